This design comes from an exercise in tuning for small area on the open sky130 flow, not from production work.
Where RTL was checked, it was by simulation tests only, not by an equivalence proof against the original.
The runs stand in the order in which they began. Some may have run side by side, so a run need not build on the results above it, and the first need not be the original design.
The series may have gaps, and a smaller design here may also do less where the tests do not look.
Only the layout flow was run in runs 1 and 3 to 5; the RTL was not checked for function there.
Power and IR drop assume default switching activity.

$ cat flow/design.v
`timescale 1ns / 1ps
module BCDtoSEG(
    input [4:0] bcd,
    output reg[7:0] seg
    );
    always @(bcd) begin
        case(bcd)
        5'h0_0: seg= 8'hc0;
        5'h0_1: seg= 8'hf9;
        5'h0_2: seg = 8'ha4;
        5'h0_3: seg=8'hb0;
        5'h0_4: seg=8'h99;
        5'h0_5: seg=8'h92;
        5'h0_6: seg=8'h82;
        5'h0_7: seg=8'hf8;
        5'h0_8: seg=8'h80;
        5'h0_9: seg=8'h90;
        5'h0_a: seg=8'h7f;
        5'h0_b: seg=8'h83;
        5'h0_c: seg=8'hc6;
        5'h0_d: seg=8'ha1;
        5'h0_e: seg=8'h86;
        5'h0_f: seg=8'hff;
        5'h1_0: seg=8'h86;  
        5'h1_1: seg=8'h8f;  
        5'h1_2: seg = 8'h0f;  
        5'h1_3: seg=8'h87;  
        5'h1_4: seg=8'ha3;  
        5'h1_5: seg=8'he3;  
        5'h1_6: seg=8'h89;  
        5'h1_7: seg=8'ha1;  
        default:seg=8'hff;
        endcase
    end
endmodule
`timescale 1ns / 1ps
module dht_to_data#(
    parameter DATA_WIDTH=8,
    parameter ADDR_WIDTH=4    
)(
    input clk,
    input rst,
    input tick_100hz,
    input i_error,
    input [3:0] humi0,
    input [3:0] humi10,
    input [3:0] humi_minority,
    input [3:0] temp0,
    input [3:0] temp10,
    input [3:0] temp_minority,
    output[DATA_WIDTH-1:0] o_data
    );
    wire [DATA_WIDTH-1:0] pc_to_humi0, pc_to_humi10, pc_to_humi_minority, 
        pc_to_temp0, pc_to_temp10, pc_to_temp_minority;
    wire [4:0] sel_out;
    reg [4:0] sel_reg, sel_next;
    assign sel_out = sel_reg;
    always @(posedge clk or posedge rst) begin
        if(rst) begin
            sel_reg <= 0;
        end else begin
            sel_reg <= sel_next;
        end
    end
    always @(*) begin
        sel_next = sel_reg;
        if(tick_100hz) begin
            if(sel_reg == 25-1) begin
                sel_next = 0;
            end else begin
                sel_next= sel_reg +1;
            end
        end
    end
    t_mux_25X1 U_MUX25X1_t(
        .sel(sel_out),
        .x0(8'h74),  
        .x1(8'h65),  
        .x2(8'h6d),  
        .x3(8'h70),  
        .x4(8'h3a),  
        .x5(8'h20),  
        .x6(pc_to_temp10), 
        .x7(pc_to_temp0),
        .x8(8'h2e),  
        .x9(pc_to_temp_minority),
        .x10(8'h20),
        .x11(8'h68),  
        .x12(8'h75),  
        .x13(8'h6d),  
        .x14(8'h69),  
        .x15(8'h3a),  
        .x16(8'h20),  
        .x17(pc_to_humi10),
        .x18(pc_to_humi0),
        .x19(8'h2e),
        .x20(pc_to_humi_minority),
        .x21(8'h09),
        .x22((i_error)?8'h58:8'h4f),
        .x23((i_error)? 8'h58:8'h4b),
        .x24(8'h0a),
        .y(o_data)
    );
    timeTOascii humi0_to_ascii(
        .i_time(humi0),
        .ascii(pc_to_humi0)
    );
    timeTOascii humi10_to_ascii(
        .i_time(humi10),
        .ascii(pc_to_humi10)
    );
    timeTOascii humi_minority_to_ascii(
        .i_time(humi_minority),
        .ascii(pc_to_humi_minority)
    );    
    timeTOascii temp0_to_ascii(
        .i_time(temp0),
        .ascii(pc_to_temp0)
    );    
    timeTOascii temp10_to_ascii(
        .i_time(temp10),
        .ascii(pc_to_temp10)
    );    
    timeTOascii temp_minority_to_ascii(
        .i_time(temp_minority),
        .ascii(pc_to_temp_minority)
    );    
endmodule
`timescale 1ns / 1ps
module DHTtoFND(
    input clk,
    input rst,
    input [7:0] temp_integral,
    input [7:0] temp_decimal,
    input [7:0] humi_integral,
    input [7:0] humi_decimal,
    input [7:0] parity,
    output [4:0] o_temp,
    output [4:0] o_humi,
    output [3:0] temp0, 
    output [3:0] temp10, 
    output [3:0] temp_minority,
    output [3:0] humi0, 
    output [3:0] humi10, 
    output [3:0] humi_minority
    );
    wire [2:0] sel;
    wire o_clk;
    digitSplitter_4 temp_inte(
        .i_digit(temp_integral),
        .o_digit_1(temp0),
        .o_digit_10(temp10),
        .o_digit_100(),
        .o_digit_1000()  
    );
    digitSplitter_4 temp_deci(
        .i_digit(temp_decimal),
        .o_digit_1(),
        .o_digit_10(),
        .o_digit_100(temp_minority),
        .o_digit_1000()  
    );
    digitSplitter_4 humi_inte(
        .i_digit(humi_integral),
        .o_digit_1(humi0),
        .o_digit_10(humi10),
        .o_digit_100(),
        .o_digit_1000()  
    );
    digitSplitter_4 humi_deci(
        .i_digit(humi_decimal),
        .o_digit_1(),
        .o_digit_10(),
        .o_digit_100(humi_minority),
        .o_digit_1000()  
    );
    clk_divider U_Clk_Divider(
        .clk(clk),
        .reset(rst),
        .o_clk(o_clk)
    );
    counter_8 U_Counter_8(
        .clk(clk),
        .en(o_clk),
        .reset(rst),
        .o_sel(sel)
    );
    mux5_8X1 U_Mux_Temp(
        .sel(sel),
        .x0(temp_minority),
        .x1(temp0),
        .x2(temp10),
        .x3(5'h1_3),  
        .x4(5'h0_f),
        .x5(5'h0_a),  
        .x6(5'h0_f),
        .x7(5'h0_f),
        .y(o_temp)
    );
    mux5_8X1 U_Mux_Humi(
        .sel(sel),
        .x0(humi_minority),
        .x1(humi0),
        .x2(humi10),
        .x3(5'h1_6),  
        .x4(5'h0_f),
        .x5(5'h0_a),  
        .x6(5'h0_f),
        .x7(5'h0_f),
        .y(o_humi)
    );
endmodule
`timescale 1ns / 1ps
module DSTtoFND(
    input clk,
    input rst,
    input [8:0] distance,
    output [4:0] o_dst
    );
    wire [2:0] sel;
    wire o_clk;
    wire [3:0] dst_1 ;
    wire [3:0] dst_10 ;
    wire [3:0] dst_100 ;
    digitSplitter_4 #(.DATAWIDTH (9)) U_digitsplitter_3 
(
        .i_digit(distance),
        .o_digit_1(dst_1),
        .o_digit_10(dst_10),
        .o_digit_100(dst_100),
        .o_digit_1000()  
    );
    clk_divider U_Clk_Divider(
        .clk(clk),
        .reset(rst),
        .o_clk(o_clk)
    );
    counter_8 U_Counter_8(
        .clk(clk),
        .en(o_clk),
        .reset(rst),
        .o_sel(sel)
    );
    mux5_8X1 U_Mux_DST(
        .sel(sel),
        .x0(dst_1),
        .x1(dst_10),
        .x2(dst_100),
        .x3(5'h1_7),  
        .x4(5'h0_f),
        .x5(5'h0_f), 
        .x6(5'h0_f),
        .x7(5'h0_a),  
        .y(o_dst)
    );
endmodule
`timescale 1ns / 1ps
module FIFO #(
    parameter ADDR_WIDTH =4,
    parameter DATA_WIDTH =8
)(
    input clk,
    input rst,
    input [DATA_WIDTH-1:0] wdata,
    input we, re,
    output full, empty,
    output [DATA_WIDTH-1:0] rdata
    );
    wire [ADDR_WIDTH-1:0] w_raddr, w_waddr;
    wire [DATA_WIDTH-1:0] w_rdata;
    ram_ip #(
        .ADDR_WIDTH(ADDR_WIDTH),
        .DATA_WIDTH(DATA_WIDTH)
    )U_REG(
        .clk(clk),
        .waddr(w_waddr),
        .wdata(wdata),
        .raddr(w_raddr),
        .we(we&&!full),
        .rdata(w_rdata)
    );
    controllUnit #(
        .ADDR_WIDTH(ADDR_WIDTH)
    )U_CU(
        .clk(clk),
        .rst(rst),
        .we(we),
        .re(re),
        .wptr(w_waddr),
        .rptr(w_raddr),
        .empty(empty),
        .full(full)
    );
    assign rdata=(re && !empty)?w_rdata :8'h00;
endmodule
`timescale 1ns / 1ps
module TIME_to_DATA#(
    parameter DATA_WIDTH=8,
    parameter ADDR_WIDTH=4,    
    parameter BIT_100HZ = 100,
    parameter SECOND_60 = 60,
    parameter HOUR = 24
)(
    input clk,
    input rst,
    input sw_mode,
    input tick_100hz,
    input [3:0] sec0,
    input [3:0] sec1,
    input [3:0] min0,
    input [3:0] min1,
    input [3:0] hour0,
    input [3:0] hour1,
    output[DATA_WIDTH-1:0] time_data
    );
    wire [DATA_WIDTH-1:0] pc_to_sec0, pc_to_sec1, pc_to_min0, pc_to_min1, pc_to_hour0, pc_to_hour1;
    wire [3:0] sel_out;
    reg [3:0] sel_reg, sel_next;
    assign sel_out = sel_reg;
    always @(posedge clk or posedge rst) begin
        if(rst) begin
            sel_reg <= 0;
        end else begin
            sel_reg <= sel_next;
        end
    end
    always @(*) begin
        sel_next = sel_reg;
        if(tick_100hz) begin
            if(sel_reg == 11) begin
                sel_next = 0;
            end else begin
                sel_next= sel_reg +1;
            end
        end
    end
    t_mux_12X1 U_MUX12X1_t(
        .sel(sel_out),
        .x0(sw_mode?"C":"S"),
        .x1(sw_mode?"L":"W"),
        .x2(8'h20),
        .x3(pc_to_hour1),
        .x4(pc_to_hour0),
        .x5(8'h3a), 
        .x6(pc_to_min1),
        .x7(pc_to_min0),
        .x8(8'h3a),
        .x9(pc_to_sec1),
        .x10(pc_to_sec0),
        .x11(8'h0a),
        .y(time_data)
    );
    timeTOascii sec0_to_ascii(
        .i_time(sec0),
        .ascii(pc_to_sec0)
    );
    timeTOascii sec1_to_ascii(
        .i_time(sec1),
        .ascii(pc_to_sec1)
    );
    timeTOascii min0_to_ascii(
        .i_time(min0),
        .ascii(pc_to_min0)
    );    
    timeTOascii min1_to_ascii(
        .i_time(min1),
        .ascii(pc_to_min1)
    );    
    timeTOascii hour0_to_ascii(
        .i_time(hour0),
        .ascii(pc_to_hour0)
    );    
    timeTOascii hour1_to_ascii(
        .i_time(hour1),
        .ascii(pc_to_hour1)
    );    
endmodule
`timescale 1ns / 1ps
module UART_FIFO #(
    parameter DATA_WIDTH =8,
        ADDR_WIDTH=4
)(
    input clk,
    input rst,
    input rx,
    input sel,
    input tick_100hz,
    input tick_1s,
    input [7:0] i_data,
    output tx,
    output [DATA_WIDTH-1:0] o_data,
    output re_rx
);
wire [DATA_WIDTH-1:0] w_rdata, RX_out;
wire w_rdone;
wire RX_empty;
wire TX_empty, TX_full, TX_done;
wire [DATA_WIDTH-1:0] TX_wdata;
wire [DATA_WIDTH-1:0] TX_out;
wire RX_RE, TX_WE, TX_START;
reg tick_reg, tick_next;
assign TX_START = sel? (!TX_done &!TX_empty)&tick_reg:!TX_empty;
assign TX_wdata=sel?i_data:RX_out;
assign TX_WE=sel?(!TX_full & tick_100hz):!RX_empty;
assign RX_RE=sel?!RX_empty:!TX_full;
assign o_data=RX_out;
assign re_rx= RX_RE;
always @(posedge clk or posedge rst) begin
    if(rst) begin
        tick_reg <=0;
    end else begin
        tick_reg <= tick_next;
    end
end
always @(*) begin
    tick_next=1'b0;
    if(tick_100hz) begin
        tick_next= 1'b1;
    end
end
top_uart U_UART(
    .clk(clk),
    .rst(rst),
    .tx_start(TX_START),
    .rx(rx),
    .tx_data_in(TX_out),
    .tx_done(TX_done),
    .tx(tx),  
    .rx_data(w_rdata),
    .rx_done(w_rdone)
);
FIFO #(
    .ADDR_WIDTH(ADDR_WIDTH)
)FIFO_RX(
    .clk(clk),
    .rst(rst),
    .wdata(w_rdata),
    .we(w_rdone), 
    .re(RX_RE),
    .full(),  
    .empty(RX_empty),
    .rdata(RX_out)
    );
FIFO #(
    .ADDR_WIDTH(ADDR_WIDTH)
)FIFO_TX(
    .clk(clk),
    .rst(rst),
    .wdata(TX_wdata),
    .we(TX_WE), 
    .re(!TX_done &!TX_empty),
    .full(TX_full),  
    .empty(TX_empty),
    .rdata(TX_out)
    );
endmodule
`timescale 1ns / 1ps
module WATCHtoFND(
    input clk,
    input rst,
    input [6:0] msec,
    input [3:0] digit_msec_1, 
    input [3:0] digit_msec_10,
    input [3:0] digit_sec_1, 
    input [3:0] digit_sec_10,
    input [3:0] digit_min_1, 
    input [3:0] digit_min_10,
    input [3:0] digit_hour_1, 
    input [3:0] digit_hour_10,
    output [3:0] msec_sec,
    output [3:0] min_hour
    );
    wire [3:0] w_msec_sec;
    wire [3:0] w_min_hour;
    wire [2:0] sel;
    wire [3:0] dot;
    assign msec_sec=w_msec_sec;
    assign min_hour = w_min_hour;
    detect_dot U_detect_dot(
        .msec(msec),
        .dot(dot)
    );
    clk_divider U_Clk_Divider(
        .clk(clk),
        .reset(rst),
        .o_clk(o_clk)
    );
    counter_8 U_Counter_8(
        .clk(clk),
        .en(o_clk),
        .reset(rst),
        .o_sel(sel)
    );
    mux_8X1 U_Mux_Msec_Sec(
        .sel(sel),
        .x0(digit_msec_1),
        .x1(digit_msec_10),
        .x2(digit_sec_1),
        .x3(digit_sec_10),
        .x4(4'hf),
        .x5(4'hf),
        .x6(dot),
        .x7(4'hf),
        .y(w_msec_sec)
    );
    mux_8X1 U_Mux_Min_Hour(
        .sel(sel),
        .x0(digit_min_1),
        .x1(digit_min_10),
        .x2(digit_hour_1),
        .x3(digit_hour_10),
        .x4(4'hf),
        .x5(4'hf),
        .x6(dot),
        .x7(4'hf),
        .y(w_min_hour)
    );
endmodule
`timescale 1ns / 1ps
module baud_tick_gen(
    input clk,
    input rst,
    output baud_tick
    );
    parameter BAUD_RATE = 9600;  
    localparam BAUD_COUNT = 3;  
    reg [$clog2(BAUD_COUNT)-1:0] count_reg, count_next;
    reg tick_reg, tick_next;
    assign baud_tick = tick_reg;
    always @(posedge clk or posedge rst) begin
        if(rst) begin
            tick_reg <=0;
            count_reg <=0;
        end else begin
            tick_reg <= tick_next;
            count_reg <= count_next;
        end
    end
    always @(*) begin
        tick_next = 1'b0;
        count_next = count_reg;
        if(count_next == BAUD_COUNT -1) begin
            tick_next = 1'b1;
            count_next = 0;
        end else begin
            tick_next= 1'b0;
            count_next=count_reg +1;
        end
    end
endmodule
`timescale 1ns / 1ps
module btn_debounce(
    input clk,
    input reset,
    input i_btn,
    output o_btn
    );
    wire btn_debounce;
    reg [7:0] q_reg, q_next;
    reg edge_detect;
    reg r_1khz;
    parameter COUNT =50;
    reg [$clog2(COUNT)-1:0] counter;
    always @(posedge clk or posedge reset) begin
        if(reset) begin
            counter <= 0;
            r_1khz<=1'b0;
        end else begin
            if (counter == COUNT -1) begin
                counter <=0;
                r_1khz <=1'b1;
            end else begin
                counter <= counter +1;
                r_1khz <=1'b0;
            end
        end
    end
    always @(posedge clk or posedge reset) begin
        if(reset) q_reg <=0;
        else if (r_1khz) q_reg <= q_next;
    end
    always @(*) begin
        q_next = {i_btn, q_reg[7:1]};
    end 
    assign btn_debounce = ~&q_reg;
    always @(posedge clk or posedge reset) begin
        if(reset) begin
            edge_detect <= 0;
        end else begin
            edge_detect <= btn_debounce;
        end
    end
    assign o_btn =(~edge_detect) & btn_debounce;
endmodule
`timescale 1ns / 1ps
module clk_divider(
    input clk,
    input reset,
    output o_clk
    );
    parameter FCOUNT = 50 ;
    reg r_clk;
    reg [$clog2(FCOUNT)-1:0] r_counter;
    always @(posedge clk or posedge reset) begin
        if (reset) begin
            r_counter <= 0;
            r_clk <=1'b0;
        end else begin
            if (r_counter == FCOUNT -1) begin
                r_counter <=0;
                r_clk <= 1'b1;
            end else begin
                r_clk <= 1'b0;
                r_counter <= r_counter+1;
            end
        end 
    end
    assign o_clk = r_clk;
endmodule
`timescale 1ns / 1ps
module controllUnit #(
    parameter ADDR_WIDTH=4
)(
    input clk,
    input rst,
    input we,
    input re,
    output [ADDR_WIDTH-1:0] wptr,
    output [ADDR_WIDTH-1:0] rptr,
    output empty,
    output full
    );
    reg [1:0] state, next;    
    reg full_reg, full_next;
    reg empty_reg, empty_next;
    reg [ADDR_WIDTH-1:0] wptr_reg, wptr_next;
    reg [ADDR_WIDTH-1:0] rptr_reg, rptr_next;
    assign wptr= wptr_reg;
    assign rptr= rptr_reg;
    assign full=full_reg;
    assign empty=empty_reg;
    always @(posedge clk or posedge rst) begin
        if(rst) begin
            full_reg <=0;
            empty_reg=1;
            wptr_reg <=0;
            rptr_reg <=0;
            state <=0;
        end else begin
            full_reg <= full_next;
            empty_reg <= empty_next;
            wptr_reg <= wptr_next;
            rptr_reg <= rptr_next;
            state <= next;
        end
    end
    always @(*) begin
        wptr_next=wptr_reg;
        rptr_next=rptr_reg;
        next = 2'b00;
        case ({we, re})
            2'b01: begin  
                if(!empty_reg) begin
                    rptr_next=rptr_reg+1;
                    next = 2'b01;
                end
            end
            2'b10: begin  
                if(!full_reg) begin
                    wptr_next =wptr_reg+1;
                    next=2'b10;
                end
            end
            2'b11: begin
                if(empty_reg) begin
                    wptr_next=wptr_reg+1;
                    next= 2'b10;
                end else if (full_reg) begin
                    rptr_next=rptr_reg+1;
                    next=2'b01;
                end else begin
                    wptr_next=wptr_reg+1;
                    rptr_next=rptr_reg+1;
                    next=2'b00;
                end
            end
        endcase
    end
    always @(*) begin
       full_next= full_reg;
       empty_next=empty_reg;
        case (next)
            2'b00: begin
                empty_next=empty_next;
                full_next=full_next;
            end
            2'b01: begin  
                if(rptr_next==wptr_reg) begin
                    empty_next = 1'b1;
                    full_next=1'b0;
                end else begin
                    empty_next = 1'b0;
                    full_next=1'b0;
                end
            end
            2'b10: begin
                if(wptr_next == rptr_reg) begin
                    full_next= 1'b1;
                    empty_next=1'b0;
                end else begin
                    full_next= 1'b0;
                    empty_next=1'b0;
                end
            end
        endcase
    end
endmodule
`timescale 1ns / 1ps
module controller(
    input clk,
    input reset,
    input i_run,
    input i_clear,
    output o_run,
    output o_clear
    );
    parameter [1:0] STOP = 2'b00;
    parameter [1:0] RUN = 2'b01;
    parameter [1:0] CLEAR = 2'b10;
    reg [1:0] p_state;
    reg [1:0] n_state;
    reg r_o_run;
    reg r_o_clear;
    always @(posedge clk or posedge reset) begin
        if (reset) begin
            p_state <=STOP;
        end else begin
            p_state <= n_state;
        end
    end
    always @(*) begin
        case(p_state)
            STOP: begin
                if(i_run) n_state <= RUN;
                else if (i_clear) n_state <= CLEAR;
                else n_state <= STOP;
            end
            RUN: begin
                if(i_run) n_state <=STOP;
                else n_state <= RUN;
            end
            CLEAR: begin
                if(i_clear) n_state <= STOP;
                else n_state <= CLEAR;
            end
            default: begin
                n_state <= p_state;
            end
        endcase
    end
    always @(*) begin
        case(p_state)
            STOP: begin
                r_o_run = 1'b0;
                r_o_clear=1'b0;
            end
            RUN: begin
                r_o_run = 1'b1;
                r_o_clear=1'b0;
            end
            CLEAR: begin
                r_o_run=1'b0;
                r_o_clear=1'b1;
            end
            default: begin
                r_o_run = 1'b0;
                r_o_clear=1'b0;
            end
        endcase
    end
    assign o_run= r_o_run;
    assign o_clear = r_o_clear;
endmodule
`timescale 1ns / 1ps
module counter #(
    parameter COUNT =100,
    parameter INIT=0
)(
    input clk,
    input tick,
    input reset,
    input clear,
    input i_btn,
    input sw_mode,
    output [$clog2(COUNT)-1:0] o_counter,
    output o_tick
    );
    parameter BIT_WIDTH= $clog2(COUNT);
    reg [BIT_WIDTH-1:0] count_bit;
    reg [BIT_WIDTH-1:0] count_next;
    reg tick_reg, tick_next;
    reg delay_tick;
    reg delay;
    always @(posedge clk, posedge reset) begin
        if(reset) begin
            count_bit <=0;
            tick_reg <=0;
            delay_tick <=0;
            delay <=0;
        end else if(!delay_tick) begin
            delay_tick <=1;
            delay <= 1;
        end else begin 
            count_bit <= count_next;
            tick_reg <= tick_next;
            delay <=0;
        end
    end
    assign o_counter = count_bit;
    always @(*) begin
        count_next = count_bit;
        tick_next = 1'b0;
        if (delay) begin
            count_next = sw_mode ? INIT : 0;   
            tick_next = 0;
        end else if (tick) begin
            if (count_bit == COUNT-1) begin
                count_next =0;
                tick_next =1'b1;
            end else begin
                count_next = count_bit+1;
                tick_next =1'b0;
            end
        end else if (clear) begin
            count_next = 0;
            tick_next = tick_next;
        end else if (i_btn) begin
            if(count_bit == COUNT-1) begin
                count_next=0;
                tick_next=1'b1;
            end else begin
                count_next= count_bit +1;
            end
        end
    end
    assign o_tick = tick_reg;
endmodule
`timescale 1ns / 1ps
module counter_8(
    input clk,
    input en,
    input reset,
    output [2:0] o_sel
    );
    reg [2:0] r_counter;
    always @(posedge clk, posedge reset) begin
        if(reset) begin
            r_counter <=3'b000;
        end else if (en) begin
            r_counter <= r_counter +1;
        end
    end
    assign o_sel=r_counter;
endmodule
`timescale 1ns / 1ps
module cu_DHT #(
    parameter DHT_OUT=40
)(
    input clk,
    input rst,
    input i_start,
    input tick_1ms,
    input tick_1us,
    input dht_in,
    output dht_oe,
    output dht_drv,
    output [DHT_OUT-1:0] dht_out,
    output done,
    output o_tOut
);
    parameter MCU_LOW_CNT=18, SYNC_CNT=8, DATA_LOW=40, 
                MCU_HIGH_CNT=30, TIME_OUT=150, RECEIVED_TIME=40, TIME_OUT_ms=30;
    parameter MAX_BIT=100;
    parameter CNT_10s=500;
    parameter IDLE=0, MCU_LOW=1, MCU_HIGH=2, WAIT=3,SYNC_LOW=4, SYNC_HIGH=5, DATA_SYNC=6, DATA_L=7, DATA_H=8, DONE=9, STOP=10;
    reg [3:0] state, next;
    reg [1:0] time_state, time_next;
    parameter WAIT_10s=1, DONE_10s=2;
    reg [DHT_OUT -1:0] dht_reg, dht_next;
    reg o_tOut_reg, o_tOut_next;
    reg done_reg, done_next;
    assign dht_out=dht_reg;
    assign done=done_reg;
    assign o_tOut=o_tOut_reg;
    reg [$clog2(MAX_BIT)-1:0] counter_reg, counter_next;
    reg [$clog2(RECEIVED_TIME)-1:0] recivedTimes_reg, recivedTimes_next;
    reg [$clog2(TIME_OUT)-1:0] timeOut_reg, timeOut_next;
    reg [$clog2(CNT_10s)-1:0] time_10s_reg, time_10s_next;
    reg io_oe_reg, io_oe_next; 
    reg r_mcu, n_mcu;
    assign dht_oe = io_oe_reg;
    assign dht_drv = r_mcu;
    wire io_dht = dht_in;
    reg start_DHT, start_DHT_next;
    reg go_IDLE_reg, go_IDLE_next;
    always @(posedge clk or posedge rst) begin
        if (rst) begin
            o_tOut_reg <=0;
            done_reg <=0;
            time_state <=0;
            start_DHT<=0;
            time_10s_reg <=0;
            go_IDLE_reg <=0;
        end else begin
            o_tOut_reg <= o_tOut_next;
            done_reg <= done_next;
            time_state <= time_next;
            start_DHT <=start_DHT_next;
            time_10s_reg <= time_10s_next;
            go_IDLE_reg <= go_IDLE_next;
        end
    end
    always @(posedge clk or posedge rst) begin
        if(rst) begin
            state <=0;
            r_mcu <=1'b1;  
            io_oe_reg <= 1'b0;
            counter_reg <=0;
            dht_reg <= 0;
            recivedTimes_reg <=0;
            timeOut_reg <=0;
        end else begin
            state <= next;
            r_mcu <= n_mcu;
            io_oe_reg <= io_oe_next;
            counter_reg <=counter_next;
            dht_reg <= dht_next;
            recivedTimes_reg <= recivedTimes_next;
            timeOut_reg <= timeOut_next;
        end
    end
    always @(*) begin
        next = state;
        n_mcu=r_mcu;
        counter_next = counter_reg;
        io_oe_next = io_oe_reg;
        dht_next=dht_reg;
        recivedTimes_next =recivedTimes_reg;
        done_next=1'b0;
        timeOut_next = timeOut_reg;
        o_tOut_next=o_tOut_reg;
        start_DHT_next=start_DHT;
        case (state)
            IDLE: begin
                n_mcu=1'b1;
                done_next=1'b0;
                timeOut_next=0;
                start_DHT_next=1'b0;
                counter_next=0;
                recivedTimes_next=0;
                if(i_start) begin
                    next=MCU_LOW;
                    o_tOut_next=0;
                    start_DHT_next=1;
                end        
            end
            MCU_LOW: begin
                start_DHT_next=1'b0;
                io_oe_next=1'b1;
                n_mcu=1'b0;
                if(tick_1ms) begin
                    if(counter_reg == MCU_LOW_CNT -1) begin
                        counter_next=0;
                        next= MCU_HIGH;
                    end else begin
                        counter_next=counter_reg+1;
                    end
                end
            end 
            MCU_HIGH: begin    
                n_mcu=1'b1;
                if(tick_1us) begin
                    if(counter_reg == MCU_HIGH_CNT -1) begin
                        io_oe_next = 1'b0;
                        next=WAIT;
                        counter_next=0;
                    end else begin
                        counter_next = counter_reg +1;
                    end
                end
            end
            WAIT: begin
                if(tick_1us &!io_dht) begin
                    next=SYNC_LOW;
                end
            end
            SYNC_LOW: begin
                if(tick_1us &io_dht) begin
                    next=SYNC_HIGH;
                end
            end
            SYNC_HIGH: begin
                if(tick_1us & !io_dht) begin
                    next=DATA_SYNC;
                end
            end
            DATA_SYNC: begin
                counter_next=0;
                if(tick_1us) begin
                    if(io_dht) begin
                        next = DATA_H; 
                        timeOut_next=0;
                    end else begin
                        if(timeOut_reg == TIME_OUT-1) begin
                            next=IDLE;
                            timeOut_next=0;
                            o_tOut_next=1'b1;
                        end else begin
                            timeOut_next=timeOut_reg+1;
                        end
                    end
                end
            end
            DATA_H: begin
                if(tick_1us) begin
                    if(!io_dht) begin
                        next=DATA_L;
                    end else begin
                        counter_next=counter_reg+1;
                        if(timeOut_next ==TIME_OUT-1) begin
                            next=IDLE;
                            timeOut_next=0;
                            counter_next=0;
                            o_tOut_next=1'b1;
                        end else begin
                            timeOut_next=timeOut_reg+1;
                        end
                    end
                end
            end
            DATA_L: begin
                if(counter_reg > DATA_LOW) begin
                    dht_next[DHT_OUT-recivedTimes_reg-1]=1'b1;
                end else begin
                    dht_next[DHT_OUT- recivedTimes_reg-1]=1'b0;
                end
                if(recivedTimes_reg == RECEIVED_TIME-1) begin
                    recivedTimes_next=0;
                    next=DONE;
                    counter_next=0;
                    timeOut_next=0;
                end else begin
                    next=DATA_SYNC;
                    counter_next=0;
                    recivedTimes_next=recivedTimes_reg+1;
                    timeOut_next=0;
                end                
            end
            DONE: begin
                if(!io_dht & tick_1us) begin
                    next=STOP;
                    done_next=1'b1;
                end
            end
            STOP: begin
                done_next=1'b0;
                if(go_IDLE_reg) begin
                    next=IDLE;
                end
            end
        endcase
    end
    always @(*) begin
        time_next=time_state;
        time_10s_next=time_10s_reg;
        go_IDLE_next=go_IDLE_reg;
        case(time_state)
            IDLE: begin
                go_IDLE_next=1'b0;
                if(start_DHT) begin
                    time_next=WAIT_10s;
                end
            end
            WAIT_10s: begin
                if(tick_1ms) begin
                    if(time_10s_reg == CNT_10s-1) begin
                        time_10s_next=0;
                        time_next=DONE_10s;
                    end else begin
                        time_10s_next=time_10s_reg+1;
                    end
                end
                if(o_tOut_reg) begin
                    time_next=IDLE;
                end
            end
            DONE_10s: begin
                go_IDLE_next=1'b1;
                time_next=IDLE;
            end
        endcase
    end
endmodule
`timescale 1ns / 1ps
module decoder(
    input [2:0] x,
    output reg [3:0] y
    );
    always @(x) begin
        case(x)
            3'b000: y=4'b1110;
            3'b001: y=4'b1101;
            3'b010: y=4'b1011;
            3'b011: y=4'b0111;
            3'b100: y=4'b1110;
            3'b101: y=4'b1101;
            3'b110: y=4'b1011;
            3'b111: y=4'b0111;
            default: y=4'b1111;
        endcase
    end
endmodule
`timescale 1ns / 1ps
module detect_dot(
    input [6:0] msec,
    output [3:0] dot
);
    assign dot = (msec > 50-1)?4'ha: 4'hf;  
endmodule
`timescale 1ns / 1ps
module digitSplitter #(
    parameter BIT_WIDTH = 6
)(
    input [BIT_WIDTH:0] i_digit,
    output [3:0] o_digit_1,
    output [3:0] o_digit_10  
    );
    assign o_digit_1=i_digit%10;
    assign o_digit_10=i_digit/10%10;
endmodule
`timescale 1ns / 1ps
module digitSplitter_4#(
    parameter DATAWIDTH = 8
)(
    input [DATAWIDTH-1:0] i_digit,
    output [3:0] o_digit_1,
    output [3:0] o_digit_10,
    output [3:0] o_digit_100,
    output [3:0] o_digit_1000  
    );
    assign o_digit_1=i_digit%10;
    assign o_digit_10=i_digit/10%10;
    assign o_digit_100=i_digit/100 %10;
    assign o_digit_1000=i_digit/1000 %10;
endmodule
`timescale 1ns / 1ps
module display_cu(
    input clk,
    input rst,
    input sig,
    output mode
    );
    parameter NORMAL=1'b0, DISPLAY = 1'b1;
    reg state, next;
    assign mode = state;
    always @(posedge clk or posedge rst) begin
        if(rst) begin
            state <= 0;
        end else begin
            state <= next;
        end
    end
    always @(*) begin
        next = state;
        case (state)
        NORMAL:begin
            if(sig) begin
                next=DISPLAY;
            end            
        end 
        DISPLAY: begin
            if(sig) begin
                next= NORMAL;
            end           
        end
        endcase
    end
endmodule
`timescale 1ns / 1ps
module distance_to_data#(
    parameter DATA_WIDTH=8,
    parameter ADDR_WIDTH=4,    
    parameter BIT_100HZ = 100,
    parameter SECOND_60 = 60,
    parameter HOUR = 24
)(
    input clk,
    input rst,
    input tick_100hz,
    input [8:0] distance,
    output[DATA_WIDTH-1:0] dst_data
    );
    wire [DATA_WIDTH-1:0] pc_to_dst100, pc_to_dst10, pc_to_dst1;
    wire [3:0] sel_out;
    reg [3:0] sel_reg, sel_next;
    assign sel_out = sel_reg;
    wire [3:0] dst_100 ;
    wire [3:0] dst_10 ;
    wire [3:0] dst_1 ;
    always @(posedge clk or posedge rst) begin
        if(rst) begin
            sel_reg <= 0;
        end else begin
            sel_reg <= sel_next;
        end
    end
    always @(*) begin
        sel_next = sel_reg;
        if(tick_100hz) begin
            if(sel_reg == 11 -1) begin
                sel_next = 0;
            end else begin
                sel_next= sel_reg +1;
            end
        end
    end
    t_mux_11X1 U_MUX_t(
        .sel(sel_out),
        .x0("D"), 
        .x1("S"),
        .x2("T"), 
        .x3(":"),
        .x4(" "),
        .x5(pc_to_dst100),
        .x6(pc_to_dst10),
        .x7(pc_to_dst1),
        .x8("c"),
        .x9("m"),
        .x10(8'h0a),
        .y(dst_data)
    );
    digitSplitter_4 u_digitsplitter_3(
    .i_digit(distance),
    .o_digit_1(dst_1),
    .o_digit_10(dst_10),
    .o_digit_100(dst_100),
    .o_digit_1000 () 
    );
    timeTOascii dst100_to_ascii(
        .i_time(dst_100),
        .ascii(pc_to_dst100)
    );
    timeTOascii dst10_to_ascii(
        .i_time(dst_10),
        .ascii(pc_to_dst10)
    );
    timeTOascii dst1_to_ascii(
        .i_time(dst_1),
        .ascii(pc_to_dst1)
    );    
endmodule
`timescale 1ns / 1ps
module fndController(
    input clk,
    input reset,
    input [2:0] sw_mode,
    input [3:0] msec_sec,
    input [3:0] min_hour,
    input [4:0] temp,
    input [4:0] humi,
    input [4:0] i_dist,
    output [7:0] fndFont,
    output [3:0] fndCom
    );
    wire [2:0] sel;
    wire o_clk;
    clk_divider U_Clk_Divider(
        .clk(clk),
        .reset(reset),
        .o_clk(o_clk)
    );
    counter_8 U_Counter_8(
        .clk(clk),
        .en(o_clk),
        .reset(reset),
        .o_sel(sel)
    );
    decoder U_Decoder(
        .x(sel),
        .y(fndCom)
    );
    wire [5:0] w_digit;
    mux5_5X1 data_to_FND(
        .sel(sw_mode),
        .x0({1'b0, msec_sec}),  
        .x1({1'b0, min_hour}),  
        .x2(i_dist),  
        .x3(temp),     
        .x4(humi),     
        .y(w_digit)
    );
    BCDtoSEG U_BcdToSeg(
        .bcd(w_digit),
        .seg(fndFont)
    );
endmodule
`timescale 1ns / 1ps
module mux5_8X1(
    input [2:0] sel,
    input [4:0] x1,
    input [4:0] x0,
    input [4:0] x2,
    input [4:0] x3,
    input [4:0] x4,
    input [4:0] x5,
    input [4:0] x6,
    input [4:0] x7,
    output reg [4:0] y
    );
    always @(*) begin
        case(sel)
            3'b000: y=x0;
            3'b001: y=x1;
            3'b010: y=x2;
            3'b011: y=x3;
            3'b100: y=x4;
            3'b101: y=x5;
            3'b110: y=x6;
            3'b111: y=x7;
            default: y=x0;
        endcase
    end
endmodule
`timescale 1ns / 1ps
module mux5_5X1(
    input [2:0] sel,
    input [4:0] x0,
    input [4:0] x1,
    input [4:0] x2,
    input [4:0] x3,
    input [4:0] x4,
    output reg [4:0] y
    );
    always @(*) begin
        case(sel)
            3'b000: y=x0;  
            3'b001: y=x1;  
            3'b010: y=x2;  
            3'b100: y=x3;  
            3'b101: y=x4;  
            default: y=x0; 
        endcase
    end
endmodule
`timescale 1ns / 1ps
module mux_3X1  #(
    parameter DATA_WIDTH=8 
)(
    input [3:0] sw_mode,
    input [DATA_WIDTH-1:0] x0,
    input [DATA_WIDTH-1:0] x1,
    input [DATA_WIDTH-1:0] x2,
    output reg [DATA_WIDTH-1:0] y
    );
    always @(*) begin
        case(sw_mode)
            4'b0000: y=x0;
            4'b0001: y=x0;
            4'b0010: y=x0;
            4'b0011: y=x0;
            4'b0100: y=x1;
            4'b0101: y=x1;
            4'b1000: y=x2;
            4'b1001: y=x2;
            default: y=x0;
        endcase
    end
endmodule
`timescale 1ns / 1ps
module mux_8X1(
    input [2:0] sel,
    input [3:0] x1,
    input [3:0] x0,
    input [3:0] x2,
    input [3:0] x3,
    input [3:0] x4,
    input [3:0] x5,
    input [3:0] x6,
    input [3:0] x7,
    output reg [3:0] y
    );
    always @(*) begin
        case(sel)
            3'b000: y=x0;
            3'b001: y=x1;
            3'b010: y=x2;
            3'b011: y=x3;
            3'b100: y=x4;
            3'b101: y=x5;
            3'b110: y=x6;
            3'b111: y=x7;
            default: y=3'bx;
        endcase
    end
endmodule
`timescale 1ns / 1ps
module ram_ip #(
    parameter  ADDR_WIDTH=4,
    DATA_WIDTH=8
)(
    input clk,
    input [ADDR_WIDTH-1:0] waddr,
    input [DATA_WIDTH-1:0] wdata,
    input [ADDR_WIDTH-1:0] raddr,
    input we,
    output [DATA_WIDTH-1:0] rdata
    );
    reg [DATA_WIDTH-1:0] ram [0:(2**ADDR_WIDTH)-1];  
    always @(posedge clk) begin
        if(we) begin
            ram[waddr] = wdata;
        end
    end
    assign rdata=ram[raddr];
endmodule
`timescale 1ns / 1ps
module rx(
    input clk,
    input rst,
    input rx,
    input tick,
    output [7:0] rx_data,
    output rx_done
    );
    parameter IDLE=0, START=1,DATA=2, STOP=3;
    reg [1:0] rx_state, rx_next;
    reg [7:0] rx_out_reg, rx_out_next;
    reg [3:0] tick_cnt_reg, tick_cnt_next;
    reg [3:0] data_cnt_reg, data_cnt_next;
    reg rx_done_reg, rx_done_next;
    always @(posedge clk or posedge rst) begin
        if (rst) begin
            rx_state <=0;
            rx_done_reg <=1'b0;
            rx_out_reg <=8'b0;
            data_cnt_reg <= 8'b0;
            tick_cnt_reg <= 8'b0;
        end else begin
            rx_state <= rx_next;
            rx_out_reg <= rx_out_next;
            data_cnt_reg <= data_cnt_next;
            rx_done_reg <= rx_done_next;
            tick_cnt_reg <= tick_cnt_next;
        end
    end
    assign rx_done=rx_done_reg;
    assign rx_data= rx_out_reg;
    always @(*) begin
        rx_out_next=rx_out_reg;
        rx_next=rx_state;
        data_cnt_next=data_cnt_reg;
        rx_done_next=1'b0;
        tick_cnt_next=tick_cnt_reg;
        case(rx_state)
            IDLE: begin
                rx_done_next=1'b0;
                if (!rx) begin
                    rx_next= START;
                end
            end
            START: begin
                if(tick) begin
                    if(tick_cnt_reg == 8-1) begin
                        tick_cnt_next =0;
                        rx_next=DATA;
                    end else begin
                        tick_cnt_next = tick_cnt_reg+1;
                    end
                end
            end
            DATA: begin
                if (tick) begin
                    if (tick_cnt_reg == 16-1) begin
                        rx_out_next[data_cnt_reg]=rx;
                        tick_cnt_next = 0;
                        if (data_cnt_reg < 8-1) begin
                            data_cnt_next= data_cnt_reg+1;
                            rx_next = DATA;
                        end else begin
                            data_cnt_next =0;
                            rx_next = STOP;
                        end
                    end else begin
                        tick_cnt_next = tick_cnt_reg+1;
                    end
                end
            end
            STOP: begin
                if(tick) begin
                    if(tick_cnt_next == 16-1) begin
                        rx_done_next = 1'b1;
                        tick_cnt_next=0;
                        rx_next=IDLE;
                    end else begin
                        tick_cnt_next=tick_cnt_reg+1;
                        rx_next=STOP;
                    end                
                end
            end
        endcase
    end
endmodule
`timescale 1ns / 1ps
module top_stop_watch #(
    parameter BIT_100HZ = 100,
    parameter SECOND_60 = 60,
    parameter HOUR = 24
)
(
    input clk,
    input reset,
    input sw_mode,
    input run,
    input clear,
    output [$clog2(BIT_100HZ)-1:0] msec,
    output [$clog2(SECOND_60)-1:0] sec,
    output [$clog2(SECOND_60)-1:0] min,
    output [$clog2(HOUR)-1:0] hour,
    output tick_100hz
    );
    wire o_run;
    wire o_clear;
    wire f_run;
    wire f_clear;
    assign f_run = o_run && !(sw_mode);
    assign f_clear = o_clear && !(sw_mode);
    controller Controller(
        .clk(clk),
        .reset(reset),
        .i_run(run),
        .i_clear(clear),
        .o_run(o_run),
        .o_clear(o_clear)
    );
    wire w_reset;
    assign w_reset = !sw_mode && reset;
    datapath U_StopWatch_DP(
        .clk(clk),
        .reset(w_reset),
        .run(f_run),
        .clear(f_clear),
        .i_hour(1'b0),
        .i_min(1'b0),
        .i_sec(1'b0),
        .msec(msec),
        .sec(sec),
        .min(min),
        .hour(hour),
        .sw_mode(1'b0),
        .tick_100hz(tick_100hz)
    );
endmodule
`timescale 1ns / 1ps
module datapath #(
    parameter BIT_100HZ = 100,
    parameter SECOND_60 = 60,
    parameter HOUR = 24
)(
    input clk,
    input reset,
    input run,
    input clear,
    input i_hour,
    input i_min,
    input i_sec,
    input sw_mode,
    output [$clog2(BIT_100HZ)-1:0] msec,
    output [$clog2(SECOND_60)-1:0] sec,
    output [$clog2(SECOND_60)-1:0] min,
    output [$clog2(HOUR)-1:0] hour,
    output tick_100hz,
    output tick_1s
    );
    wire o_tick_100hz;
    wire o_tick_1s;
    wire o_tick_1m;
    wire o_tick_1h;
    assign tick_100hz = o_tick_100hz;
    assign tick_1s=o_tick_1s;
    clk_div_100 u_tick_100hz(
        .clk(clk),
        .reset(reset),
        .run(run),
        .clear(clear),
        .o_clk(o_tick_100hz)
    );
    reg [5:0] count_bit, count_next;
    reg tick_reg, tick_next;
    reg count_10, r_count_10;
    always @(posedge clk, posedge reset) begin
        if(reset) begin
            count_bit <=0;
            tick_reg <=0;
            r_count_10 <=0;
        end else begin
            count_bit <= count_next;
            tick_reg <= tick_next;
            count_10 <= r_count_10;
        end
    end
    counter #(
        .COUNT(BIT_100HZ)
    ) count_msec(
        .clk(clk),
        .clear(clear),
        .tick(o_tick_100hz),
        .reset(reset),
        .i_btn(1'b0),
        .o_counter(msec),
        .o_tick(o_tick_1s),
        .sw_mode(1'b0)
    );
    counter #(
        .COUNT(SECOND_60)
    ) count_sec(
        .clk(clk),
        .clear(clear),
        .tick(o_tick_1s),
        .reset(reset),
        .i_btn(i_sec),
        .o_counter(sec),
        .o_tick(o_tick_1m),
        .sw_mode(1'b0)
    );
    counter #(
        .COUNT(SECOND_60)
    ) count_min(
        .clk(clk),
        .clear(clear),
        .tick(o_tick_1m),
        .reset(reset),
        .i_btn(i_min),
        .o_counter(min),
        .o_tick(o_tick_1h),
        .sw_mode(1'b0)
    );
    counter #(
        .COUNT(HOUR),
        .INIT(12)
    ) count_hour(
        .clk(clk),
        .clear(clear),
        .tick(o_tick_1h),
        .reset(reset),
        .i_btn(i_hour),
        .o_counter(hour),
        .sw_mode(sw_mode),
        .o_tick()
    );
endmodule
`timescale 1ns / 1ps
module t_mux_11X1(
    input [3:0] sel,
    input [7:0] x0,
    input [7:0] x1,
    input [7:0] x2,
    input [7:0] x3,
    input [7:0] x4,
    input [7:0] x5,
    input [7:0] x6,
    input [7:0] x7,
    input [7:0] x8,
    input [7:0] x9,
    input [7:0] x10,
    output reg [7:0] y
    );
    always @(*) begin
        case(sel)
            4'h0: y=x0;
            4'h1: y=x1;
            4'h2: y=x2;
            4'h3: y=x3;
            4'h4: y=x4;
            4'h5: y=x5;            
            4'h6: y=x6;
            4'h7: y=x7;
            4'h8: y=x8;
            4'h9: y=x9;
            4'ha: y=x10;
            default: y=x0;
        endcase
    end
endmodule
`timescale 1ns / 1ps
module t_mux_12X1(
    input [3:0] sel,
    input [7:0] x0,
    input [7:0] x1,
    input [7:0] x2,
    input [7:0] x3,
    input [7:0] x4,
    input [7:0] x5,
    input [7:0] x6,
    input [7:0] x7,
    input [7:0] x8,
    input [7:0] x9,
    input [7:0] x10,
    input [7:0] x11,
    output reg [7:0] y
    );
    always @(*) begin
        case(sel)
            4'h0: y=x0;
            4'h1: y=x1;
            4'h2: y=x2;
            4'h3: y=x3;
            4'h4: y=x4;
            4'h5: y=x5;            
            4'h6: y=x6;
            4'h7: y=x7;
            4'h8: y=x8;
            4'h9: y=x9;
            4'ha: y=x10;
            4'hb: y=x11;
            default: y=x0;
        endcase
    end
endmodule
`timescale 1ns / 1ps
module t_mux_25X1(
    input [4:0] sel,
    input [7:0] x0,
    input [7:0] x1,
    input [7:0] x2,
    input [7:0] x3,
    input [7:0] x4,
    input [7:0] x5,
    input [7:0] x6,
    input [7:0] x7,
    input [7:0] x8,
    input [7:0] x9,
    input [7:0] x10,
    input [7:0] x11,
    input [7:0] x12,
    input [7:0] x13,
    input [7:0] x14,
    input [7:0] x15,
    input [7:0] x16,
    input [7:0] x17,
    input [7:0] x18,
    input [7:0] x19,
    input [7:0] x20,
    input [7:0] x21,
    input [7:0] x22,
    input [7:0] x23,
    input [7:0] x24,
    output reg [7:0] y
    );
    always @(*) begin
        case(sel)
            5'h0_0: y=x0;
            5'h0_1: y=x1;
            5'h0_2: y=x2;
            5'h0_3: y=x3;
            5'h0_4: y=x4;
            5'h0_5: y=x5;            
            5'h0_6: y=x6;
            5'h0_7: y=x7;
            5'h0_8: y=x8;
            5'h0_9: y=x9;
            5'h0_a: y=x10;
            5'h0_b: y=x11;
            5'h0_c: y=x12;
            5'h0_d: y=x13;
            5'h0_e: y=x14;
            5'h0_f: y=x15;
            5'h1_0: y=x16;
            5'h1_1: y=x17;
            5'h1_2: y=x18;
            5'h1_3: y=x19;
            5'h1_4: y=x20;
            5'h1_5: y=x21;
            5'h1_6: y=x22;
            5'h1_7: y=x23;
            5'h1_8: y=x24;
            default: y=x0;
        endcase
    end
endmodule
`timescale 1ns / 1ps
module clk_div_100 (
    input clk,
    input reset,
    input run,
    input clear,
    output o_clk
);
    parameter FCOUNT = 500;
    reg [$clog2(FCOUNT)-1:0] count_reg, count_next;
    reg clk_reg, clk_next;  
    always @(posedge clk or posedge reset) begin
        if(reset) begin
            count_reg <=0;
            clk_reg <=0;
        end else begin
            count_reg <= count_next;
            clk_reg <= clk_next;
        end
    end
    always @(*) begin
        count_next <= count_reg;
        clk_next <= 1'b0;
        if (run) begin
            if( count_reg == FCOUNT -1) begin
                count_next <=0;
                clk_next <= 1'b1;
            end else begin
                count_next <= count_reg +1;
                clk_next <= 1'b0;
            end
        end else if(clear) begin
            count_next <=0;
            clk_next <=0;
        end
    end
    assign o_clk = clk_reg;
endmodule
module tick_gen #(
    parameter TICK = 100_000,
    parameter CLK_FREQ = 100_000_000
)(
    input clk,
    input rst,
    output o_tick
);
parameter TICK_FREQ = CLK_FREQ / TICK;
reg [$clog2(TICK_FREQ)-1:0] count_reg, count_next;
reg tick_reg, tick_next;
assign o_tick = tick_reg;
always @(posedge clk or posedge rst) begin
    if(rst) begin
        count_reg <=0;
        tick_reg <=0;
    end else begin
        count_reg <= count_next;
        tick_reg <= tick_next;
    end
end
always @(*) begin
    count_next = count_reg;
    tick_next = 1'b0;
    if(count_reg == TICK_FREQ -1) begin
        tick_next=1'b1;
        count_next=0;
    end else begin
        count_next=count_reg +1;
    end
end
endmodule
`timescale 1ns / 1ps
module timeTOascii(
    input [3:0] i_time,
    output reg [7:0] ascii
    );
    always @(*) begin
        case(i_time)
            4'h0: begin
                ascii = 8'h30;
            end
            4'h1: begin
                ascii = 8'h31;
            end
            4'h2: begin
                ascii=8'h32;
            end
            4'h3: begin
                ascii=8'h33;
            end
            4'h4: begin
                ascii=8'h34;
            end
            4'h5: begin
                ascii=8'h35;
            end
            4'h6: begin
                ascii=8'h36;
            end
            4'h7: begin
                ascii=8'h37;
            end
            4'h8: begin
                ascii=8'h38;
            end
            4'h9: begin
                ascii=8'h39;
            end
            default: begin
                ascii=8'h3f;
            end
        endcase
    end
endmodule
`timescale 1ns / 1ps
module top_DHT(
    input clk,
    input rst,
    input i_btn,
    input dht_in,
    output dht_oe,
    output dht_drv,
    output [7:0] temp_integral,
    output [7:0] temp_decimal,
    output [7:0] humi_integral,
    output [7:0] humi_decimal,
    output [7:0] parity,
    output o_tOut,
    output o_error
    );
    wire w_tick_1us;
    wire w_tick_1ms;
    wire [$clog2(40)-1:0] dht_index;
    wire done;
    wire [40-1:0] dht_out;
    reg [40-1:0] dht_out_reg, dht_out_next;
    wire [7:0] dht_data;
    assign humi_integral=dht_out_reg[39:32];
    assign humi_decimal = dht_out_reg[31:24];
    assign temp_integral=dht_out_reg[23:16];
    assign temp_decimal = dht_out_reg[15:8];
    assign parity = dht_out_reg[7:0];
    reg char_sel;
    wire [7:0] humi_sum;
    wire [7:0] temp_sum;
    wire [7:0] sum_all;
    always @(posedge clk or posedge rst) begin
        if(rst) begin
            dht_out_reg <=0;
        end else begin
            dht_out_reg <=dht_out_next;
        end
    end
    always @(*) begin
        dht_out_next= dht_out_reg;
        if(done) begin
            dht_out_next=dht_out;
        end
    end
    assign o_error = (parity == sum_all) ? 1'b0:1'b1;
    wire [2:0] led_mode;
    tick_gen #(
        .TICK(25_000_000)
    )tick_1us(
        .clk(clk),
        .rst(rst),
        .o_tick(w_tick_1us)   
    );
    tick_gen #(
        .TICK(2_500_000)
    )tick_1ms(
        .clk(clk),
        .rst(rst),
        .o_tick(w_tick_1ms)   
    );
    cu_DHT U_CU(
        .clk(clk),
        .rst(rst),
        .i_start(i_btn),
        .tick_1ms(w_tick_1ms),
        .tick_1us(w_tick_1us),
        .dht_in(dht_in),
        .dht_oe(dht_oe),
        .dht_drv(dht_drv),
        .dht_out(dht_out),
        .done(done),
        .o_tOut(o_tOut)
    );
    assign sum_all = humi_integral+humi_decimal+temp_decimal+temp_integral;
endmodule
`timescale 1ns / 1ps
module watch_digitSplitter(
    input [6:0] msec,
    input [5:0] sec,
    input [5:0] min,
    input [4:0] hour,
    output [3:0] digit_msec_1, 
    output [3:0] digit_msec_10,
    output [3:0] digit_sec_1, 
    output [3:0] digit_sec_10,
    output [3:0] digit_min_1, 
    output [3:0] digit_min_10,
    output [3:0] digit_hour_1, 
    output [3:0] digit_hour_10
    );
    wire [3:0] w_digit_msec_1, w_digit_msec_10;
    wire [3:0] w_digit_sec_1, w_digit_sec_10;
    wire [3:0] w_digit_min_1, w_digit_min_10;
    wire [3:0] w_digit_hour_1, w_digit_hour_10;
    assign digit_msec_1 = w_digit_msec_1;
    assign digit_msec_10 = w_digit_msec_10;
    assign digit_sec_1 = w_digit_sec_1;
    assign digit_sec_10 = w_digit_sec_10;
    assign digit_min_1 = w_digit_min_1;
    assign digit_min_10 = w_digit_min_10;
    assign digit_hour_1 = w_digit_hour_1;
    assign digit_hour_10 = w_digit_hour_10;
    digitSplitter #(
        .BIT_WIDTH(6)
    ) ms(
        .i_digit(msec),
        .o_digit_1(w_digit_msec_1),
        .o_digit_10(w_digit_msec_10)
    );
    digitSplitter #(
        .BIT_WIDTH(5)
    ) second(
        .i_digit(sec),
        .o_digit_1(w_digit_sec_1),
        .o_digit_10(w_digit_sec_10)
    );
    digitSplitter  #(
        .BIT_WIDTH(5)
    )u_min(
        .i_digit(min),
        .o_digit_1(w_digit_min_1),
        .o_digit_10(w_digit_min_10)
    );
    digitSplitter  #(
        .BIT_WIDTH(4)
    ) u_hour(
        .i_digit(hour),
        .o_digit_1(w_digit_hour_1),
        .o_digit_10(w_digit_hour_10)
    );
endmodule
`timescale 1ns / 1ps
module top_uart(
    input clk,
    input rst,
    input tx_start,
    input rx,
    output tx,
    input [7:0] tx_data_in,
    output tx_done,
    output [7:0] rx_data,
    output rx_done
    );
    wire w_tick;
    tx U_TX(
        .clk(clk),
        .rst(rst),
        .tick(w_tick),
        .tx_start(tx_start),
        .i_data(tx_data_in),
        .o_tx(tx),
        .o_tx_done(tx_done)
    );
    baud_tick_gen U_BAUD_Tick_Gen(
        .clk(clk),
        .rst(rst),
        .baud_tick(w_tick)
    );
    rx U_RX(
        .clk(clk),
        .rst(rst),
        .rx(rx),
        .tick(w_tick),
        .rx_data(rx_data),
        .rx_done(rx_done)
    );
endmodule
`timescale 1ns / 1ps
module top_watch#(
    parameter BIT_100HZ = 100,
    parameter SECOND_60 = 60,
    parameter HOUR = 24
)(
    input clk,
    input reset,
    input sw_mode,
    input btn_hour,
    input btn_min,
    input btn_sec,
    input i_h, i_m, i_s,
    output [$clog2(BIT_100HZ)-1:0] msec,
    output [$clog2(SECOND_60)-1:0] sec,
    output [$clog2(SECOND_60)-1:0] min,
    output [$clog2(HOUR)-1:0] hour,
    output tick_100hz,
    output tick_1s
    );
    assign f_hour= (btn_hour || i_h) && sw_mode;
    assign f_min = (btn_min || i_m) && sw_mode;
    assign f_sec= (btn_sec || i_s) && sw_mode;
    wire w_reset;
    assign w_reset = sw_mode && reset;
    datapath U_Watch_DP(
        .clk(clk),
        .reset(w_reset),
        .run(1'b1),
        .clear(1'b0),
        .sw_mode(sw_mode),
        .i_hour(f_hour),
        .i_min(f_min),
        .i_sec(f_sec),
        .msec(msec),
        .sec(sec),
        .min(min),
        .hour(hour),
        .tick_100hz(tick_100hz),
        .tick_1s(tick_1s)
    );
endmodule
`timescale 1ns / 1ps
module top_watch_stopwatch #(
    parameter BIT_100HZ = 100,
    parameter SECOND_60 = 60,
    parameter HOUR = 24
)(
    input [1:0] sw_mode,
    input btn_L, btn_R, btn_D, btn_U,
    input run,
    input clear,
    input i_h, i_m, i_s,
    input clk,
    input reset,
    output [$clog2(BIT_100HZ)-1:0] msec,
    output [$clog2(SECOND_60)-1:0] sec,
    output [$clog2(SECOND_60)-1:0] min,
    output [$clog2(HOUR)-1:0] hour,
    output tick_100hz,
    output tick_1s
    );
    wire [$clog2(BIT_100HZ)-1:0] w_msec [1:0];
    wire [$clog2(SECOND_60)-1:0] w_sec [1:0];
    wire [$clog2(SECOND_60)-1:0] w_min [1:0];
    wire [$clog2(HOUR)-1:0] w_hour [1:0];
    wire w_btn_L, w_btn_D, w_btn_U, btn_clear;
    btn_debounce L_btn_debounce(
        .clk(clk),
        .reset(reset),
        .i_btn(btn_L),
        .o_btn(w_btn_L)
    );
    btn_debounce CLEAR_btn_debounce(
        .clk(clk),
        .reset(reset),
        .i_btn(btn_R),
        .o_btn(btn_clear)
    );
    btn_debounce MIN_btn_debounce(
        .clk(clk),
        .reset(reset),
        .i_btn(btn_D),
        .o_btn(w_btn_D)
    );
    btn_debounce SEC_btn_debounce(
        .clk(clk),
        .reset(reset),
        .i_btn(btn_U),
        .o_btn(w_btn_U)
    );
    top_stop_watch u_stop_watch(
        .clk(clk),
        .reset(reset),
        .sw_mode(sw_mode[1]),
        .run(w_btn_L || run),
        .clear(btn_clear || clear),
        .msec(w_msec[0]),
        .sec(w_sec[0]),
        .min(w_min[0]),
        .hour(w_hour[0])
    );
    top_watch u_top_watch(
        .clk(clk),
        .reset(reset),
        .sw_mode(sw_mode[1]),
        .btn_hour(w_btn_L),
        .btn_min(w_btn_D),
        .btn_sec(w_btn_U),
        .i_h(i_h),
        .i_m(i_m),
        .i_s(i_s),
        .msec(w_msec[1]),
        .sec(w_sec[1]),
        .min(w_min[1]),
        .hour(w_hour[1]),
        .tick_100hz(tick_100hz),
        .tick_1s(tick_1s)
    );
    wire set_mode;
    assign set_mode = sw_mode[1];
    assign msec=set_mode?w_msec[1]:w_msec[0];
    assign sec=set_mode?w_sec[1]: w_sec[0];
    assign min=set_mode?w_min[1]:w_min[0];
    assign hour=set_mode?w_hour[1]:w_hour[0];
endmodule
module tx (
    input clk,
    input rst,
    input [7:0] i_data,
    input tick,
    input tx_start,
    output o_tx,
    output o_tx_done
);
    parameter IDLE = 4'h0, SEND = 4'h1, START = 4'h2, DATA = 4'h3, STOP = 4'h4;
    reg [2:0] state, next;
    reg tx_reg, tx_next;
    reg tx_done_reg, tx_done_next;
    reg [3:0] bit_count_reg, bit_count_next;
    reg [3:0] tick_count_reg, tick_count_next;
    reg [7:0] temp_data_reg, temp_data_next;
    assign o_tx = tx_reg;
    assign o_tx_done = tx_done_reg;
    always @(posedge clk, posedge rst) begin
        if (rst) begin
            state <= 0;
            tx_reg <= 1'b1;  
            tx_done_reg <= 0;
            bit_count_reg <= 0;   
            tick_count_reg <= 0;  
            temp_data_reg <=0;
        end else begin
            state <= next;
            tx_reg <= tx_next;
            tx_done_reg <= tx_done_next;
            bit_count_reg <= bit_count_next;
            tick_count_reg <= tick_count_next;
            temp_data_reg <= temp_data_next;
        end
    end
    always @(*) begin
        next = state;
        tx_next = tx_reg;
        tx_done_next = tx_done_reg;
        bit_count_next = bit_count_reg;
        tick_count_next = tick_count_reg;
        temp_data_next = temp_data_reg;
        case (state)
            IDLE: begin
                tx_next = 1'b1;
                tx_done_next = 1'b0;
                if (tx_start) begin
                    next = SEND;
                    temp_data_next=i_data;
                end
            end
            SEND: begin   
                if (tick == 1'b1) begin
                    next = START;
                end
            end
            START: begin
                tx_done_next = 1'b1;
                tx_next = 1'b0;
                if (tick == 1'b1) begin
                    if (tick_count_reg == 15) begin
                        bit_count_next = 1'b0;  
                        tick_count_next = 1'b0;
                        next = DATA;
                    end else begin
                        tick_count_next = tick_count_reg + 1;
                    end
                end
            end
            DATA: begin
                tx_next = temp_data_reg[bit_count_reg];
                if (tick == 1'b1) begin
                    if (tick_count_reg == 15) begin
                        tick_count_next = 0;
                        if (bit_count_reg == 7) begin
                            next = STOP;
                        end else begin
                            next = DATA;
                            bit_count_next = bit_count_reg + 1;
                        end
                    end else begin
                        tick_count_next = tick_count_reg + 1;
                    end
                end
            end
            STOP: begin
                tx_next = 1'b1;
                if (tick == 1'b1) begin
                    if (tick_count_reg == 15) begin
                        next = IDLE;
                        tick_count_next = 0;
                    end else begin
                        tick_count_next = tick_count_reg + 1;
                    end
                end
            end
        endcase
    end
endmodule
`timescale 1ns / 1ps
module uart_cu(
    input clk,
    input rst,
    input [7:0] i_cmd,
    input valid,
    output run,
    output clear,
    output hour,
    output min,
    output sec,
    output mode
    );
    reg run_reg, run_next;
    reg clear_reg, clear_next;
    reg hour_reg, hour_next;
    reg min_reg, min_next;
    reg sec_reg, sec_next;
    reg mode_reg, mode_next;
    assign run=run_reg;
    assign clear=clear_reg;
    assign hour=hour_reg;
    assign min=min_reg;
    assign sec=sec_reg;
    assign mode=mode_reg;
    always @(posedge clk or posedge rst) begin
        if(rst) begin
            run_reg <= 1'b0;
            clear_reg <=1'b0;
            hour_reg <=1'b0;
            min_reg <= 1'b0;
            sec_reg <=1'b0;
            mode_reg <=1'b0;
        end else begin
            run_reg <= run_next;
            clear_reg <= clear_next;
            hour_reg <= hour_next;
            min_reg <= min_next;
            sec_reg <= sec_next;
            mode_reg <= mode_next;
        end
    end
    always @(*) begin
        run_next=1'b0;
        clear_next=1'b0;
        hour_next=1'b0;
        min_next=1'b0;
        sec_next=1'b0;
        mode_next=1'b0;
        case(i_cmd)
            "R": begin
                run_next=1'b1 & valid;
            end
            "r": begin
                run_next=1'b1 & valid;
            end
            "C": begin
                clear_next=1'b1 & valid;                
            end
            "c": begin
                clear_next=1'b1 & valid;                
            end
            "H": begin
                hour_next= 1'b1 & valid;
            end
            "h": begin
                hour_next= 1'b1 & valid;
            end
            "M": begin
                min_next= 1'b1 & valid;
            end
            "m": begin
                min_next= 1'b1 & valid;
            end
            "S": begin
                sec_next= 1'b1 & valid;
            end
            "s": begin
                sec_next= 1'b1 & valid;
            end
            "X": begin
                mode_next=1'b1 & valid;
            end
            "x": begin
                mode_next=1'b1 & valid;
            end
        endcase
    end
endmodule
`timescale 1ns / 1ps
module ultrasonic(
    input clk,
    input reset,
    input start,  
    input echo,  
    output trig, 
    output [8:0] distance,  
    output done,
    output [2:0]o_state
    );
    localparam IDLE = 3'b000, SEND_WAIT =3'b001, SEND = 3'b010, RECEIVE = 3'b011, COUNT = 3'b100, RESULT = 3'b101, IDLE_WAIT = 3'b110; 
    reg [2:0]state, next;
    reg [14:0]e_count, e_count_next;  
    reg [18:0]w_count, w_count_next;  
    reg [4:0]s_count, s_count_next;  
    reg done_reg, done_next;
    reg trig_reg, trig_next;
    assign distance = (e_count > 24000)? 9'b111111111:(e_count)/(58);   
    assign done = done_reg;
    assign o_state = state;
    assign trig = trig_reg;
    wire tick;
    us_tick_gen #(.FCOUNT(4))U_tick_gen(  
    .clk(clk),
    .rst(reset),
    .tick(tick)
    );
    always @(posedge clk, posedge reset) begin
        if (reset) begin
            state <= 0;
            trig_reg <= 0;
            e_count <= 0; 
            w_count <= 0; 
            s_count <= 0; 
            done_reg <= 0;
        end else begin
            state <= next;
            trig_reg <= trig_next;
            e_count <= e_count_next;
            w_count <= w_count_next;
            s_count <= s_count_next;
            done_reg <= done_next;
        end
    end
    always @(*) begin
        next = state;
        trig_next = trig_reg;
        e_count_next = e_count;
        w_count_next = w_count;
        s_count_next = s_count;
        done_next = done_reg;
        case (state)
            IDLE: begin
                next = 0;
                done_next = 1'b0;
                w_count_next = 0;    
                s_count_next = 0;    
                if (start) begin
                    next = SEND_WAIT; 
                end
            end
            SEND_WAIT: begin   
                if (tick == 1'b1) begin
                    next = SEND;
                end
            end
            SEND: begin
                trig_next = 1'b1;
                if(s_count == 20 - 1) begin  
                        next = RECEIVE;
                        s_count_next = 0;
                end else begin
                        if(tick == 1'b1) begin
                            s_count_next = s_count +1;
                        end
                end
            end
            RECEIVE: begin
                trig_next = 1'b0;
                if (echo) begin
                    e_count_next =0;
                    next = COUNT;
                end else begin
                    if(w_count == 2_000 - 1) begin
                        next = IDLE;
                        w_count_next = 0;
                        e_count_next =0;
                    end else begin
                        if(tick == 1'b1) begin
                            w_count_next = w_count_next +1;
                        end
                    end
                end
            end
            COUNT : begin
                if(echo == 1'b0) begin
                    next = RESULT;
                    end
                else begin
                    if(tick == 1'b1) begin
                        next = COUNT;
                        e_count_next = e_count_next +1; 
                    end
                end
            end
            RESULT: begin
                if(tick ==1'b1) begin
                    done_next = 1'b1;
                    next = IDLE_WAIT;
                end
            end
            IDLE_WAIT: begin
                if(w_count == 2_500 - 1) begin  
                    next = IDLE;
                end else begin
                    if(tick == 1'b1) begin
                        w_count_next = w_count_next +1;
                    end
                end
            end
        endcase
    end
endmodule
module us_tick_gen (
    input  clk,
    input  rst,
    output tick
);
    parameter FCOUNT = 1_000;  
    reg [$clog2(FCOUNT)-1:0] count_reg, count_next;
    reg tick_reg, tick_next;
    assign tick = tick_reg;
    always @(posedge clk, posedge rst) begin
        if (rst == 1'b1) begin
            count_reg <= 0;
            tick_reg  <= 0;
        end else begin
            count_reg <= count_next;
            tick_reg  <= tick_next;
        end
    end
    always @(*) begin
        count_next = count_reg;
        tick_next  = tick_reg;
        if (count_reg ==  FCOUNT- 1) begin
            count_next = 1'b0;
            tick_next  = 1'b1;
        end else begin
            count_next = count_reg + 1;
            tick_next  = 1'b0;
        end
    end
endmodule
`timescale 1ns / 1ps
module top #(
    parameter DATA_WIDTH=8,
    parameter ADDR_WIDTH=4,    
    parameter BIT_100HZ = 100,
    parameter SECOND_60 = 60,
    parameter HOUR = 24
)(
    input clk,
    input rst,
    input rx,
    input [3:0] sw_mode,
    input btn_L, btn_R, btn_D, btn_U,
    input echo,
    input dht_in,
    output dht_oe,
    output dht_drv,
    output trig,
    output tx,
    output [3:0] fndCom,
    output [7:0] fndFont
);
    wire pc_run, pc_clear, pc_hour, pc_min, pc_sec, valid, w_mode, sel;
    wire [$clog2(BIT_100HZ)-1:0] msec;
    wire [$clog2(SECOND_60)-1:0] sec, min, hour;
    wire [3:0] msec0, msec1;
    wire [3:0] sec0, sec1;
    wire [3:0] min0, min1;
    wire [3:0] hour0, hour1;
    wire [DATA_WIDTH-1:0] w_cmd;
    wire [DATA_WIDTH-1:0] time_data, dht_data, dst_data, w_data_to_pc;
    wire [3:0] w_msec_sec;
    wire [3:0] w_min_hour;
    wire [3:0] sel_out;
    reg [3:0] sel_reg, sel_next;
    wire tick_100hz, tick_1s;
    wire [8:0] w_distance;
    display_cu U_display_cu(
        .clk(clk),
        .rst(rst),
        .sig(w_mode),
        .mode(sel)
    );
    uart_cu U_CU(
        .clk(clk),
        .rst(rst),
        .i_cmd(w_cmd),
        .run(pc_run),
        .clear(pc_clear),
        .hour(pc_hour),
        .min(pc_min),
        .sec(pc_sec),
        .valid(valid),
        .mode(w_mode)
    );
    ultrasonic U_ultrasonic(
        .clk(clk),
        .reset(rst),
        .start(sw_mode[2]),  
        .echo(echo),  
        .trig(trig),  
        .distance(w_distance),  
        .done(),
        .o_state()
    );
    wire [7:0] temp_integral;
    wire [7:0] temp_decimal;
    wire [7:0] humi_integral;
    wire [7:0] humi_decimal;
    wire [7:0] parity;
    wire w_tOut, w_error;
    top_DHT U_topDHT(
        .clk(clk),
        .rst(rst),
        .i_btn(sw_mode[3]),
        .dht_in(dht_in),
        .dht_oe(dht_oe),
        .dht_drv(dht_drv),
        .temp_integral(temp_integral),
        .temp_decimal(temp_decimal),
        .humi_integral(humi_integral),
        .humi_decimal(humi_decimal),
        .parity(parity),
        .o_tOut(w_tOut),
        .o_error(w_error)
    );
    wire [4:0] w_temp, w_humi;
    wire [3:0] humi0;
    wire [3:0] humi10;
    wire [3:0] humi_minority;
    wire [3:0] temp0;
    wire [3:0] temp10;
    wire [3:0] temp_minority;
    DHTtoFND U_DHT_to_FND(
        .clk(clk),
        .rst(rst),
        .temp_integral(temp_integral),
        .temp_decimal(temp_decimal),
        .humi_integral(humi_integral),
        .humi_decimal(humi_decimal),
        .parity(parity),
        .o_temp(w_temp),
        .o_humi(w_humi),
        .temp0(temp0), 
        .temp10(temp10), 
        .temp_minority(temp_minority),
        .humi0(humi0), 
        .humi10(humi10), 
        .humi_minority(humi_minority)
    );
    wire [4:0]w_dst;
    DSTtoFND U_DST_to_FND(
    .clk(clk),
    .rst(rst),
    .distance(w_distance),
    .o_dst(w_dst)
    );
    TIME_to_DATA U_Time_to_Data(
        .clk(clk),
        .rst(rst),
        .sw_mode(sw_mode[1]),
        .tick_100hz(tick_100hz),
        .sec0(sec0),
        .sec1(sec1),
        .min0(min0),
        .min1(min1),
        .hour0(hour0),
        .hour1(hour1),
        .time_data(time_data)
    );
    distance_to_data U_DST_to_Data(
        .clk(clk),
        .rst(rst),
        .tick_100hz(tick_100hz),
        .distance(w_distance),
        .dst_data(dst_data)
    );
    dht_to_data U_DHT_to_DATA(
        .clk(clk),
        .rst(rst),
        .i_error(w_error | w_tOut),
        .tick_100hz(tick_100hz),
        .humi0(humi0),
        .humi10(humi10),
        .humi_minority(humi_minority),
        .temp0(temp0),
        .temp10(temp10),
        .temp_minority(temp_minority),
        .o_data(dht_data)
    );
    mux_3X1 U_data_mux(
        .sw_mode(sw_mode),
        .x0(time_data),
        .x1(dst_data),
        .x2(dht_data),
        .y(w_data_to_pc)
    );
    UART_FIFO #(
        .ADDR_WIDTH(ADDR_WIDTH)
    )
    U_UART_FIFO (
        .clk(clk),
        .rst(rst),
        .rx(rx),
        .tx(tx),
        .o_data(w_cmd),
        .re_rx(valid),
        .sel(sel),
        .i_data(w_data_to_pc),
        .tick_100hz(tick_100hz),
        .tick_1s(tick_1s)
    );
    top_watch_stopwatch U_top_watch_stopwatch(
        .clk(clk),
        .reset(rst),
        .sw_mode(sw_mode[1:0]),
        .btn_L(btn_L), 
        .btn_R(btn_R), 
        .btn_D(btn_D), 
        .btn_U(btn_U),
        .run(pc_run),
        .clear(pc_clear),
        .i_h(pc_hour),
        .i_m(pc_min),
        .i_s(pc_sec),
        .msec(msec),
        .sec(sec),
        .min(min),
        .hour(hour),
        .tick_100hz(tick_100hz),
        .tick_1s(tick_1s)
    );
    fndController U_FND(
        .clk(clk),
        .reset(rst),
        .sw_mode({sw_mode[3:2], sw_mode[0]}),
        .msec_sec(w_msec_sec),
        .min_hour(w_min_hour),
        .temp(w_temp),
        .humi(w_humi),
        .i_dist(w_dst),
        .fndFont(fndFont),
        .fndCom(fndCom)
    );
    watch_digitSplitter watch_digitSplitter(
        .msec(msec),
        .sec(sec),
        .min(min),
        .hour(hour),
        .digit_msec_1(msec0), 
        .digit_msec_10(msec1),
        .digit_sec_1(sec0), 
        .digit_sec_10(sec1),
        .digit_min_1(min0), 
        .digit_min_10(min1),
        .digit_hour_1(hour0), 
        .digit_hour_10(hour1)
    );
    WATCHtoFND U_WATCHtoFND(
        .clk(clk),
        .rst(rst),
        .msec(msec),
        .digit_msec_1(msec0), 
        .digit_msec_10(msec1),
        .digit_sec_1(sec0), 
        .digit_sec_10(sec1),
        .digit_min_1(min0), 
        .digit_min_10(min1),
        .digit_hour_1(hour0), 
        .digit_hour_10(hour1),
        .msec_sec(w_msec_sec),
        .min_hour(w_min_hour)
    );
endmodule
$ cat flow/run.sh
#!/bin/bash
# synth_recipe.tcl (not shown) runs the flow's synth.tcl, then flattens the netlist and writes it again
# the make line also repeats each setting of config.mk as NAME=value (left out here)
make -C /OpenROAD-flow-scripts/flow DESIGN_CONFIG=/design/flow/config.mk WORK_HOME=/design/flow/orfs CLKGATE_MAP_FILE= SYNTH_SCRIPT=/design/flow/synth_recipe.tcl finish
$ cat flow/config.mk
export PLATFORM = sky130hd
export DESIGN_NAME = top
export DESIGN_NICKNAME = top
export VERILOG_FILES = /design/flow/design.v
export SDC_FILE = /design/flow/constraint.sdc
export NUM_CORES = 4
export LEC_CHECK = 0
export CAP_MARGIN = 20
export CORE_MARGIN = 2
export CORE_UTILIZATION = 40
export SLEW_MARGIN = 20
$ cat flow/constraint.sdc
create_clock -name core_clock -period 110.0 [get_ports {clk}]
set_input_delay 22.0000 -clock core_clock [delete_from_list [all_inputs] [get_ports {clk}]]
set_output_delay 22.0000 -clock core_clock [all_outputs]
set_load 0.01 [all_outputs]
==> impl_metrics.toml, run 1 <==
[synthesis]
synth_area_sq_um = 43200
synth-edff-count = 256
ys_seq_area_share_pct = 43.6
synth_warnings = 55
netlist_instances = 4313
syn_avg_cell_area_sq_um = 10.0
synth_top_area_share_pct = 25.6
netlist-cell-type-count = 122
synth_async_sr_flop_share_pct = 63.5
yosys.area.top_type = "dfrtp_1"
synthFlopType = "dfrtp_1"
ys_ff_latch = 701
synthTopCellsByArea = "dfrtp_1, edfxtp_1, ha_1, mux4_2, mux2_2"

[cts]
cts_hold_buf = 0
ctsLongestPathBuffers = 3
root_buffer = "clkbuf_16"
cts_setup_buffers = 0
cts_tree = "yes"
clk_pin_slew_ns = 0.05
ctsHtreeMaxLevel = 3
clock_latency_ns = 0.64
cts.sinks = 701
cts_buffers = 80
cts_resized = 0

[sta]
rsz0062_at_grt = "no"
fin_crit_ns = 52.06
final.setup.tns_ns = 0
setup_ws_ns = 57.94
finalCritPeriodShare_pct = 47.3
tightest_slew_ns = 1.09
finClkSkew_ns = 0.0286
max_freq_mhz = 19.2
hold_viol_final = 0
setup_viol_count_final = 0
relSlewSlack_pct = 26.7
finalMaxSlewViolations = 0

[route]
post_drt_wl_per_cell_microns = 17.4
routed_wl_mm = 100
num_vias = 32500
drt_iter0_markers = 2368
avgViaCountPerCell = 5.65
drc = 0
drtPass1Iterations = 8
ant_nets = 0

[place]
pre_cts_slack_ns = 58.04
hpwl_mm = 70.5
place_congestion = 0.904
io_buffers = 28

[power]
p_total_mw = 0.646
seqPwrFrac_pct = 44.7
ir_drop_v = 0.0000103
power_density_nw_per_um2 = 13.6
clock_power_share_pct = 41.5
power.share.switching_pct = 27.4
internal-power_mw = 0.469
p_leak_nw = 19.1
p_switching_mw = 0.177
p_comb_share_pct = 13.8

[cells_and_area]
areaGrowthSynthToFinish_pct = 10.0
drive_above_1_share_pct = 10.9
nNetsFinal = 4528
final_cell_mix = "dfrtp_1, nor2_1, nand2_1"
final_common_cell = "dfrtp_1"

[hold_path]
min_from = "U_ultrasonic.U_tick_gen.count_reg[0]"
whs_endpoint = "U_ultrasonic.U_tick_gen.count_reg[0]"
hold_depth = 1
hold_path.class = "flop to flop"

[floorplanning]
die_width_microns = 333
start_util_pct = 40.3
ios = 29
rows = 120
die_h_microns = 333
dieArea_sq_um = 111000
core_sq_um = 107000

[setup_path]
slowest_delay_ns = 0.88
cp_max_fo = 38
crit_type = "input pin to output port"
slowest_stage = "mux2i_1"
worstPathRequired_ns = 88.00
endpoint_kind = "output port"
start_kind = "input pin"
r2r_start = "U_ultrasonic.e_count[10]"
arrival_ns = 30.06
r2r_cells = 44
r2r-end = "U_UART_FIFO.FIFO_TX.U_REG.ram[4][2]"
r2r_slack_ns = 97.57

[grt]
grt_pass1_vias = 31100
antenna_found_initial = 1
grt_usage_pct = 17.9
grt_remaining_overflow = 0
grt_max_degree = 163
grt_first_pass_wirelength_mm = 165

[run_status]
status = "no timing/DRC/antenna violations"

[flow_run]
drv_cap = 0
critical path: cells and delay by family:
kind	cells	cell delay, ns
AOI/OAI and AO/OA	10	2.55
xor gates and xnor gates	3	0.62
adders and majority gates	2	0.46
buffers and inverters	5	1.85
muxes	1	0.88
and+or+nand+nor	8	1.64
layout make-up:
class | count | area (sq um)
Sequential cell | 701 | 18800
Inverter | 194 | 739
Clock buffer | 105 | 2210
Clock inverter | 40 | 430
Multi-Input combinational cell | 3251 | 23000
Timing Repair Buffer | 64 | 558
Antenna cell | 5 | 12.5
Fill cell | 9967 | 59500
Tap cell | 1403 | 1760
how the worst max path moves through the flow:
stage / depth (start not counted) / startpoint / endpoint / slack, ns
after global placement: 29 / sw_mode[1] / fndFont[0] / 58.20
final: 29 / sw_mode[1] / fndFont[0] / 57.94
after global routing: 30 / sw_mode[1] / fndFont[0] / 57.28
after detailed placement: 30 / sw_mode[1] / fndFont[0] / 58.04
after floorplan: 31 / sw_mode[1] / fndFont[0] / 60.21
after CTS: 30 / sw_mode[1] / fndFont[0] / 57.99
routing by layer:
| layer | vias up | share of wire [%] | routed length (microns) | global-route usage (%) |
|---|---|---|---|---|
| li1 | 15900 | - | - | - |
| met1 | 15800 | 48 | 47800 | 25.6 |
| met2 | 729 | 45 | 45300 | 28.2 |
| met3 | 143 | 5.1 | 5130 | 2.72 |
| met4 | 2 | 2.1 | 2080 | 5.05 |
| met5 | - | 0.011 | 11 | 0 |
metrics by stage:
step	utilization, %	cell area [sq um]	hold slack [ns]	instances
final	44.4	47500	0.426	5763
after global routing	44.4	47500	0.448	5758
after CTS	44.4	47500	0.429	5758
after detailed placement	41.9	44800	0.419	5613
after global placement	41.9	44800	0.414	5612
after floorplan	-	43200	0.393	4315
cells by family after synthesis:
| family | share of synthesized area (%) |
|---|---|
| other | 0.0174 |
| and+or+nand+nor | 17.0 |
| adders and majority gates | 6.89 |
| muxes | 9.11 |
| buffers and inverters | 3.27 |
| AOI/OAI and AO/OA | 15.6 |
| DFF | 43.6 |
| xor gates and xnor gates | 4.48 |
cells in the mapped netlist (all sizes together) (28+ instances only):
cell,count
and2,43
dfrtp,441
buf,41
clkbuf,128
and3,41
edfxtp,256
nor3,111
a21oi,206
o211ai,38
mux2i,47
nand4,56
o22ai,31
o31ai,42
inv,183
o21ai,331
o21a,28
or2,28
mux2,142
a31oi,42
ha,209
nand3,150
or3,40
mux4,82
a21o,33
xnor2,146
nand2b,51
nor2b,61
xor2,75
nand2,383
nor2,417
power by group through the flow:
stage / registers, mW / clock network, mW / logic (mW)
2_1_floorplan: 0.286 / 0 / 0.0727
3_3_place_gp: 0.294 / 0 / 0.0879
3_5_place_dp: 0.294 / 0 / 0.0890
4_1_cts: 0.289 / 0.275 / 0.0895
5_1_grt: 0.291 / 0.286 / 0.102
6_report: 0.289 / 0.268 / 0.0891
==> run 2: changes to the inputs <==
==> flow/design.v (replaced) <==
`timescale 1ns / 1ps
module mm_deb (
    input  clk,
    input  rst,
    input  smp,
    input  b,
    output o
);
    reg [3:0] n;
    reg e;
    wire full = n[3];
    always @(posedge clk or posedge rst) begin
        if (rst) n <= 4'd0;
        else if (smp) n <= b ? (full ? n : n + 4'd1) : 4'd0;
    end
    always @(posedge clk or posedge rst) begin
        if (rst) e <= 1'b0;
        else e <= ~full;
    end
    assign o = ~e & ~full;
endmodule
module mm_dp (
    input clk,
    input rst,
    input run,
    input clear,
    input bs,
    input bm,
    input bh,
    input init12,
    output reg [3:0] m1,
    output reg [3:0] m0,
    output reg [2:0] s1,
    output reg [3:0] s0,
    output reg [2:0] n1,
    output reg [3:0] n0,
    output reg [1:0] h1,
    output reg [3:0] h0,
    output reg t100
);
    reg [8:0] c;
    always @(posedge clk or posedge rst) begin
        if (rst) begin
            c <= 9'd0;
            t100 <= 1'b0;
        end else if (run) begin
            if (c == 9'd499) begin
                c <= 9'd0;
                t100 <= 1'b1;
            end else begin
                c <= c + 9'd1;
                t100 <= 1'b0;
            end
        end else if (clear) begin
            c <= 9'd0;
            t100 <= 1'b0;
        end else begin
            t100 <= 1'b0;
        end
    end
    wire mw = (m1 == 4'd9) && (m0 == 4'd9);
    wire sw = (s1 == 3'd5) && (s0 == 4'd9);
    wire nw = (n1 == 3'd5) && (n0 == 4'd9);
    wire hw = (h1 == 2'd2) && (h0 == 4'd3);
    reg dt, dl, t1s, t1m, t1h;
    wire is = t1s | (~clear & bs);
    wire im = t1m | (~clear & bm);
    wire ih = t1h | (~clear & bh);
    always @(posedge clk or posedge rst) begin
        if (rst) begin
            dt <= 1'b0; dl <= 1'b0;
            m1 <= 4'd0; m0 <= 4'd0; s1 <= 3'd0; s0 <= 4'd0;
            n1 <= 3'd0; n0 <= 4'd0; h1 <= 2'd0; h0 <= 4'd0;
            t1s <= 1'b0; t1m <= 1'b0; t1h <= 1'b0;
        end else if (!dt) begin
            dt <= 1'b1;
            dl <= 1'b1;
        end else begin
            dl <= 1'b0;
            if (dl) begin
                m1 <= 4'd0; m0 <= 4'd0; s1 <= 3'd0; s0 <= 4'd0;
                n1 <= 3'd0; n0 <= 4'd0;
                h1 <= init12 ? 2'd1 : 2'd0;
                h0 <= init12 ? 4'd2 : 4'd0;
                t1s <= 1'b0; t1m <= 1'b0; t1h <= 1'b0;
            end else begin
                t1s <= t100 & mw;
                if (t100) begin
                    if (m0 == 4'd9) begin
                        m0 <= 4'd0;
                        m1 <= (m1 == 4'd9) ? 4'd0 : m1 + 4'd1;
                    end else m0 <= m0 + 4'd1;
                end else if (clear) begin
                    m1 <= 4'd0; m0 <= 4'd0;
                end
                t1m <= is & sw;
                if (is) begin
                    if (s0 == 4'd9) begin
                        s0 <= 4'd0;
                        s1 <= (s1 == 3'd5) ? 3'd0 : s1 + 3'd1;
                    end else s0 <= s0 + 4'd1;
                end else if (clear) begin
                    s1 <= 3'd0; s0 <= 4'd0;
                end
                t1h <= im & nw;
                if (im) begin
                    if (n0 == 4'd9) begin
                        n0 <= 4'd0;
                        n1 <= (n1 == 3'd5) ? 3'd0 : n1 + 3'd1;
                    end else n0 <= n0 + 4'd1;
                end else if (clear) begin
                    n1 <= 3'd0; n0 <= 4'd0;
                end
                if (ih) begin
                    if (hw) begin
                        h1 <= 2'd0; h0 <= 4'd0;
                    end else if (h0 == 4'd9) begin
                        h0 <= 4'd0;
                        h1 <= h1 + 2'd1;
                    end else h0 <= h0 + 4'd1;
                end else if (clear) begin
                    h1 <= 2'd0; h0 <= 4'd0;
                end
            end
        end
    end
endmodule
module top (
    input clk,
    input rst,
    input rx,
    input [3:0] sw_mode,
    input btn_L, btn_R, btn_D, btn_U,
    input echo,
    input dht_in,
    output dht_oe,
    output dht_drv,
    output trig,
    output tx,
    output [3:0] fndCom,
    output [7:0] fndFont
);
    wire sw1 = sw_mode[1];
    reg [5:0] c50;
    reg t50;
    always @(posedge clk or posedge rst) begin
        if (rst) begin
            c50 <= 6'd0; t50 <= 1'b0;
        end else if (c50 == 6'd49) begin
            c50 <= 6'd0; t50 <= 1'b1;
        end else begin
            c50 <= c50 + 6'd1; t50 <= 1'b0;
        end
    end
    reg [2:0] scan;
    always @(posedge clk or posedge rst) begin
        if (rst) scan <= 3'd0;
        else if (t50) scan <= scan + 3'd1;
    end
    reg [1:0] c4;
    reg [3:0] c10;
    reg tus, tms;
    always @(posedge clk or posedge rst) begin
        if (rst) begin
            c4 <= 2'd0; c10 <= 4'd0; tus <= 1'b0; tms <= 1'b0;
        end else begin
            c4 <= c4 + 2'd1;
            tus <= (c4 == 2'd3);
            tms <= (c4 == 2'd3) && (c10 == 4'd9);
            if (c4 == 2'd3) c10 <= (c10 == 4'd9) ? 4'd0 : c10 + 4'd1;
        end
    end
    reg [1:0] bc;
    reg bt;
    always @(posedge clk or posedge rst) begin
        if (rst) begin
            bc <= 2'd0; bt <= 1'b0;
        end else if (bc == 2'd2) begin
            bc <= 2'd0; bt <= 1'b1;
        end else begin
            bc <= bc + 2'd1; bt <= 1'b0;
        end
    end
    wire pL, pR, pD, pU;
    mm_deb dL (.clk(clk), .rst(rst), .smp(t50), .b(btn_L), .o(pL));
    mm_deb dR (.clk(clk), .rst(rst), .smp(t50), .b(btn_R), .o(pR));
    mm_deb dD (.clk(clk), .rst(rst), .smp(t50), .b(btn_D), .o(pD));
    mm_deb dU (.clk(clk), .rst(rst), .smp(t50), .b(btn_U), .o(pU));
    reg rxv;                 
    wire [7:0] rxb;          
    wire [7:0] cu = rxb & 8'hdf;
    reg u_run, u_clear, u_hour, u_min, u_sec, u_mode;
    always @(posedge clk or posedge rst) begin
        if (rst) begin
            u_run <= 1'b0; u_clear <= 1'b0; u_hour <= 1'b0;
            u_min <= 1'b0; u_sec <= 1'b0; u_mode <= 1'b0;
        end else begin
            u_run   <= rxv && (cu == "R");
            u_clear <= rxv && (cu == "C");
            u_hour  <= rxv && (cu == "H");
            u_min   <= rxv && (cu == "M");
            u_sec   <= rxv && (cu == "S");
            u_mode  <= rxv && (cu == "X");
        end
    end
    reg rep;                 
    always @(posedge clk or posedge rst) begin
        if (rst) rep <= 1'b0;
        else if (u_mode) rep <= ~rep;
    end
    reg [1:0] swst;          
    wire i_run = pL | u_run;
    wire i_clr = pR | u_clear;
    always @(posedge clk or posedge rst) begin
        if (rst) swst <= 2'd0;
        else case (swst)
            2'd0: if (i_run) swst <= 2'd1; else if (i_clr) swst <= 2'd2;
            2'd1: if (i_run) swst <= 2'd0;
            2'd2: if (i_clr) swst <= 2'd0;
            default: ;
        endcase
    end
    wire [3:0] wm1, wm0, wn0, ws0, wh0, sm1, sm0, sn0, ss0, sh0;
    wire [2:0] ws1, wn1, ss1, sn1;
    wire [1:0] wh1, sh1;
    wire t100w, t100s;
    mm_dp u_w (
        .clk(clk), .rst(rst & sw1), .run(1'b1), .clear(1'b0),
        .bs((pU | u_sec) & sw1), .bm((pD | u_min) & sw1), .bh((pL | u_hour) & sw1),
        .init12(sw1),
        .m1(wm1), .m0(wm0), .s1(ws1), .s0(ws0), .n1(wn1), .n0(wn0), .h1(wh1), .h0(wh0),
        .t100(t100w));
    mm_dp u_s (
        .clk(clk), .rst(rst & ~sw1), .run((swst == 2'd1) & ~sw1), .clear((swst == 2'd2) & ~sw1),
        .bs(1'b0), .bm(1'b0), .bh(1'b0), .init12(1'b0),
        .m1(sm1), .m0(sm0), .s1(ss1), .s0(ss0), .n1(sn1), .n0(sn0), .h1(sh1), .h0(sh0),
        .t100(t100s));
    wire [3:0] dm1 = sw1 ? wm1 : sm1;
    wire [3:0] dm0 = sw1 ? wm0 : sm0;
    wire [2:0] ds1 = sw1 ? ws1 : ss1;
    wire [3:0] ds0 = sw1 ? ws0 : ss0;
    wire [2:0] dn1 = sw1 ? wn1 : sn1;
    wire [3:0] dn0 = sw1 ? wn0 : sn0;
    wire [1:0] dh1 = sw1 ? wh1 : sh1;
    wire [3:0] dh0 = sw1 ? wh0 : sh0;
    reg [2:0] ust;
    reg trig_r;
    reg [11:0] uw;
    reg [5:0] er;
    reg [2:0] q2;
    reg [3:0] q1, q0;
    reg [1:0] l2;
    reg [3:0] l1, l0;
    wire e_top = (q2 == 3'd5) && (q1 == 4'd6) && (q0 == 4'd4) && (er == 6'd55);   
    wire l_top = (l2 == 2'd2) && (l1 == 4'd5) && (l0 == 4'd5);
    always @(posedge clk or posedge rst) begin
        if (rst) begin
            ust <= 3'd0; trig_r <= 1'b0; uw <= 12'd0;
            er <= 6'd0; q2 <= 3'd0; q1 <= 4'd0; q0 <= 4'd0;
            l2 <= 2'd0; l1 <= 4'd0; l0 <= 4'd0;
        end else begin
            case (ust)
                3'd0: begin
                    uw <= 12'd0;
                    if (sw_mode[2]) ust <= 3'd1;
                end
                3'd1: if (tus) ust <= 3'd2;
                3'd2: begin
                    trig_r <= 1'b1;
                    if (uw == 12'd19) begin
                        ust <= 3'd3; uw <= 12'd0;
                    end else if (tus) uw <= uw + 12'd1;
                end
                3'd3: begin
                    trig_r <= 1'b0;
                    if (echo) begin
                        ust <= 3'd4;
                        er <= 6'd0; q2 <= 3'd0; q1 <= 4'd0; q0 <= 4'd0;
                        l2 <= 2'd0; l1 <= 4'd0; l0 <= 4'd0;
                    end else if (uw == 12'd1999) begin
                        ust <= 3'd0; uw <= 12'd0;
                        er <= 6'd0; q2 <= 3'd0; q1 <= 4'd0; q0 <= 4'd0;
                        l2 <= 2'd0; l1 <= 4'd0; l0 <= 4'd0;
                    end else if (tus) uw <= uw + 12'd1;
                end
                3'd4: begin
                    if (!echo) ust <= 3'd5;
                    else if (tus) begin
                        if (e_top) begin
                            er <= 6'd0; q2 <= 3'd0; q1 <= 4'd0; q0 <= 4'd0;
                            l2 <= 2'd0; l1 <= 4'd0; l0 <= 4'd0;
                        end else if (er == 6'd57) begin
                            er <= 6'd0;
                            if (q0 == 4'd9) begin
                                q0 <= 4'd0;
                                if (q1 == 4'd9) begin
                                    q1 <= 4'd0; q2 <= q2 + 3'd1;
                                end else q1 <= q1 + 4'd1;
                            end else q0 <= q0 + 4'd1;
                            if (l_top) begin
                                l2 <= 2'd0; l1 <= 4'd0; l0 <= 4'd0;
                            end else if (l0 == 4'd9) begin
                                l0 <= 4'd0;
                                if (l1 == 4'd9) begin
                                    l1 <= 4'd0; l2 <= l2 + 2'd1;
                                end else l1 <= l1 + 4'd1;
                            end else l0 <= l0 + 4'd1;
                        end else er <= er + 6'd1;
                    end
                end
                3'd5: if (tus) ust <= 3'd6;
                3'd6: begin
                    if (uw == 12'd2499) ust <= 3'd0;
                    else if (tus) uw <= uw + 12'd1;
                end
                default: ;
            endcase
        end
    end
    assign trig = trig_r;
    wire big = (q2 > 3'd4) ||
               (q2 == 3'd4 && (q1 > 4'd1 ||
               (q1 == 4'd1 && (q0 > 4'd3 ||
               (q0 == 4'd3 && er > 6'd46)))));
    wire [3:0] dd2 = big ? 4'd5 : {1'b0, q2};
    wire [3:0] dd1 = big ? 4'd1 : q1;
    wire [3:0] dd0 = big ? 4'd1 : q0;
    wire [3:0] ld2 = big ? 4'd2 : {2'b0, l2};
    wire [3:0] ld1 = big ? 4'd5 : l1;
    wire [3:0] ld0 = big ? 4'd5 : l0;
    reg [3:0] dst;
    reg r_mcu, io_oe, o_tout, done_r;
    reg [7:0] dcnt;          
    reg [5:0] rcv;           
    reg [1:0] tst;           
    reg [8:0] t10;
    reg go_idle;
    wire start_dht = (dst == 4'd1) & ~io_oe;    
    wire bitv = dcnt[6:0] > 7'd40;
    reg [7:0] db;            
    wire [7:0] dbc = {db[6:0], bitv};
    reg [7:0] dsum;          
    reg [3:0] st_h1, st_h0, st_t1, st_t0;
    reg [1:0] st_hm, st_tm;
    wire [7:0] m100 = (dbc >= 8'd200) ? dbc - 8'd200 : (dbc >= 8'd100) ? dbc - 8'd100 : dbc;
    wire [1:0] d100 = (dbc >= 8'd200) ? 2'd2 : (dbc >= 8'd100) ? 2'd1 : 2'd0;
    wire [3:0] m100_1 = m100 / 10;
    wire [3:0] m100_0 = m100 % 10;
    wire byte_end = (dst == 4'd7) && (rcv[2:0] == 3'd7);
    always @(posedge clk) begin
        if (dst == 4'd7) db <= dbc;
        if (byte_end) begin
            if (!rcv[5]) dsum <= (rcv[4:3] == 2'd0 ? 8'd0 : dsum) + dbc;
            case (rcv[5:3])
                3'd0: begin st_h1 <= m100_1; st_h0 <= m100_0; end
                3'd1: st_hm <= d100;
                3'd2: begin st_t1 <= m100_1; st_t0 <= m100_0; end
                3'd3: st_tm <= d100;
                default: ;
            endcase
        end
    end
    always @(posedge clk or posedge rst) begin
        if (rst) begin
            dst <= 4'd0; r_mcu <= 1'b1; io_oe <= 1'b0; dcnt <= 8'd0; rcv <= 6'd0;
            o_tout <= 1'b0; done_r <= 1'b0;
        end else begin
            done_r <= 1'b0;
            case (dst)
                4'd0: begin
                    r_mcu <= 1'b1; dcnt <= 8'd0; rcv <= 6'd0;
                    if (sw_mode[3]) begin
                        dst <= 4'd1; o_tout <= 1'b0;
                    end
                end
                4'd1: begin
                    io_oe <= 1'b1; r_mcu <= 1'b0;
                    if (tms) begin
                        if (dcnt == 8'd17) begin
                            dcnt <= 8'd0; dst <= 4'd2;
                        end else dcnt <= dcnt + 8'd1;
                    end
                end
                4'd2: begin
                    r_mcu <= 1'b1;
                    if (tus) begin
                        if (dcnt == 8'd29) begin
                            io_oe <= 1'b0; dst <= 4'd3; dcnt <= 8'd0;
                        end else dcnt <= dcnt + 8'd1;
                    end
                end
                4'd3: if (tus & ~dht_in) dst <= 4'd4;
                4'd4: if (tus & dht_in) dst <= 4'd5;
                4'd5: if (tus & ~dht_in) dst <= 4'd6;
                4'd6: begin
                    if (tus) begin
                        if (dht_in) begin
                            dst <= 4'd8; dcnt <= 8'd0;
                        end else if (dcnt == 8'd149) begin
                            dst <= 4'd0; dcnt <= 8'd0; o_tout <= 1'b1;
                        end else dcnt <= dcnt + 8'd1;
                    end
                end
                4'd8: begin
                    if (tus) begin
                        if (!dht_in) dst <= 4'd7;
                        else if (dcnt == 8'd149) begin
                            dst <= 4'd0; dcnt <= 8'd0; o_tout <= 1'b1;
                        end else dcnt <= dcnt + 8'd1;
                    end
                end
                4'd7: begin
                    dcnt <= 8'd0;
                    if (rcv == 6'd39) begin
                        rcv <= 6'd0; dst <= 4'd9;
                    end else begin
                        rcv <= rcv + 6'd1; dst <= 4'd6;
                    end
                end
                4'd9: if (~dht_in & tus) begin
                    dst <= 4'd10; done_r <= 1'b1;
                end
                4'd10: if (go_idle) dst <= 4'd0;
                default: ;
            endcase
        end
    end
    always @(posedge clk or posedge rst) begin
        if (rst) begin
            tst <= 2'd0; t10 <= 9'd0; go_idle <= 1'b0;
        end else case (tst)
            2'd0: begin
                go_idle <= 1'b0;
                if (start_dht) tst <= 2'd1;
            end
            2'd1: begin
                if (tms) begin
                    if (t10 == 9'd499) begin
                        t10 <= 9'd0; tst <= 2'd2;
                    end else t10 <= t10 + 9'd1;
                end
                if (o_tout) tst <= 2'd0;
            end
            2'd2: begin
                go_idle <= 1'b1; tst <= 2'd0;
            end
            default: ;
        endcase
    end
    assign dht_oe = io_oe;
    assign dht_drv = r_mcu;
    reg [3:0] h1d, h0d, t1d, t0d;
    reg [1:0] hmd, tmd;
    reg derr;
    always @(posedge clk or posedge rst) begin
        if (rst) begin
            h1d <= 4'd0; h0d <= 4'd0; t1d <= 4'd0; t0d <= 4'd0;
            hmd <= 2'd0; tmd <= 2'd0; derr <= 1'b0;
        end else if (done_r) begin
            h1d <= st_h1; h0d <= st_h0; t1d <= st_t1; t0d <= st_t0;
            hmd <= st_hm; tmd <= st_tm; derr <= (db != dsum);
        end
    end
    wire dht_bad = derr | o_tout;
    reg [1:0] rs;
    reg [3:0] rc;
    reg [2:0] rdc;
    reg rdone;
    reg [7:0] rbuf;
    always @(posedge clk) begin
        if (rs == 2'd2 && bt && rc == 4'd15) rbuf <= {rx, rbuf[7:1]};
    end
    assign rxb = rbuf;
    always @(posedge clk or posedge rst) begin
        if (rst) begin
            rs <= 2'd0; rc <= 4'd0; rdc <= 3'd0; rdone <= 1'b0; rxv <= 1'b0;
        end else begin
            rdone <= 1'b0;
            rxv <= rdone;
            case (rs)
                2'd0: if (!rx) rs <= 2'd1;
                2'd1: if (bt) begin
                    if (rc == 4'd7) begin
                        rc <= 4'd0; rs <= 2'd2;
                    end else rc <= rc + 4'd1;
                end
                2'd2: if (bt) begin
                    if (rc == 4'd15) begin
                        rc <= 4'd0;
                        rdc <= rdc + 3'd1;
                        if (rdc == 3'd7) rs <= 2'd3;
                    end else rc <= rc + 4'd1;
                end
                2'd3: if (bt) begin
                    if (rc == 4'd15) begin
                        rdone <= 1'b1; rc <= 4'd0; rs <= 2'd0;
                    end else rc <= rc + 4'd1;
                end
            endcase
        end
    end
    reg [3:0] selT, selD;
    reg [4:0] selH;
    reg tick_d;
    always @(posedge clk or posedge rst) begin
        if (rst) begin
            selT <= 4'd0; selD <= 4'd0; selH <= 5'd0; tick_d <= 1'b0;
        end else begin
            tick_d <= t100w;
            if (t100w) begin
                selT <= (selT == 4'd11) ? 4'd0 : selT + 4'd1;
                selD <= (selD == 4'd10) ? 4'd0 : selD + 4'd1;
                selH <= (selH == 5'd24) ? 5'd0 : selH + 5'd1;
            end
        end
    end
    reg [7:0] chT, chD, chH, rep_ch;
    always @(*) begin
        case (selT)
            4'd1: chT = sw1 ? "L" : "W";
            4'd2: chT = 8'h20;
            4'd3: chT = {6'b001100, dh1};
            4'd4: chT = {4'h3, dh0};
            4'd5: chT = 8'h3a;
            4'd6: chT = {5'b00110, dn1};
            4'd7: chT = {4'h3, dn0};
            4'd8: chT = 8'h3a;
            4'd9: chT = {5'b00110, ds1};
            4'd10: chT = {4'h3, ds0};
            4'd11: chT = 8'h0a;
            default: chT = sw1 ? "C" : "S";
        endcase
        case (selD)
            4'd1: chD = "S";
            4'd2: chD = "T";
            4'd3: chD = ":";
            4'd4: chD = " ";
            4'd5: chD = {4'h3, ld2};
            4'd6: chD = {4'h3, ld1};
            4'd7: chD = {4'h3, ld0};
            4'd8: chD = "c";
            4'd9: chD = "m";
            4'd10: chD = 8'h0a;
            default: chD = "D";
        endcase
        case (selH)
            5'd1: chH = 8'h65;
            5'd2: chH = 8'h6d;
            5'd3: chH = 8'h70;
            5'd4: chH = 8'h3a;
            5'd5: chH = 8'h20;
            5'd6: chH = {4'h3, t1d};
            5'd7: chH = {4'h3, t0d};
            5'd8: chH = 8'h2e;
            5'd9: chH = {6'b001100, tmd};
            5'd10: chH = 8'h20;
            5'd11: chH = 8'h68;
            5'd12: chH = 8'h75;
            5'd13: chH = 8'h6d;
            5'd14: chH = 8'h69;
            5'd15: chH = 8'h3a;
            5'd16: chH = 8'h20;
            5'd17: chH = {4'h3, h1d};
            5'd18: chH = {4'h3, h0d};
            5'd19: chH = 8'h2e;
            5'd20: chH = {6'b001100, hmd};
            5'd21: chH = 8'h09;
            5'd22: chH = dht_bad ? 8'h58 : 8'h4f;
            5'd23: chH = dht_bad ? 8'h58 : 8'h4b;
            5'd24: chH = 8'h0a;
            default: chH = 8'h74;
        endcase
        case (sw_mode)
            4'b0100, 4'b0101: rep_ch = chD;
            4'b1000, 4'b1001: rep_ch = chH;
            default: rep_ch = chT;
        endcase
    end
    reg [7:0] fm0, fm1, fm2, fm3;
    reg [1:0] wp, rp;
    reg txd;                 
    wire f_empty = (wp == rp);
    wire f_re = ~txd & ~f_empty;
    wire f_we = rep ? t100w : rxv;
    wire [7:0] f_wd = rep ? rep_ch : rxb;
    reg [7:0] f_head;
    always @(*) begin
        case (rp)
            2'd0: f_head = fm0;
            2'd1: f_head = fm1;
            2'd2: f_head = fm2;
            default: f_head = fm3;
        endcase
    end
    wire [7:0] f_out = f_re ? f_head : 8'h00;
    always @(posedge clk) begin
        if (f_we) begin
            case (wp)
                2'd0: fm0 <= f_wd;
                2'd1: fm1 <= f_wd;
                2'd2: fm2 <= f_wd;
                default: fm3 <= f_wd;
            endcase
        end
    end
    always @(posedge clk or posedge rst) begin
        if (rst) begin
            wp <= 2'd0; rp <= 2'd0;
        end else begin
            if (f_we) wp <= wp + 2'd1;
            if (f_re) rp <= rp + 2'd1;
        end
    end
    wire tx_start = rep ? (f_re & tick_d) : ~f_empty;
    reg [2:0] ts;
    reg txr;
    reg [2:0] tbc;
    reg [3:0] ttc;
    reg [7:0] tdat;
    always @(posedge clk) begin
        if (ts == 3'd0 && tx_start) tdat <= f_out;
    end
    always @(posedge clk or posedge rst) begin
        if (rst) begin
            ts <= 3'd0; txr <= 1'b1; txd <= 1'b0; tbc <= 3'd0; ttc <= 4'd0;
        end else case (ts)
            3'd0: begin
                txr <= 1'b1; txd <= 1'b0;
                if (tx_start) ts <= 3'd1;
            end
            3'd1: if (bt) ts <= 3'd2;
            3'd2: begin
                txd <= 1'b1; txr <= 1'b0;
                if (bt) begin
                    if (ttc == 4'd15) begin
                        tbc <= 3'd0; ttc <= 4'd0; ts <= 3'd3;
                    end else ttc <= ttc + 4'd1;
                end
            end
            3'd3: begin
                txr <= tdat[tbc];
                if (bt) begin
                    if (ttc == 4'd15) begin
                        ttc <= 4'd0;
                        if (tbc == 3'd7) ts <= 3'd4;
                        else tbc <= tbc + 3'd1;
                    end else ttc <= ttc + 4'd1;
                end
            end
            3'd4: begin
                txr <= 1'b1;
                if (bt) begin
                    if (ttc == 4'd15) begin
                        ts <= 3'd0; ttc <= 4'd0;
                    end else ttc <= ttc + 4'd1;
                end
            end
            default: ;
        endcase
    end
    assign tx = txr;
    wire dot = (dm1 >= 4'd5);
    reg [4:0] code_ws, code_mh, code_d, code_t, code_h, code;
    always @(*) begin
        case (scan)
            3'd0: begin code_ws = {1'b0, dm0}; code_mh = {1'b0, dn0}; end
            3'd1: begin code_ws = {1'b0, dm1}; code_mh = {2'b0, dn1}; end
            3'd2: begin code_ws = {1'b0, ds0}; code_mh = {1'b0, dh0}; end
            3'd3: begin code_ws = {2'b0, ds1}; code_mh = {3'b0, dh1}; end
            3'd6: begin code_ws = dot ? 5'h0a : 5'h0f; code_mh = dot ? 5'h0a : 5'h0f; end
            default: begin code_ws = 5'h0f; code_mh = 5'h0f; end
        endcase
        case (scan)
            3'd0: code_d = {1'b0, dd0};
            3'd1: code_d = {1'b0, dd1};
            3'd2: code_d = {1'b0, dd2};
            3'd3: code_d = 5'h17;
            3'd7: code_d = 5'h0a;
            default: code_d = 5'h0f;
        endcase
        case (scan)
            3'd0: begin code_t = {3'b0, tmd}; code_h = {3'b0, hmd}; end
            3'd1: begin code_t = {1'b0, t0d}; code_h = {1'b0, h0d}; end
            3'd2: begin code_t = {1'b0, t1d}; code_h = {1'b0, h1d}; end
            3'd3: begin code_t = 5'h13; code_h = 5'h16; end
            3'd5: begin code_t = 5'h0a; code_h = 5'h0a; end
            default: begin code_t = 5'h0f; code_h = 5'h0f; end
        endcase
        case ({sw_mode[3:2], sw_mode[0]})
            3'b001: code = code_mh;
            3'b010: code = code_d;
            3'b100: code = code_t;
            3'b101: code = code_h;
            default: code = code_ws;
        endcase
    end
    reg [7:0] seg;
    always @(*) begin
        case (code)
            5'h00: seg = 8'hc0;
            5'h01: seg = 8'hf9;
            5'h02: seg = 8'ha4;
            5'h03: seg = 8'hb0;
            5'h04: seg = 8'h99;
            5'h05: seg = 8'h92;
            5'h06: seg = 8'h82;
            5'h07: seg = 8'hf8;
            5'h08: seg = 8'h80;
            5'h09: seg = 8'h90;
            5'h0a: seg = 8'h7f;
            5'h0b: seg = 8'h83;
            5'h0c: seg = 8'hc6;
            5'h0d: seg = 8'ha1;
            5'h0e: seg = 8'h86;
            5'h10: seg = 8'h86;
            5'h11: seg = 8'h8f;
            5'h12: seg = 8'h0f;
            5'h13: seg = 8'h87;
            5'h14: seg = 8'ha3;
            5'h15: seg = 8'he3;
            5'h16: seg = 8'h89;
            5'h17: seg = 8'ha1;
            default: seg = 8'hff;
        endcase
    end
    assign fndFont = seg;
    assign fndCom = ~(4'b0001 << scan[1:0]);
endmodule
==> impl_metrics.toml, run 2 <==
[cts]
cts_tree = "yes"
clock_latency_ns = 0.58
cts_resized = 0
cts_setup_buffers = 0
cts_buffers = 40
clk_pin_slew_ns = 0.06
cts_hold_buf = 0
ctsHtreeMaxLevel = 2
ctsLongestPathBuffers = 3
cts.sinks = 359
root_buffer = "clkbuf_16"

[cells_and_area]
nNetsFinal = 2376
regMostFlops = "uw"
areaGrowthSynthToFinish_pct = 10.5
largest_register_ff_count = 12
fillers = 4972
drive_above_1_share_pct = 8.11
final_common_cell = "dfrtp_1"
antennaDiodeCount = 0
final_cell_mix = "dfrtp_1, nand2_1, o21ai_0"

[sta]
finClkSkew_ns = 0.0184
hold-worst-slack_ns = 0.355
tightest_slew_ns = 1.13
final.setup.tns_ns = 0
max_freq_mhz = 20.9
relSlewSlack_pct = 24.1
finalMaxSlewViolations = 0
finalCritPeriodShare_pct = 43.6
fin_crit_ns = 47.91
rsz0062_at_grt = "no"
setup_viol_count_final = 0
hold_viol_final = 0

[hold_path]
whs_endpoint = "rxv"
hold_path.class = "flop to flop"
min_from = "rdone"
hold_depth = 0

[synthesis]
ys_ff_latch = 359
synthTopCellsByArea = "dfrtp_1, edfxtp_1, ha_1, o21ai_0, nand2_1"
synth_warnings = 3
ys_seq_area_share_pct = 44.6
ys_top_cells_by_count = "dfrtp_1, nand2_1, o21ai_0"
synthFlopType = "dfrtp_1"
yosys.area.top_type = "dfrtp_1"
synth_most_common_cell = "dfrtp_1"
netlist_instances = 2259
synth_area_sq_um = 21100
syn_avg_cell_area_sq_um = 9.34
netlist-cell-type-count = 106
synth-edff-count = 84
synth_top_area_share_pct = 32.4
synth_async_sr_flop_share_pct = 76.6

[grt]
grt_remaining_overflow = 0
grt_usage_pct = 18.8
grt_first_pass_wirelength_mm = 84.0
grt_pass1_vias = 16100
antenna_found_initial = 0
grt_max_degree = 129

[power]
power_density_nw_per_um2 = 15.4
p_leak_nw = 9.71
ir_drop_v = 0.0000102
p_total_mw = 0.358

[route]
drc = 0
post_drt_wl_per_cell_microns = 17.0
avgViaCountPerCell = 5.62
drt_iter0_markers = 1119
drtPass1Iterations = 5
num_vias = 16700
ant_nets = 0
routed_wl_mm = 50.3

[setup_path]
worstPathRequired_ns = 88.00
endpoint_kind = "output port"
start_kind = "input pin"
r2r_start = "db[2]"
cp_max_fo = 43
r2r-end = "st_h0[1]"
r2r_cells = 21
crit_type = "input pin to output port"
arrival_ns = 25.91
r2r_slack_ns = 103.66

[run_status]
status = "no timing/DRC/antenna violations"

[floorplanning]
rows = 84
ios = 29
die_h_microns = 234
die_width_microns = 234
start_util_pct = 40.3
dieArea_sq_um = 54600
core_sq_um = 52300

[place]
io_buffers = 28
place_congestion = 0.919
hpwl_mm = 36.3

[flow_run]
drv_cap = 0
[run 2: layout make-up]
cell class	count	area (sq um)	share of cell area [%]
timing repair buffer	36	335	1.44
multi-input combinational	1686	10800	46.5
inverter	125	478	2.05
sequential	359	9410	40.3
clock buffer	50	1090	4.67
clock inverter	24	312	1.34
tap	688	861	3.69
[run 2: worst max-delay path by stage]
stage               startpoint         end  slack [ns]  cells past startpoint
floorplan           sw_mode[1]  fndFont[3]       62.89                     14
global placement    sw_mode[1]  fndFont[5]       62.19                     12
detailed placement  sw_mode[1]  fndFont[3]       62.14                     12
CTS                 sw_mode[1]  fndFont[5]       62.12                     12
global route        sw_mode[1]  fndFont[5]       61.75                     13
finish              sw_mode[1]  fndFont[5]       62.09                     12
[run 2: layer usage]
layer | wire, microns | GRT usage, % | vias up | share of wire, %
met5 | 0 | 0 | - | 0
met3 | 2280 | 2.89 | 89 | 4.5
met4 | 1540 | 6.70 | 0 | 3.1
met2 | 23800 | 31.1 | 394 | 47
met1 | 22700 | 25.1 | 8047 | 45
li1 | - | - | 8151 | -
[run 2: power breakdown]
group,total [mW],switching (mW),internal (mW),leakage (nW)
clock,0.141,0.0561,0.0851,0.685
sequential,0.159,0.0139,0.145,4.37
combinational,0.0583,0.0334,0.0249,4.65
[run 2: worst max-delay path, cell delays in order]
cell and delay, ns:
buf_2 0.80, mux2_2 0.45, nand2_1 0.07, o21ai_0 0.11, o32a_1 0.32, o211ai_1 0.52, inv_1 0.25, ha_1 0.26
nor2_1 0.22, a211oi_1 0.07, or3_1 0.34, clkdlybuf4s50_1 0.49
[run 2: cell families (layout without fill, tap and decap cells)]
kind of cell	after synthesis	count (layout)	synth area share, %
fa+ha+maj	116	116	6.90
other cells	1	2	0.0178
compound gates	626	626	19.2
flops	359	359	44.6
buf+inv	215	235	4.13
simple gates	789	789	17.7
xor+xnor	60	60	2.49
mux	93	93	4.91
[run 2: metrics by stage]
step / instance area, sq um / instances / utilization (%) / worst slack [ns]
floorplan: 21100 / 2260 / - / 62.89
global placement: 21900 / 2894 / 41.9 / 62.19
detailed placement: 21900 / 2894 / 41.9 / 62.14
CTS: 23300 / 2968 / 44.6 / 62.12
global route: 23300 / 2968 / 44.6 / 61.75
finish: 23300 / 2968 / 44.6 / 62.09
==> run 3: changes to the inputs <==
--- a/flow/design.v
+++ b/flow/design.v
@@ -46,3 +46,3 @@
         end else if (run) begin
-            if (c == 9'd499) begin
+            if (c == 9'd33) begin
                 c <= 9'd0;
@@ -50,3 +50,3 @@
             end else begin
-                c <= c + 9'd1;
+                c <= {c[7:0], ~(c[8] ^ c[4])};
                 t100 <= 1'b0;
@@ -148,6 +148,6 @@
             c50 <= 6'd0; t50 <= 1'b0;
-        end else if (c50 == 6'd49) begin
+        end else if (c50 == 6'd9) begin
             c50 <= 6'd0; t50 <= 1'b1;
         end else begin
-            c50 <= c50 + 6'd1; t50 <= 1'b0;
+            c50 <= {c50[4:0], ~(c50[5] ^ c50[4])}; t50 <= 1'b0;
         end
@@ -169,3 +169,3 @@
             tms <= (c4 == 2'd3) && (c10 == 4'd9);
-            if (c4 == 2'd3) c10 <= (c10 == 4'd9) ? 4'd0 : c10 + 4'd1;
+            if (c4 == 2'd3) c10 <= (c10 == 4'd9) ? 4'd0 : {c10[2:0], ~(c10[3] ^ c10[2])};
         end
@@ -191,16 +191,13 @@
     wire [7:0] cu = rxb & 8'hdf;
-    reg u_run, u_clear, u_hour, u_min, u_sec, u_mode;
+    reg rxv_d;
     always @(posedge clk or posedge rst) begin
-        if (rst) begin
-            u_run <= 1'b0; u_clear <= 1'b0; u_hour <= 1'b0;
-            u_min <= 1'b0; u_sec <= 1'b0; u_mode <= 1'b0;
-        end else begin
-            u_run   <= rxv && (cu == "R");
-            u_clear <= rxv && (cu == "C");
-            u_hour  <= rxv && (cu == "H");
-            u_min   <= rxv && (cu == "M");
-            u_sec   <= rxv && (cu == "S");
-            u_mode  <= rxv && (cu == "X");
-        end
+        if (rst) rxv_d <= 1'b0;
+        else rxv_d <= rxv;
     end
+    wire u_run   = rxv_d && (cu == "R");
+    wire u_clear = rxv_d && (cu == "C");
+    wire u_hour  = rxv_d && (cu == "H");
+    wire u_min   = rxv_d && (cu == "M");
+    wire u_sec   = rxv_d && (cu == "S");
+    wire u_mode  = rxv_d && (cu == "X");
     reg rep;                 
@@ -247,3 +244,4 @@
     reg trig_r;
-    reg [11:0] uw;
+    reg [11:0] uw;           
+    wire [11:0] uw_nx = {uw[10:0], ~(uw[11] ^ uw[5] ^ uw[3] ^ uw[0])};
     reg [5:0] er;
@@ -251,6 +249,3 @@
     reg [3:0] q1, q0;
-    reg [1:0] l2;
-    reg [3:0] l1, l0;
     wire e_top = (q2 == 3'd5) && (q1 == 4'd6) && (q0 == 4'd4) && (er == 6'd55);   
-    wire l_top = (l2 == 2'd2) && (l1 == 4'd5) && (l0 == 4'd5);
     always @(posedge clk or posedge rst) begin
@@ -259,3 +254,2 @@
             er <= 6'd0; q2 <= 3'd0; q1 <= 4'd0; q0 <= 4'd0;
-            l2 <= 2'd0; l1 <= 4'd0; l0 <= 4'd0;
         end else begin
@@ -269,5 +263,5 @@
                     trig_r <= 1'b1;
-                    if (uw == 12'd19) begin
+                    if (uw == 12'd3753) begin
                         ust <= 3'd3; uw <= 12'd0;
-                    end else if (tus) uw <= uw + 12'd1;
+                    end else if (tus) uw <= uw_nx;
                 end
@@ -278,8 +272,6 @@
                         er <= 6'd0; q2 <= 3'd0; q1 <= 4'd0; q0 <= 4'd0;
-                        l2 <= 2'd0; l1 <= 4'd0; l0 <= 4'd0;
-                    end else if (uw == 12'd1999) begin
+                    end else if (uw == 12'd1861) begin
                         ust <= 3'd0; uw <= 12'd0;
                         er <= 6'd0; q2 <= 3'd0; q1 <= 4'd0; q0 <= 4'd0;
-                        l2 <= 2'd0; l1 <= 4'd0; l0 <= 4'd0;
-                    end else if (tus) uw <= uw + 12'd1;
+                    end else if (tus) uw <= uw_nx;
                 end
@@ -290,3 +282,2 @@
                             er <= 6'd0; q2 <= 3'd0; q1 <= 4'd0; q0 <= 4'd0;
-                            l2 <= 2'd0; l1 <= 4'd0; l0 <= 4'd0;
                         end else if (er == 6'd57) begin
@@ -299,10 +290,2 @@
                             end else q0 <= q0 + 4'd1;
-                            if (l_top) begin
-                                l2 <= 2'd0; l1 <= 4'd0; l0 <= 4'd0;
-                            end else if (l0 == 4'd9) begin
-                                l0 <= 4'd0;
-                                if (l1 == 4'd9) begin
-                                    l1 <= 4'd0; l2 <= l2 + 2'd1;
-                                end else l1 <= l1 + 4'd1;
-                            end else l0 <= l0 + 4'd1;
                         end else er <= er + 6'd1;
@@ -312,4 +295,4 @@
                 3'd6: begin
-                    if (uw == 12'd2499) ust <= 3'd0;
-                    else if (tus) uw <= uw + 12'd1;
+                    if (uw == 12'd518) ust <= 3'd0;
+                    else if (tus) uw <= uw_nx;
                 end
@@ -327,5 +310,11 @@
     wire [3:0] dd0 = big ? 4'd1 : q0;
-    wire [3:0] ld2 = big ? 4'd2 : {2'b0, l2};
-    wire [3:0] ld1 = big ? 4'd5 : l1;
-    wire [3:0] ld0 = big ? 4'd5 : l0;
+    wire ge256 = (q2 > 3'd2) || (q2 == 3'd2 && (q1 > 4'd5 || (q1 == 4'd5 && q0 >= 4'd6)));
+    wire b0 = (q0 < 4'd6);
+    wire [3:0] s0 = b0 ? q0 + 4'd4 : q0 - 4'd6;
+    wire b1 = (q1 < 4'd5) || (q1 == 4'd5 && b0);
+    wire [3:0] s1 = q1 + (b1 ? 4'd5 : 4'd11) - {3'd0, b0};
+    wire [2:0] s2 = q2 - 3'd2 - {2'd0, b1};
+    wire [3:0] ld2 = big ? 4'd2 : ge256 ? {1'b0, s2} : {1'b0, q2};
+    wire [3:0] ld1 = big ? 4'd5 : ge256 ? s1 : q1;
+    wire [3:0] ld0 = big ? 4'd5 : ge256 ? s0 : q0;
     reg [3:0] dst;
@@ -344,6 +333,14 @@
     reg [1:0] st_hm, st_tm;
-    wire [7:0] m100 = (dbc >= 8'd200) ? dbc - 8'd200 : (dbc >= 8'd100) ? dbc - 8'd100 : dbc;
+    function [7:0] bcd2x(input [7:0] v, input b);
+        reg [2:0] o5, t5;
+        begin
+            o5 = (v[3:0] >= 4'd5) ? v[2:0] - 3'd5 : v[2:0];
+            t5 = (v[7:4] >= 4'd5) ? v[6:4] - 3'd5 : v[6:4];
+            bcd2x = {t5, v[3:0] >= 4'd5, o5, b};
+        end
+    endfunction
+    wire first_bit = (rcv[2:0] == 3'd0);
+    wire [7:0] nx_h = bcd2x(first_bit ? 8'd0 : {st_h1, st_h0}, bitv);
+    wire [7:0] nx_t = bcd2x(first_bit ? 8'd0 : {st_t1, st_t0}, bitv);
     wire [1:0] d100 = (dbc >= 8'd200) ? 2'd2 : (dbc >= 8'd100) ? 2'd1 : 2'd0;
-    wire [3:0] m100_1 = m100 / 10;
-    wire [3:0] m100_0 = m100 % 10;
     wire byte_end = (dst == 4'd7) && (rcv[2:0] == 3'd7);
@@ -351,11 +348,8 @@
         if (dst == 4'd7) db <= dbc;
+        if (dst == 4'd7 && rcv[5:3] == 3'd0) {st_h1, st_h0} <= nx_h;
+        if (dst == 4'd7 && rcv[5:3] == 3'd2) {st_t1, st_t0} <= nx_t;
         if (byte_end) begin
             if (!rcv[5]) dsum <= (rcv[4:3] == 2'd0 ? 8'd0 : dsum) + dbc;
-            case (rcv[5:3])
-                3'd0: begin st_h1 <= m100_1; st_h0 <= m100_0; end
-                3'd1: st_hm <= d100;
-                3'd2: begin st_t1 <= m100_1; st_t0 <= m100_0; end
-                3'd3: st_tm <= d100;
-                default: ;
-            endcase
+            if (rcv[5:3] == 3'd1) st_hm <= d100;
+            if (rcv[5:3] == 3'd3) st_tm <= d100;
         end
@@ -437,5 +431,5 @@
                 if (tms) begin
-                    if (t10 == 9'd499) begin
+                    if (t10 == 9'd33) begin          
                         t10 <= 9'd0; tst <= 2'd2;
-                    end else t10 <= t10 + 9'd1;
+                    end else t10 <= {t10[7:0], ~(t10[8] ^ t10[4])};
                 end
@@ -516,64 +510,71 @@
     end
-    reg [7:0] chT, chD, chH, rep_ch;
+    wire mD = (sw_mode[3:1] == 3'b010);
+    wire mH = (sw_mode[3:1] == 3'b100);
+    reg isdig;
+    reg [3:0] rdig;
+    reg [7:0] rcst;
     always @(*) begin
-        case (selT)
-            4'd1: chT = sw1 ? "L" : "W";
-            4'd2: chT = 8'h20;
-            4'd3: chT = {6'b001100, dh1};
-            4'd4: chT = {4'h3, dh0};
-            4'd5: chT = 8'h3a;
-            4'd6: chT = {5'b00110, dn1};
-            4'd7: chT = {4'h3, dn0};
-            4'd8: chT = 8'h3a;
-            4'd9: chT = {5'b00110, ds1};
-            4'd10: chT = {4'h3, ds0};
-            4'd11: chT = 8'h0a;
-            default: chT = sw1 ? "C" : "S";
-        endcase
-        case (selD)
-            4'd1: chD = "S";
-            4'd2: chD = "T";
-            4'd3: chD = ":";
-            4'd4: chD = " ";
-            4'd5: chD = {4'h3, ld2};
-            4'd6: chD = {4'h3, ld1};
-            4'd7: chD = {4'h3, ld0};
-            4'd8: chD = "c";
-            4'd9: chD = "m";
-            4'd10: chD = 8'h0a;
-            default: chD = "D";
-        endcase
-        case (selH)
-            5'd1: chH = 8'h65;
-            5'd2: chH = 8'h6d;
-            5'd3: chH = 8'h70;
-            5'd4: chH = 8'h3a;
-            5'd5: chH = 8'h20;
-            5'd6: chH = {4'h3, t1d};
-            5'd7: chH = {4'h3, t0d};
-            5'd8: chH = 8'h2e;
-            5'd9: chH = {6'b001100, tmd};
-            5'd10: chH = 8'h20;
-            5'd11: chH = 8'h68;
-            5'd12: chH = 8'h75;
-            5'd13: chH = 8'h6d;
-            5'd14: chH = 8'h69;
-            5'd15: chH = 8'h3a;
-            5'd16: chH = 8'h20;
-            5'd17: chH = {4'h3, h1d};
-            5'd18: chH = {4'h3, h0d};
-            5'd19: chH = 8'h2e;
-            5'd20: chH = {6'b001100, hmd};
-            5'd21: chH = 8'h09;
-            5'd22: chH = dht_bad ? 8'h58 : 8'h4f;
-            5'd23: chH = dht_bad ? 8'h58 : 8'h4b;
-            5'd24: chH = 8'h0a;
-            default: chH = 8'h74;
-        endcase
-        case (sw_mode)
-            4'b0100, 4'b0101: rep_ch = chD;
-            4'b1000, 4'b1001: rep_ch = chH;
-            default: rep_ch = chT;
-        endcase
+        isdig = 1'b0;
+        rdig = 4'd0;
+        rcst = 8'h00;
+        if (mD) begin
+            case (selD)
+                4'd1: rcst = "S";
+                4'd2: rcst = "T";
+                4'd3: rcst = ":";
+                4'd4: rcst = " ";
+                4'd5: begin isdig = 1'b1; rdig = ld2; end
+                4'd6: begin isdig = 1'b1; rdig = ld1; end
+                4'd7: begin isdig = 1'b1; rdig = ld0; end
+                4'd8: rcst = "c";
+                4'd9: rcst = "m";
+                4'd10: rcst = 8'h0a;
+                default: rcst = "D";
+            endcase
+        end else if (mH) begin
+            case (selH)
+                5'd1: rcst = 8'h65;
+                5'd2: rcst = 8'h6d;
+                5'd3: rcst = 8'h70;
+                5'd4: rcst = 8'h3a;
+                5'd5: rcst = 8'h20;
+                5'd6: begin isdig = 1'b1; rdig = t1d; end
+                5'd7: begin isdig = 1'b1; rdig = t0d; end
+                5'd8: rcst = 8'h2e;
+                5'd9: begin isdig = 1'b1; rdig = {2'b0, tmd}; end
+                5'd10: rcst = 8'h20;
+                5'd11: rcst = 8'h68;
+                5'd12: rcst = 8'h75;
+                5'd13: rcst = 8'h6d;
+                5'd14: rcst = 8'h69;
+                5'd15: rcst = 8'h3a;
+                5'd16: rcst = 8'h20;
+                5'd17: begin isdig = 1'b1; rdig = h1d; end
+                5'd18: begin isdig = 1'b1; rdig = h0d; end
+                5'd19: rcst = 8'h2e;
+                5'd20: begin isdig = 1'b1; rdig = {2'b0, hmd}; end
+                5'd21: rcst = 8'h09;
+                5'd22: rcst = dht_bad ? 8'h58 : 8'h4f;
+                5'd23: rcst = dht_bad ? 8'h58 : 8'h4b;
+                5'd24: rcst = 8'h0a;
+                default: rcst = 8'h74;
+            endcase
+        end else begin
+            case (selT)
+                4'd1: rcst = sw1 ? "L" : "W";
+                4'd2: rcst = 8'h20;
+                4'd3: begin isdig = 1'b1; rdig = {2'b0, dh1}; end
+                4'd4: begin isdig = 1'b1; rdig = dh0; end
+                4'd5: rcst = 8'h3a;
+                4'd6: begin isdig = 1'b1; rdig = {1'b0, dn1}; end
+                4'd7: begin isdig = 1'b1; rdig = dn0; end
+                4'd8: rcst = 8'h3a;
+                4'd9: begin isdig = 1'b1; rdig = {1'b0, ds1}; end
+                4'd10: begin isdig = 1'b1; rdig = ds0; end
+                4'd11: rcst = 8'h0a;
+                default: rcst = sw1 ? "C" : "S";
+            endcase
+        end
     end
+    wire [7:0] rep_ch = isdig ? {4'h3, rdig} : rcst;
     reg [7:0] fm0, fm1, fm2, fm3;
@@ -662,34 +663,51 @@
     wire dot = (dm1 >= 4'd5);
-    reg [4:0] code_ws, code_mh, code_d, code_t, code_h, code;
+    wire [7:0] dotp = dot ? 8'h7f : 8'hff;
+    reg sdig;
+    reg [3:0] sv;
+    reg [7:0] spat;
     always @(*) begin
-        case (scan)
-            3'd0: begin code_ws = {1'b0, dm0}; code_mh = {1'b0, dn0}; end
-            3'd1: begin code_ws = {1'b0, dm1}; code_mh = {2'b0, dn1}; end
-            3'd2: begin code_ws = {1'b0, ds0}; code_mh = {1'b0, dh0}; end
-            3'd3: begin code_ws = {2'b0, ds1}; code_mh = {3'b0, dh1}; end
-            3'd6: begin code_ws = dot ? 5'h0a : 5'h0f; code_mh = dot ? 5'h0a : 5'h0f; end
-            default: begin code_ws = 5'h0f; code_mh = 5'h0f; end
-        endcase
-        case (scan)
-            3'd0: code_d = {1'b0, dd0};
-            3'd1: code_d = {1'b0, dd1};
-            3'd2: code_d = {1'b0, dd2};
-            3'd3: code_d = 5'h17;
-            3'd7: code_d = 5'h0a;
-            default: code_d = 5'h0f;
-        endcase
-        case (scan)
-            3'd0: begin code_t = {3'b0, tmd}; code_h = {3'b0, hmd}; end
-            3'd1: begin code_t = {1'b0, t0d}; code_h = {1'b0, h0d}; end
-            3'd2: begin code_t = {1'b0, t1d}; code_h = {1'b0, h1d}; end
-            3'd3: begin code_t = 5'h13; code_h = 5'h16; end
-            3'd5: begin code_t = 5'h0a; code_h = 5'h0a; end
-            default: begin code_t = 5'h0f; code_h = 5'h0f; end
-        endcase
+        sdig = 1'b0;
+        sv = 4'd0;
+        spat = 8'hff;
         case ({sw_mode[3:2], sw_mode[0]})
-            3'b001: code = code_mh;
-            3'b010: code = code_d;
-            3'b100: code = code_t;
-            3'b101: code = code_h;
-            default: code = code_ws;
+            3'b001: case (scan)
+                3'd0: begin sdig = 1'b1; sv = dn0; end
+                3'd1: begin sdig = 1'b1; sv = {1'b0, dn1}; end
+                3'd2: begin sdig = 1'b1; sv = dh0; end
+                3'd3: begin sdig = 1'b1; sv = {2'b0, dh1}; end
+                3'd6: spat = dotp;
+                default: ;
+            endcase
+            3'b010: case (scan)
+                3'd0: begin sdig = 1'b1; sv = dd0; end
+                3'd1: begin sdig = 1'b1; sv = dd1; end
+                3'd2: begin sdig = 1'b1; sv = dd2; end
+                3'd3: spat = 8'ha1;
+                3'd7: spat = 8'h7f;
+                default: ;
+            endcase
+            3'b100: case (scan)
+                3'd0: begin sdig = 1'b1; sv = {2'b0, tmd}; end
+                3'd1: begin sdig = 1'b1; sv = t0d; end
+                3'd2: begin sdig = 1'b1; sv = t1d; end
+                3'd3: spat = 8'h87;
+                3'd5: spat = 8'h7f;
+                default: ;
+            endcase
+            3'b101: case (scan)
+                3'd0: begin sdig = 1'b1; sv = {2'b0, hmd}; end
+                3'd1: begin sdig = 1'b1; sv = h0d; end
+                3'd2: begin sdig = 1'b1; sv = h1d; end
+                3'd3: spat = 8'h89;
+                3'd5: spat = 8'h7f;
+                default: ;
+            endcase
+            default: case (scan)
+                3'd0: begin sdig = 1'b1; sv = dm0; end
+                3'd1: begin sdig = 1'b1; sv = dm1; end
+                3'd2: begin sdig = 1'b1; sv = ds0; end
+                3'd3: begin sdig = 1'b1; sv = {1'b0, ds1}; end
+                3'd6: spat = dotp;
+                default: ;
+            endcase
         endcase
@@ -698,28 +716,15 @@
     always @(*) begin
-        case (code)
-            5'h00: seg = 8'hc0;
-            5'h01: seg = 8'hf9;
-            5'h02: seg = 8'ha4;
-            5'h03: seg = 8'hb0;
-            5'h04: seg = 8'h99;
-            5'h05: seg = 8'h92;
-            5'h06: seg = 8'h82;
-            5'h07: seg = 8'hf8;
-            5'h08: seg = 8'h80;
-            5'h09: seg = 8'h90;
-            5'h0a: seg = 8'h7f;
-            5'h0b: seg = 8'h83;
-            5'h0c: seg = 8'hc6;
-            5'h0d: seg = 8'ha1;
-            5'h0e: seg = 8'h86;
-            5'h10: seg = 8'h86;
-            5'h11: seg = 8'h8f;
-            5'h12: seg = 8'h0f;
-            5'h13: seg = 8'h87;
-            5'h14: seg = 8'ha3;
-            5'h15: seg = 8'he3;
-            5'h16: seg = 8'h89;
-            5'h17: seg = 8'ha1;
-            default: seg = 8'hff;
+        case (sv)
+            4'd0: seg = 8'hc0;
+            4'd1: seg = 8'hf9;
+            4'd2: seg = 8'ha4;
+            4'd3: seg = 8'hb0;
+            4'd4: seg = 8'h99;
+            4'd5: seg = 8'h92;
+            4'd6: seg = 8'h82;
+            4'd7: seg = 8'hf8;
+            4'd8: seg = 8'h80;
+            default: seg = 8'h90;
         endcase
+        if (!sdig) seg = spat;
     end
==> flow/flow/run.sh (new file) <==
#!/bin/bash
# Standard synthesis, then the combinational logic between the (untouched) registers is
# re-mapped by ABC with an area-oriented script; then the standard layout steps.
set -euo pipefail
W=$(pwd)
R=$W/orfs/results/$FLOW_PLATFORM/top/base
L=$W/orfs/logs/$FLOW_PLATFORM/top/base
LIB=$FLOW_HOME/platforms/$FLOW_PLATFORM/lib/sky130_fd_sc_hd__tt_025C_1v80.lib

bash standard.sh synth > $W/std_synth.log 2>&1

yosys -p "read_liberty -ignore_miss_func $LIB; write_verilog -noattr $W/cells_all.v" > $W/cells.log 2>&1
python3 $W/flow/comb.py $W/cells_all.v $W/comb_cells.v
DU=$(grep -o -- '-dont_use [A-Za-z0-9_]*' $L/1_2_yosys.log | sort -u | tr '\n' ' ')
cp $R/1_2_yosys.v $W/std_1_2_yosys.v
yosys -p "read_liberty -lib $LIB; read_verilog $W/std_1_2_yosys.v; hierarchy -top $FLOW_TOP; \
  techmap -map $W/comb_cells.v; techmap; opt -purge; \
  abc -liberty $LIB $DU -script $W/flow/resyn.abc; \
  splitnets; opt_clean -purge; \
  hilomap -singleton -hicell sky130_fd_sc_hd__conb_1 HI -locell sky130_fd_sc_hd__conb_1 LO; \
  insbuf -buf sky130_fd_sc_hd__buf_4 A X; opt_clean -purge; \
  stat -liberty $LIB; write_verilog -noattr -nohex -nodec $W/resyn.v" > $W/resyn.log 2>&1
cp $W/resyn.v $R/1_2_yosys.v
rm -f $R/1_synth.odb $R/1_synth.sdc
bash standard.sh > $W/std_finish.log 2>&1
==> flow/flow/comb.py (new file) <==
# Keep the combinational cell models (no state) from a Yosys dump of the liberty file,
# to map the standard synthesis's gates back to logic for re-mapping.
import re, sys
s = open(sys.argv[1]).read()
keep = [b for b, n in re.findall(r'(module (\S+?)\(.*?endmodule)', s, re.S)
        if 'always' not in b and ' reg ' not in b]
open(sys.argv[2], 'w').write('\n\n'.join(keep) + '\n')
==> flow/flow/resyn.abc (new file) <==
strash
ifraig
dc2
dch -f
map -a
mfs2 -a
strash
dc2
dch -f
map -a
mfs2 -a
strash
dch -f
map -a
mfs2 -a
strash
dch -f
map -a
topo
==> flow/standard.sh (new file) <==
#!/bin/bash
# synth_recipe.tcl (not shown) runs the flow's synth.tcl, then flattens the netlist and writes it again
# the make line also repeats each setting of config.mk as NAME=value (left out here)
make -C /OpenROAD-flow-scripts/flow DESIGN_CONFIG=/design/flow/config.mk WORK_HOME=/design/flow/orfs CLKGATE_MAP_FILE= SYNTH_SCRIPT=/design/flow/synth_recipe.tcl "${@:-finish}"
removed: flow/run.sh
==> impl_metrics.toml, run 3 <==
[run_status]
status = "no timing/DRC/antenna violations"

[sta]
fin_crit_ns = 48.15
finalCritPeriodShare_pct = 43.8
max_freq_mhz = 20.8
relSlewSlack_pct = 31.1
finalMaxSlewViolations = 0
hold_viol_final = 0
setup_viol_count_final = 0
rsz0062_at_grt = "no"
tightest_slew_ns = 1.01
finClkSkew_ns = 0.0240
final.setup.tns_ns = 0

[cells_and_area]
areaGrowthSynthToFinish_pct = 13.5
final_common_cell = "clkinv_1"
finish.instance_area_sq_um = 19500
antennaDiodeCount = 0
final_cell_mix = "clkinv_1, nor2_1, dfrtp_1"
regMostFlops = "uw"
largest_register_ff_count = 12
drive_above_1_share_pct = 4.97
nNetsFinal = 2116

[grt]
grt_max_degree = 99
grt_remaining_overflow = 0
grt_usage_pct = 20.5
grt_pass1_vias = 14200
antenna_found_initial = 0
grt_first_pass_wirelength_mm = 73.4

[synthesis]
synth_warnings = 3
netlist_instances = 2037
syn_avg_cell_area_sq_um = 8.42
synth_area_sq_um = 17200

[setup_path]
worstPathRequired_ns = 88.00
start_kind = "input pin"
r2r_slack_ns = 106.75
endpoint_kind = "output port"
cp_max_fo = 4
crit_type = "input pin to output port"
arrival_ns = 26.15

[route]
drt_iter0_markers = 1178
num_vias = 14600
drc = 0
routed_wl_mm = 44.5
avgViaCountPerCell = 5.48
post_drt_wl_per_cell_microns = 16.7
ant_nets = 0
drtPass1Iterations = 6

[cts]
clk_pin_slew_ns = 0.06
cts_resized = 0
ctsLongestPathBuffers = 3
root_buffer = "clkbuf_16"
cts_hold_buf = 0
cts_tree = "yes"
cts.sinks = 344
cts_buffers = 39
ctsHtreeMaxLevel = 2
clock_latency_ns = 0.55
cts_setup_buffers = 0

[floorplanning]
die_width_microns = 211
ios = 29
core_sq_um = 42100
start_util_pct = 40.7
die_h_microns = 211
dieArea_sq_um = 44600
rows = 75

[place]
hpwl_mm = 32.7
io_buffers = 28
placed_area_sq_um = 18100
place_congestion = 0.918

[power]
p_leak_nw = 7.48
p_switching_mw = 0.0961
power_density_nw_per_um2 = 17.4
seqPwrFrac_pct = 44.8
clock_power_share_pct = 40.2
power.share.switching_pct = 28.4
p_comb_share_pct = 15.0
p_total_mw = 0.339
ir_drop_v = 0.0000128
internal-power_mw = 0.243

[hold_path]
hold_path.class = "flop to flop"

[flow_run]
drv_cap = 0
## run 3: worst paths after layout
kind                             from    endpoint  cells past startpoint
max reg2reg                    rcv[3]     dsum[7]                     14
max                        sw_mode[2]  fndFont[5]                     16
min reg2reg                     rdone         rxv                      0
max in group asynchronous         rst     dR.n[3]                      3
min                             rdone         rxv                      0
min in group asynchronous  sw_mode[1]   u_w.n1[1]                      3
## run 3: power groups by stage
stage	combinational, mW	sequential (mW)	clock, mW
2_1_floorplan	0.0372	0.151	0
3_3_place_gp	0.0494	0.154	0
3_5_place_dp	0.0505	0.154	0
4_1_cts	0.0507	0.152	0.140
5_1_grt	0.0579	0.153	0.146
6_report	0.0508	0.152	0.136
## run 3: cell type report
type                       instances  area (sq um)
timing repair buffer              37           344
multi-input combinational       1338          6770
clock inverter                    17           219
tap                              539           674
fill                            4043         22700
clock buffer                      54          1130
inverter                         343          1290
sequential                       344          9030
## run 3: worst max-delay path, cell delays in order
cell	delay, ns
clkdlybuf4s50_1	0.65
clkinv_1	0.11
nor2_1	0.14
clkinv_1	0.11
nor2_1	0.27
nor2_1	0.08
clkinv_1	0.08
nor2_1	0.08
nand3_1	0.10
clkinv_1	0.06
a2111oi_0	0.79
clkinv_1	0.24
nor2_1	0.18
nand2_1	0.09
o21ai_0	0.51
clkdlybuf4s50_1	0.66
## run 3: metrics by stage
| stage | std cells | util (%) | worst slack, ns | hold slack [ns] |
|---|---|---|---|---|
| 4_1_cts | 2672 | 46.2 | 61.95 | 0.347 |
| 6_report | 2672 | 46.2 | 61.85 | 0.344 |
| 5_1_grt | 2672 | 46.2 | 61.62 | 0.360 |
| 2_1_floorplan | 2038 | - | 64.10 | 0.331 |
| 3_3_place_gp | 2600 | 42.9 | 62.00 | 0.342 |
| 3_5_place_dp | 2601 | 42.9 | 61.99 | 0.345 |
## run 3: per-layer routing
metal  global-route usage [%]  up-vias  routed length (microns)
met5                        0        -                        0
met1                     28.9     6985                    21000
met4                     8.01        0                     1360
met2                     32.1      387                    19900
met3                     2.65       87                     2250
li1                         -     7188                        -
==> run 4: changes to the inputs <==
--- a/flow/design.v
+++ b/flow/design.v
@@ -143,13 +143,3 @@
     wire sw1 = sw_mode[1];
-    reg [5:0] c50;
     reg t50;
-    always @(posedge clk or posedge rst) begin
-        if (rst) begin
-            c50 <= 6'd0; t50 <= 1'b0;
-        end else if (c50 == 6'd9) begin
-            c50 <= 6'd0; t50 <= 1'b1;
-        end else begin
-            c50 <= {c50[4:0], ~(c50[5] ^ c50[4])}; t50 <= 1'b0;
-        end
-    end
     reg [2:0] scan;
@@ -161,2 +151,3 @@
     reg [3:0] c10;
+    reg [2:0] m5;
     reg tus, tms;
@@ -164,3 +155,3 @@
         if (rst) begin
-            c4 <= 2'd0; c10 <= 4'd0; tus <= 1'b0; tms <= 1'b0;
+            c4 <= 2'd0; c10 <= 4'd0; m5 <= 3'd0; tus <= 1'b0; tms <= 1'b0; t50 <= 1'b0;
         end else begin
@@ -169,2 +160,7 @@
             tms <= (c4 == 2'd3) && (c10 == 4'd9);
+            t50 <= (m5 == 3'd1 && c10 == 4'd3 && c4 == 2'd1) ||
+                   (m5 == 3'd2 && c10 == 4'd14 && c4 == 2'd3) ||
+                   (m5 == 3'd3 && c10 == 4'd6 && c4 == 2'd1) ||
+                   (m5 == 3'd4 && c10 == 4'd9 && c4 == 2'd3);
+            if (c4 == 2'd3 && c10 == 4'd9) m5 <= (m5 == 3'd4) ? 3'd0 : m5 + 3'd1;
             if (c4 == 2'd3) c10 <= (c10 == 4'd9) ? 4'd0 : {c10[2:0], ~(c10[3] ^ c10[2])};
--- a/flow/flow/run.sh
+++ b/flow/flow/run.sh
@@ -24,2 +24,6 @@
 rm -f $R/1_synth.odb $R/1_synth.sdc
+# A clock tree of clkbuf_8 buffers without dummy loads.
+
+export CTS_ARGS="-sink_clustering_enable -repair_clock_nets -dont_use_dummy_load -buf_list sky130_fd_sc_hd__clkbuf_8"
+export RECOVER_POWER=100
 bash standard.sh > $W/std_finish.log 2>&1
==> flow/flow/resyn.abc (replaced) <==
strash
ifraig
dc2
dch -f
amap
mfs2 -a
strash
dc2
dch -f
amap
mfs2 -a
strash
dc2
dch -f
amap
mfs2 -a
strash
dch -f
amap
mfs2 -a
strash
dch -f
amap
topo
==> impl_metrics.toml, run 4 <==
[cts]
cts_tree = "yes"
cts_setup_buffers = 0
ctsHtreeMaxLevel = 2
root_buffer = "clkbuf_8"
cts_buffers = 58
clock_latency_ns = 0.64
clk_pin_slew_ns = 0.06
cts_resized = 0
ctsLongestPathBuffers = 3
cts_hold_buf = 0
cts.sinks = 341

[place]
hpwl_mm = 32.3
io_buffers = 28
place_congestion = 0.982

[sta]
hold_viol_final = 0
relSlewSlack_pct = -185
rsz0062_at_grt = "no"
max_freq_mhz = 19.9
finalCritPeriodShare_pct = 45.8
setup_viol_count_final = 0
fin_crit_ns = 50.35
finalMaxSlewViolations = 309
finClkSkew_ns = 0.0257
tightest_slew_ns = 4.25
final.setup.tns_ns = 0

[cells_and_area]
final_core_util_pct = 44.6
final_cell_mix = "nor2_1, clkinv_1, dfrtp_1"
areaGrowthSynthToFinish_pct = 10.0
drive_above_1_share_pct = 3.11
regMostFlops = "uw"
nNetsFinal = 2070
final_common_cell = "nor2_1"
largest_register_ff_count = 12

[grt]
grt_first_pass_wirelength_mm = 72.8
grt_pass1_vias = 14100
grt_usage_pct = 20.3
antenna_found_initial = 0
grt_max_degree = 91
grt_remaining_overflow = 0

[synthesis]
syn_avg_cell_area_sq_um = 8.64
synth_area_sq_um = 17100
netlist_instances = 1973
synth_warnings = 3

[floorplanning]
dieArea_sq_um = 44300
core_sq_um = 42000
die_width_microns = 210
rows = 75
ios = 29
die_h_microns = 210
start_util_pct = 40.6

[run_status]
so_faults = "capacitance limit, slew limit"
status = "finished with violations"

[route]
avgViaCountPerCell = 5.68
drc = 0
routed_wl_mm = 44.2
ant_nets = 0
post_drt_wl_per_cell_microns = 17.0
drtPass1Iterations = 5
drt_iter0_markers = 1164
num_vias = 14700

[setup_path]
slowest_stage = "clkinv_1"
worstPathRequired_ns = 88.00
start_kind = "input pin"
crit_type = "input pin to output port"
cp_max_fo = 35
arrival_ns = 28.35
endpoint_kind = "output port"
slowest_delay_ns = 1.25
cp_cell_sequence = "dlygate4sd3_1, clkbuf_1, clkinv_1, o22ai_1, nor2_1, a2111oi_0, nor2_1, nor4_1, o21ai_0, a21oi_1, clkinv_1, o21ai_0, o221ai_1, dlygate4sd3_1"

[power]
p_leak_nw = 6.95
ir_drop_v = 0.0000106
power_density_nw_per_um2 = 17.4

[flow_run]
drv_cap = 6

[hold_path]
hold_path.class = "flop to flop"
## run 4: cell type report
| cell class | instances | area, sq um |
|---|---|---|
| multi-input cells | 1324 | 6900 |
| clock buffers | 58 | 798 |
| inverters | 297 | 1120 |
| fillers | 4054 | 23300 |
| repair buffers | 35 | 318 |
| diodes | 1 | 2.50 |
| flip-flops and latches | 341 | 8960 |
| well taps | 539 | 674 |
## run 4: power by group
| part | switching (mW) | internal [mW] | total, mW |
|---|---|---|---|
| registers | 0.0169 | 0.149 | 0.166 |
| clock network | 0.0459 | 0.0461 | 0.0920 |
| logic | 0.0441 | 0.0248 | 0.0689 |
## run 4: worst paths after layout
check	start	to	depth (start not counted)	slack, ns
worst max-delay path	sw_mode[1]	fndFont[3]	14	59.65
worst min-delay path	rdone	rxv	0	0.36
worst max register to register	uw[2]	q2[2]	22	104.91
worst min register to register	rdone	rxv	0	0.36
max in group asynchronous	rst	hmd[0]	3	81.46
min in group asynchronous	rst	u_s.n0[3]	2	22.53
## run 4: through the flow
| stage | area [sq um] | total power [mW] | setup slack (ns) | hold slack, ns | instances |
|---|---|---|---|---|---|
| 3_3_place_gp | 18000 | 0.236 | 61.55 | 0.344 | 2536 |
| 6_report | 18800 | 0.327 | 59.65 | 0.360 | 2595 |
| 4_1_cts | 18800 | 0.331 | 61.34 | 0.362 | 2594 |
| 5_1_grt | 18800 | 0.347 | 59.26 | 0.369 | 2594 |
| 2_1_floorplan | 17100 | 0.215 | 63.64 | 0.331 | 1974 |
| 3_5_place_dp | 18000 | 0.238 | 61.35 | 0.339 | 2536 |
## run 4: layer usage
metal	wire length, microns	GRT usage, %	up-vias
met5	0	0	-
met4	1430	7.94	0
met3	2550	3.69	99
li1	-	-	7182
met2	19800	31.4	427
met1	20400	28.5	7036
## run 4: critical path: cells and delay by family
| kind | cells | cell delay (ns) |
|---|---|---|
| AND/OR/NAND/NOR | 3 | 0.47 |
| buffers and inverters | 5 | 3.72 |
| AO/OA/AOI/OAI | 6 | 2.15 |
==> run 5: changes to the inputs <==
--- a/flow/flow/run.sh
+++ b/flow/flow/run.sh
@@ -24,5 +24,5 @@
 rm -f $R/1_synth.odb $R/1_synth.sdc
-# A clock tree of clkbuf_8 buffers without dummy loads.
+# A clock tree without dummy loads.
 
-export CTS_ARGS="-sink_clustering_enable -repair_clock_nets -dont_use_dummy_load -buf_list sky130_fd_sc_hd__clkbuf_8"
+export CTS_ARGS="-sink_clustering_enable -repair_clock_nets -dont_use_dummy_load"
 export RECOVER_POWER=100
==> impl_metrics.toml, run 5 <==
[hold_path]
hold_path.class = "flop to flop"

[cts]
clk_pin_slew_ns = 0.06
cts_tree = "yes"
cts_resized = 0
cts.sinks = 341
ctsLongestPathBuffers = 3
cts_buffers = 38
clock_latency_ns = 0.55
root_buffer = "clkbuf_16"
cts_setup_buffers = 0
ctsHtreeMaxLevel = 2
cts_hold_buf = 0

[floorplanning]
dieArea_sq_um = 44300
ios = 29
die_width_microns = 210
rows = 75
start_util_pct = 40.6
core_sq_um = 42000
die_h_microns = 210

[cells_and_area]
fillers = 4028
final_cell_mix = "nor2_1, clkinv_1, dfrtp_1"
finish.instance_area_sq_um = 18900
drive_above_1_share_pct = 2.16
final_common_cell = "nor2_1"
areaGrowthSynthToFinish_pct = 10.9
largest_register_ff_count = 12
regMostFlops = "uw"
nNetsFinal = 2050

[setup_path]
cp_max_fo = 35
worstPathRequired_ns = 88.00
path_delay_family = "buffers and inverters"
arrival_ns = 28.33
critPathBufInv = 5
slowest_delay_ns = 1.26
endpoint_kind = "output port"
start_kind = "input pin"
slowest_stage = "clkinv_1"
cp_cell_sequence = "dlygate4sd3_1, clkbuf_1, clkinv_1, o22ai_1, nor2_1, a2111oi_0, nor2_1, nor4_1, o21ai_0, a21oi_1, clkinv_1, o21ai_0, o221ai_1, dlygate4sd3_1"
crit_type = "input pin to output port"

[synthesis]
syn_avg_cell_area_sq_um = 8.64
synth_area_sq_um = 17100
netlist_instances = 1973
synth_warnings = 3

[sta]
max_freq_mhz = 19.9
finalCritPeriodShare_pct = 45.8
finalMaxSlewViolations = 309
finClkSkew_ns = 0.0329
final.setup.tns_ns = 0
rsz0062_at_grt = "no"
relSlewSlack_pct = -183
tightest_slew_ns = 4.22
hold_viol_final = 0
fin_crit_ns = 50.33
setup_viol_count_final = 0

[flow_run]
drv_cap = 6

[power]
power_density_nw_per_um2 = 18.1
ir_drop_v = 0.0000107
p_leak_nw = 7.00

[grt]
grt_max_degree = 91
grt_pass1_vias = 14000
grt_remaining_overflow = 0
grt_usage_pct = 20.3
grt_first_pass_wirelength_mm = 72.6
antenna_found_initial = 0

[run_status]
so_faults = "capacitance limit, slew limit"
status = "finished with violations"

[route]
num_vias = 14700
routed_wl_mm = 44.0
drt_iter0_markers = 1199
drc = 0
avgViaCountPerCell = 5.72
drtPass1Iterations = 7
ant_nets = 0
post_drt_wl_per_cell_microns = 17.1

[place]
io_buffers = 28
hpwl_mm = 32.3
placed_area_sq_um = 18000
place_congestion = 0.982
==> run 5: layout make-up <==
cell class	count	area, sq um	share of cell area (%)
flip-flops and latches	341	8960	47.3
multi-input cells	1324	6900	36.5
inverters	297	1120	5.90
clock buffers	38	951	5.03
well taps	539	674	3.57
repair buffers	35	318	1.68
diodes	1	2.50	0.0132
==> run 5: per-stage QoR <==
| stage | util [%] | hold WS [ns] | instances | setup slack [ns] | power, mW |
|---|---|---|---|---|---|
| 4_1_cts | 45.1 | 0.360 | 2574 | 61.34 | 0.346 |
| 5_1_grt | 45.0 | 0.367 | 2574 | 59.26 | 0.362 |
| 3_5_place_dp | 42.8 | 0.339 | 2536 | 61.35 | 0.238 |
| 2_1_floorplan | - | 0.331 | 1974 | 63.64 | 0.215 |
| 3_3_place_gp | 42.8 | 0.344 | 2536 | 61.55 | 0.236 |
| 6_report | 45.0 | 0.354 | 2575 | 59.67 | 0.342 |
==> run 5: per-layer routing <==
| metal | vias up | routed length [microns] | GRT usage, % |
|---|---|---|---|
| met5 | - | 0 | 0 |
| met4 | 0 | 1540 | 8.01 |
| met3 | 95 | 2440 | 3.34 |
| met2 | 452 | 19700 | 31.4 |
| met1 | 7021 | 20300 | 28.6 |
| li1 | 7149 | - | - |
==> run 5: worst register-to-register path: cells and delay by family, from the launching register on <==
family	cells	cell delay, ns
DFF	1	0.32
and+or+nand+nor	13	3.49
buffers and inverters	5	0.62
AOI/OAI and AO/OA	4	0.55
==> run 5: where the power goes <==
part           total, mW  leakage (nW)  internal [mW]  switching (mW)
combinational     0.0689          2.55         0.0249          0.0440
clock              0.107         0.468         0.0606          0.0466
sequential         0.166          3.99          0.149          0.0168
total              0.342          7.00          0.235           0.107
==> run 5: final timing paths <==
check	slack, ns	depth (start not counted)	to	from
max reg2reg	104.94	22	q2[2]	uw[2]
min	0.35	0	rxv	rdone
min reg2reg	0.35	0	rxv	rdone
max in group asynchronous	81.42	3	er[4]	rst
max	59.67	14	fndFont[3]	sw_mode[1]
min in group asynchronous	22.61	2	u_w.s0[2]	rst
==> run 6: changes to the inputs <==
--- a/flow/design.v
+++ b/flow/design.v
@@ -11,3 +11,3 @@
     wire full = n[3];
-    always @(posedge clk or posedge rst) begin
+    always @(posedge clk) begin
         if (rst) n <= 4'd0;
@@ -15,3 +15,3 @@
     end
-    always @(posedge clk or posedge rst) begin
+    always @(posedge clk) begin
         if (rst) e <= 1'b0;
@@ -41,3 +41,3 @@
     reg [8:0] c;
-    always @(posedge clk or posedge rst) begin
+    always @(posedge clk) begin
         if (rst) begin
@@ -68,7 +68,5 @@
     wire ih = t1h | (~clear & bh);
-    always @(posedge clk or posedge rst) begin
+    always @(posedge clk) begin
         if (rst) begin
             dt <= 1'b0; dl <= 1'b0;
-            m1 <= 4'd0; m0 <= 4'd0; s1 <= 3'd0; s0 <= 4'd0;
-            n1 <= 3'd0; n0 <= 4'd0; h1 <= 2'd0; h0 <= 4'd0;
             t1s <= 1'b0; t1m <= 1'b0; t1h <= 1'b0;
@@ -80,2 +78,16 @@
             if (dl) begin
+                t1s <= 1'b0; t1m <= 1'b0; t1h <= 1'b0;
+            end else begin
+                t1s <= t100 & mw;
+                t1m <= is & sw;
+                t1h <= im & nw;
+            end
+        end
+    end
+    always @(posedge clk or posedge rst) begin
+        if (rst) begin
+            m1 <= 4'd0; m0 <= 4'd0; s1 <= 3'd0; s0 <= 4'd0;
+            n1 <= 3'd0; n0 <= 4'd0; h1 <= 2'd0; h0 <= 4'd0;
+        end else if (dt) begin
+            if (dl) begin
                 m1 <= 4'd0; m0 <= 4'd0; s1 <= 3'd0; s0 <= 4'd0;
@@ -84,5 +96,3 @@
                 h0 <= init12 ? 4'd2 : 4'd0;
-                t1s <= 1'b0; t1m <= 1'b0; t1h <= 1'b0;
             end else begin
-                t1s <= t100 & mw;
                 if (t100) begin
@@ -95,3 +105,2 @@
                 end
-                t1m <= is & sw;
                 if (is) begin
@@ -104,3 +113,2 @@
                 end
-                t1h <= im & nw;
                 if (im) begin
@@ -153,3 +161,3 @@
     reg tus, tms;
-    always @(posedge clk or posedge rst) begin
+    always @(posedge clk) begin
         if (rst) begin
@@ -170,3 +178,3 @@
     reg bt;
-    always @(posedge clk or posedge rst) begin
+    always @(posedge clk) begin
         if (rst) begin
@@ -188,3 +196,3 @@
     reg rxv_d;
-    always @(posedge clk or posedge rst) begin
+    always @(posedge clk) begin
         if (rst) rxv_d <= 1'b0;
@@ -199,3 +207,3 @@
     reg rep;                 
-    always @(posedge clk or posedge rst) begin
+    always @(posedge clk) begin
         if (rst) rep <= 1'b0;
@@ -206,3 +214,3 @@
     wire i_clr = pR | u_clear;
-    always @(posedge clk or posedge rst) begin
+    always @(posedge clk) begin
         if (rst) swst <= 2'd0;
@@ -246,6 +254,5 @@
     wire e_top = (q2 == 3'd5) && (q1 == 4'd6) && (q0 == 4'd4) && (er == 6'd55);   
-    always @(posedge clk or posedge rst) begin
+    always @(posedge clk) begin
         if (rst) begin
-            ust <= 3'd0; trig_r <= 1'b0; uw <= 12'd0;
-            er <= 6'd0; q2 <= 3'd0; q1 <= 4'd0; q0 <= 4'd0;
+            ust <= 3'd0; uw <= 12'd0;
         end else begin
@@ -258,3 +265,2 @@
                 3'd2: begin
-                    trig_r <= 1'b1;
                     if (uw == 12'd3753) begin
@@ -264,9 +270,6 @@
                 3'd3: begin
-                    trig_r <= 1'b0;
                     if (echo) begin
                         ust <= 3'd4;
-                        er <= 6'd0; q2 <= 3'd0; q1 <= 4'd0; q0 <= 4'd0;
                     end else if (uw == 12'd1861) begin
                         ust <= 3'd0; uw <= 12'd0;
-                        er <= 6'd0; q2 <= 3'd0; q1 <= 4'd0; q0 <= 4'd0;
                     end else if (tus) uw <= uw_nx;
@@ -275,15 +278,2 @@
                     if (!echo) ust <= 3'd5;
-                    else if (tus) begin
-                        if (e_top) begin
-                            er <= 6'd0; q2 <= 3'd0; q1 <= 4'd0; q0 <= 4'd0;
-                        end else if (er == 6'd57) begin
-                            er <= 6'd0;
-                            if (q0 == 4'd9) begin
-                                q0 <= 4'd0;
-                                if (q1 == 4'd9) begin
-                                    q1 <= 4'd0; q2 <= q2 + 3'd1;
-                                end else q1 <= q1 + 4'd1;
-                            end else q0 <= q0 + 4'd1;
-                        end else er <= er + 6'd1;
-                    end
                 end
@@ -298,2 +288,26 @@
     end
+    always @(posedge clk or posedge rst) begin
+        if (rst) trig_r <= 1'b0;
+        else if (ust == 3'd2) trig_r <= 1'b1;
+        else if (ust == 3'd3) trig_r <= 1'b0;
+    end
+    wire e_clr = (ust == 3'd3) && (echo || uw == 12'd1861);
+    wire e_inc = (ust == 3'd4) && echo && tus;
+    always @(posedge clk or posedge rst) begin
+        if (rst) begin
+            er <= 6'd0; q2 <= 3'd0; q1 <= 4'd0; q0 <= 4'd0;
+        end else if (e_clr || (e_inc && e_top)) begin
+            er <= 6'd0; q2 <= 3'd0; q1 <= 4'd0; q0 <= 4'd0;
+        end else if (e_inc) begin
+            if (er == 6'd57) begin
+                er <= 6'd0;
+                if (q0 == 4'd9) begin
+                    q0 <= 4'd0;
+                    if (q1 == 4'd9) begin
+                        q1 <= 4'd0; q2 <= q2 + 3'd1;
+                    end else q1 <= q1 + 4'd1;
+                end else q0 <= q0 + 4'd1;
+            end else er <= er + 6'd1;
+        end
+    end
     assign trig = trig_r;
@@ -352,5 +366,5 @@
     end
-    always @(posedge clk or posedge rst) begin
+    always @(posedge clk) begin
         if (rst) begin
-            dst <= 4'd0; r_mcu <= 1'b1; io_oe <= 1'b0; dcnt <= 8'd0; rcv <= 6'd0;
+            dst <= 4'd0; dcnt <= 8'd0; rcv <= 6'd0;
             o_tout <= 1'b0; done_r <= 1'b0;
@@ -360,3 +374,3 @@
                 4'd0: begin
-                    r_mcu <= 1'b1; dcnt <= 8'd0; rcv <= 6'd0;
+                    dcnt <= 8'd0; rcv <= 6'd0;
                     if (sw_mode[3]) begin
@@ -366,3 +380,2 @@
                 4'd1: begin
-                    io_oe <= 1'b1; r_mcu <= 1'b0;
                     if (tms) begin
@@ -374,6 +387,5 @@
                 4'd2: begin
-                    r_mcu <= 1'b1;
                     if (tus) begin
                         if (dcnt == 8'd29) begin
-                            io_oe <= 1'b0; dst <= 4'd3; dcnt <= 8'd0;
+                            dst <= 4'd3; dcnt <= 8'd0;
                         end else dcnt <= dcnt + 8'd1;
@@ -417,3 +429,3 @@
     end
-    always @(posedge clk or posedge rst) begin
+    always @(posedge clk) begin
         if (rst) begin
@@ -439,2 +451,15 @@
     end
+    always @(posedge clk or posedge rst) begin
+        if (rst) begin
+            r_mcu <= 1'b1; io_oe <= 1'b0;
+        end else case (dst)
+            4'd0: r_mcu <= 1'b1;
+            4'd1: begin r_mcu <= 1'b0; io_oe <= 1'b1; end
+            4'd2: begin
+                r_mcu <= 1'b1;
+                if (tus && dcnt == 8'd29) io_oe <= 1'b0;
+            end
+            default: ;
+        endcase
+    end
     assign dht_oe = io_oe;
@@ -463,3 +488,3 @@
     assign rxb = rbuf;
-    always @(posedge clk or posedge rst) begin
+    always @(posedge clk) begin
         if (rst) begin
@@ -494,3 +519,3 @@
     reg tick_d;
-    always @(posedge clk or posedge rst) begin
+    always @(posedge clk) begin
         if (rst) begin
@@ -602,3 +627,3 @@
     end
-    always @(posedge clk or posedge rst) begin
+    always @(posedge clk) begin
         if (rst) begin
@@ -619,8 +644,8 @@
     end
-    always @(posedge clk or posedge rst) begin
+    always @(posedge clk) begin
         if (rst) begin
-            ts <= 3'd0; txr <= 1'b1; txd <= 1'b0; tbc <= 3'd0; ttc <= 4'd0;
+            ts <= 3'd0; txd <= 1'b0; tbc <= 3'd0; ttc <= 4'd0;
         end else case (ts)
             3'd0: begin
-                txr <= 1'b1; txd <= 1'b0;
+                txd <= 1'b0;
                 if (tx_start) ts <= 3'd1;
@@ -629,3 +654,3 @@
             3'd2: begin
-                txd <= 1'b1; txr <= 1'b0;
+                txd <= 1'b1;
                 if (bt) begin
@@ -637,3 +662,2 @@
             3'd3: begin
-                txr <= tdat[tbc];
                 if (bt) begin
@@ -647,3 +671,2 @@
             3'd4: begin
-                txr <= 1'b1;
                 if (bt) begin
@@ -655,2 +678,11 @@
             default: ;
+        endcase
+    end
+    always @(posedge clk or posedge rst) begin
+        if (rst) txr <= 1'b1;
+        else case (ts)
+            3'd0, 3'd4: txr <= 1'b1;
+            3'd2: txr <= 1'b0;
+            3'd3: txr <= tdat[tbc];
+            default: ;
         endcase
--- a/flow/flow/run.sh
+++ b/flow/flow/run.sh
@@ -24,6 +24,6 @@
 rm -f $R/1_synth.odb $R/1_synth.sdc
-# A clock tree without dummy loads.
+# Small port buffers; a clock tree of clkbuf_8 buffers without dummy loads.
 
-export CTS_ARGS="-sink_clustering_enable -repair_clock_nets -dont_use_dummy_load"
-export RECOVER_POWER=100
+export BUFFER_PORTS_ARGS="-buffer_cell sky130_fd_sc_hd__buf_2"
+export CTS_ARGS="-sink_clustering_enable -repair_clock_nets -dont_use_dummy_load -buf_list sky130_fd_sc_hd__clkbuf_8"
 bash standard.sh > $W/std_finish.log 2>&1
==> impl_metrics.toml, run 6 <==
[run_status]
status = "no timing/DRC/antenna violations"

[setup_path]
endpoint_kind = "output port"
worstSetupStartpoint = "sw_mode[1]"
crit_type = "input pin to output port"
arrival_ns = 26.04
r2r_start = "q0[2]"
cp_max_fo = 35
worstPathRequired_ns = 88.00
start_kind = "input pin"

[sta]
setup_viol_count_final = 0
fin_crit_ns = 48.04
tightest_slew_ns = 1.01
finalMaxSlewViolations = 0
max_freq_mhz = 20.8
hold_viol_final = 0
rsz0062_at_grt = "no"
hold-worst-slack_ns = 0.424
finClkSkew_ns = 0.0635
final.setup.tns_ns = 0
relSlewSlack_pct = 32.0
setup_ws_ns = 61.96
finalCritPeriodShare_pct = 43.7

[place]
pre_cts_slack_ns = 62.14
io_buffers = 28
place_congestion = 0.928
hpwl_mm = 31.9

[power]
p_switching_mw = 0.0946
p_total_mw = 0.299
ir_drop_v = 0.00000981
clock_power_share_pct = 31.1
internal-power_mw = 0.204
power_density_nw_per_um2 = 16.7
power.share.switching_pct = 31.7
p_leak_nw = 6.16
p_comb_share_pct = 18.2
seqPwrFrac_pct = 50.7

[route]
num_vias = 14500
routed_wl_mm = 43.5
drc = 0
avgViaCountPerCell = 5.63
ant_nets = 0
drtPass1Iterations = 6
post_drt_wl_per_cell_microns = 16.9
drt_iter0_markers = 1053

[cells_and_area]
nNetsFinal = 2066
fillers = 3944
regMostFlops = "uw"
largest_register_ff_count = 12
areaGrowthSynthToFinish_pct = 9.61
final_cell_mix = "nor2_1, clkinv_1, dfxtp_1"
multi_input_area_sq_um = 7040
seqCellArea_sq_um = 8180
final_common_cell = "nor2_1"
drive_above_1_share_pct = 4.73

[cts]
clk_pin_slew_ns = 0.06
ctsHtreeMaxLevel = 2
cts_hold_buf = 0
clock_latency_ns = 0.66
root_buffer = "clkbuf_8"
cts_resized = 0
cts.sinks = 341
ctsLongestPathBuffers = 3
cts_buffers = 58
cts_setup_buffers = 0
cts_tree = "yes"

[grt]
grt_first_pass_wirelength_mm = 71.7
antenna_found_initial = 0
grt_usage_pct = 21.0
grt_remaining_overflow = 0
grt_pass1_vias = 14100
grt_max_degree = 74

[floorplanning]
rows = 73
core_sq_um = 40000
die_h_microns = 206
ios = 29
die_width_microns = 206
dieArea_sq_um = 42400
start_util_pct = 40.7

[synthesis]
syn_avg_cell_area_sq_um = 8.27
synth_warnings = 3
synth_area_sq_um = 16300
netlist_instances = 1970

[hold_path]
hold_path.class = "flop to flop"
min_from = "rxv"

[flow_run]
drv_cap = 0
## run 6: stage by stage
step	instance area, sq um	std cells	utilization, %
3_3_place_gp	17100	2518	42.6
4_1_cts	17800	2576	44.6
5_1_grt	17900	2576	44.6
3_5_place_dp	17100	2518	42.6
2_1_floorplan	16300	1970	-
6_report	17900	2577	44.6
## run 6: cell type report
| type | count | share of cell area [%] |
|---|---|---|
| timing repair buffer | 35 | 1.08 |
| multi-input combinational | 1352 | 39.4 |
| tap | 525 | 3.68 |
| antenna | 1 | 0.0140 |
| inverter | 265 | 5.57 |
| sequential | 341 | 45.8 |
| clock buffer | 58 | 4.47 |
## run 6: final timing paths
check / slack [ns] / depth (start not counted) / endpoint
worst max register to register: 106.45 / 17 / fm1[3]
min in group asynchronous: 21.70 / 3 / scan[0]
worst min-delay path: 0.42 / 2 / rxv_d
max in group asynchronous: 86.73 / 5 / u_w.m1[2]
worst min register to register: 0.42 / 2 / rxv_d
worst max-delay path: 61.96 / 11 / fndFont[6]
## run 6: per-layer routing
metal | vias up | routed length [microns] | track usage, %
met3 | 97 | 2510 | 4.09
li1 | 7220 | - | -
met4 | 0 | 1380 | 8.27
met5 | - | 0 | 0
met1 | 6793 | 20000 | 27.7
met2 | 394 | 19700 | 34.2
## run 6: worst max-delay path, stage by stage
cell and delay (ns):
buf_2 0.50, clkinv_1 1.01, o22ai_1 0.46, o22ai_1 0.14, a21oi_1 0.14, a21oi_1 0.11
nor4_1 0.69, clkinv_1 0.19, or3_1 0.39, o21ai_0 0.21, buf_2 0.17
## run 6: power by group through the flow
stage | Clock, mW | Combinational (mW) | Sequential, mW
finish | 0.0929 | 0.0544 | 0.151
global route | 0.101 | 0.0614 | 0.153
CTS | 0.0963 | 0.0540 | 0.151
detailed placement | 0 | 0.0538 | 0.153
global placement | 0 | 0.0532 | 0.154
floorplan | 0 | 0.0411 | 0.149
==> run 7: changes to the inputs <==
--- a/flow/flow/run.sh
+++ b/flow/flow/run.sh
@@ -24,6 +24,6 @@
 rm -f $R/1_synth.odb $R/1_synth.sdc
-# Small port buffers; a clock tree of clkbuf_8 buffers without dummy loads.
+# Small port buffers; a clock tree of clkbuf_8 buffers in clusters of up to 20, without dummy loads.
 
-export BUFFER_PORTS_ARGS="-buffer_cell sky130_fd_sc_hd__buf_2"
-export CTS_ARGS="-sink_clustering_enable -repair_clock_nets -dont_use_dummy_load -buf_list sky130_fd_sc_hd__clkbuf_8"
+export BUFFER_PORTS_ARGS="-buffer_cell sky130_fd_sc_hd__buf_1"
+export CTS_ARGS="-sink_clustering_enable -repair_clock_nets -dont_use_dummy_load -buf_list sky130_fd_sc_hd__clkbuf_8 -sink_clustering_size 20 -sink_clustering_max_diameter 60"
 bash standard.sh > $W/std_finish.log 2>&1
==> impl_metrics.toml, run 7 <==
[cts]
cts_tree = "yes"
cts_setup_buffers = 0
cts.sinks = 341
cts_resized = 0
ctsHtreeMaxLevel = 1
cts_buffers = 31
cts_hold_buf = 0
clock_latency_ns = 0.67
root_buffer = "clkbuf_8"
ctsLongestPathBuffers = 3
clk_pin_slew_ns = 0.08

[route]
num_vias = 14400
ant_nets = 0
drt_iter0_markers = 1229
routed_wl_mm = 42.7
avgViaCountPerCell = 5.65
drtPass1Iterations = 5
post_drt_wl_per_cell_microns = 16.8
drc = 0

[setup_path]
critPathBufInv = 5
r2r_slack_ns = 106.46
slowest_delay_ns = 0.87
cp_max_fo = 35
arrival_ns = 25.85
worstPathRequired_ns = 88.00
endpoint_kind = "output port"
start_kind = "input pin"
slowest_stage = "clkinv_1"
cp_cell_sequence = "buf_1, buf_4, clkinv_1, o22ai_1, o22ai_1, a21oi_1, a21oi_1, nor4_1, clkinv_1, or3_1, o21ai_0, buf_1"
r2r_cells = 17
path_delay_family = "buffers and inverters"
crit_path_end = "fndFont[6]"
crit_type = "input pin to output port"
cp.depth = 12
worstSetupStartpoint = "sw_mode[1]"
r2r_start = "q0[2]"
r2r-end = "fm0[3]"

[cells_and_area]
antennaDiodeCount = 0
finish.instance_area_sq_um = 17400
nNetsFinal = 2038
final_common_cell = "nor2_1"
largest_register_ff_count = 12
regMostFlops = "uw"
final_cell_mix = "nor2_1, clkinv_1, dfxtp_1"
areaGrowthSynthToFinish_pct = 7.07
drive_above_1_share_pct = 2.13
fillers = 4004
final_core_util_pct = 43.6

[synthesis]
syn_avg_cell_area_sq_um = 8.27
netlist_instances = 1970
synth_warnings = 3
synth_area_sq_um = 16300

[grt]
grt_usage_pct = 20.3
grt_max_degree = 60
antenna_found_initial = 1
grt_pass1_vias = 13600
grt_remaining_overflow = 0
grt_first_pass_wirelength_mm = 69.7

[sta]
max_freq_mhz = 20.9
finalCritPeriodShare_pct = 43.5
rsz0062_at_grt = "no"
fin_crit_ns = 47.85
hold_viol_final = 0
final.setup.tns_ns = 0
hold-worst-slack_ns = 0.422
setup_viol_count_final = 0
relSlewSlack_pct = 33.2
finClkSkew_ns = 0.0913
finalMaxSlewViolations = 0
tightest_slew_ns = 0.999

[power]
clock_power_share_pct = 24.1
seqPwrFrac_pct = 56.0
p_comb_share_pct = 19.9
internal-power_mw = 0.182
p_leak_nw = 5.90
ir_drop_v = 0.0000113
power_density_nw_per_um2 = 15.5
p_switching_mw = 0.0881
power.share.switching_pct = 32.6

[floorplanning]
start_util_pct = 40.7
rows = 73
die_width_microns = 206
ios = 29
core_sq_um = 40000
dieArea_sq_um = 42400
die_h_microns = 206

[hold_path]
hold_path.class = "flop to flop"

[run_status]
status = "no timing/DRC/antenna violations"

[place]
io_buffers = 28
placed_area_sq_um = 17000
place_congestion = 0.934
hpwl_mm = 31.7

[flow_run]
drv_cap = 0
## run 7: how the worst min path moves through the flow
stage,startpoint,endpoint,cells past startpoint
4_1_cts,u_w.c[1],u_w.c[2],2
6_report,u_w.c[1],u_w.c[2],2
3_3_place_gp,rxv,rxv_d,2
5_1_grt,rxv,rxv_d,2
2_1_floorplan,rxv,rxv_d,2
3_5_place_dp,rxv,rxv_d,2
## run 7: final cells by class
cell class | instances | area (sq um) | share of cell area [%]
clock buffer | 31 | 427 | 2.45
inverter | 265 | 996 | 5.71
multi-input combinational | 1352 | 7040 | 40.3
sequential | 341 | 8180 | 46.9
tap | 525 | 657 | 3.77
timing repair buffer | 34 | 151 | 0.868
## run 7: tightest hold or removal path, delay by kind of cell, from the launching register on
family                 cells  cell delay [ns]
buffers and inverters      1             0.05
flip-flops                 1             0.31
AND/OR/NAND/NOR            1             0.03
## run 7: power by group through the flow
| stage | registers, mW | logic, mW | clock network [mW] |
|---|---|---|---|
| 2_1_floorplan | 0.149 | 0.0411 | 0 |
| 6_report | 0.151 | 0.0539 | 0.0650 |
| 3_3_place_gp | 0.154 | 0.0527 | 0 |
| 5_1_grt | 0.152 | 0.0611 | 0.0727 |
| 4_1_cts | 0.151 | 0.0536 | 0.0683 |
| 3_5_place_dp | 0.153 | 0.0535 | 0 |
## run 7: through the flow
stage / power [mW] / setup slack (ns) / instances
2_1_floorplan: 0.190 / 63.64 / 1970
3_3_place_gp: 0.207 / 62.49 / 2517
3_5_place_dp: 0.207 / 62.31 / 2517
4_1_cts: 0.273 / 62.32 / 2548
5_1_grt: 0.286 / 61.83 / 2548
6_report: 0.270 / 62.15 / 2548
## run 7: routing by layer
| layer | part of all wire [%] | vias up | track usage (%) |
|---|---|---|---|
| met1 | 45 | 6696 | 27.0 |
| li1 | - | 7182 | - |
| met4 | 4.0 | 2 | 8.04 |
| met2 | 45 | 397 | 32.7 |
| met5 | 0.035 | - | 0 |
| met3 | 5.8 | 127 | 3.82 |
==> run 8: changes to the inputs <==
==> flow/flow/run.sh (replaced) <==
#!/bin/bash
# Standard synthesis; then the combinational logic between the (untouched) registers is
# re-mapped by ABC with area-oriented scripts (the smallest result is kept); then the
# standard layout steps, with small port buffers and a clock tree of clkbuf_8 buffers
# without dummy loads.
set -euo pipefail
W=$(pwd)
R=$W/orfs/results/$FLOW_PLATFORM/top/base
L=$W/orfs/logs/$FLOW_PLATFORM/top/base
LIB=$FLOW_HOME/platforms/$FLOW_PLATFORM/lib/sky130_fd_sc_hd__tt_025C_1v80.lib

bash standard.sh synth > $W/std_synth.log 2>&1

yosys -p "read_liberty -ignore_miss_func $LIB; write_verilog -noattr $W/cells_all.v" > $W/cells.log 2>&1
python3 $W/flow/comb.py $W/cells_all.v $W/comb_cells.v
DU=$(grep -o -- '-dont_use [A-Za-z0-9_]*' $L/1_2_yosys.log | sort -u | tr '\n' ' ')
cp $R/1_2_yosys.v $W/std_1_2_yosys.v

resyn() {
  yosys -p "read_liberty -lib $LIB; read_verilog $W/std_1_2_yosys.v; hierarchy -top $FLOW_TOP; \
    techmap -map $W/comb_cells.v; techmap; opt -purge; \
    abc -liberty $LIB $DU -script $W/flow/resyn_$1.abc; \
    splitnets; opt_clean -purge; \
    hilomap -singleton -hicell sky130_fd_sc_hd__conb_1 HI -locell sky130_fd_sc_hd__conb_1 LO; \
    insbuf -buf sky130_fd_sc_hd__buf_4 A X; opt_clean -purge; \
    stat -liberty $LIB; write_verilog -noattr -nohex -nodec $W/resyn_$1.v" > $W/resyn_$1.log 2>&1
}
resyn a & resyn b & resyn c & wait
best=""; besta=""
for k in a b c; do
  a=$(grep "Chip area for module" $W/resyn_$k.log | tail -1 | awk '{print $NF}')
  echo "resyn $k: $a" >> $W/resyn_pick.log
  if [[ -n "$a" ]] && { [[ -z "$besta" ]] || python3 -c "import sys; sys.exit(0 if float('$a') < float('$besta') else 1)"; }; then
    best=$k; besta=$a
  fi
done
echo "picked $best ($besta)" >> $W/resyn_pick.log
cp $W/resyn_$best.v $R/1_2_yosys.v
rm -f $R/1_synth.odb $R/1_synth.sdc

export BUFFER_PORTS_ARGS="-buffer_cell sky130_fd_sc_hd__buf_1"
export CTS_ARGS="-sink_clustering_enable -repair_clock_nets -dont_use_dummy_load -buf_list sky130_fd_sc_hd__clkbuf_8 -sink_clustering_size 16 -sink_clustering_max_diameter 60"
bash standard.sh > $W/std_finish.log 2>&1
==> flow/flow/resyn_a.abc (new file) <==
strash
ifraig
dc2
dch -f
amap
mfs2 -a
strash
dc2
dch -f
amap
mfs2 -a
strash
dc2
dch -f
amap
mfs2 -a
strash
dch -f
amap
mfs2 -a
strash
dch -f
amap
topo
==> flow/flow/resyn_b.abc (new file) <==
strash
ifraig
dc2
&get -n
&deepsyn -T 240
&put
dch -f
amap
mfs2 -a
strash
dc2
dch -f
amap
mfs2 -a
strash
dc2
dch -f
amap
mfs2 -a
strash
dch -f
amap
topo
==> flow/flow/resyn_c.abc (new file) <==
strash
ifraig
dc2
dch -f
amap
mfs2 -a
strash
dc2
dch -f
amap
mfs2 -a
strash
dch -f
amap
topo
removed: flow/flow/resyn.abc
==> impl_metrics.toml, run 8 <==
[run_status]
status = "no timing/DRC/antenna violations"

[place]
place_inst = 2393
io_buffers = 28
pre_cts_slack_ns = 62.05
hpwl_mm = 30.8
place_congestion = 0.916

[cts]
clk_pin_slew_ns = 0.09
ctsHtreeMaxLevel = 2
cts_setup_buffers = 0
clock_latency_ns = 0.59
cts_buffers = 34
cts.sinks = 341
ctsLongestPathBuffers = 3
cts_resized = 0
root_buffer = "clkbuf_8"
cts_tree = "yes"
cts_hold_buf = 0

[sta]
relSlewSlack_pct = 27.9
fin_crit_ns = 48.05
finalCritPeriodShare_pct = 43.7
setup_viol_count_final = 0
hold_viol_final = 0
tightest_slew_ns = 1.07
rsz0062_at_grt = "no"
setup_ws_ns = 61.95
finClkSkew_ns = 0.0685
final.setup.tns_ns = 0
max_freq_mhz = 20.8
finalMaxSlewViolations = 0

[floorplanning]
dieArea_sq_um = 40900
core_sq_um = 38700
start_util_pct = 40.6
ios = 29
rows = 72
die_h_microns = 202
die_width_microns = 202

[power]
p_leak_nw = 5.82
ir_drop_v = 0.00000862
seqPwrFrac_pct = 55.9
clock_power_share_pct = 26.5
p_switching_mw = 0.0786
p_comb_share_pct = 17.6
power_density_nw_per_um2 = 15.2
p_total_mw = 0.258
internal-power_mw = 0.179
power.share.switching_pct = 30.5

[grt]
antenna_found_initial = 0
grt_pass1_vias = 12800
grt_first_pass_wirelength_mm = 67.0
grt_remaining_overflow = 0
grt_max_degree = 56
grt_usage_pct = 20.4

[route]
drt_iter0_markers = 1122
num_vias = 13600
routed_wl_mm = 41.5
drtPass1Iterations = 5
post_drt_wl_per_cell_microns = 17.1
ant_nets = 0
drc = 0
avgViaCountPerCell = 5.60

[setup_path]
cp_max_fo = 38
arrival_ns = 26.05
start_kind = "input pin"
r2r_slack_ns = 106.06
endpoint_kind = "output port"
crit_type = "input pin to output port"
worstPathRequired_ns = 88.00

[synthesis]
synth_warnings = 3
syn_avg_cell_area_sq_um = 8.50
synth_area_sq_um = 15700
netlist_instances = 1848

[cells_and_area]
drive_above_1_share_pct = 2.83
nNetsFinal = 1924
antennaDiodeCount = 0
seqCellArea_sq_um = 8180
largest_register_ff_count = 12
regMostFlops = "uw"
final_cell_mix = "nor2_1, clkinv_1, dfxtp_1"
final_core_util_pct = 43.7
fillers = 3897
final_common_cell = "nor2_1"
multi_input_area_sq_um = 6500
areaGrowthSynthToFinish_pct = 7.82
stdcell_count = 2427

[flow_run]
drv_cap = 0

[hold_path]
hold_path.class = "flop to flop"
==> run 8: layout make-up <==
class	instances	area share [%]
sequential	341	48.3
multi-input combinational	1239	38.4
inverter	256	5.67
tap	518	3.83
clock buffer	34	2.76
timing repair buffer	39	1.11
==> run 8: per-stage QoR <==
step,cell area [sq um],hold slack [ns]
2_1_floorplan,15700,0.403
3_3_place_gp,16500,0.412
3_5_place_dp,16500,0.414
4_1_cts,16900,0.421
5_1_grt,16900,0.436
6_report,16900,0.419
==> run 8: per-layer routing <==
metal | vias up | share of wire [%] | wire length, microns | global-route usage (%)
met5 | - | 0 | 0 | 0
met4 | 0 | 4.4 | 1810 | 9.65
met3 | 113 | 5.6 | 2310 | 3.45
met2 | 395 | 44 | 18300 | 31.9
met1 | 6373 | 46 | 19100 | 27.5
li1 | 6717 | - | - | -
==> run 8: path summary, 6_finish.rpt <==
check                        endpoint  startpoint  cells past startpoint
setup / recovery           fndFont[6]  sw_mode[1]                     10
hold / removal               u_w.c[3]    u_w.c[2]                      2
setup reg to reg              dsum[7]     dcnt[2]                     18
hold reg to reg              u_w.c[3]    u_w.c[2]                      2
max in group asynchronous   u_w.m0[2]  sw_mode[1]                      5
min in group asynchronous         txr         rst                      3
==> run 8: worst max-delay path: stages <==
cell,delay (ns)
clkbuf_2,0.63
clkinv_1,0.96
o22ai_1,0.50
nor2_1,0.09
a2111oi_0,0.43
o22a_1,0.19
o221ai_1,0.19
or3_1,0.47
o21ai_0,0.36
buf_1,0.20
==> run 8: power groups by stage <==
stage                     registers [mW]  clock network, mW  logic (mW)
after floorplan                    0.144                  0      0.0328
after global placement             0.147                  0      0.0444
after detailed placement           0.147                  0      0.0447
after CTS                          0.144             0.0714      0.0449
after global routing               0.145             0.0760      0.0504
final                              0.144             0.0682      0.0454
==> run 9: changes to the inputs <==
--- a/flow/design.v
+++ b/flow/design.v
@@ -86,3 +86,3 @@
     end
-    always @(posedge clk or posedge rst) begin
+    always @(posedge clk) begin
         if (rst) begin
@@ -153,3 +153,3 @@
     reg [2:0] scan;
-    always @(posedge clk or posedge rst) begin
+    always @(posedge clk) begin
         if (rst) scan <= 3'd0;
@@ -295,3 +295,3 @@
     wire e_inc = (ust == 3'd4) && echo && tus;
-    always @(posedge clk or posedge rst) begin
+    always @(posedge clk) begin
         if (rst) begin
@@ -452,11 +452,14 @@
     always @(posedge clk or posedge rst) begin
-        if (rst) begin
-            r_mcu <= 1'b1; io_oe <= 1'b0;
-        end else case (dst)
-            4'd0: r_mcu <= 1'b1;
-            4'd1: begin r_mcu <= 1'b0; io_oe <= 1'b1; end
-            4'd2: begin
-                r_mcu <= 1'b1;
-                if (tus && dcnt == 8'd29) io_oe <= 1'b0;
-            end
+        if (rst) io_oe <= 1'b0;
+        else case (dst)
+            4'd1: io_oe <= 1'b1;
+            4'd2: if (tus && dcnt == 8'd29) io_oe <= 1'b0;
+            default: ;
+        endcase
+    end
+    always @(posedge clk) begin
+        if (rst) r_mcu <= 1'b1;
+        else case (dst)
+            4'd0, 4'd2: r_mcu <= 1'b1;
+            4'd1: r_mcu <= 1'b0;
             default: ;
@@ -469,3 +472,3 @@
     reg derr;
-    always @(posedge clk or posedge rst) begin
+    always @(posedge clk) begin
         if (rst) begin
@@ -758,4 +761,4 @@
     end
-    assign fndFont = seg;
-    assign fndCom = ~(4'b0001 << scan[1:0]);
+    assign fndFont = rst ? 8'hc0 : seg;
+    assign fndCom = rst ? 4'b1110 : ~(4'b0001 << scan[1:0]);
 endmodule
--- a/flow/flow/run.sh
+++ b/flow/flow/run.sh
@@ -24,8 +24,8 @@
     hilomap -singleton -hicell sky130_fd_sc_hd__conb_1 HI -locell sky130_fd_sc_hd__conb_1 LO; \
-    insbuf -buf sky130_fd_sc_hd__buf_4 A X; opt_clean -purge; \
+    insbuf -buf sky130_fd_sc_hd__buf_1 A X; opt_clean -purge; \
     stat -liberty $LIB; write_verilog -noattr -nohex -nodec $W/resyn_$1.v" > $W/resyn_$1.log 2>&1
 }
-resyn a & resyn b & resyn c & wait
+resyn a & resyn b & resyn c & resyn d & wait
 best=""; besta=""
-for k in a b c; do
+for k in a b c d; do
   a=$(grep "Chip area for module" $W/resyn_$k.log | tail -1 | awk '{print $NF}')
==> flow/flow/resyn_c.abc (replaced) <==
strash
ifraig
dc2
&get -n
&deepsyn -T 240 -S 1
&put
dch -f
amap
mfs2 -a
strash
dc2
dch -f
amap
mfs2 -a
strash
dc2
dch -f
amap
mfs2 -a
strash
dch -f
amap
topo
==> flow/flow/resyn_d.abc (new file) <==
strash
ifraig
dc2
&get -n
&deepsyn -T 240 -S 2
&put
dch -f
amap
mfs2 -a
strash
dc2
dch -f
amap
mfs2 -a
strash
dc2
dch -f
amap
mfs2 -a
strash
dch -f
amap
topo
==> impl_metrics.toml, run 9 <==
[setup_path]
r2r_start = "q0[2]"
r2r-end = "fm0[1]"
arrival_ns = 26.11
cp_max_fo = 34
worstPathRequired_ns = 88.00
critPathBufInv = 5
path_common_cell = "o21ai_0"
cp_cell_sequence = "clkbuf_2, buf_4, clkinv_1, o22ai_1, o21ai_0, a211oi_1, o21ai_0, a311oi_1, nor2_1, clkinv_1, nor2_1, nor4_1, a211oi_1, and3_1, a21oi_1, o21ai_0, buf_1"
r2r_slack_ns = 105.72
slowest_stage = "clkinv_1"
r2r_cells = 14
endpoint_kind = "output port"
worstSetupStartpoint = "sw_mode[1]"
slowest_delay_ns = 0.78
path_delay_family = "compound AO/OA/AOI/OAI gates"
start_kind = "input pin"
crit_type = "input pin to output port"

[power]
p_leak_nw = 5.13
ir_drop_v = 0.00000914
p_total_mw = 0.231
power_density_nw_per_um2 = 14.1

[cts]
cts_resized = 0
cts.sinks = 341
ctsLongestPathBuffers = 3
clock_latency_ns = 0.64
cts_buffers = 31
cts_hold_buf = 0
root_buffer = "clkbuf_8"
clk_pin_slew_ns = 0.07
cts_setup_buffers = 0
cts_tree = "yes"
ctsHtreeMaxLevel = 1

[route]
met3WireLength_mm = 2.63
routed.top_layer = "met5"
drtPass1Iterations = 6
ant_nets = 0
routed_wl_mm = 41.1
drt_iter0_markers = 1132
num_vias = 13400
wl_met1_mm = 18.5
wl_met2_mm = 18.8
drc = 0
avgViaCountPerCell = 5.60
post_drt_wl_per_cell_microns = 17.1

[synthesis]
syn_avg_cell_area_sq_um = 8.30
synth_warnings = 3
netlist_instances = 1830
synth_area_sq_um = 15200

[floorplanning]
ios = 29
die_width_microns = 199
die_h_microns = 199
dieArea_sq_um = 39600
start_util_pct = 40.4
core_sq_um = 37600
rows = 71

[sta]
final.setup.tns_ns = 0
tightest_slew_ns = 1.06
max_freq_mhz = 20.8
finalCritPeriodShare_pct = 43.7
setup_ws_ns = 61.89
fin_crit_ns = 48.11
setup_viol_count_final = 0
finClkSkew_ns = 0.0613
rsz0062_at_grt = "no"
hold_viol_final = 0
relSlewSlack_pct = 28.9
finalMaxSlewViolations = 0

[place]
io_buffers = 28
place_inst = 2367
place_congestion = 0.968
placed_area_sq_um = 16000
pre_cts_slack_ns = 62.10
hpwl_mm = 31.0

[cells_and_area]
antennaDiodeCount = 0
nNetsFinal = 1902
largest_register_ff_count = 12
final_cell_mix = "nor2_1, dfxtp_1, clkinv_1"
stdcell_count = 2398
areaGrowthSynthToFinish_pct = 8.08
final_common_cell = "nor2_1"
regMostFlops = "uw"
drive_above_1_share_pct = 2.65
finish.instance_area_sq_um = 16400

[grt]
grt_first_pass_wirelength_mm = 65.8
grt_pass1_vias = 12600
grt_remaining_overflow = 0
grt_max_degree = 45
antenna_found_initial = 1
grt_usage_pct = 20.9

[flow_run]
drv_cap = 0

[hold_path]
hold_depth = 1
hold_path.class = "flop to flop"
whs_endpoint = "c4[0]"
min_from = "c4[0]"

[run_status]
status = "no timing/DRC/antenna violations"
[run 9: cell count changes in the layout (fill, tap and decap cells not counted), sizes merged, moves of 8 or more]
cell    delta
o32ai     -10
nor3       +9
clkinv    -17
a32o      +15
nor2      -26
nand2      -8
a22oi     +10
dfxtp     +98
dfrtp     -97
[run 9: through the flow]
| step | hold slack [ns] | utilization (%) |
|---|---|---|
| after floorplan | 0.389 | - |
| after global placement | 0.404 | 42.5 |
| after detailed placement | 0.409 | 42.5 |
| after CTS | 0.425 | 43.6 |
| after global routing | 0.447 | 43.7 |
| final | 0.423 | 43.7 |
[run 9: worst max path at each step]
stage,to,cells past startpoint
after detailed placement,fndFont[0],17
after global placement,fndFont[3],16
after floorplan,fndFont[3],15
after CTS,fndFont[0],17
final,fndFont[0],17
after global routing,fndFont[0],17
[run 9: power by group]
| part | internal [mW] | switching, mW |
|---|---|---|
| clock network | 0.0249 | 0.0396 |
| logic | 0.00961 | 0.0205 |
| registers | 0.133 | 0.00381 |
| total | 0.167 | 0.0639 |
[run 9: final cells by class]
| class | count | area [sq um] |
|---|---|---|
| clock buffers | 31 | 427 |
| fillers | 3762 | 21200 |
| inverters | 238 | 893 |
| multi-input cells | 1239 | 6600 |
| flip-flops and latches | 341 | 7680 |
| well taps | 511 | 639 |
| repair buffers | 38 | 180 |
[run 9: routing by layer]
layer | GRT usage, % | vias to the layer above
met3 | 4.34 | 76
met1 | 27.3 | 6272
met5 | 0 | -
li1 | - | 6723
met2 | 34.6 | 349
met4 | 6.55 | 2
==> run 10: changes to the inputs <==
--- a/flow/design.v
+++ b/flow/design.v
@@ -9,13 +9,8 @@
     reg [3:0] n;
-    reg e;
-    wire full = n[3];
     always @(posedge clk) begin
-        if (rst) n <= 4'd0;
-        else if (smp) n <= b ? (full ? n : n + 4'd1) : 4'd0;
+        if (rst) n <= 4'd9;
+        else if (n == 4'd9) n <= 4'd0;
+        else if (smp) n <= b ? (n[3] ? n : n + 4'd1) : (n[3] ? 4'd9 : 4'd0);
     end
-    always @(posedge clk) begin
-        if (rst) e <= 1'b0;
-        else e <= ~full;
-    end
-    assign o = ~e & ~full;
+    assign o = (n == 4'd9);
 endmodule
--- a/flow/flow/resyn_b.abc
+++ b/flow/flow/resyn_b.abc
@@ -4,3 +4,3 @@
 &get -n
-&deepsyn -T 240
+&deepsyn -T 300
 &put
--- a/flow/flow/resyn_c.abc
+++ b/flow/flow/resyn_c.abc
@@ -4,3 +4,3 @@
 &get -n
-&deepsyn -T 240 -S 1
+&deepsyn -T 300 -S 1
 &put
--- a/flow/flow/resyn_d.abc
+++ b/flow/flow/resyn_d.abc
@@ -4,3 +4,3 @@
 &get -n
-&deepsyn -T 240 -S 2
+&deepsyn -T 300 -S 2
 &put
==> impl_metrics.toml, run 10 <==
[synthesis]
synth_area_sq_um = 15200
syn_avg_cell_area_sq_um = 8.19
netlist_instances = 1852
synth_warnings = 3

[grt]
grt_max_degree = 37
grt_pass1_vias = 12400
grt_usage_pct = 20.3
antenna_found_initial = 0
grt_first_pass_wirelength_mm = 64.7
grt_remaining_overflow = 0

[power]
p_total_mw = 0.228
p_leak_nw = 5.26
ir_drop_v = 0.0000111
power_density_nw_per_um2 = 13.9

[cells_and_area]
antennaDiodeCount = 0
finish.instance_area_sq_um = 16400
areaGrowthSynthToFinish_pct = 8.30
regMostFlops = "uw"
final_cell_mix = "nor2_1, clkinv_1, dfxtp_1"
nNetsFinal = 1931
stdcell_count = 2427
drive_above_1_share_pct = 2.71
final_core_util_pct = 43.8
largest_register_ff_count = 12
final_common_cell = "nor2_1"

[setup_path]
start_kind = "input pin"
r2r_cells = 19
r2r-end = "dsum[7]"
worstPathRequired_ns = 88.00
crit_type = "input pin to output port"
arrival_ns = 25.33
endpoint_kind = "output port"
cp_max_fo = 33
r2r_slack_ns = 105.64
r2r_start = "dcnt[3]"

[floorplanning]
start_util_pct = 40.5
ios = 29
core_sq_um = 37500
rows = 71
die_h_microns = 199
dieArea_sq_um = 39500
die_width_microns = 199

[route]
ant_nets = 0
drtPass1Iterations = 6
drt_iter0_markers = 888
post_drt_wl_per_cell_microns = 16.4
drc = 0
num_vias = 13500
routed_wl_mm = 39.7
avgViaCountPerCell = 5.54

[place]
pre_cts_slack_ns = 62.75
place_inst = 2396
hpwl_mm = 29.7
io_buffers = 28
place_congestion = 0.882
placed_area_sq_um = 16000

[cts]
clock_latency_ns = 0.64
cts_hold_buf = 0
ctsHtreeMaxLevel = 1
clk_pin_slew_ns = 0.10
root_buffer = "clkbuf_8"
cts_resized = 0
cts.sinks = 337
cts_setup_buffers = 0
ctsLongestPathBuffers = 3
cts_buffers = 31
cts_tree = "yes"

[hold_path]
min_from = "bc[1]"
whs_endpoint = "bc[0]"
hold_depth = 1
hold_path.class = "flop to flop"

[flow_run]
drv_cap = 0

[sta]
rsz0062_at_grt = "no"
finClkSkew_ns = 0.0537
setup_ws_ns = 62.67
setup_viol_count_final = 0
fin_crit_ns = 47.33
hold-worst-slack_ns = 0.421
tightest_slew_ns = 1.06
finalMaxSlewViolations = 0
hold_viol_final = 0
final.setup.tns_ns = 0
finalCritPeriodShare_pct = 43.0
max_freq_mhz = 21.1
relSlewSlack_pct = 28.5

[run_status]
status = "no timing/DRC/antenna violations"
==> run 10: final cells by class <==
| cell class | instances | area (sq um) |
|---|---|---|
| fillers | 3770 | 21100 |
| repair buffers | 45 | 234 |
| clock buffers | 31 | 427 |
| multi-input cells | 1237 | 6540 |
| well taps | 511 | 639 |
| inverters | 266 | 998 |
| flip-flops and latches | 337 | 7600 |
==> run 10: power by group <==
part	internal [mW]	total [mW]	switching (mW)
sequential	0.131	0.135	0.00410
combinational	0.00947	0.0280	0.0186
clock	0.0249	0.0645	0.0396
==> run 10: worst max path at each step <==
| stage | startpoint | end | slack [ns] | cells past startpoint |
|---|---|---|---|---|
| 4_1_cts | sw_mode[1] | fndFont[5] | 62.73 | 15 |
| 5_1_grt | sw_mode[1] | fndFont[5] | 62.21 | 17 |
| 3_3_place_gp | sw_mode[1] | fndFont[5] | 62.83 | 15 |
| 3_5_place_dp | sw_mode[1] | fndFont[5] | 62.75 | 15 |
| 2_1_floorplan | sw_mode[1] | fndFont[5] | 63.95 | 13 |
| 6_report | sw_mode[1] | fndFont[5] | 62.67 | 17 |
==> run 10: worst max-delay path, cell delays in order <==
cell and delay (ns):
buf_1 0.08, buf_4 0.36, clkinv_1 0.78, o22ai_1 0.50, nor2_1 0.08, nor2_1 0.10, a221oi_1 0.06, nor3_1 0.14
o21ai_0 0.10, o21ai_0 0.21, nand2_1 0.13, nor2_1 0.18, clkinv_1 0.12, a21oi_1 0.19, nor2_1 0.05, o21ai_0 0.06
buf_1 0.16
==> run 10: layer usage <==
layer	part of all wire [%]	GRT usage, %	routed length [microns]	vias to the layer above
met5	0	0	0	-
met4	2.5	5.72	986	0
met3	4.2	2.83	1690	72
met2	47	34.2	18600	319
met1	47	27.2	18500	6301
li1	-	-	-	6758
==> run 11: changes to the inputs <==
--- a/flow/flow/run.sh
+++ b/flow/flow/run.sh
@@ -27,5 +27,5 @@
 }
-resyn a & resyn b & resyn c & resyn d & wait
+resyn a
 best=""; besta=""
-for k in a b c d; do
+for k in a; do
   a=$(grep "Chip area for module" $W/resyn_$k.log | tail -1 | awk '{print $NF}')
@@ -41,3 +41,3 @@
 export BUFFER_PORTS_ARGS="-buffer_cell sky130_fd_sc_hd__buf_1"
-export CTS_ARGS="-sink_clustering_enable -repair_clock_nets -dont_use_dummy_load -buf_list sky130_fd_sc_hd__clkbuf_8 -sink_clustering_size 16 -sink_clustering_max_diameter 60"
+export CTS_ARGS="-sink_clustering_enable -repair_clock_nets -dont_use_dummy_load -buf_list sky130_fd_sc_hd__clkbuf_4 -sink_clustering_size 8 -sink_clustering_max_diameter 40"
 bash standard.sh > $W/std_finish.log 2>&1
removed: flow/flow/resyn_b.abc
removed: flow/flow/resyn_c.abc
removed: flow/flow/resyn_d.abc
==> impl_metrics.toml, run 11 <==
[power]
clock_power_share_pct = 26.8
p_switching_mw = 0.0730
power.share.switching_pct = 30.2
power_density_nw_per_um2 = 14.1
ir_drop_v = 0.00000807
p_comb_share_pct = 15.4
internal-power_mw = 0.169
p_leak_nw = 5.36
seqPwrFrac_pct = 57.8

[route]
drtPass1Iterations = 5
num_vias = 14800
ant_nets = 0
avgViaCountPerCell = 5.65
drc = 0
post_drt_wl_per_cell_microns = 16.7
routed_wl_mm = 43.9
drt_iter0_markers = 1033

[sta]
hold_viol_final = 0
final.setup.tns_ns = 0
finalMaxSlewViolations = 0
finalCritPeriodShare_pct = 43.8
tightest_slew_ns = 1.11
relSlewSlack_pct = 24.0
rsz0062_at_grt = "no"
finClkSkew_ns = 0.0844
fin_crit_ns = 48.16
setup_viol_count_final = 0
max_freq_mhz = 20.8

[cells_and_area]
final_cell_mix = "nor2_1, clkinv_1, dfxtp_1"
areaGrowthSynthToFinish_pct = 7.72
largest_register_ff_count = 12
final_core_util_pct = 43.5
nNetsFinal = 2115
regMostFlops = "uw"
finish.instance_area_sq_um = 17200
stdcell_count = 2628
drive_above_1_share_pct = 3.29
final_common_cell = "nor2_1"

[setup_path]
endpoint_kind = "output port"
start_kind = "input pin"
cp_max_fo = 34
slowest_delay_ns = 0.80
r2r_start = "selH[2]"
crit_type = "input pin to output port"
path_delay_family = "buffers and inverters"
arrival_ns = 26.16
worstPathRequired_ns = 88.00
critPathBufInv = 5
cp_cell_sequence = "buf_1, buf_4, clkinv_1, o22ai_1, nor2_1, nor4_1, nor2_1, a2111oi_1, clkinv_1, nor2b_1, nor2_1, o21ai_0, buf_1"
slowest_stage = "clkinv_1"
worstSetupStartpoint = "sw_mode[1]"
path_common_cell = "nor2_1"

[place]
hpwl_mm = 32.6
placed_area_sq_um = 16800
place_inst = 2568
place_congestion = 0.941
io_buffers = 28

[synthesis]
syn_avg_cell_area_sq_um = 7.92
synth_warnings = 3
synth_area_sq_um = 16000
netlist_instances = 2017

[floorplanning]
die_width_microns = 204
dieArea_sq_um = 41500
die_h_microns = 204
start_util_pct = 40.4
ios = 29
rows = 73
core_sq_um = 39500

[cts]
ctsLongestPathBuffers = 3
cts_buffers = 57
root_buffer = "clkbuf_4"
cts_setup_buffers = 0
cts_tree = "yes"
cts.sinks = 337
clk_pin_slew_ns = 0.09
cts_hold_buf = 0
clock_latency_ns = 0.80
cts_resized = 0
ctsHtreeMaxLevel = 2

[run_status]
status = "no timing/DRC/antenna violations"

[grt]
grt_remaining_overflow = 0
grt_pass1_vias = 14000
grt_usage_pct = 21.2
antenna_found_initial = 3
grt_max_degree = 73
grt_first_pass_wirelength_mm = 71.4

[hold_path]
hold_path.class = "flop to flop"
min_from = "rxv"

[flow_run]
drv_cap = 0
run 11: per-stage QoR:
step | power, mW | hold WS [ns] | setup WS (ns)
after floorplan | 0.167 | 0.389 | 63.57
after global placement | 0.179 | 0.401 | 61.67
after detailed placement | 0.179 | 0.412 | 61.71
after CTS | 0.245 | 0.418 | 61.71
after global routing | 0.255 | 0.440 | 61.47
final | 0.242 | 0.417 | 61.84
run 11: area by class of cell:
| class | count | area, sq um |
|---|---|---|
| inverter | 282 | 1060 |
| timing repair buffer | 38 | 184 |
| fill | 4027 | 22400 |
| clock buffer | 57 | 428 |
| tap | 525 | 657 |
| antenna | 3 | 7.51 |
| sequential | 337 | 7600 |
| multi-input combinational | 1386 | 7260 |
run 11: path summary, 6_finish.rpt:
kind	slack, ns	cells after the start	endpoint
max	61.84	13	fndFont[0]
min	0.42	2	rxv_d
max reg2reg	105.39	13	fm0[4]
min reg2reg	0.42	2	rxv_d
max in group asynchronous	87.89	3	trig_r
min in group asynchronous	21.66	2	txr
run 11: tightest hold or removal path: stages, from the launching register on:
cell and delay [ns]:
dfxtp_1 0.31, clkinv_1 0.05, nor2_1 0.03
run 11: power by group through the flow:
stage / Sequential (mW) / Combinational [mW] / Clock, mW
finish: 0.140 / 0.0371 / 0.0648
CTS: 0.140 / 0.0369 / 0.0682
global route: 0.141 / 0.0418 / 0.0729
floorplan: 0.140 / 0.0270 / 0
detailed placement: 0.142 / 0.0368 / 0
global placement: 0.143 / 0.0365 / 0
run 11: per-layer routing:
layer,routed length [microns],vias to the layer above,part of all wire (%),global-route usage (%)
li1,-,7417,-,-
met1,19700,6944,45,27.3
met2,20600,400,47,35.7
met3,2300,85,5.2,3.85
met4,1190,2,2.7,7.53
met5,11,-,0.025,0
==> run 12: changes to the inputs <==
--- a/flow/flow/run.sh
+++ b/flow/flow/run.sh
@@ -41,3 +41,3 @@
 export BUFFER_PORTS_ARGS="-buffer_cell sky130_fd_sc_hd__buf_1"
-export CTS_ARGS="-sink_clustering_enable -repair_clock_nets -dont_use_dummy_load -buf_list sky130_fd_sc_hd__clkbuf_4 -sink_clustering_size 8 -sink_clustering_max_diameter 40"
+export CTS_ARGS="-sink_clustering_enable -repair_clock_nets -dont_use_dummy_load -buf_list {sky130_fd_sc_hd__clkbuf_4 sky130_fd_sc_hd__clkbuf_8} -sink_clustering_size 12 -sink_clustering_max_diameter 50"
 bash standard.sh > $W/std_finish.log 2>&1
==> impl_metrics.toml, run 12 <==
[run_status]
status = "no timing/DRC/antenna violations"

[route]
num_vias = 14800
routed_wl_mm = 43.8
drtPass1Iterations = 5
drt_iter0_markers = 1104
drc = 0
post_drt_wl_per_cell_microns = 16.8
avgViaCountPerCell = 5.66
ant_nets = 0

[cts]
cts_buffers = 40
cts_setup_buffers = 0
cts_resized = 0
ctsHtreeMaxLevel = 2
clk_pin_slew_ns = 0.08
root_buffer = "clkbuf_8"
cts_tree = "yes"
clock_latency_ns = 0.61
ctsLongestPathBuffers = 3
cts.sinks = 337
cts_hold_buf = 0

[sta]
finalCritPeriodShare_pct = 43.8
tightest_slew_ns = 1.25
finalMaxSlewViolations = 0
setup_viol_count_final = 0
hold_viol_final = 0
max_freq_mhz = 20.8
final.setup.tns_ns = 0
finClkSkew_ns = 0.0407
fin_crit_ns = 48.17
relSlewSlack_pct = 14.5
rsz0062_at_grt = "no"

[power]
power.share.switching_pct = 29.3
p_total_mw = 0.251
clock_power_share_pct = 29.5
ir_drop_v = 0.00000825
p_leak_nw = 5.39
internal-power_mw = 0.178
p_switching_mw = 0.0737
seqPwrFrac_pct = 55.7
p_comb_share_pct = 14.8
power_density_nw_per_um2 = 14.5

[grt]
grt_max_degree = 73
grt_remaining_overflow = 0
globalRouteMet3Util_pct = 3.56
grt_pass1_vias = 13800
busiest_layer = "met2"
grt.met2_usage_pct = 35.8
grt_first_pass_wirelength_mm = 71.4
grt_usage_pct = 21.3
grt_use_met1_pct = 27.7
antenna_found_initial = 1

[cells_and_area]
finish.instance_area_sq_um = 17300
nNetsFinal = 2098
antennaDiodeCount = 0
final_common_cell = "nor2_1"
regMostFlops = "uw"
fillers = 3996
largest_register_ff_count = 12
final_cell_mix = "nor2_1, clkinv_1, dfxtp_1"
final_core_util_pct = 43.8
stdcell_count = 2608
areaGrowthSynthToFinish_pct = 8.44
drive_above_1_share_pct = 2.50

[floorplanning]
start_util_pct = 40.4
die_width_microns = 204
ios = 29
core_sq_um = 39500
rows = 73
die_h_microns = 204
dieArea_sq_um = 41500

[place]
hpwl_mm = 32.6
io_buffers = 28
place_inst = 2568
placed_area_sq_um = 16800
place_congestion = 0.941

[flow_run]
drv_cap = 0

[setup_path]
arrival_ns = 26.17
cp_max_fo = 34
crit_type = "input pin to output port"
worstPathRequired_ns = 88.00
start_kind = "input pin"
endpoint_kind = "output port"

[synthesis]
synth_area_sq_um = 16000
syn_avg_cell_area_sq_um = 7.92
netlist_instances = 2017
synth_warnings = 3

[hold_path]
hold_path.class = "flop to flop"
run 12: power groups by stage:
stage	registers, mW	clock network, mW	logic, mW
floorplan	0.140	0	0.0270
global placement	0.143	0	0.0365
detailed placement	0.142	0	0.0368
CTS	0.140	0.0772	0.0370
global route	0.141	0.0817	0.0418
finish	0.140	0.0741	0.0373
run 12: stage by stage:
stage	setup WS [ns]	hold WS (ns)
after CTS	61.71	0.425
after detailed placement	61.71	0.412
after global placement	61.67	0.401
final	61.83	0.417
after floorplan	63.57	0.389
after global routing	61.46	0.447
run 12: routing by layer:
| layer | vias up | share of wire [%] |
|---|---|---|
| met1 | 6937 | 45 |
| met4 | 2 | 2.5 |
| met3 | 72 | 5.1 |
| met5 | - | 0.027 |
| met2 | 390 | 47 |
| li1 | 7360 | - |
run 12: worst paths after layout:
| check | start | end | slack [ns] | depth (start not counted) |
|---|---|---|---|---|
| min in group asynchronous | rst | txr | 21.86 | 2 |
| worst min-delay path | c4[0] | c4[0] | 0.42 | 1 |
| worst min register to register | c4[0] | c4[0] | 0.42 | 1 |
| worst max register to register | selH[2] | fm1[3] | 105.33 | 10 |
| max in group asynchronous | rst | trig_r | 87.67 | 3 |
| worst max-delay path | sw_mode[1] | fndFont[0] | 61.83 | 13 |
run 12: critical path, stage by stage:
cell and delay, ns:
buf_1 0.07, buf_4 0.35, clkinv_1 0.79, o22ai_1 0.43, nor2_1 0.09, nor4_1 0.35, nor2_1 0.09, a2111oi_1 0.80
clkinv_1 0.27, nor2b_1 0.26, nor2_1 0.07, o21ai_0 0.36, buf_1 0.21
run 12: final cells by class:
type / instances / area (sq um) / area share, %
inverters: 282 / 1060 / 6.11
well taps: 525 / 657 / 3.79
clock buffers: 40 / 551 / 3.18
multi-input cells: 1386 / 7260 / 41.9
repair buffers: 38 / 184 / 1.06
flip-flops and latches: 337 / 7600 / 43.9
==> run 13: changes to the inputs <==
--- a/flow/flow/run.sh
+++ b/flow/flow/run.sh
@@ -41,3 +41,3 @@
 export BUFFER_PORTS_ARGS="-buffer_cell sky130_fd_sc_hd__buf_1"
-export CTS_ARGS="-sink_clustering_enable -repair_clock_nets -dont_use_dummy_load -buf_list {sky130_fd_sc_hd__clkbuf_4 sky130_fd_sc_hd__clkbuf_8} -sink_clustering_size 12 -sink_clustering_max_diameter 50"
+export CTS_ARGS="-sink_clustering_enable -repair_clock_nets -dont_use_dummy_load -buf_list sky130_fd_sc_hd__clkbuf_16 -sink_clustering_size 30 -sink_clustering_max_diameter 80"
 bash standard.sh > $W/std_finish.log 2>&1
==> impl_metrics.toml, run 13 <==
[grt]
grt_remaining_overflow = 0
grt_first_pass_wirelength_mm = 70.7
antenna_found_initial = 1
grt_usage_pct = 20.8
grt_max_degree = 73
grt_pass1_vias = 13700

[place]
placed_area_sq_um = 16800
place_congestion = 0.941
place_inst = 2568
io_buffers = 28
pre_cts_slack_ns = 61.71
hpwl_mm = 32.6

[setup_path]
crit_type = "input pin to output port"
worstPathRequired_ns = 88.00
start_kind = "input pin"
cp_max_fo = 34
endpoint_kind = "output port"
arrival_ns = 26.10

[floorplanning]
die_h_microns = 204
ios = 29
dieArea_sq_um = 41500
start_util_pct = 40.4
die_width_microns = 204
rows = 73
core_sq_um = 39500

[cts]
cts_setup_buffers = 0
cts.sinks = 337
cts_resized = 0
clk_pin_slew_ns = 0.11
ctsHtreeMaxLevel = 1
root_buffer = "clkbuf_16"
clock_latency_ns = 0.56
ctsLongestPathBuffers = 3
cts_hold_buf = 0
cts_tree = "yes"
cts_buffers = 21

[power]
p_comb_share_pct = 14.8
seqPwrFrac_pct = 55.8
power.share.switching_pct = 28.5
ir_drop_v = 0.0000113
clock_power_share_pct = 29.4
power_density_nw_per_um2 = 14.5
p_leak_nw = 5.36
p_switching_mw = 0.0713
internal-power_mw = 0.179

[cells_and_area]
stdcell_count = 2589
fillers = 3998
final_core_util_pct = 43.7
antennaDiodeCount = 0
multi_input_area_sq_um = 7260
finish.instance_area_sq_um = 17300
nNetsFinal = 2079
regMostFlops = "uw"
final_cell_mix = "nor2_1, clkinv_1, dfxtp_1"
seqCellArea_sq_um = 7600
areaGrowthSynthToFinish_pct = 8.28
drive_above_1_share_pct = 1.60
largest_register_ff_count = 12
final_common_cell = "nor2_1"

[route]
num_vias = 14600
drc = 0
drt_iter0_markers = 1070
avgViaCountPerCell = 5.65
drtPass1Iterations = 5
post_drt_wl_per_cell_microns = 16.8
routed_wl_mm = 43.4
ant_nets = 0

[sta]
tightest_slew_ns = 1.13
max_freq_mhz = 20.8
finalCritPeriodShare_pct = 43.7
setup_viol_count_final = 0
setup_ws_ns = 61.90
final.setup.tns_ns = 0
finClkSkew_ns = 0.0650
fin_crit_ns = 48.10
relSlewSlack_pct = 22.6
hold_viol_final = 0
rsz0062_at_grt = "no"
finalMaxSlewViolations = 0

[synthesis]
syn_avg_cell_area_sq_um = 7.92
netlist_instances = 2017
synth_warnings = 3
synth_area_sq_um = 16000

[hold_path]
hold_path.class = "flop to flop"

[run_status]
status = "no timing/DRC/antenna violations"

[flow_run]
drv_cap = 0
run 13: final timing paths:
kind / start / end / slack [ns] / depth (start not counted)
hold reg to reg: rxv / rxv_d / 0.36 / 2
hold / removal: rxv / rxv_d / 0.36 / 2
setup / recovery: sw_mode[1] / fndFont[0] / 61.90 / 13
setup reg to reg: selH[2] / fm0[4] / 105.55 / 13
max in group asynchronous: rst / io_oe / 87.62 / 3
min in group asynchronous: rst / txr / 21.95 / 2
run 13: stage by stage:
step	hold WS, ns	total power [mW]
2_1_floorplan	0.389	0.167
3_3_place_gp	0.401	0.179
3_5_place_dp	0.412	0.179
4_1_cts	0.368	0.253
5_1_grt	0.382	0.263
6_report	0.363	0.251
run 13: per-layer routing:
layer	global-route usage, %	wire, microns	share of wire (%)
met2	35.8	20600	47
met1	27.5	19600	45
met4	6.49	1120	2.6
met5	0	11	0.025
met3	2.00	2130	4.9
run 13: critical path: stages:
cell       delay, ns
buf_1           0.07
buf_4           0.35
clkinv_1        0.78
o22ai_1         0.44
nor2_1          0.09
nor4_1          0.35
nor2_1          0.09
a2111oi_1       0.76
clkinv_1        0.25
nor2b_1         0.25
nor2_1          0.07
o21ai_0         0.35
buf_1           0.21
run 13: power by group through the flow:
stage                     clock, mW  sequential, mW  combinational [mW]
after global placement            0           0.143              0.0365
final                        0.0736           0.140              0.0371
after global routing         0.0802           0.141              0.0418
after CTS                    0.0765           0.140              0.0369
after floorplan                   0           0.140              0.0270
after detailed placement          0           0.142              0.0368
run 13: area by class of cell:
cell class	count	area share, %
tap	525	3.80
clock buffer	21	3.04
multi-input combinational	1386	42.0
sequential	337	44.0
timing repair buffer	38	1.06
inverter	282	6.12
==> run 14: changes to the inputs <==
--- a/flow/design.v
+++ b/flow/design.v
@@ -171,13 +171,8 @@
     end
-    reg [1:0] bc;
-    reg bt;
+    reg [1:0] bs;
     always @(posedge clk) begin
-        if (rst) begin
-            bc <= 2'd0; bt <= 1'b0;
-        end else if (bc == 2'd2) begin
-            bc <= 2'd0; bt <= 1'b1;
-        end else begin
-            bc <= bc + 2'd1; bt <= 1'b0;
-        end
+        if (rst) bs <= 2'd0;
+        else bs <= (bs == 2'd3) ? 2'd1 : bs + 2'd1;
     end
+    wire bt = (bs == 2'd3);
     wire pL, pR, pD, pU;
@@ -325,3 +320,3 @@
     reg [3:0] dst;
-    reg r_mcu, io_oe, o_tout, done_r;
+    reg r_mcu, io_oe, o_tout;
     reg [7:0] dcnt;          
@@ -332,2 +327,3 @@
     wire start_dht = (dst == 4'd1) & ~io_oe;    
+    wire done_r = (dst == 4'd11);               
     wire bitv = dcnt[6:0] > 7'd40;
@@ -364,5 +360,4 @@
             dst <= 4'd0; dcnt <= 8'd0; rcv <= 6'd0;
-            o_tout <= 1'b0; done_r <= 1'b0;
+            o_tout <= 1'b0;
         end else begin
-            done_r <= 1'b0;
             case (dst)
@@ -416,5 +411,4 @@
                 end
-                4'd9: if (~dht_in & tus) begin
-                    dst <= 4'd10; done_r <= 1'b1;
-                end
+                4'd9: if (~dht_in & tus) dst <= 4'd11;
+                4'd11: dst <= go_idle ? 4'd0 : 4'd10;      
                 4'd10: if (go_idle) dst <= 4'd0;
@@ -600,3 +594,3 @@
     reg [1:0] wp, rp;
-    reg txd;                 
+    wire txd;                
     wire f_empty = (wp == rp);
@@ -640,3 +634,3 @@
     always @(posedge clk) begin
-        if (ts == 3'd0 && tx_start) tdat <= f_out;
+        if ((ts == 3'd0 || ts == 3'd5) && tx_start) tdat <= f_out;
     end
@@ -644,11 +638,9 @@
         if (rst) begin
-            ts <= 3'd0; txd <= 1'b0; tbc <= 3'd0; ttc <= 4'd0;
+            ts <= 3'd0; tbc <= 3'd0; ttc <= 4'd0;
         end else case (ts)
-            3'd0: begin
-                txd <= 1'b0;
-                if (tx_start) ts <= 3'd1;
-            end
-            3'd1: if (bt) ts <= 3'd2;
+            3'd0: if (tx_start) ts <= 3'd1;
+            3'd5: ts <= tx_start ? 3'd1 : 3'd0;     
+            3'd1: if (bt) ts <= 3'd6;
+            3'd6: ts <= 3'd2;                       
             3'd2: begin
-                txd <= 1'b1;
                 if (bt) begin
@@ -671,3 +663,3 @@
                     if (ttc == 4'd15) begin
-                        ts <= 3'd0; ttc <= 4'd0;
+                        ts <= 3'd5; ttc <= 4'd0;
                     end else ttc <= ttc + 4'd1;
@@ -678,2 +670,3 @@
     end
+    assign txd = (ts == 3'd2) || (ts == 3'd3) || (ts == 3'd4) || (ts == 3'd5);
     always @(posedge clk or posedge rst) begin
@@ -681,4 +674,4 @@
         else case (ts)
-            3'd0, 3'd4: txr <= 1'b1;
-            3'd2: txr <= 1'b0;
+            3'd0, 3'd4, 3'd5: txr <= 1'b1;
+            3'd2, 3'd6: txr <= 1'b0;
             3'd3: txr <= tdat[tbc];
--- a/flow/flow/run.sh
+++ b/flow/flow/run.sh
@@ -27,5 +27,5 @@
 }
-resyn a
+resyn a & resyn b & resyn c & resyn d & wait
 best=""; besta=""
-for k in a; do
+for k in a b c d; do
   a=$(grep "Chip area for module" $W/resyn_$k.log | tail -1 | awk '{print $NF}')
@@ -41,3 +41,3 @@
 export BUFFER_PORTS_ARGS="-buffer_cell sky130_fd_sc_hd__buf_1"
-export CTS_ARGS="-sink_clustering_enable -repair_clock_nets -dont_use_dummy_load -buf_list sky130_fd_sc_hd__clkbuf_16 -sink_clustering_size 30 -sink_clustering_max_diameter 80"
+export CTS_ARGS="-sink_clustering_enable -repair_clock_nets -dont_use_dummy_load -buf_list sky130_fd_sc_hd__clkbuf_8 -sink_clustering_size 16 -sink_clustering_max_diameter 60"
 bash standard.sh > $W/std_finish.log 2>&1
==> flow/flow/resyn_a.abc (replaced) <==
strash
ifraig
dc2
&get -n
&deepsyn -T 600 -S 3
&put
dch -f
amap
mfs2 -a
strash
dc2
dch -f
amap
mfs2 -a
strash
dc2
dch -f
amap
mfs2 -a
strash
dch -f
amap
topo
==> flow/flow/resyn_b.abc (new file) <==
strash
ifraig
dc2
&get -n
&deepsyn -T 600
&put
dch -f
amap
mfs2 -a
strash
dc2
dch -f
amap
mfs2 -a
strash
dc2
dch -f
amap
mfs2 -a
strash
dch -f
amap
topo
==> flow/flow/resyn_c.abc (new file) <==
strash
ifraig
dc2
&get -n
&deepsyn -T 600 -S 1
&put
dch -f
amap
mfs2 -a
strash
dc2
dch -f
amap
mfs2 -a
strash
dc2
dch -f
amap
mfs2 -a
strash
dch -f
amap
topo
==> flow/flow/resyn_d.abc (new file) <==
strash
ifraig
dc2
&get -n
&deepsyn -T 600 -S 2
&put
dch -f
amap
mfs2 -a
strash
dc2
dch -f
amap
mfs2 -a
strash
dc2
dch -f
amap
mfs2 -a
strash
dch -f
amap
topo
==> impl_metrics.toml, run 14 <==
[route]
avgViaCountPerCell = 5.55
drc = 0
post_drt_wl_per_cell_microns = 16.6
drtPass1Iterations = 7
num_vias = 13600
drt_iter0_markers = 1019
routed_wl_mm = 40.6
ant_nets = 0

[sta]
hold_viol_final = 0
setup_viol_count_final = 0
rsz0062_at_grt = "no"
relSlewSlack_pct = 27.3
finalCritPeriodShare_pct = 43.2
fin_crit_ns = 47.47
finalMaxSlewViolations = 0
max_freq_mhz = 21.1
finClkSkew_ns = 0.0571
hold-worst-slack_ns = 0.435
final.setup.tns_ns = 0
tightest_slew_ns = 1.08

[grt]
antenna_found_initial = 0
grt_pass1_vias = 12600
grt_usage_pct = 20.6
grt_remaining_overflow = 0
grt_max_degree = 40
grt_first_pass_wirelength_mm = 65.9

[power]
p_leak_nw = 5.20
power_density_nw_per_um2 = 13.8
ir_drop_v = 0.00000789

[cts]
cts_resized = 0
ctsHtreeMaxLevel = 1
cts_hold_buf = 0
ctsLongestPathBuffers = 3
cts_buffers = 31
cts_tree = "yes"
clk_pin_slew_ns = 0.09
cts_setup_buffers = 0
root_buffer = "clkbuf_8"
clock_latency_ns = 0.64
cts.sinks = 334

[hold_path]
hold_path.class = "flop to flop"
min_from = "u_w.c[1]"
hold_depth = 2
whs_endpoint = "u_w.c[2]"

[setup_path]
r2r_cells = 16
r2r-end = "dst[1]"
cp_max_fo = 31
arrival_ns = 25.47
start_kind = "input pin"
worstPathRequired_ns = 88.00
endpoint_kind = "output port"
crit_type = "input pin to output port"
r2r_slack_ns = 106.16
r2r_start = "dst[1]"

[flow_run]
drv_cap = 0

[floorplanning]
start_util_pct = 40.5
core_sq_um = 37600
rows = 71
die_h_microns = 199
ios = 29
dieArea_sq_um = 39600
die_width_microns = 199

[cells_and_area]
stdcell_count = 2453
drive_above_1_share_pct = 2.78
nNetsFinal = 1957
areaGrowthSynthToFinish_pct = 8.54
antennaDiodeCount = 0
regMostFlops = "uw"
final_cell_mix = "nor2_1, clkinv_1, dfxtp_1"
largest_register_ff_count = 12
fillers = 3728
final_common_cell = "nor2_1"

[run_status]
status = "no timing/DRC/antenna violations"

[synthesis]
synth_area_sq_um = 15200
syn_avg_cell_area_sq_um = 8.10
synth_warnings = 3
netlist_instances = 1877

[place]
place_congestion = 0.930
hpwl_mm = 30.2
place_inst = 2421
io_buffers = 28
## run 14: area by class of cell
class / instances / area [sq um] / area share (%)
Inverter: 270 / 1010 / 6.14
Timing Repair Buffer: 46 / 262 / 1.58
Clock buffer: 31 / 427 / 2.58
Multi-Input combinational cell: 1261 / 6620 / 40.1
Tap cell: 511 / 639 / 3.87
Sequential cell: 334 / 7540 / 45.7
## run 14: worst max-delay path: stages
cell,delay (ns)
buf_1,0.07
buf_4,0.32
clkinv_1,0.40
buf_16,0.29
o22ai_1,0.26
a21oi_1,0.10
o21ai_0,0.08
nor3_1,0.10
a2111oi_0,0.62
clkinv_1,0.26
nor2_1,0.17
nor2_1,0.08
or3_1,0.37
o21ai_0,0.17
buf_1,0.17
## run 14: report_power, final
group          switching, mW  leakage (nW)  internal (mW)
clock network         0.0392         0.223         0.0249
logic                 0.0194          2.20        0.00936
registers            0.00385          2.78          0.131
## run 14: stage by stage
| stage | cell area [sq um] | util (%) | power, mW | worst slack, ns |
|---|---|---|---|---|
| floorplan | 15200 | - | 0.155 | 63.34 |
| global placement | 16000 | 42.7 | 0.165 | 62.22 |
| detailed placement | 16000 | 42.7 | 0.166 | 62.10 |
| CTS | 16500 | 43.8 | 0.230 | 62.11 |
| global route | 16500 | 43.9 | 0.238 | 62.13 |
| finish | 16500 | 43.9 | 0.227 | 62.53 |
## run 14: worst max-delay path by stage
| stage | startpoint | depth (start not counted) | slack, ns | end |
|---|---|---|---|---|
| 3_5_place_dp | sw_mode[1] | 14 | 62.10 | fndFont[0] |
| 5_1_grt | sw_mode[1] | 15 | 62.13 | fndFont[0] |
| 4_1_cts | sw_mode[1] | 14 | 62.11 | fndFont[0] |
| 2_1_floorplan | sw_mode[1] | 12 | 63.34 | fndFont[0] |
| 3_3_place_gp | sw_mode[1] | 14 | 62.22 | fndFont[0] |
| 6_report | sw_mode[1] | 15 | 62.53 | fndFont[0] |
## run 14: routing by layer
metal	wire [microns]	share of wire (%)	up-vias	global-route usage, %
met5	0	0	-	0
li1	-	-	6865	-
met1	18300	45	6245	27.4
met4	1440	3.6	0	7.85
met3	2200	5.4	109	2.42
met2	18600	46	406	34.4
==> run 15: changes to the inputs <==
--- a/flow/design.v
+++ b/flow/design.v
@@ -325,3 +325,3 @@
     reg [8:0] t10;
-    reg go_idle;
+    wire go_idle = (tst == 2'd3);    
     wire start_dht = (dst == 4'd1) & ~io_oe;    
@@ -420,8 +420,5 @@
         if (rst) begin
-            tst <= 2'd0; t10 <= 9'd0; go_idle <= 1'b0;
+            tst <= 2'd0; t10 <= 9'd0;
         end else case (tst)
-            2'd0: begin
-                go_idle <= 1'b0;
-                if (start_dht) tst <= 2'd1;
-            end
+            2'd0, 2'd3: tst <= start_dht ? 2'd1 : 2'd0;
             2'd1: begin
@@ -434,6 +431,3 @@
             end
-            2'd2: begin
-                go_idle <= 1'b1; tst <= 2'd0;
-            end
-            default: ;
+            default: tst <= 2'd3;    
         endcase
--- a/flow/flow/run.sh
+++ b/flow/flow/run.sh
@@ -27,5 +27,5 @@
 }
-resyn a & resyn b & resyn c & resyn d & wait
+resyn a
 best=""; besta=""
-for k in a b c d; do
+for k in a; do
   a=$(grep "Chip area for module" $W/resyn_$k.log | tail -1 | awk '{print $NF}')
==> flow/flow/resyn_a.abc (replaced) <==
strash
ifraig
dc2
dch -f
amap
mfs2 -a
strash
dc2
dch -f
amap
mfs2 -a
strash
dc2
dch -f
amap
mfs2 -a
strash
dch -f
amap
mfs2 -a
strash
dch -f
amap
topo
removed: flow/flow/resyn_b.abc
removed: flow/flow/resyn_c.abc
removed: flow/flow/resyn_d.abc
==> impl_metrics.toml, run 15 <==
[grt]
grt_usage_pct = 20.9
antenna_found_initial = 1
grt_max_degree = 60
grt_first_pass_wirelength_mm = 70.9
grt_remaining_overflow = 0
grt_pass1_vias = 13700

[cells_and_area]
nNetsFinal = 2088
largest_register_ff_count = 12
antennaDiodeCount = 0
final_common_cell = "nor2_1"
regMostFlops = "uw"
areaGrowthSynthToFinish_pct = 7.85
final_cell_mix = "nor2_1, clkinv_1, dfxtp_1"
drive_above_1_share_pct = 2.36

[flow_run]
drv_cap = 0

[route]
routed_wl_mm = 43.3
avgViaCountPerCell = 5.62
num_vias = 14600
drt_iter0_markers = 962
drtPass1Iterations = 5
drc = 0
ant_nets = 0
post_drt_wl_per_cell_microns = 16.7

[cts]
ctsHtreeMaxLevel = 1
cts.sinks = 333
cts_resized = 0
cts_tree = "yes"
ctsLongestPathBuffers = 3
cts_buffers = 31
clock_latency_ns = 0.66
cts_setup_buffers = 0
clk_pin_slew_ns = 0.08
root_buffer = "clkbuf_8"
cts_hold_buf = 0

[hold_path]
hold_path.class = "flop to flop"
min_from = "m5[2]"

[place]
io_buffers = 28
hpwl_mm = 32.3
place_congestion = 0.923

[floorplanning]
die_h_microns = 203
dieArea_sq_um = 41400
rows = 73
die_width_microns = 203
core_sq_um = 39500
start_util_pct = 40.3
ios = 29

[setup_path]
endpoint_kind = "output port"
r2r_slack_ns = 105.90
crit_path_end = "fndFont[4]"
start_kind = "input pin"
r2r-end = "fm0[3]"
worstPathRequired_ns = 88.00
r2r_cells = 16
arrival_ns = 25.79
worstSetupStartpoint = "sw_mode[1]"
cp_cell_sequence = "clkbuf_2, clkinv_1, o22ai_1, nor2_1, nor4_1, o22ai_1, nor2_1, clkinv_1, nand2_1, nor2_1, a2111oi_0, buf_1"
path_common_cell = "nor2_1"
slowest_delay_ns = 0.92
cp.depth = 12
slowest_stage = "clkinv_1"
critPathBufInv = 4
crit_type = "input pin to output port"
r2r_start = "q0[1]"
path_delay_family = "buffers and inverters"
cp_max_fo = 38

[power]
ir_drop_v = 0.00000859
power_density_nw_per_um2 = 14.1
p_total_mw = 0.242
p_leak_nw = 5.32

[sta]
finalMaxSlewViolations = 0
rsz0062_at_grt = "no"
finalCritPeriodShare_pct = 43.4
hold_viol_final = 0
fin_crit_ns = 47.79
setup_viol_count_final = 0
tightest_slew_ns = 0.900
final.setup.tns_ns = 0
finClkSkew_ns = 0.0966
relSlewSlack_pct = 39.8
max_freq_mhz = 20.9

[synthesis]
netlist_instances = 2014
synth_warnings = 3
syn_avg_cell_area_sq_um = 7.90
synth_area_sq_um = 15900

[run_status]
status = "no timing/DRC/antenna violations"
-- run 15: cell count changes in the layout (fill, tap and decap cells not counted), moves of 9 or more --
cell      previous run  this run
nor2_1             361       431
o22ai_1            102        70
nand3_1             26        51
o21ai_0            103       125
a211oi_1            37        57
nor3_1             116        97
a22oi_1             13        31
a31oi_1             29        44
clkinv_1           270       284
nand2_1            149       136
a221oi_1            12        23
a32oi_1              4        13
-- run 15: cell type report --
class	instances	area, sq um
sequential	333	7520
tap	525	657
fill	3949	22300
inverter	285	1070
timing repair buffer	40	200
clock buffer	31	427
multi-input combinational	1384	7280
-- run 15: where the power goes --
group          switching, mW  internal (mW)
Sequential           0.00622          0.131
Clock                 0.0393         0.0249
Combinational         0.0267         0.0130
-- run 15: worst reg2reg max path, stage by stage (launching register included) --
cell and delay [ns]:
dfxtp_1 0.50, clkinv_1 0.26, nor2_1 0.20, nor2_1 0.07, nor2_1 0.15, clkinv_1 0.14, a21oi_1 0.31, nor2_1 0.11
nand2_1 0.11, clkinv_1 0.08, nor2_1 0.31, clkinv_1 0.24, o21ai_0 0.24, a31oi_1 0.12, a2111oi_0 0.37, nor3_1 0.12
o31ai_1 0.55
-- run 15: stage by stage --
| step | hold WS [ns] | util, % | cell area (sq um) | std cells | setup WS [ns] |
|---|---|---|---|---|---|
| floorplan | 0.398 | - | 15900 | 2014 | 64.02 |
| global placement | 0.415 | 42.4 | 16700 | 2567 | 62.47 |
| detailed placement | 0.420 | 42.4 | 16700 | 2567 | 62.35 |
| CTS | 0.400 | 43.5 | 17200 | 2598 | 62.33 |
| global route | 0.408 | 43.5 | 17200 | 2598 | 61.82 |
| finish | 0.394 | 43.5 | 17200 | 2598 | 62.21 |
-- run 15: worst min-delay path by stage --
stage	endpoint	slack, ns	cells after the start
2_1_floorplan	rxv_d	0.40	2
3_3_place_gp	u_w.c[1]	0.41	2
3_5_place_dp	u_w.c[1]	0.42	2
4_1_cts	t50	0.40	1
5_1_grt	t50	0.41	1
6_report	t50	0.39	1
-- run 15: routing by layer --
metal | global-route usage (%) | vias to the layer above | part of all wire [%]
li1 | - | 7381 | -
met1 | 27.6 | 6832 | 46
met2 | 35.4 | 296 | 47
met3 | 2.68 | 86 | 4.0
met4 | 7.06 | 0 | 3.5
met5 | 0 | - | 0
==> run 16: changes to the inputs <==
--- a/flow/config.mk
+++ b/flow/config.mk
@@ -7,5 +7,5 @@
 export LEC_CHECK = 0
-export CAP_MARGIN = 20
+export CAP_MARGIN = 5
 export CORE_MARGIN = 2
 export CORE_UTILIZATION = 40
-export SLEW_MARGIN = 20
+export SLEW_MARGIN = 5
==> impl_metrics.toml, run 16 <==
[cts]
cts_resized = 0
ctsHtreeMaxLevel = 1
cts_hold_buf = 0
cts_tree = "yes"
ctsLongestPathBuffers = 3
clk_pin_slew_ns = 0.08
cts_buffers = 31
clock_latency_ns = 0.66
root_buffer = "clkbuf_8"
cts.sinks = 333
cts_setup_buffers = 0

[flow_run]
drv_cap = 0

[grt]
globalRouteMet3Util_pct = 2.68
grt_use_met1_pct = 27.6
grt_pass1_vias = 13700
grt_first_pass_wirelength_mm = 70.9
grt_remaining_overflow = 0
grt_usage_pct = 20.9
grt.met2_usage_pct = 35.4
antenna_found_initial = 1
grt_max_degree = 60
busiest_layer = "met2"

[cells_and_area]
regMostFlops = "uw"
multi_input_area_sq_um = 7280
final_common_cell = "nor2_1"
largest_register_ff_count = 12
drive_above_1_share_pct = 2.32
antennaDiodeCount = 0
seqCellArea_sq_um = 7520
areaGrowthSynthToFinish_pct = 7.82
nNetsFinal = 2088
fillers = 3949
final_cell_mix = "nor2_1, clkinv_1, dfxtp_1"

[setup_path]
slowest_stage = "clkinv_1"
path_common_cell = "nor2_1"
r2r_slack_ns = 105.90
start_kind = "input pin"
slowest_delay_ns = 0.92
cp_max_fo = 38
worstPathRequired_ns = 88.00
crit_type = "input pin to output port"
cp_cell_sequence = "clkbuf_2, clkinv_1, o22ai_1, nor2_1, nor4_1, o22ai_1, nor2_1, clkinv_1, nand2_1, nor2_1, a2111oi_0, buf_1"
endpoint_kind = "output port"
arrival_ns = 25.78

[sta]
finalMaxSlewViolations = 0
rsz0062_at_grt = "no"
relSlewSlack_pct = 31.1
hold_viol_final = 0
finClkSkew_ns = 0.0965
fin_crit_ns = 47.78
tightest_slew_ns = 1.03
setup_viol_count_final = 0
finalCritPeriodShare_pct = 43.4
max_freq_mhz = 20.9
final.setup.tns_ns = 0

[run_status]
status = "no timing/DRC/antenna violations"

[floorplanning]
rows = 73
ios = 29
core_sq_um = 39500
die_width_microns = 203
dieArea_sq_um = 41400
die_h_microns = 203
start_util_pct = 40.3

[hold_path]
hold_path.class = "flop to flop"

[route]
post_drt_wl_per_cell_microns = 16.7
avgViaCountPerCell = 5.61
drtPass1Iterations = 5
num_vias = 14600
ant_nets = 0
drc = 0
routed_wl_mm = 43.3
drt_iter0_markers = 973

[place]
io_buffers = 28
place_congestion = 0.923
hpwl_mm = 32.3

[synthesis]
syn_avg_cell_area_sq_um = 7.90
synth_area_sq_um = 15900
netlist_instances = 2014
synth_warnings = 3

[power]
p_leak_nw = 5.32
ir_drop_v = 0.00000858
power_density_nw_per_um2 = 14.1
p_total_mw = 0.241
run 16: changes by cell type in the layout (fill, tap and decap cells not counted):
cell and delta:
nor3_1 +1, nor3_2 -1
run 16: worst paths after layout:
kind | startpoint | endpoint | cells after the start
min | m5[2] | t50 | 1
max in group asynchronous | rst | io_oe | 3
max reg2reg | q0[1] | fm0[3] | 16
min reg2reg | m5[2] | t50 | 1
max | sw_mode[1] | fndFont[4] | 12
min in group asynchronous | rst | txr | 2
run 16: area by class of cell:
type / instances / share of cell area [%]
clock buffers: 31 / 2.49
inverters: 285 / 6.24
multi-input cells: 1384 / 42.4
flip-flops and latches: 333 / 43.9
well taps: 525 / 3.83
repair buffers: 40 / 1.17
run 16: metal layers:
| layer | part of all wire (%) | up-vias |
|---|---|---|
| li1 | - | 7382 |
| met1 | 45 | 6825 |
| met2 | 47 | 297 |
| met3 | 4.2 | 82 |
| met4 | 3.5 | 0 |
| met5 | 0 | - |
run 16: power by group:
part / leakage [nW] / switching (mW) / internal [mW]
combinational: 2.30 / 0.0266 / 0.0129
sequential: 2.80 / 0.00620 / 0.132
clock: 0.223 / 0.0393 / 0.0249
total: 5.32 / 0.0721 / 0.169
run 16: per-stage QoR:
step                      hold slack [ns]  cell area [sq um]  setup slack (ns)  instances  util (%)
after floorplan                     0.398              15900             64.02       2014         -
after global placement              0.415              16700             62.47       2567      42.4
after detailed placement            0.420              16700             62.35       2567      42.4
after CTS                           0.400              17200             62.33       2598      43.5
after global routing                0.408              17200             61.82       2598      43.5
final                               0.394              17200             62.22       2598      43.5
run 16: critical path: cells and delay by family:
kind            cells  cell delay (ns)
buf+inv             4             1.85
simple gates        5             0.88
compound gates      3             1.02
==> run 17: changes to the inputs <==
--- a/flow/config.mk
+++ b/flow/config.mk
@@ -7,5 +7,6 @@
 export LEC_CHECK = 0
-export CAP_MARGIN = 5
+export CAP_MARGIN = 20
 export CORE_MARGIN = 2
 export CORE_UTILIZATION = 40
-export SLEW_MARGIN = 5
+export GPL_TIMING_DRIVEN = 0
+export SLEW_MARGIN = 20
==> impl_metrics.toml, run 17 <==
[grt]
grt_remaining_overflow = 0
grt_usage_pct = 19.6
grt_pass1_vias = 13500
grt_max_degree = 41
grt_first_pass_wirelength_mm = 67.2
antenna_found_initial = 0

[floorplanning]
die_h_microns = 203
start_util_pct = 40.3
ios = 29
dieArea_sq_um = 41400
rows = 73
die_width_microns = 203
core_sq_um = 39500

[setup_path]
arrival_ns = 26.13
r2r_slack_ns = 105.99
endpoint_kind = "output port"
r2r-end = "fm2[3]"
worstPathRequired_ns = 88.00
r2r_start = "q0[1]"
cp_max_fo = 38
r2r_cells = 16
worstSetupStartpoint = "sw_mode[1]"
start_kind = "input pin"
crit_type = "input pin to output port"

[synthesis]
syn_avg_cell_area_sq_um = 7.90
netlist_instances = 2014
synth_area_sq_um = 15900
synth_warnings = 3

[place]
place_congestion = 0.944
hpwl_mm = 30.5
io_buffers = 28

[cells_and_area]
regMostFlops = "uw"
antennaDiodeCount = 0
final_cell_mix = "nor2_1, clkinv_1, dfxtp_1"
areaGrowthSynthToFinish_pct = 8.21
largest_register_ff_count = 12
drive_above_1_share_pct = 2.26
nNetsFinal = 2094
final_core_util_pct = 43.6
final_common_cell = "nor2_1"

[cts]
cts_tree = "yes"
cts_buffers = 30
ctsHtreeMaxLevel = 1
clk_pin_slew_ns = 0.10
clock_latency_ns = 0.65
ctsLongestPathBuffers = 3
cts_setup_buffers = 0
root_buffer = "clkbuf_8"
cts_resized = 0
cts.sinks = 333
cts_hold_buf = 0

[run_status]
status = "no timing/DRC/antenna violations"

[power]
power_density_nw_per_um2 = 14.0
p_leak_nw = 5.32
ir_drop_v = 0.00000903

[route]
post_drt_wl_per_cell_microns = 15.7
avgViaCountPerCell = 5.55
drc = 0
drtPass1Iterations = 5
num_vias = 14500
routed_wl_mm = 40.8
drt_iter0_markers = 982
ant_nets = 0

[hold_path]
hold_depth = 2
hold_path.class = "flop to flop"
min_from = "rxv"
whs_endpoint = "rxv_d"

[sta]
rsz0062_at_grt = "no"
finalMaxSlewViolations = 0
relSlewSlack_pct = 31.5
fin_crit_ns = 48.13
hold_viol_final = 0
tightest_slew_ns = 1.02
finalCritPeriodShare_pct = 43.8
finClkSkew_ns = 0.0879
final.setup.tns_ns = 0
max_freq_mhz = 20.8
setup_viol_count_final = 0

[flow_run]
drv_cap = 0
[run 17: how the worst max path moves through the flow]
stage / to / slack, ns
after floorplan: fndFont[5] / 64.02
after global placement: fndFont[7] / 58.80
final: fndFont[3] / 61.87
after CTS: fndFont[4] / 62.01
after detailed placement: fndFont[4] / 62.05
after global routing: fndFont[4] / 61.50
[run 17: worst max-delay path: stages]
cell and delay, ns:
buf_2 0.59, clkinv_1 0.96, o22ai_1 0.65, o22ai_1 0.19
nor3_1 0.23, nor3_1 0.09, nor3_1 0.47, clkinv_1 0.22
nor2_1 0.21, nor2_1 0.09, o21ai_0 0.16, buf_1 0.10
buf_1 0.14
[run 17: metrics by stage]
step | setup slack [ns] | area (sq um) | total power, mW | hold WS, ns | instances
after detailed placement | 62.05 | 16800 | 0.179 | 0.418 | 2574
after global routing | 61.50 | 17200 | 0.253 | 0.450 | 2604
after CTS | 62.01 | 17200 | 0.243 | 0.438 | 2604
after global placement | 58.80 | 16700 | 0.178 | 0.418 | 2567
after floorplan | 64.02 | 15900 | 0.167 | 0.398 | 2014
final | 61.87 | 17200 | 0.240 | 0.432 | 2604
[run 17: power by group]
part | leakage, nW | internal, mW | total, mW | switching [mW]
Sequential | 2.80 | 0.132 | 0.137 | 0.00577
Combinational | 2.31 | 0.0130 | 0.0396 | 0.0267
Clock | 0.216 | 0.0242 | 0.0633 | 0.0391
[run 17: final cells by class]
type	instances	area, sq um
sequential	333	7520
clock buffer	30	413
tap	525	657
fill	4016	22200
inverter	285	1070
multi-input combinational	1384	7300
buffer	12	45.0
timing repair buffer	35	205
[run 17: per-layer routing]
metal,GRT usage (%),part of all wire [%],routed length [microns]
met1,25.2,46,18800
met2,34.4,47,19400
met3,2.86,4.2,1700
met4,4.93,2.2,883
met5,0,0,0
==> run 18: changes to the inputs <==
--- a/flow/flow/run.sh
+++ b/flow/flow/run.sh
@@ -27,5 +27,5 @@
 }
-resyn a
+resyn a & resyn b & resyn c & resyn d & wait
 best=""; besta=""
-for k in a; do
+for k in a b c d; do
   a=$(grep "Chip area for module" $W/resyn_$k.log | tail -1 | awk '{print $NF}')
==> flow/flow/resyn_a.abc (replaced) <==
strash
ifraig
dc2
&get -n
&deepsyn -T 600 -S 3
&put
dch -f
amap
mfs2 -a
strash
dc2
dch -f
amap
mfs2 -a
strash
dc2
dch -f
amap
mfs2 -a
strash
dch -f
amap
topo
==> flow/flow/resyn_b.abc (new file) <==
strash
ifraig
dc2
&get -n
&deepsyn -T 600
&put
dch -f
amap
mfs2 -a
strash
dc2
dch -f
amap
mfs2 -a
strash
dc2
dch -f
amap
mfs2 -a
strash
dch -f
amap
topo
==> flow/flow/resyn_c.abc (new file) <==
strash
ifraig
dc2
&get -n
&deepsyn -T 600 -S 1
&put
dch -f
amap
mfs2 -a
strash
dc2
dch -f
amap
mfs2 -a
strash
dc2
dch -f
amap
mfs2 -a
strash
dch -f
amap
topo
==> flow/flow/resyn_d.abc (new file) <==
strash
ifraig
dc2
&get -n
&deepsyn -T 600 -S 2
&put
dch -f
amap
mfs2 -a
strash
dc2
dch -f
amap
mfs2 -a
strash
dc2
dch -f
amap
mfs2 -a
strash
dch -f
amap
topo
--- a/flow/config.mk
+++ b/flow/config.mk
@@ -10,3 +10,2 @@
 export CORE_UTILIZATION = 40
-export GPL_TIMING_DRIVEN = 0
 export SLEW_MARGIN = 20
==> impl_metrics.toml, run 18 <==
[run_status]
status = "no timing/DRC/antenna violations"

[place]
io_buffers = 28
place_congestion = 0.902
hpwl_mm = 29.3
placed_area_sq_um = 15900
pre_cts_slack_ns = 62.36

[floorplanning]
die_h_microns = 198
core_sq_um = 37400
dieArea_sq_um = 39300
start_util_pct = 40.3
rows = 71
ios = 29
die_width_microns = 198

[sta]
finalCritPeriodShare_pct = 43.4
tightest_slew_ns = 0.971
setup_viol_count_final = 0
max_freq_mhz = 20.9
final.setup.tns_ns = 0
finClkSkew_ns = 0.0679
rsz0062_at_grt = "no"
hold_viol_final = 0
relSlewSlack_pct = 34.8
finalMaxSlewViolations = 0
fin_crit_ns = 47.74
setup_ws_ns = 62.26

[power]
p_total_mw = 0.233
power_density_nw_per_um2 = 14.3
clock_power_share_pct = 27.0
ir_drop_v = 0.0000103
seqPwrFrac_pct = 58.4
p_comb_share_pct = 14.6
p_switching_mw = 0.0665
internal-power_mw = 0.167
power.share.switching_pct = 28.5
p_leak_nw = 5.16

[route]
ant_nets = 0
routed_wl_mm = 39.7
drtPass1Iterations = 8
num_vias = 13400
post_drt_wl_per_cell_microns = 16.5
drt_iter0_markers = 1095
drc = 0
avgViaCountPerCell = 5.60

[setup_path]
cp_max_fo = 32
start_kind = "input pin"
worstPathRequired_ns = 88.00
r2r_slack_ns = 106.09
r2r_cells = 15
r2r_start = "q0[1]"
endpoint_kind = "output port"
r2r-end = "fm0[3]"
arrival_ns = 25.74
crit_type = "input pin to output port"

[grt]
grt_pass1_vias = 12500
grt_remaining_overflow = 0
grt_first_pass_wirelength_mm = 65.4
grt_max_degree = 45
grt_usage_pct = 20.4
antenna_found_initial = 0

[cts]
cts_setup_buffers = 0
cts.sinks = 333
ctsHtreeMaxLevel = 1
cts_tree = "yes"
clock_latency_ns = 0.64
clk_pin_slew_ns = 0.10
root_buffer = "clkbuf_8"
cts_resized = 0
cts_buffers = 30
cts_hold_buf = 0
ctsLongestPathBuffers = 3

[hold_path]
whs_endpoint = "u_s.dl"
hold_depth = 1
hold_path.class = "flop to flop"
min_from = "u_s.dt"

[synthesis]
synth_area_sq_um = 15100
syn_avg_cell_area_sq_um = 8.21
synth_warnings = 3
netlist_instances = 1837

[cells_and_area]
antennaDiodeCount = 0
final_common_cell = "nor2_1"
final_cell_mix = "nor2_1, clkinv_1, dfxtp_1"
regMostFlops = "uw"
nNetsFinal = 1907
drive_above_1_share_pct = 2.48
final_core_util_pct = 43.6
largest_register_ff_count = 12
finish.instance_area_sq_um = 16300
areaGrowthSynthToFinish_pct = 8.06

[flow_run]
drv_cap = 0
[run 18: changes by cell type in the layout (fill, tap and decap cells not counted), moves of 15 or more]
cell      change
a31oi_1      -20
nor3_1       +17
nand2_1      +24
nand3_1      -29
nor2_1       -77
o21ai_0      -23
clkinv_1     -21
a21oi_1      -19
o22ai_1      +17
a211oi_1     -15
[run 18: final cells by class]
| class | instances | area [sq um] |
|---|---|---|
| Sequential cell | 333 | 7520 |
| Inverter | 263 | 987 |
| Fill cell | 3773 | 21100 |
| Timing Repair Buffer | 37 | 174 |
| Clock buffer | 30 | 413 |
| Multi-Input combinational cell | 1229 | 6560 |
| Tap cell | 511 | 639 |
[run 18: critical path, stage by stage]
cell	delay [ns]
buf_1	0.07
buf_4	0.29
clkinv_1	0.77
o22ai_1	0.54
o22ai_1	0.15
nor2_1	0.15
o22ai_1	0.10
a2111oi_0	0.68
clkinv_1	0.26
o21bai_1	0.28
nor2_1	0.09
nor3_1	0.17
buf_1	0.17
[run 18: worst max path at each step]
stage / start / endpoint / slack (ns) / depth (start not counted)
2_1_floorplan: sw_mode[1] / fndFont[3] / 63.54 / 10
3_3_place_gp: sw_mode[1] / fndFont[4] / 62.50 / 13
3_5_place_dp: sw_mode[1] / fndFont[0] / 62.36 / 12
4_1_cts: sw_mode[1] / fndFont[0] / 62.36 / 12
5_1_grt: sw_mode[1] / fndFont[4] / 61.87 / 13
6_report: sw_mode[1] / fndFont[4] / 62.26 / 13
[run 18: power groups by stage]
stage / logic [mW] / clock network (mW) / registers, mW
4_1_cts: 0.0337 / 0.0659 / 0.136
6_report: 0.0341 / 0.0629 / 0.136
3_5_place_dp: 0.0335 / 0 / 0.139
5_1_grt: 0.0382 / 0.0701 / 0.137
3_3_place_gp: 0.0333 / 0 / 0.139
2_1_floorplan: 0.0246 / 0 / 0.137
[run 18: metrics by stage]
step                      cells  hold WS (ns)
after floorplan            1837         0.403
after global placement     2373         0.418
after detailed placement   2373         0.425
after CTS                  2403         0.411
after global routing       2403         0.432
final                      2403         0.401
[run 18: layer usage]
| metal | share of wire (%) | global-route usage (%) | up-vias |
|---|---|---|---|
| met1 | 46 | 27.9 | 6308 |
| met4 | 3.2 | 6.43 | 0 |
| met2 | 45 | 33.5 | 355 |
| met5 | 0 | 0 | - |
| li1 | - | - | 6704 |
| met3 | 5.1 | 2.81 | 80 |
==> run 19: changes to the inputs <==
==> flow/run.sh (new file) <==
#!/bin/bash
# synth_recipe.tcl (not shown) runs the flow's synth.tcl, then flattens the netlist and writes it again
# the make line also repeats each setting of config.mk as NAME=value (left out here)
make -C /OpenROAD-flow-scripts/flow DESIGN_CONFIG=/design/flow/config.mk WORK_HOME=/design/flow/orfs CLKGATE_MAP_FILE= SYNTH_SCRIPT=/design/flow/synth_recipe.tcl finish
--- a/flow/config.mk
+++ b/flow/config.mk
@@ -7,2 +7,3 @@
 export LEC_CHECK = 0
+export ABC_AREA = 1
 export CAP_MARGIN = 20
@@ -10,2 +11,5 @@
 export CORE_UTILIZATION = 40
+export CTS_BUF_LIST = sky130_fd_sc_hd__clkbuf_8
+export CTS_CLUSTER_DIAMETER = 60
+export CTS_CLUSTER_SIZE = 16
 export SLEW_MARGIN = 20
removed: flow/flow/run.sh
removed: flow/flow/comb.py
removed: flow/flow/resyn_a.abc
removed: flow/flow/resyn_b.abc
removed: flow/flow/resyn_c.abc
removed: flow/flow/resyn_d.abc
removed: flow/standard.sh
==> impl_metrics.toml, run 19 <==
[setup_path]
r2r_slack_ns = 106.78
r2r_start = "q0[3]"
r2r-end = "fm0[2]"
r2r_cells = 15
crit_type = "input pin to output port"
worstPathRequired_ns = 88.00
slowest_delay_ns = 0.65
arrival_ns = 25.30
start_kind = "input pin"
cp_cell_sequence = "buf_2, inv_2, o21ai_0, a221oi_1, nor2_1, nor2_1, nand3_1, inv_1, ha_1, nand4_1, nand3_1, o22ai_1, clkdlybuf4s50_1"
slowest_stage = "buf_2"
endpoint_kind = "output port"
cp_max_fo = 55

[floorplanning]
rows = 80
start_util_pct = 40.3
core_sq_um = 47500
die_h_microns = 223
ios = 29
dieArea_sq_um = 49600
die_width_microns = 223

[hold_path]
hold_path.class = "flop to flop"
min_from = "rdone"
hold_depth = 2
whs_endpoint = "rxv"

[flow_run]
drv_cap = 0

[sta]
rsz0062_at_grt = "no"
finalMaxSlewViolations = 0
setup_viol_count_final = 0
setup_ws_ns = 62.70
hold-worst-slack_ns = 0.425
finClkSkew_ns = 0.0587
final.setup.tns_ns = 0
tightest_slew_ns = 1.03
finalCritPeriodShare_pct = 43.0
max_freq_mhz = 21.1
relSlewSlack_pct = 31.5
fin_crit_ns = 47.30
hold_viol_final = 0

[synthesis]
yosys.area.top_type = "dfxtp_1"
netlist_instances = 2574
netlist-cell-type-count = 72
ys_top_cells_by_count = "nand2_1, inv_1, nor2_1"
synth-edff-count = 84
synth_area_sq_um = 19100
synthFlopType = "dfxtp_1"
ys_seq_area_share_pct = 39.3
syn_avg_cell_area_sq_um = 7.44
synthTopCellsByArea = "dfxtp_1, edfxtp_1, nand2_1, ha_1, inv_1"
synth_top_area_share_pct = 25.7
synth_warnings = 3
synth_async_sr_flop_share_pct = 0.901
ys_ff_latch = 333
synth_most_common_cell = "nand2_1"

[cts]
clock_latency_ns = 0.63
cts_setup_buffers = 0
cts_hold_buf = 0
root_buffer = "clkbuf_8"
cts_buffers = 35
cts_resized = 0
clk_pin_slew_ns = 0.09
cts_tree = "yes"
cts.sinks = 333
ctsLongestPathBuffers = 3
ctsHtreeMaxLevel = 2

[cells_and_area]
final_cell_mix = "nand2_1, inv_1, nor2_1"
drive_above_1_share_pct = 5.82
largest_register_ff_count = 12
antennaDiodeCount = 0
stdcell_count = 3227
final_common_cell = "nand2_1"
finish.instance_area_sq_um = 20800
nNetsFinal = 2726
regMostFlops = "uw"
areaGrowthSynthToFinish_pct = 8.64

[route]
drt_iter0_markers = 1303
ant_nets = 0
routed_wl_mm = 49.3
post_drt_wl_per_cell_microns = 15.3
num_vias = 17100
avgViaCountPerCell = 5.29
drc = 0
drtPass1Iterations = 6

[power]
power_density_nw_per_um2 = 14.8
p_comb_share_pct = 22.7
internal-power_mw = 0.202
clock_power_share_pct = 30.8
p_switching_mw = 0.105
seqPwrFrac_pct = 46.5
ir_drop_v = 0.0000114
p_leak_nw = 8.50
power.share.switching_pct = 34.2

[place]
hpwl_mm = 36.5
place_inst = 3163
pre_cts_slack_ns = 62.77
io_buffers = 28
placed_area_sq_um = 20000
place_congestion = 0.910

[grt]
grt_pass1_vias = 15800
antenna_found_initial = 1
grt_remaining_overflow = 0
grt_max_degree = 57
grt_usage_pct = 19.5
grt_first_pass_wirelength_mm = 79.9

[run_status]
status = "no timing/DRC/antenna violations"
-- run 19: cell type report --
cell class,instances,area (sq um)
fillers,4783,26700
flip-flops and latches,333,7520
inverters,398,1500
multi-input cells,1782,9860
well taps,615,769
clock inverters,25,294
clock buffers,39,537
repair buffers,35,323
-- run 19: critical path, delay by kind of cell --
| kind | cells | cell delay, ns |
|---|---|---|
| buffers and inverters | 4 | 1.77 |
| AOI/OAI and AO/OA | 3 | 0.79 |
| and+or+nand+nor | 5 | 0.51 |
| adders and majority gates | 1 | 0.20 |
-- run 19: power groups by stage --
stage | logic, mW | clock network, mW | registers (mW)
6_report | 0.0696 | 0.0946 | 0.143
5_1_grt | 0.0795 | 0.102 | 0.144
4_1_cts | 0.0696 | 0.0979 | 0.143
3_5_place_dp | 0.0692 | 0 | 0.145
3_3_place_gp | 0.0680 | 0 | 0.145
2_1_floorplan | 0.0534 | 0 | 0.142
-- run 19: metrics by stage --
stage | power [mW] | util, %
3_3_place_gp | 0.213 | 42.0
5_1_grt | 0.326 | 43.8
4_1_cts | 0.310 | 43.7
2_1_floorplan | 0.196 | -
3_5_place_dp | 0.215 | 42.0
6_report | 0.307 | 43.8
-- run 19: kinds of logic after synthesis --
kind of cell	Yosys count	share of synthesized area, %
xor+xnor	39	1.78
buf+inv	459	9.26
fa+ha+maj	128	8.44
compound gates	532	16.6
flops	333	39.3
simple gates	1083	24.6
-- run 19: worst max path at each step --
stage,startpoint,to,slack (ns),cells after the start
2_1_floorplan,sw_mode[1],fndFont[3],64.30,14
3_3_place_gp,sw_mode[1],fndFont[5],62.85,13
3_5_place_dp,sw_mode[1],fndFont[5],62.77,13
4_1_cts,sw_mode[1],fndFont[5],62.76,13
5_1_grt,sw_mode[1],fndFont[4],62.36,16
6_report,sw_mode[1],fndFont[5],62.70,13
-- run 19: per-layer routing --
| layer | vias up | global-route usage, % | part of all wire (%) |
|---|---|---|---|
| li1 | 8600 | - | - |
| met1 | 8007 | 26.6 | 47 |
| met2 | 411 | 31.9 | 45 |
| met3 | 64 | 3.41 | 5.3 |
| met4 | 2 | 5.37 | 2.0 |
| met5 | - | 0 | 0.026 |
==> run 20: changes to the inputs <==
==> flow/flow/run.sh (new file) <==
#!/bin/bash
# Standard synthesis; then the combinational logic between the (untouched) registers is
# re-mapped by ABC with area-oriented scripts (the smallest result is kept); then the
# standard layout steps, with small port buffers and a clock tree of clkbuf_8 buffers
# without dummy loads.
set -euo pipefail
W=$(pwd)
R=$W/orfs/results/$FLOW_PLATFORM/top/base
L=$W/orfs/logs/$FLOW_PLATFORM/top/base
LIB=$FLOW_HOME/platforms/$FLOW_PLATFORM/lib/sky130_fd_sc_hd__tt_025C_1v80.lib

bash standard.sh synth > $W/std_synth.log 2>&1

yosys -p "read_liberty -ignore_miss_func $LIB; write_verilog -noattr $W/cells_all.v" > $W/cells.log 2>&1
python3 $W/flow/comb.py $W/cells_all.v $W/comb_cells.v
DU=$(grep -o -- '-dont_use [A-Za-z0-9_]*' $L/1_2_yosys.log | sort -u | tr '\n' ' ')
cp $R/1_2_yosys.v $W/std_1_2_yosys.v

resyn() {
  yosys -p "read_liberty -lib $LIB; read_verilog $W/std_1_2_yosys.v; hierarchy -top $FLOW_TOP; \
    techmap -map $W/comb_cells.v; techmap; opt -purge; \
    abc -liberty $LIB $DU -script $W/flow/resyn_$1.abc; \
    splitnets; opt_clean -purge; \
    hilomap -singleton -hicell sky130_fd_sc_hd__conb_1 HI -locell sky130_fd_sc_hd__conb_1 LO; \
    insbuf -buf sky130_fd_sc_hd__buf_1 A X; opt_clean -purge; \
    stat -liberty $LIB; write_verilog -noattr -nohex -nodec $W/resyn_$1.v" > $W/resyn_$1.log 2>&1
}
resyn a & resyn b & resyn c & resyn d & wait
best=""; besta=""
for k in a b c d; do
  a=$(grep "Chip area for module" $W/resyn_$k.log | tail -1 | awk '{print $NF}')
  echo "resyn $k: $a" >> $W/resyn_pick.log
  if [[ -n "$a" ]] && { [[ -z "$besta" ]] || python3 -c "import sys; sys.exit(0 if float('$a') < float('$besta') else 1)"; }; then
    best=$k; besta=$a
  fi
done
echo "picked $best ($besta)" >> $W/resyn_pick.log
cp $W/resyn_$best.v $R/1_2_yosys.v
rm -f $R/1_synth.odb $R/1_synth.sdc

export BUFFER_PORTS_ARGS="-buffer_cell sky130_fd_sc_hd__buf_1"
export CTS_ARGS="-sink_clustering_enable -repair_clock_nets -dont_use_dummy_load -buf_list sky130_fd_sc_hd__clkbuf_8 -sink_clustering_size 18 -sink_clustering_max_diameter 60"
bash standard.sh > $W/std_finish.log 2>&1
==> flow/flow/comb.py (new file) <==
# Keep the combinational cell models (no state) from a Yosys dump of the liberty file,
# to map the standard synthesis's gates back to logic for re-mapping.
import re, sys
s = open(sys.argv[1]).read()
keep = [b for b, n in re.findall(r'(module (\S+?)\(.*?endmodule)', s, re.S)
        if 'always' not in b and ' reg ' not in b]
open(sys.argv[2], 'w').write('\n\n'.join(keep) + '\n')
==> flow/flow/resyn_a.abc (new file) <==
strash
ifraig
dc2
&get -n
&deepsyn -T 600 -S 3
&put
dch -f
amap
mfs2 -a
strash
dc2
dch -f
amap
mfs2 -a
strash
dc2
dch -f
amap
mfs2 -a
strash
dch -f
amap
topo
==> flow/flow/resyn_b.abc (new file) <==
strash
ifraig
dc2
&get -n
&deepsyn -T 600
&put
dch -f
amap
mfs2 -a
strash
dc2
dch -f
amap
mfs2 -a
strash
dc2
dch -f
amap
mfs2 -a
strash
dch -f
amap
topo
==> flow/flow/resyn_c.abc (new file) <==
strash
ifraig
dc2
&get -n
&deepsyn -T 600 -S 1
&put
dch -f
amap
mfs2 -a
strash
dc2
dch -f
amap
mfs2 -a
strash
dc2
dch -f
amap
mfs2 -a
strash
dch -f
amap
topo
==> flow/flow/resyn_d.abc (new file) <==
strash
ifraig
dc2
&get -n
&deepsyn -T 600 -S 2
&put
dch -f
amap
mfs2 -a
strash
dc2
dch -f
amap
mfs2 -a
strash
dc2
dch -f
amap
mfs2 -a
strash
dch -f
amap
topo
==> flow/standard.sh (new file) <==
#!/bin/bash
# synth_recipe.tcl (not shown) runs the flow's synth.tcl, then flattens the netlist and writes it again
# the make line also repeats each setting of config.mk as NAME=value (left out here)
make -C /OpenROAD-flow-scripts/flow DESIGN_CONFIG=/design/flow/config.mk WORK_HOME=/design/flow/orfs CLKGATE_MAP_FILE= SYNTH_SCRIPT=/design/flow/synth_recipe.tcl "${@:-finish}"
--- a/flow/config.mk
+++ b/flow/config.mk
@@ -7,3 +7,2 @@
 export LEC_CHECK = 0
-export ABC_AREA = 1
 export CAP_MARGIN = 20
@@ -11,5 +10,2 @@
 export CORE_UTILIZATION = 40
-export CTS_BUF_LIST = sky130_fd_sc_hd__clkbuf_8
-export CTS_CLUSTER_DIAMETER = 60
-export CTS_CLUSTER_SIZE = 16
 export SLEW_MARGIN = 20
removed: flow/run.sh
==> impl_metrics.toml, run 20 <==
[run_status]
status = "no timing/DRC/antenna violations"

[grt]
grt_max_degree = 45
grt_remaining_overflow = 0
grt_pass1_vias = 12500
grt_usage_pct = 20.4
grt_first_pass_wirelength_mm = 65.4
antenna_found_initial = 0

[hold_path]
hold_path.class = "flop to flop"

[sta]
tightest_slew_ns = 0.980
hold_viol_final = 0
finClkSkew_ns = 0.0651
hold-worst-slack_ns = 0.417
fin_crit_ns = 47.71
finalCritPeriodShare_pct = 43.4
final.setup.tns_ns = 0
relSlewSlack_pct = 34.2
rsz0062_at_grt = "no"
setup_viol_count_final = 0
max_freq_mhz = 21.0
finalMaxSlewViolations = 0

[cts]
cts_setup_buffers = 0
ctsLongestPathBuffers = 3
ctsHtreeMaxLevel = 1
cts.sinks = 333
root_buffer = "clkbuf_8"
clock_latency_ns = 0.63
cts_hold_buf = 0
cts_buffers = 29
clk_pin_slew_ns = 0.11
cts_resized = 0
cts_tree = "yes"

[setup_path]
endpoint_kind = "output port"
worstPathRequired_ns = 88.00
crit_type = "input pin to output port"
path_delay_family = "compound AO/OA/AOI/OAI gates"
slowest_delay_ns = 0.77
cp_max_fo = 32
start_kind = "input pin"
cp_cell_sequence = "buf_1, buf_4, clkinv_1, o22ai_1, o22ai_1, nor2_1, o22ai_1, a2111oi_0, nor2_1, or4_1, o21ai_0, buf_1"
slowest_stage = "clkinv_1"
critPathBufInv = 4
arrival_ns = 25.71
path_common_cell = "o22ai_1"

[flow_run]
drv_cap = 0

[route]
routed_wl_mm = 39.7
avgViaCountPerCell = 5.61
num_vias = 13500
drt_iter0_markers = 1014
drc = 0
ant_nets = 0
post_drt_wl_per_cell_microns = 16.5
drtPass1Iterations = 5

[place]
hpwl_mm = 29.3
io_buffers = 28
place_congestion = 0.902

[cells_and_area]
largest_register_ff_count = 12
final_cell_mix = "nor2_1, clkinv_1, dfxtp_1"
drive_above_1_share_pct = 2.43
regMostFlops = "uw"
seqCellArea_sq_um = 7520
fillers = 3781
final_common_cell = "nor2_1"
multi_input_area_sq_um = 6560
final_core_util_pct = 43.5
nNetsFinal = 1906
areaGrowthSynthToFinish_pct = 7.97
antennaDiodeCount = 0

[floorplanning]
rows = 71
die_h_microns = 198
dieArea_sq_um = 39300
core_sq_um = 37400
start_util_pct = 40.3
die_width_microns = 198
ios = 29

[power]
p_total_mw = 0.232
power_density_nw_per_um2 = 14.3
ir_drop_v = 0.00000844
p_leak_nw = 5.15

[synthesis]
syn_avg_cell_area_sq_um = 8.21
synth_area_sq_um = 15100
netlist_instances = 1837
synth_warnings = 3
[run 20: through the flow]
stage | area (sq um) | std cells | setup slack [ns]
after floorplan | 15100 | 1837 | 63.54
after detailed placement | 15900 | 2373 | 62.36
after CTS | 16300 | 2402 | 62.36
after global routing | 16300 | 2402 | 61.87
after global placement | 15900 | 2373 | 62.50
final | 16300 | 2402 | 62.29
[run 20: cell type report]
cell class | count | area share (%)
clock buffer | 29 | 2.45
inverter | 263 | 6.06
multi-input combinational | 1229 | 40.3
sequential | 333 | 46.2
tap | 511 | 3.93
timing repair buffer | 37 | 1.07
[run 20: path summary, 6_finish.rpt]
kind	from	endpoint	slack, ns	cells past startpoint
setup / recovery	sw_mode[1]	fndFont[3]	62.29	12
hold / removal	u_w.c[5]	u_w.c[6]	0.42	2
setup reg to reg	q0[1]	fm3[3]	106.03	15
hold reg to reg	u_w.c[5]	u_w.c[6]	0.42	2
max in group asynchronous	rst	trig_r	87.65	3
min in group asynchronous	rst	io_oe	21.96	3
[run 20: power breakdown]
group | internal (mW) | leakage, nW | switching [mW]
Clock | 0.0234 | 0.209 | 0.0383
Combinational | 0.0117 | 2.14 | 0.0225
Sequential | 0.131 | 2.80 | 0.00530
[run 20: worst register-to-register path, cell delays in order (launching register included)]
cell and delay [ns]:
dfxtp_1 0.43, clkinv_1 0.26, nor2_1 0.20, nor2_1 0.07
nor2_1 0.18, clkinv_1 0.18, a21oi_1 0.24, or3_1 0.15
nor2_1 0.05, o21ai_0 0.23, clkinv_1 0.25, nor2_1 0.18
nand2_1 0.09, o221a_1 0.26, or4_1 0.49, a31oi_1 0.47
[run 20: layer usage]
metal	share of wire (%)	track usage (%)	vias to the layer above
met3	4.8	2.59	83
li1	-	-	6705
met5	0	0	-
met2	45	33.5	367
met4	3.4	6.57	0
met1	46	28.0	6310

afterwards: timing with drivers on the ports:
How much do the figures lean on ideal ports? The routed layouts below were timed once more, with nothing changed but the port constraints.
Step 1 assumes that a clkbuf_16 drives the clock port and a buf_2 every other input.
Step 2 also shifts input and output timing later by t, the mid clock arrival at the registers, as if the neighbouring blocks saw the same clock.
Three values: ideal ports, drivers, drivers and shift; two values: the first two.
| run | t, ns | slack for setup (ns) | worst setup path at the end | slew at the worst register clock pin (ns) | pins driven straight from the clock port |
|---|---|---|---|---|---|
| run 1 | 0.695 | 57.940 / 57.915 / 57.915 | input to output | 0.06 / 0.06 | 1 |
| run 2 | 0.624 | 62.087 / 62.044 / 62.044 | input to output | 0.06 / 0.06 | 1 |
| run 3 | 0.597 | 61.854 / 61.829 / 61.829 | input to output | 0.07 / 0.07 | 1 |
| run 4 | 0.669 | 59.651 / 59.623 / 59.623 | input to output | 0.06 / 0.06 | 1 |
| run 5 | 0.590 | 59.668 / 59.640 / 59.640 | input to output | 0.06 / 0.06 | 1 |
| run 6 | 0.676 | 61.964 / 61.940 / 61.940 | input to output | 0.06 / 0.06 | 1 |
| run 7 | 0.664 | 62.146 / 62.123 / 62.123 | input to output | 0.12 / 0.12 | 1 |
| run 8 | 0.615 | 61.948 / 61.919 / 61.919 | input to output | 0.10 / 0.10 | 1 |
| run 9 | 0.663 | 61.892 / 61.801 / 61.801 | input to output | 0.10 / 0.10 | 1 |
| run 10 | 0.664 | 62.673 / 62.647 / 62.647 | input to output | 0.10 / 0.10 | 1 |
| run 11 | 0.815 | 61.836 / 61.810 / 61.810 | input to output | 0.09 / 0.09 | 1 |
| run 12 | 0.640 | 61.829 / 61.803 / 61.803 | input to output | 0.08 / 0.08 | 1 |
| run 13 | 0.582 | 61.900 / 61.874 / 61.874 | input to output | 0.11 / 0.11 | 1 |
| run 14 | 0.665 | 62.529 / 62.503 / 62.503 | input to output | 0.10 / 0.10 | 1 |
| run 15 | 0.665 | 62.211 / 62.175 / 62.175 | input to output | 0.10 / 0.10 | 1 |
| run 16 | 0.666 | 62.221 / 62.185 / 62.185 | input to output | 0.10 / 0.10 | 1 |
| run 17 | 0.656 | 61.875 / 61.850 / 61.850 | input to output | 0.10 / 0.10 | 1 |
| run 18 | 0.651 | 62.265 / 62.237 / 62.237 | input to output | 0.10 / 0.10 | 1 |
| run 19 | 0.651 | 62.702 / 62.662 / 62.662 | input to output | 0.11 / 0.11 | 1 |
| run 20 | 0.647 | 62.295 / 62.267 / 62.267 | input to output | 0.11 / 0.11 | 1 |
The setup slack of run 9, which loses most, moves by -0.091 ns with the drivers and by -0.091 ns with both steps.
